Background: an optimization exercise with open tools, aiming at small area, a short achievable clock period and few clock cycles per item. Do not read the settings as production practice. Function was checked by simulation only, so behaviour that the tests miss may differ from the original. Runs are listed by start time; runs that overlapped did not see each other's results, and the first one shown may already differ from the original design. The series may have gaps, and a smaller design here may also do less where the tests do not look. Power figures rest on the tool's default switching activity, not on a simulated workload.

<file path="design/flow/design.v">
`timescale 1ns / 1ps
(* dont_touch="true" *)
module CRC32_D32#(
    parameter               HW      =   10,
                            HIGH    =   0
    )(
    input                   clk,
    input                   rst_n,
    input       [63:0]      calc_data_i,
    input                   calc_en_i,
    output      [HW-1:0]    crc32_o,
    output  reg             crc32_valid_o
    );
    wire    [31:0]  new_crc;
    reg     [31:0]  crc32;
    assign new_crc = nextCRC32_D32(calc_data_i[31:0],32'h8ec7_95ad);
    always@(posedge clk or negedge rst_n)begin
        if(!rst_n)begin
            crc32           <=    32'h0;
        end
        else if(calc_en_i) begin
            crc32           <=    new_crc;
        end
    end
    assign  crc32_o     =   (HIGH == 1)?crc32[31:32-HW]:crc32[HW-1:0]; 
    always@(posedge clk or negedge rst_n)begin
        if(!rst_n)begin
            crc32_valid_o   <=    1'h0;
        end
        else begin
            crc32_valid_o   <=    calc_en_i;
        end
    end
  function [31:0] nextCRC32_D32;
    input [31:0] Data;
    input [31:0] crc;
    reg [31:0] d;
    reg [31:0] c;
    reg [31:0] newcrc;
  begin
    d = Data;
    c = crc;
    newcrc[0] = d[31] ^ d[30] ^ d[29] ^ d[28] ^ d[26] ^ d[25] ^ d[24] ^ d[16] ^ d[12] ^ d[10] ^ d[9] ^ d[6] ^ d[0] ^ c[0] ^ c[6] ^ c[9] ^ c[10] ^ c[12] ^ c[16] ^ c[24] ^ c[25] ^ c[26] ^ c[28] ^ c[29] ^ c[30] ^ c[31];
    newcrc[1] = d[28] ^ d[27] ^ d[24] ^ d[17] ^ d[16] ^ d[13] ^ d[12] ^ d[11] ^ d[9] ^ d[7] ^ d[6] ^ d[1] ^ d[0] ^ c[0] ^ c[1] ^ c[6] ^ c[7] ^ c[9] ^ c[11] ^ c[12] ^ c[13] ^ c[16] ^ c[17] ^ c[24] ^ c[27] ^ c[28];
    newcrc[2] = d[31] ^ d[30] ^ d[26] ^ d[24] ^ d[18] ^ d[17] ^ d[16] ^ d[14] ^ d[13] ^ d[9] ^ d[8] ^ d[7] ^ d[6] ^ d[2] ^ d[1] ^ d[0] ^ c[0] ^ c[1] ^ c[2] ^ c[6] ^ c[7] ^ c[8] ^ c[9] ^ c[13] ^ c[14] ^ c[16] ^ c[17] ^ c[18] ^ c[24] ^ c[26] ^ c[30] ^ c[31];
    newcrc[3] = d[31] ^ d[27] ^ d[25] ^ d[19] ^ d[18] ^ d[17] ^ d[15] ^ d[14] ^ d[10] ^ d[9] ^ d[8] ^ d[7] ^ d[3] ^ d[2] ^ d[1] ^ c[1] ^ c[2] ^ c[3] ^ c[7] ^ c[8] ^ c[9] ^ c[10] ^ c[14] ^ c[15] ^ c[17] ^ c[18] ^ c[19] ^ c[25] ^ c[27] ^ c[31];
    newcrc[4] = d[31] ^ d[30] ^ d[29] ^ d[25] ^ d[24] ^ d[20] ^ d[19] ^ d[18] ^ d[15] ^ d[12] ^ d[11] ^ d[8] ^ d[6] ^ d[4] ^ d[3] ^ d[2] ^ d[0] ^ c[0] ^ c[2] ^ c[3] ^ c[4] ^ c[6] ^ c[8] ^ c[11] ^ c[12] ^ c[15] ^ c[18] ^ c[19] ^ c[20] ^ c[24] ^ c[25] ^ c[29] ^ c[30] ^ c[31];
    newcrc[5] = d[29] ^ d[28] ^ d[24] ^ d[21] ^ d[20] ^ d[19] ^ d[13] ^ d[10] ^ d[7] ^ d[6] ^ d[5] ^ d[4] ^ d[3] ^ d[1] ^ d[0] ^ c[0] ^ c[1] ^ c[3] ^ c[4] ^ c[5] ^ c[6] ^ c[7] ^ c[10] ^ c[13] ^ c[19] ^ c[20] ^ c[21] ^ c[24] ^ c[28] ^ c[29];
    newcrc[6] = d[30] ^ d[29] ^ d[25] ^ d[22] ^ d[21] ^ d[20] ^ d[14] ^ d[11] ^ d[8] ^ d[7] ^ d[6] ^ d[5] ^ d[4] ^ d[2] ^ d[1] ^ c[1] ^ c[2] ^ c[4] ^ c[5] ^ c[6] ^ c[7] ^ c[8] ^ c[11] ^ c[14] ^ c[20] ^ c[21] ^ c[22] ^ c[25] ^ c[29] ^ c[30];
    newcrc[7] = d[29] ^ d[28] ^ d[25] ^ d[24] ^ d[23] ^ d[22] ^ d[21] ^ d[16] ^ d[15] ^ d[10] ^ d[8] ^ d[7] ^ d[5] ^ d[3] ^ d[2] ^ d[0] ^ c[0] ^ c[2] ^ c[3] ^ c[5] ^ c[7] ^ c[8] ^ c[10] ^ c[15] ^ c[16] ^ c[21] ^ c[22] ^ c[23] ^ c[24] ^ c[25] ^ c[28] ^ c[29];
    newcrc[8] = d[31] ^ d[28] ^ d[23] ^ d[22] ^ d[17] ^ d[12] ^ d[11] ^ d[10] ^ d[8] ^ d[4] ^ d[3] ^ d[1] ^ d[0] ^ c[0] ^ c[1] ^ c[3] ^ c[4] ^ c[8] ^ c[10] ^ c[11] ^ c[12] ^ c[17] ^ c[22] ^ c[23] ^ c[28] ^ c[31];
    newcrc[9] = d[29] ^ d[24] ^ d[23] ^ d[18] ^ d[13] ^ d[12] ^ d[11] ^ d[9] ^ d[5] ^ d[4] ^ d[2] ^ d[1] ^ c[1] ^ c[2] ^ c[4] ^ c[5] ^ c[9] ^ c[11] ^ c[12] ^ c[13] ^ c[18] ^ c[23] ^ c[24] ^ c[29];
    newcrc[10] = d[31] ^ d[29] ^ d[28] ^ d[26] ^ d[19] ^ d[16] ^ d[14] ^ d[13] ^ d[9] ^ d[5] ^ d[3] ^ d[2] ^ d[0] ^ c[0] ^ c[2] ^ c[3] ^ c[5] ^ c[9] ^ c[13] ^ c[14] ^ c[16] ^ c[19] ^ c[26] ^ c[28] ^ c[29] ^ c[31];
    newcrc[11] = d[31] ^ d[28] ^ d[27] ^ d[26] ^ d[25] ^ d[24] ^ d[20] ^ d[17] ^ d[16] ^ d[15] ^ d[14] ^ d[12] ^ d[9] ^ d[4] ^ d[3] ^ d[1] ^ d[0] ^ c[0] ^ c[1] ^ c[3] ^ c[4] ^ c[9] ^ c[12] ^ c[14] ^ c[15] ^ c[16] ^ c[17] ^ c[20] ^ c[24] ^ c[25] ^ c[26] ^ c[27] ^ c[28] ^ c[31];
    newcrc[12] = d[31] ^ d[30] ^ d[27] ^ d[24] ^ d[21] ^ d[18] ^ d[17] ^ d[15] ^ d[13] ^ d[12] ^ d[9] ^ d[6] ^ d[5] ^ d[4] ^ d[2] ^ d[1] ^ d[0] ^ c[0] ^ c[1] ^ c[2] ^ c[4] ^ c[5] ^ c[6] ^ c[9] ^ c[12] ^ c[13] ^ c[15] ^ c[17] ^ c[18] ^ c[21] ^ c[24] ^ c[27] ^ c[30] ^ c[31];
    newcrc[13] = d[31] ^ d[28] ^ d[25] ^ d[22] ^ d[19] ^ d[18] ^ d[16] ^ d[14] ^ d[13] ^ d[10] ^ d[7] ^ d[6] ^ d[5] ^ d[3] ^ d[2] ^ d[1] ^ c[1] ^ c[2] ^ c[3] ^ c[5] ^ c[6] ^ c[7] ^ c[10] ^ c[13] ^ c[14] ^ c[16] ^ c[18] ^ c[19] ^ c[22] ^ c[25] ^ c[28] ^ c[31];
    newcrc[14] = d[29] ^ d[26] ^ d[23] ^ d[20] ^ d[19] ^ d[17] ^ d[15] ^ d[14] ^ d[11] ^ d[8] ^ d[7] ^ d[6] ^ d[4] ^ d[3] ^ d[2] ^ c[2] ^ c[3] ^ c[4] ^ c[6] ^ c[7] ^ c[8] ^ c[11] ^ c[14] ^ c[15] ^ c[17] ^ c[19] ^ c[20] ^ c[23] ^ c[26] ^ c[29];
    newcrc[15] = d[30] ^ d[27] ^ d[24] ^ d[21] ^ d[20] ^ d[18] ^ d[16] ^ d[15] ^ d[12] ^ d[9] ^ d[8] ^ d[7] ^ d[5] ^ d[4] ^ d[3] ^ c[3] ^ c[4] ^ c[5] ^ c[7] ^ c[8] ^ c[9] ^ c[12] ^ c[15] ^ c[16] ^ c[18] ^ c[20] ^ c[21] ^ c[24] ^ c[27] ^ c[30];
    newcrc[16] = d[30] ^ d[29] ^ d[26] ^ d[24] ^ d[22] ^ d[21] ^ d[19] ^ d[17] ^ d[13] ^ d[12] ^ d[8] ^ d[5] ^ d[4] ^ d[0] ^ c[0] ^ c[4] ^ c[5] ^ c[8] ^ c[12] ^ c[13] ^ c[17] ^ c[19] ^ c[21] ^ c[22] ^ c[24] ^ c[26] ^ c[29] ^ c[30];
    newcrc[17] = d[31] ^ d[30] ^ d[27] ^ d[25] ^ d[23] ^ d[22] ^ d[20] ^ d[18] ^ d[14] ^ d[13] ^ d[9] ^ d[6] ^ d[5] ^ d[1] ^ c[1] ^ c[5] ^ c[6] ^ c[9] ^ c[13] ^ c[14] ^ c[18] ^ c[20] ^ c[22] ^ c[23] ^ c[25] ^ c[27] ^ c[30] ^ c[31];
    newcrc[18] = d[31] ^ d[28] ^ d[26] ^ d[24] ^ d[23] ^ d[21] ^ d[19] ^ d[15] ^ d[14] ^ d[10] ^ d[7] ^ d[6] ^ d[2] ^ c[2] ^ c[6] ^ c[7] ^ c[10] ^ c[14] ^ c[15] ^ c[19] ^ c[21] ^ c[23] ^ c[24] ^ c[26] ^ c[28] ^ c[31];
    newcrc[19] = d[29] ^ d[27] ^ d[25] ^ d[24] ^ d[22] ^ d[20] ^ d[16] ^ d[15] ^ d[11] ^ d[8] ^ d[7] ^ d[3] ^ c[3] ^ c[7] ^ c[8] ^ c[11] ^ c[15] ^ c[16] ^ c[20] ^ c[22] ^ c[24] ^ c[25] ^ c[27] ^ c[29];
    newcrc[20] = d[30] ^ d[28] ^ d[26] ^ d[25] ^ d[23] ^ d[21] ^ d[17] ^ d[16] ^ d[12] ^ d[9] ^ d[8] ^ d[4] ^ c[4] ^ c[8] ^ c[9] ^ c[12] ^ c[16] ^ c[17] ^ c[21] ^ c[23] ^ c[25] ^ c[26] ^ c[28] ^ c[30];
    newcrc[21] = d[31] ^ d[29] ^ d[27] ^ d[26] ^ d[24] ^ d[22] ^ d[18] ^ d[17] ^ d[13] ^ d[10] ^ d[9] ^ d[5] ^ c[5] ^ c[9] ^ c[10] ^ c[13] ^ c[17] ^ c[18] ^ c[22] ^ c[24] ^ c[26] ^ c[27] ^ c[29] ^ c[31];
    newcrc[22] = d[31] ^ d[29] ^ d[27] ^ d[26] ^ d[24] ^ d[23] ^ d[19] ^ d[18] ^ d[16] ^ d[14] ^ d[12] ^ d[11] ^ d[9] ^ d[0] ^ c[0] ^ c[9] ^ c[11] ^ c[12] ^ c[14] ^ c[16] ^ c[18] ^ c[19] ^ c[23] ^ c[24] ^ c[26] ^ c[27] ^ c[29] ^ c[31];
    newcrc[23] = d[31] ^ d[29] ^ d[27] ^ d[26] ^ d[20] ^ d[19] ^ d[17] ^ d[16] ^ d[15] ^ d[13] ^ d[9] ^ d[6] ^ d[1] ^ d[0] ^ c[0] ^ c[1] ^ c[6] ^ c[9] ^ c[13] ^ c[15] ^ c[16] ^ c[17] ^ c[19] ^ c[20] ^ c[26] ^ c[27] ^ c[29] ^ c[31];
    newcrc[24] = d[30] ^ d[28] ^ d[27] ^ d[21] ^ d[20] ^ d[18] ^ d[17] ^ d[16] ^ d[14] ^ d[10] ^ d[7] ^ d[2] ^ d[1] ^ c[1] ^ c[2] ^ c[7] ^ c[10] ^ c[14] ^ c[16] ^ c[17] ^ c[18] ^ c[20] ^ c[21] ^ c[27] ^ c[28] ^ c[30];
    newcrc[25] = d[31] ^ d[29] ^ d[28] ^ d[22] ^ d[21] ^ d[19] ^ d[18] ^ d[17] ^ d[15] ^ d[11] ^ d[8] ^ d[3] ^ d[2] ^ c[2] ^ c[3] ^ c[8] ^ c[11] ^ c[15] ^ c[17] ^ c[18] ^ c[19] ^ c[21] ^ c[22] ^ c[28] ^ c[29] ^ c[31];
    newcrc[26] = d[31] ^ d[28] ^ d[26] ^ d[25] ^ d[24] ^ d[23] ^ d[22] ^ d[20] ^ d[19] ^ d[18] ^ d[10] ^ d[6] ^ d[4] ^ d[3] ^ d[0] ^ c[0] ^ c[3] ^ c[4] ^ c[6] ^ c[10] ^ c[18] ^ c[19] ^ c[20] ^ c[22] ^ c[23] ^ c[24] ^ c[25] ^ c[26] ^ c[28] ^ c[31];
    newcrc[27] = d[29] ^ d[27] ^ d[26] ^ d[25] ^ d[24] ^ d[23] ^ d[21] ^ d[20] ^ d[19] ^ d[11] ^ d[7] ^ d[5] ^ d[4] ^ d[1] ^ c[1] ^ c[4] ^ c[5] ^ c[7] ^ c[11] ^ c[19] ^ c[20] ^ c[21] ^ c[23] ^ c[24] ^ c[25] ^ c[26] ^ c[27] ^ c[29];
    newcrc[28] = d[30] ^ d[28] ^ d[27] ^ d[26] ^ d[25] ^ d[24] ^ d[22] ^ d[21] ^ d[20] ^ d[12] ^ d[8] ^ d[6] ^ d[5] ^ d[2] ^ c[2] ^ c[5] ^ c[6] ^ c[8] ^ c[12] ^ c[20] ^ c[21] ^ c[22] ^ c[24] ^ c[25] ^ c[26] ^ c[27] ^ c[28] ^ c[30];
    newcrc[29] = d[31] ^ d[29] ^ d[28] ^ d[27] ^ d[26] ^ d[25] ^ d[23] ^ d[22] ^ d[21] ^ d[13] ^ d[9] ^ d[7] ^ d[6] ^ d[3] ^ c[3] ^ c[6] ^ c[7] ^ c[9] ^ c[13] ^ c[21] ^ c[22] ^ c[23] ^ c[25] ^ c[26] ^ c[27] ^ c[28] ^ c[29] ^ c[31];
    newcrc[30] = d[30] ^ d[29] ^ d[28] ^ d[27] ^ d[26] ^ d[24] ^ d[23] ^ d[22] ^ d[14] ^ d[10] ^ d[8] ^ d[7] ^ d[4] ^ c[4] ^ c[7] ^ c[8] ^ c[10] ^ c[14] ^ c[22] ^ c[23] ^ c[24] ^ c[26] ^ c[27] ^ c[28] ^ c[29] ^ c[30];
    newcrc[31] = d[31] ^ d[30] ^ d[29] ^ d[28] ^ d[27] ^ d[25] ^ d[24] ^ d[23] ^ d[15] ^ d[11] ^ d[9] ^ d[8] ^ d[5] ^ c[5] ^ c[8] ^ c[9] ^ c[11] ^ c[15] ^ c[23] ^ c[24] ^ c[25] ^ c[27] ^ c[28] ^ c[29] ^ c[30] ^ c[31];
    nextCRC32_D32 = newcrc;
  end
  endfunction
endmodule
`timescale 1ns / 1ps
module dual_port_ram #(
    parameter               DPW     =   10,
                            DW      =   64
    )(
    input                   rst_n,
    input                   clka,
    input                   wea,
    input       [DPW-1:0]   addra,
    input       [DW-1:0]    dina,
    output  reg [DW-1:0]    douta,
    input                   clkb,
    input                   web,
    input       [DPW-1:0]   addrb,
    input       [DW-1:0]    dinb,
    output  reg [DW-1:0]    doutb
    );
    wire    [DW*(2**DPW)-1:0]   ram_flat;
    genvar g;
    generate
        for (g=0; g<2**DPW; g=g+1) begin : g_word
            reg     [DW-1:0]    word;
            always @ (posedge clka or negedge rst_n) begin
                if (!rst_n)
                    word    <=  {DW{1'b0}};
                else if (web && (addrb == g))
                    word    <=  dinb;
                else if (wea && (addra == g))
                    word    <=  dina;
            end
            assign  ram_flat[g*DW +: DW]    =   word;
        end
    endgenerate
    always @ (posedge clka or negedge rst_n) begin
        if (!rst_n) begin
            douta   <=  {DW{1'b0}};
            doutb   <=  {DW{1'b0}};
        end
        else begin
            douta   <=  ram_flat[addra*DW +: DW];
            doutb   <=  ram_flat[addrb*DW +: DW];
        end
    end
endmodule
`timescale 1ns / 1ps
(* dont_touch="true" *)
module distri_sketch_ram_top_2RAM#(
	parameter               DW  =   64,      
									HW  =   10       
	)(
	input                   clk,
	input                   rst,
	input                   rama_wea_i,
	input   [HW-1:0]        rama_addra_i,
	input   [DW-1:0] 		 	rama_dina_i,
	output  [DW-1:0] 		 	rama_douta_o,
	input                   rama_web_i,
	input   [HW-1:0]        rama_addrb_i,
	input   [DW-1:0] 		 	rama_dinb_i,
	output  [DW-1:0] 		 	rama_doutb_o,
	input                   ramb_wea_i,
	input   [HW-1:0]        ramb_addra_i,
	input   [DW-1:0] 		 	ramb_dina_i,
	output  [DW-1:0] 		 	ramb_douta_o,
	input                   ramb_web_i,
	input   [HW-1:0]        ramb_addrb_i,
	input   [DW-1:0] 		 	ramb_dinb_i,
	output  [DW-1:0] 		 	ramb_doutb_o
	);
	dual_port_ram #(
		 .DPW        (HW),
		 .DW         (DW)
	) U0_dual_port_ram(
		 .rst_n      (rst),
		 .clka       (clk),
		 .wea        (rama_wea_i),
		 .addra      (rama_addra_i),
		 .dina       (rama_dina_i),
		 .douta      (rama_douta_o),
		 .clkb       (clk),
		 .web        (rama_web_i),
		 .addrb      (rama_addrb_i),
		 .dinb       (rama_dinb_i),
		 .doutb      (rama_doutb_o)
	);
	dual_port_ram #(
		 .DPW        (HW),
		 .DW         (DW)
	) U1_dual_port_ram(
		 .rst_n      (rst),
		 .clka       (clk),
		 .wea        (ramb_wea_i),
		 .addra      (ramb_addra_i),
		 .dina       (ramb_dina_i),
		 .douta      (ramb_douta_o),
		 .clkb       (clk),
		 .web        (ramb_web_i),
		 .addrb      (ramb_addrb_i),
		 .dinb       (ramb_dinb_i),
		 .doutb      (ramb_doutb_o)
	);
endmodule
module distri_sketch_ram_top_4RAM#(
	parameter               DW  =   32,      
									HW  =   10       
	)(
	input                   clk,
	input                   rst,
	input                   rama_wea_i,
	input   [HW-1:0]        rama_addra_i,
	input   [DW-1:0] 		 	rama_dina_i,
	output  [DW-1:0] 		 	rama_douta_o,
	input                   rama_web_i,
	input   [HW-1:0]        rama_addrb_i,
	input   [DW-1:0] 		 	rama_dinb_i,
	output  [DW-1:0] 		 	rama_doutb_o,
	input                   ramb_wea_i,
	input   [HW-1:0]        ramb_addra_i,
	input   [DW-1:0] 		 	ramb_dina_i,
	output  [DW-1:0] 		 	ramb_douta_o,
	input                   ramb_web_i,
	input   [HW-1:0]        ramb_addrb_i,
	input   [DW-1:0] 		 	ramb_dinb_i,
	output  [DW-1:0] 		 	ramb_doutb_o,
	input                   ramc_wea_i,
	input   [HW-1:0]        ramc_addra_i,
	input   [DW-1:0] 		 	ramc_dina_i,
	output  [DW-1:0] 		 	ramc_douta_o,
	input                   ramc_web_i,
	input   [HW-1:0]        ramc_addrb_i,
	input   [DW-1:0] 		 	ramc_dinb_i,
	output  [DW-1:0] 		 	ramc_doutb_o,
	input                   ramd_wea_i,
	input   [HW-1:0]        ramd_addra_i,
	input   [DW-1:0] 		 	ramd_dina_i,
	output  [DW-1:0] 		 	ramd_douta_o,
	input                   ramd_web_i,
	input   [HW-1:0]        ramd_addrb_i,
	input   [DW-1:0] 		 	ramd_dinb_i,
	output  [DW-1:0] 		 	ramd_doutb_o
	);
	dual_port_ram #(
		 .DPW        (HW),
		 .DW         (DW)
	) U0_dual_port_ram(
		 .rst_n      (rst),
		 .clka       (clk),
		 .wea        (rama_wea_i),
		 .addra      (rama_addra_i),
		 .dina       (rama_dina_i),
		 .douta      (rama_douta_o),
		 .clkb       (clk),
		 .web        (rama_web_i),
		 .addrb      (rama_addrb_i),
		 .dinb       (rama_dinb_i),
		 .doutb      (rama_doutb_o)
	);
	dual_port_ram #(
		 .DPW        (HW),
		 .DW         (DW)
	) U1_dual_port_ram(
		 .rst_n      (rst),
		 .clka       (clk),
		 .wea        (ramb_wea_i),
		 .addra      (ramb_addra_i),
		 .dina       (ramb_dina_i),
		 .douta      (ramb_douta_o),
		 .clkb       (clk),
		 .web        (ramb_web_i),
		 .addrb      (ramb_addrb_i),
		 .dinb       (ramb_dinb_i),
		 .doutb      (ramb_doutb_o)
	);
	dual_port_ram #(
		 .DPW        (HW),
		 .DW         (DW)
	) U2_dual_port_ram(
		 .rst_n      (rst),
		 .clka       (clk),
		 .wea        (ramc_wea_i),
		 .addra      (ramc_addra_i),
		 .dina       (ramc_dina_i),
		 .douta      (ramc_douta_o),
		 .clkb       (clk),
		 .web        (ramc_web_i),
		 .addrb      (ramc_addrb_i),
		 .dinb       (ramc_dinb_i),
		 .doutb      (ramc_doutb_o)
	);
	dual_port_ram #(
		 .DPW        (HW),
		 .DW         (DW)
	) U3_dual_port_ram(
		 .rst_n      (rst),
		 .clka       (clk),
		 .wea        (ramd_wea_i),
		 .addra      (ramd_addra_i),
		 .dina       (ramd_dina_i),
		 .douta      (ramd_douta_o),
		 .clkb       (clk),
		 .web        (ramd_web_i),
		 .addrb      (ramd_addrb_i),
		 .dinb       (ramd_dinb_i),
		 .doutb      (ramd_doutb_o)
	);
endmodule
`timescale 1ns / 1ps
module log2fun#(
    parameter   DW  =   64       
    )(
	input wire [DW-1:0] in,
	output wire [DW-1:0] out
	);
wire	[DW-1:0]	in_m1	=	in - 1'b1;
reg		[DW-1:0]	nbits;
integer k;
always @ (*) begin
	nbits = {DW{1'b0}};
	for (k=0; k<DW; k=k+1)
		if (in_m1[k]) nbits = k+1;
end
assign out = (in == {DW{1'b0}}) ? {DW{1'b0}} : nbits;
endmodule
`timescale 1ns / 1ps
module stage1_hash #(
    parameter               	HW  =   10,      
										DW  =   64       
    )(
	 input							clk,
	 input 							rst,
    input                   	insert_i,
    input   [DW-1:0]        	insert_data_i,
	 input	[DW-1:0]				freq_threshold,	 
    output                  	insert_end_o,
    output                  	insert_pass_o,		 
    input                   	search_a_i,
    input   [DW-1:0]        	search_a_data_i,
	 output  [DW-1:0]          search_a_freq,
    output                  	search_a_end_o,
    output                  	rama_wea_o,
    output  [HW-1:0]        	rama_addra_o,
    output  [DW-1:0] 			rama_dina_o,
    input   [DW-1:0] 			rama_douta_i,
    output                  	rama_web_o,
    output  [HW-1:0]        	rama_addrb_o,
    output  [DW-1:0] 			rama_dinb_o,
    input   [DW-1:0] 			rama_doutb_i,
    output                  	ramb_wea_o,
    output  [HW-1:0]        	ramb_addra_o,
    output  [DW-1:0] 			ramb_dina_o,
    input   [DW-1:0] 			ramb_douta_i,
    output                  	ramb_web_o,
    output  [HW-1:0]        	ramb_addrb_o,
    output  [DW-1:0] 			ramb_dinb_o,
    input   [DW-1:0] 			ramb_doutb_i
    );
    reg								insert_r;
    reg								insert_rr;
    reg								search_a_r;
    reg								search_a_rr;
    wire								hash_a_valid;
    wire    [DW-1:0]				hash_a_data;
    reg     [DW-1:0]				hash_a_data_r;
    reg     [DW-1:0]				hash_a_data_rr;
    wire								hasha_a_result_valid;
    wire    [HW-1:0]				hasha_a_result;
    reg     [HW-1:0]				hasha_a_result_r;
    wire								hashb_a_result_valid;
    wire    [HW-1:0]				hashb_a_result;
    reg     [HW-1:0]				hashb_a_result_r;
    wire    [HW-1:0]				rama_rd_addra;
    wire    [HW-1:0]				ramb_rd_addra;
	 wire		[DW-1:0]				rama_counter_a;
	 wire		[DW-1:0]				ramb_counter_a;
	 wire		[DW-1:0]				counter_min;
	 wire								iscounterplus;
    wire                    	rama_wr;
    wire    [HW-1:0]        	rama_wr_addr;
    wire    [DW-1:0] 			rama_wr_data_insert;
    wire    [DW-1:0] 			rama_wr_data;
    wire                    	ramb_wr;
    wire    [HW-1:0]        	ramb_wr_addr;
    wire    [DW-1:0] 			ramb_wr_data_insert;
    wire    [DW-1:0] 			ramb_wr_data;
    reg                     	insert_end;
    reg                     	insert_pass;
    always @(posedge clk or negedge rst) begin
        if (!rst) begin
            insert_r        <=  1'b0;
            insert_rr       <=  1'b0;
            search_a_r      <=  1'b0;
            search_a_rr     <=  1'b0;
        end
        else begin
            insert_r        <=  insert_i;
            insert_rr       <=  insert_r;
            search_a_r      <=  search_a_i;
            search_a_rr     <=  search_a_r;
        end
    end
    assign  hash_a_valid    =   insert_i | search_a_i;							 
    assign  hash_a_data     =   insert_i?insert_data_i:							 
                                search_a_i?search_a_data_i:{DW{1'h0}};	
    always @(posedge clk or negedge rst) begin										 
        if (!rst) begin
            hash_a_data_r   <=  {DW{1'b0}};
            hash_a_data_rr  <=  {DW{1'b0}};
        end
        else begin
            hash_a_data_r   <=  hash_a_data;
            hash_a_data_rr  <=  hash_a_data_r;
        end
    end
    CRC32_D32 #(																				 
        .HW                 (HW),
        .HIGH               (0)
    ) U0_CRC32_D32(
        .clk                (clk),
        .rst_n              (rst),
        .calc_data_i        (hash_a_data),
        .calc_en_i          (hash_a_valid),
        .crc32_o            (hasha_a_result),
        .crc32_valid_o      (hasha_a_result_valid)
    );
    CRC32_D32 #(																				 
        .HW                 (HW),
        .HIGH               (1)
    ) U1_CRC32_D32(
        .clk                (clk),
        .rst_n              (rst),
        .calc_data_i        (hash_a_data),
        .calc_en_i          (hash_a_valid),
        .crc32_o            (hashb_a_result),
        .crc32_valid_o      (hashb_a_result_valid)
    );
    always @ (posedge clk or negedge rst) begin										 
        if (!rst) begin
            hasha_a_result_r    <=  {HW{1'b0}};
            hashb_a_result_r    <=  {HW{1'b0}};
        end
        else begin
            hasha_a_result_r    <=  hasha_a_result;
            hashb_a_result_r    <=  hashb_a_result;
        end
    end
	 assign  rama_rd_addra       		=   	hasha_a_result;
    assign  ramb_rd_addra      		=   	hashb_a_result;
	 assign  rama_counter_a				=		rama_douta_i[DW-1:0];
	 assign  ramb_counter_a				=  	ramb_douta_i[DW-1:0];
	 assign  counter_min					=		rama_counter_a < ramb_counter_a?rama_counter_a:ramb_counter_a;		 
	 assign  iscounterplus				=		counter_min < freq_threshold?1:0;
	 assign  rama_wr						=	   insert_rr;
    assign  rama_wr_addr				=  	hasha_a_result_r;
    assign  ramb_wr         			=  	insert_rr;
    assign  ramb_wr_addr    			=   	hashb_a_result_r;
	 assign	rama_wr_data_insert  	=  	iscounterplus?rama_counter_a+1:rama_counter_a;							 
	 assign	ramb_wr_data_insert  	=  	iscounterplus?ramb_counter_a+1:ramb_counter_a;
	 assign  rama_wr_data    			=   	rama_wr_data_insert;
    assign  ramb_wr_data    			=   	ramb_wr_data_insert;
    always @(posedge clk or negedge rst) begin
        if (!rst) begin
            insert_end          <=  1'b0;
            insert_pass         <=  1'b0;
        end
        else begin
            insert_end          <=  insert_rr;
            insert_pass         <=  ~iscounterplus;
        end
    end
    assign  insert_end_o			=   insert_end;
    assign  insert_pass_o			=   insert_pass;
	 assign  search_a_freq			=   counter_min;
    assign  search_a_end_o			=   search_a_rr;
    assign  rama_wea_o				=   1'b0;
    assign  rama_addra_o			=   rama_rd_addra;
    assign  rama_dina_o				=   {DW{1'b0}};
    assign  rama_web_o          	=   rama_wr;
    assign  rama_addrb_o       	=   rama_wr?rama_wr_addr:{HW{1'b0}};
    assign  rama_dinb_o        	=   rama_wr?rama_wr_data:{DW{1'b0}};
    assign  ramb_wea_o          	=   1'b0;
    assign  ramb_addra_o        	=   ramb_rd_addra;
    assign  ramb_dina_o         	=   {DW{1'b0}};
    assign  ramb_web_o          	=   ramb_wr;
    assign  ramb_addrb_o        	=   ramb_wr?ramb_wr_addr:{HW{1'b0}};
    assign  ramb_dinb_o         	=   ramb_wr?ramb_wr_data:{DW{1'b0}};
endmodule
`timescale 1ns / 1ps
module stage2_hash #(
    parameter               	HW  =   10,      
										DW  =   64       
    )(
	 input							clk,
	 input 							rst,
    input                   	insert_i,
    input   [DW-1:0]        	insert_data_i,
	 input	[DW-1:0]				insert_latency,	 
    output                  	insert_end_o,
    input                   	search_a_i,
    input   [DW-1:0]        	search_a_data_i,
	 output  [DW-1:0]          search_a_freq,
	 output  [DW-1:0]          search_a_latency,
    output                  	search_a_end_o,
    output                  	rama_wea_o,
    output  [HW-1:0]        	rama_addra_o,
    output  [DW-1:0] 			rama_dina_o,
    input   [DW-1:0] 			rama_douta_i,
    output                  	rama_web_o,
    output  [HW-1:0]        	rama_addrb_o,
    output  [DW-1:0] 			rama_dinb_o,
    input   [DW-1:0] 			rama_doutb_i,
    output                  	ramb_wea_o,
    output  [HW-1:0]        	ramb_addra_o,
    output  [DW-1:0] 			ramb_dina_o,
    input   [DW-1:0] 			ramb_douta_i,
    output                  	ramb_web_o,
    output  [HW-1:0]        	ramb_addrb_o,
    output  [DW-1:0] 			ramb_dinb_o,
    input   [DW-1:0] 			ramb_doutb_i,
    output                  	ramc_wea_o,
    output  [HW-1:0]        	ramc_addra_o,
    output  [DW-1:0] 			ramc_dina_o,
    input   [DW-1:0] 			ramc_douta_i,
    output                  	ramc_web_o,
    output  [HW-1:0]        	ramc_addrb_o,
    output  [DW-1:0] 			ramc_dinb_o,
    input   [DW-1:0] 			ramc_doutb_i,
    output                  	ramd_wea_o,
    output  [HW-1:0]        	ramd_addra_o,
    output  [DW-1:0] 			ramd_dina_o,
    input   [DW-1:0] 			ramd_douta_i,
    output                  	ramd_web_o,
    output  [HW-1:0]        	ramd_addrb_o,
    output  [DW-1:0] 			ramd_dinb_o,
    input   [DW-1:0] 			ramd_doutb_i
    );
    reg								insert_r;
    reg								insert_rr;
    reg								search_a_r;
    reg								search_a_rr;
	 reg		[DW-1:0]				insert_latency_r;
	 reg		[DW-1:0]				insert_latency_rr;
    wire								hash_a_valid;
    wire    [DW-1:0]				hash_a_data;
    reg     [DW-1:0]				hash_a_data_r;
    reg     [DW-1:0]				hash_a_data_rr;
    wire								hasha_a_result_valid;
    wire    [HW-1:0]				hasha_a_result;
    reg     [HW-1:0]				hasha_a_result_r;
    wire								hashb_a_result_valid;
    wire    [HW-1:0]				hashb_a_result;
    reg     [HW-1:0]				hashb_a_result_r;
    wire    [HW-1:0]				rama_rd_addra;
    wire    [HW-1:0]				ramb_rd_addra;
	 wire    [HW-1:0]				ramc_rd_addra;
    wire    [HW-1:0]				ramd_rd_addra;
	 wire		[DW-1:0]				rama_counter_a;
	 wire		[DW-1:0]				ramb_counter_a;
	 wire		[DW-1:0]				ramc_latency_a;
	 wire		[DW-1:0]				ramd_latency_a;
	 wire		[DW-1:0]				counter_min;
	 wire		[DW-1:0]				latency_min;
    wire                    	rama_wr;
    wire    [HW-1:0]        	rama_wr_addr;
    wire    [DW-1:0] 			rama_wr_data_insert;
    wire    [DW-1:0] 			rama_wr_data;
    wire                    	ramb_wr;
    wire    [HW-1:0]        	ramb_wr_addr;
    wire    [DW-1:0] 			ramb_wr_data_insert;
    wire    [DW-1:0] 			ramb_wr_data;
	 wire                    	ramc_wr;
    wire    [HW-1:0]        	ramc_wr_addr;
    wire    [DW-1:0] 			ramc_wr_data_insert;
    wire    [DW-1:0] 			ramc_wr_data;
	 wire                    	ramd_wr;
    wire    [HW-1:0]        	ramd_wr_addr;
    wire    [DW-1:0] 			ramd_wr_data_insert;
    wire    [DW-1:0] 			ramd_wr_data;
    reg                     	insert_end;
    always @(posedge clk or negedge rst) begin
        if (!rst) begin
            insert_r        <=  1'b0;
            insert_rr       <=  1'b0;
            search_a_r      <=  1'b0;
            search_a_rr     <=  1'b0;
				insert_latency_r<=  {DW{1'b0}};
				insert_latency_rr<= {DW{1'b0}};
        end
        else begin
            insert_r        <=  insert_i;
            insert_rr       <=  insert_r;
            search_a_r      <=  search_a_i;
            search_a_rr     <=  search_a_r;
				insert_latency_r<=  insert_latency;
				insert_latency_rr<= insert_latency_r;
        end
    end
    assign  hash_a_valid    =   insert_i | search_a_i;							 
    assign  hash_a_data     =   insert_i?insert_data_i:							 
                                search_a_i?search_a_data_i:{DW{1'h0}};	
    always @(posedge clk or negedge rst) begin										 
        if (!rst) begin
            hash_a_data_r   <=  {DW{1'b0}};
            hash_a_data_rr  <=  {DW{1'b0}};
        end
        else begin
            hash_a_data_r   <=  hash_a_data;
            hash_a_data_rr  <=  hash_a_data_r;
        end
    end
    CRC32_D32 #(																				 
        .HW                 (HW),
        .HIGH               (0)
    ) U0_CRC32_D32(
        .clk                (clk),
        .rst_n              (rst),
        .calc_data_i        (hash_a_data),
        .calc_en_i          (hash_a_valid),
        .crc32_o            (hasha_a_result),
        .crc32_valid_o      (hasha_a_result_valid)
    );
    CRC32_D32 #(																				 
        .HW                 (HW),
        .HIGH               (1)
    ) U1_CRC32_D32(
        .clk                (clk),
        .rst_n              (rst),
        .calc_data_i        (hash_a_data),
        .calc_en_i          (hash_a_valid),
        .crc32_o            (hashb_a_result),
        .crc32_valid_o      (hashb_a_result_valid)
    );
    always @ (posedge clk or negedge rst) begin										 
        if (!rst) begin
            hasha_a_result_r    <=  {HW{1'b0}};
            hashb_a_result_r    <=  {HW{1'b0}};
        end
        else begin
            hasha_a_result_r    <=  hasha_a_result;
            hashb_a_result_r    <=  hashb_a_result;
        end
    end
	 assign  rama_rd_addra       		=   	hasha_a_result;
	 assign  ramc_rd_addra       		=   	hasha_a_result;
    assign  ramb_rd_addra      		=   	hashb_a_result;
	 assign  ramd_rd_addra      		=   	hashb_a_result;
	 assign  rama_counter_a				=		rama_douta_i[DW-1:0];
	 assign  ramb_counter_a				=  	ramb_douta_i[DW-1:0];
	 assign  ramc_latency_a				=		ramc_douta_i[DW-1:0];
	 assign  ramd_latency_a				=  	ramd_douta_i[DW-1:0];
	 assign  counter_min					=		rama_counter_a < ramb_counter_a?rama_counter_a:ramb_counter_a;		 
	 assign  latency_min					=		ramc_latency_a < ramd_latency_a?ramc_latency_a:ramd_latency_a;		 
	 assign  rama_wr						=	   insert_rr;
    assign  rama_wr_addr				=  	hasha_a_result_r;
	 assign  ramc_wr						=	   insert_rr;
    assign  ramc_wr_addr				=  	hasha_a_result_r;
    assign  ramb_wr         			=  	insert_rr;
    assign  ramb_wr_addr    			=   	hashb_a_result_r;
	 assign  ramd_wr         			=  	insert_rr;
    assign  ramd_wr_addr    			=   	hashb_a_result_r;
	 assign	rama_wr_data_insert  	=  	rama_counter_a+1;							 
	 assign	ramb_wr_data_insert  	=  	ramb_counter_a+1;
	 assign	ramc_wr_data_insert  	=  	ramc_latency_a > insert_latency_rr?ramc_latency_a:insert_latency_rr;							 
	 assign	ramd_wr_data_insert  	=  	ramd_latency_a > insert_latency_rr?ramd_latency_a:insert_latency_rr;	
	 assign  rama_wr_data    			=   	rama_wr_data_insert;
    assign  ramb_wr_data    			=   	ramb_wr_data_insert;
	 assign  ramc_wr_data    			=   	ramc_wr_data_insert;
    assign  ramd_wr_data    			=   	ramd_wr_data_insert;
    always @(posedge clk or negedge rst) begin
        if (!rst) begin
            insert_end          <=  1'b0;
        end
        else begin
            insert_end          <=  insert_rr;
        end
    end
    assign  insert_end_o			=   insert_end;
	 assign  search_a_freq			=   counter_min;
	 assign  search_a_latency		=   latency_min;
    assign  search_a_end_o			=   search_a_rr;
    assign  rama_wea_o				=   1'b0;
    assign  rama_addra_o			=   rama_rd_addra;
    assign  rama_dina_o				=   {DW{1'b0}};
    assign  rama_web_o          	=   rama_wr;
    assign  rama_addrb_o       	=   rama_wr?rama_wr_addr:{HW{1'b0}};
    assign  rama_dinb_o        	=   rama_wr?rama_wr_data:{DW{1'b0}};
    assign  ramb_wea_o          	=   1'b0;
    assign  ramb_addra_o        	=   ramb_rd_addra;
    assign  ramb_dina_o         	=   {DW{1'b0}};
    assign  ramb_web_o          	=   ramb_wr;
    assign  ramb_addrb_o        	=   ramb_wr?ramb_wr_addr:{HW{1'b0}};
    assign  ramb_dinb_o         	=   ramb_wr?ramb_wr_data:{DW{1'b0}};
    assign  ramc_wea_o				=   1'b0;
    assign  ramc_addra_o			=   ramc_rd_addra;
    assign  ramc_dina_o				=   {DW{1'b0}};
    assign  ramc_web_o          	=   ramc_wr;
    assign  ramc_addrb_o       	=   ramc_wr?ramc_wr_addr:{HW{1'b0}};
    assign  ramc_dinb_o        	=   ramc_wr?ramc_wr_data:{DW{1'b0}};
    assign  ramd_wea_o          	=   1'b0;
    assign  ramd_addra_o        	=   ramd_rd_addra;
    assign  ramd_dina_o         	=   {DW{1'b0}};
    assign  ramd_web_o          	=   ramd_wr;
    assign  ramd_addrb_o        	=   ramd_wr?ramd_wr_addr:{HW{1'b0}};
    assign  ramd_dinb_o         	=   ramd_wr?ramd_wr_data:{DW{1'b0}};
endmodule
`timescale 1ns / 1ps
module stage3_hash #(
    parameter               	HW  =   10,      
										DW  =   64       
    )(
	 input							clk,
	 input 							rst,
    input                   	insert_i,
    input   [DW-1:0]        	insert_data_i,
	 input	[DW-1:0]				insert_latency_i,	
    output                  	insert_end_o,
    input                   	search_a_i,
    input   [DW-1:0]        	search_a_data_i,
	 input   [DW-1:0]        	search_a_latency_i,
	 output  [DW-1:0]          search_a_freq_o,
    output                  	search_a_end_o,
    output                  	rama_wea_o,
    output  [HW-1:0]        	rama_addra_o,
    output  [DW-1:0] 			rama_dina_o,
    input   [DW-1:0] 			rama_douta_i,
    output                  	rama_web_o,
    output  [HW-1:0]        	rama_addrb_o,
    output  [DW-1:0] 			rama_dinb_o,
    input   [DW-1:0] 			rama_doutb_i,
    output                  	ramb_wea_o,
    output  [HW-1:0]        	ramb_addra_o,
    output  [DW-1:0] 			ramb_dina_o,
    input   [DW-1:0] 			ramb_douta_i,
    output                  	ramb_web_o,
    output  [HW-1:0]        	ramb_addrb_o,
    output  [DW-1:0] 			ramb_dinb_o,
    input   [DW-1:0] 			ramb_doutb_i
    );
    reg								insert_r;
    reg								insert_rr;
    reg								search_a_r;
    reg								search_a_rr;
    wire								hash_a_valid;
	 wire    [DW-1:0]				hash_a_data_temp;
    wire    [DW-1:0]				hash_a_data;
    reg     [DW-1:0]				hash_a_data_r;
    reg     [DW-1:0]				hash_a_data_rr;
    wire								hasha_a_result_valid;
    wire    [HW-1:0]				hasha_a_result;
    reg     [HW-1:0]				hasha_a_result_r;
    wire								hashb_a_result_valid;
    wire    [HW-1:0]				hashb_a_result;
    reg     [HW-1:0]				hashb_a_result_r;
    wire    [HW-1:0]				rama_rd_addra;
    wire    [HW-1:0]				ramb_rd_addra;
	 wire		[DW-1:0]				rama_counter_a;
	 wire		[DW-1:0]				ramb_counter_a;
	 wire		[DW-1:0]				counter_min;
    wire                    	rama_wr;
    wire    [HW-1:0]        	rama_wr_addr;
    wire    [DW-1:0] 			rama_wr_data_insert;
    wire    [DW-1:0] 			rama_wr_data;
    wire                    	ramb_wr;
    wire    [HW-1:0]        	ramb_wr_addr;
    wire    [DW-1:0] 			ramb_wr_data_insert;
    wire    [DW-1:0] 			ramb_wr_data;
    reg                     	insert_end;
    always @(posedge clk or negedge rst) begin
        if (!rst) begin
            insert_r        <=  1'b0;
            insert_rr       <=  1'b0;
            search_a_r      <=  1'b0;
            search_a_rr     <=  1'b0;
        end
        else begin
            insert_r        <=  insert_i;
            insert_rr       <=  insert_r;
            search_a_r      <=  search_a_i;
            search_a_rr     <=  search_a_r;
        end
    end
    assign  hash_a_valid    =   insert_i | search_a_i;							 
	 assign	hash_a_data_temp=   insert_i?{insert_data_i[DW/2-1:0],
											insert_latency_i[DW/2-1:0]}:
											search_a_i?{search_a_data_i[DW/2-1:0],
											search_a_latency_i[DW/2-1:0]}:{DW{1'b0}};					 
    assign  hash_a_data     =   hash_a_valid?hash_a_data_temp:{DW{1'h0}};	
    always @(posedge clk or negedge rst) begin										 
        if (!rst) begin
            hash_a_data_r   <=  {DW{1'b0}};
            hash_a_data_rr  <=  {DW{1'b0}};
        end
        else begin
            hash_a_data_r   <=  hash_a_data;
            hash_a_data_rr  <=  hash_a_data_r;
        end
    end
    CRC32_D32 #(																				 
        .HW                 (HW),
        .HIGH               (0)
    ) U0_CRC32_D32(
        .clk                (clk),
        .rst_n              (rst),
        .calc_data_i        (hash_a_data),
        .calc_en_i          (hash_a_valid),
        .crc32_o            (hasha_a_result),
        .crc32_valid_o      (hasha_a_result_valid)
    );
    CRC32_D32 #(																				 
        .HW                 (HW),
        .HIGH               (1)
    ) U1_CRC32_D32(
        .clk                (clk),
        .rst_n              (rst),
        .calc_data_i        (hash_a_data),
        .calc_en_i          (hash_a_valid),
        .crc32_o            (hashb_a_result),
        .crc32_valid_o      (hashb_a_result_valid)
    );
    always @ (posedge clk or negedge rst) begin										 
        if (!rst) begin
            hasha_a_result_r    <=  {HW{1'b0}};
            hashb_a_result_r    <=  {HW{1'b0}};
        end
        else begin
            hasha_a_result_r    <=  hasha_a_result;
            hashb_a_result_r    <=  hashb_a_result;
        end
    end
	 assign  rama_rd_addra       		=   	hasha_a_result;
    assign  ramb_rd_addra      		=   	hashb_a_result;
	 assign  rama_counter_a				=		rama_douta_i[DW-1:0];
	 assign  ramb_counter_a				=  	ramb_douta_i[DW-1:0];
	 assign  counter_min					=		rama_counter_a < ramb_counter_a?rama_counter_a:ramb_counter_a;		 
	 assign  rama_wr						=	   insert_rr;
    assign  rama_wr_addr				=  	hasha_a_result_r;
    assign  ramb_wr         			=  	insert_rr;
    assign  ramb_wr_addr    			=   	hashb_a_result_r;
	 assign	rama_wr_data_insert  	=  	rama_counter_a+1;							 
	 assign	ramb_wr_data_insert  	=  	ramb_counter_a+1;
	 assign  rama_wr_data    			=   	rama_wr_data_insert;
    assign  ramb_wr_data    			=   	ramb_wr_data_insert;
    always @(posedge clk or negedge rst) begin
        if (!rst) begin
            insert_end          <=  1'b0;
        end
        else begin
            insert_end          <=  insert_rr;
        end
    end
    assign  insert_end_o			=   insert_end;
	 assign  search_a_freq_o		=   counter_min;
    assign  search_a_end_o			=   search_a_rr;
    assign  rama_wea_o				=   1'b0;
    assign  rama_addra_o			=   rama_rd_addra;
    assign  rama_dina_o				=   {DW{1'b0}};
    assign  rama_web_o          	=   rama_wr;
    assign  rama_addrb_o       	=   rama_wr?rama_wr_addr:{HW{1'b0}};
    assign  rama_dinb_o        	=   rama_wr?rama_wr_data:{DW{1'b0}};
    assign  ramb_wea_o          	=   1'b0;
    assign  ramb_addra_o        	=   ramb_rd_addra;
    assign  ramb_dina_o         	=   {DW{1'b0}};
    assign  ramb_web_o          	=   ramb_wr;
    assign  ramb_addrb_o        	=   ramb_wr?ramb_wr_addr:{HW{1'b0}};
    assign  ramb_dinb_o         	=   ramb_wr?ramb_wr_data:{DW{1'b0}};
endmodule
`timescale 1ns / 1ps
module stage4_hash #(
    parameter               	HW  =   10,      
										DW  =   64       
    )(
	 input							clk,
	 input 							rst,
    input                   	insert_i,
    input   [DW-1:0]        	insert_data_i,
	 input	[DW-1:0]				insert_latency_i,	
    output                  	insert_end_o,
    input                   	search_a_i,
    input   [DW-1:0]        	search_a_data_i,
	 input   [DW-1:0]        	search_a_latency_i,
	 output  			         search_a_freq_o,
    output                  	search_a_end_o,
    output                  	rama_wea_o,
    output  [HW-1:0]        	rama_addra_o,
    output  			 			rama_dina_o,
    input   						rama_douta_i,
    output                  	rama_web_o,
    output  [HW-1:0]        	rama_addrb_o,
    output  						rama_dinb_o,
    input   			 			rama_doutb_i,
    output                  	ramb_wea_o,
    output  [HW-1:0]        	ramb_addra_o,
    output  			 			ramb_dina_o,
    input   			 			ramb_douta_i,
    output                  	ramb_web_o,
    output  [HW-1:0]        	ramb_addrb_o,
    output  			 			ramb_dinb_o,
    input   			 			ramb_doutb_i
    );
    reg								insert_r;
    reg								insert_rr;
    reg								search_a_r;
    reg								search_a_rr;
    wire								hash_a_valid;
	 wire    [DW-1:0]				hash_a_data_temp;
    wire    [DW-1:0]				hash_a_data;
    reg     [DW-1:0]				hash_a_data_r;
    reg     [DW-1:0]				hash_a_data_rr;
    wire								hasha_a_result_valid;
    wire    [HW-1:0]				hasha_a_result;
    reg     [HW-1:0]				hasha_a_result_r;
    wire								hashb_a_result_valid;
    wire    [HW-1:0]				hashb_a_result;
    reg     [HW-1:0]				hashb_a_result_r;
    wire    [HW-1:0]				rama_rd_addra;
    wire    [HW-1:0]				ramb_rd_addra;
	 wire								rama_counter_a;
	 wire								ramb_counter_a;
	 wire								counter_min;
    wire                    	rama_wr;
    wire    [HW-1:0]        	rama_wr_addr;
    wire    			 			rama_wr_data_insert;
    wire    			 			rama_wr_data;
    wire                    	ramb_wr;
    wire    [HW-1:0]        	ramb_wr_addr;
    wire    			 			ramb_wr_data_insert;
    wire    			 			ramb_wr_data;
    reg                     	insert_end;
    always @(posedge clk or negedge rst) begin
        if (!rst) begin
            insert_r        <=  1'b0;
            insert_rr       <=  1'b0;
            search_a_r      <=  1'b0;
            search_a_rr     <=  1'b0;
        end
        else begin
            insert_r        <=  insert_i;
            insert_rr       <=  insert_r;
            search_a_r      <=  search_a_i;
            search_a_rr     <=  search_a_r;
        end
    end
    assign  hash_a_valid    =   insert_i | search_a_i;							 
	 assign	hash_a_data_temp=   insert_i?{insert_data_i[DW/2-1:0],
											insert_latency_i[DW/2-1:0]}:
											search_a_i?{search_a_data_i[DW/2-1:0],
											search_a_latency_i[DW/2-1:0]}:{DW{1'b0}};					 
    assign  hash_a_data     =   hash_a_valid?hash_a_data_temp:{DW{1'h0}};	
    always @(posedge clk or negedge rst) begin										 
        if (!rst) begin
            hash_a_data_r   <=  {DW{1'b0}};
            hash_a_data_rr  <=  {DW{1'b0}};
        end
        else begin
            hash_a_data_r   <=  hash_a_data;
            hash_a_data_rr  <=  hash_a_data_r;
        end
    end
    CRC32_D32 #(																				 
        .HW                 (HW),
        .HIGH               (0)
    ) U0_CRC32_D32(
        .clk                (clk),
        .rst_n              (rst),
        .calc_data_i        (hash_a_data),
        .calc_en_i          (hash_a_valid),
        .crc32_o            (hasha_a_result),
        .crc32_valid_o      (hasha_a_result_valid)
    );
    CRC32_D32 #(																				 
        .HW                 (HW),
        .HIGH               (1)
    ) U1_CRC32_D32(
        .clk                (clk),
        .rst_n              (rst),
        .calc_data_i        (hash_a_data),
        .calc_en_i          (hash_a_valid),
        .crc32_o            (hashb_a_result),
        .crc32_valid_o      (hashb_a_result_valid)
    );
    always @ (posedge clk or negedge rst) begin										 
        if (!rst) begin
            hasha_a_result_r    <=  {HW{1'b0}};
            hashb_a_result_r    <=  {HW{1'b0}};
        end
        else begin
            hasha_a_result_r    <=  hasha_a_result;
            hashb_a_result_r    <=  hashb_a_result;
        end
    end
	 assign  rama_rd_addra       		=   	hasha_a_result;
    assign  ramb_rd_addra      		=   	hashb_a_result;
	 assign  rama_counter_a				=		rama_douta_i;
	 assign  ramb_counter_a				=  	ramb_douta_i;
	 assign  counter_min					=		rama_counter_a & ramb_counter_a;		 
	 assign  rama_wr						=	   insert_rr;
    assign  rama_wr_addr				=  	hasha_a_result_r;
    assign  ramb_wr         			=  	insert_rr;
    assign  ramb_wr_addr    			=   	hashb_a_result_r;
	 assign	rama_wr_data_insert  	=  	1;												 
	 assign	ramb_wr_data_insert  	=  	1;
	 assign  rama_wr_data    			=   	rama_wr_data_insert;
    assign  ramb_wr_data    			=   	ramb_wr_data_insert;
    always @(posedge clk or negedge rst) begin
        if (!rst) begin
            insert_end          <=  1'b0;
        end
        else begin
            insert_end          <=  insert_rr;
        end
    end
    assign  insert_end_o			=   insert_end;
	 assign  search_a_freq_o		=   counter_min;
    assign  search_a_end_o			=   search_a_rr;
    assign  rama_wea_o				=   1'b0;
    assign  rama_addra_o			=   rama_rd_addra;
    assign  rama_dina_o				=   {DW{1'b0}};
    assign  rama_web_o          	=   rama_wr;
    assign  rama_addrb_o       	=   rama_wr?rama_wr_addr:{HW{1'b0}};
    assign  rama_dinb_o        	=   rama_wr?rama_wr_data:{DW{1'b0}};
    assign  ramb_wea_o          	=   1'b0;
    assign  ramb_addra_o        	=   ramb_rd_addra;
    assign  ramb_dina_o         	=   {DW{1'b0}};
    assign  ramb_web_o          	=   ramb_wr;
    assign  ramb_addrb_o        	=   ramb_wr?ramb_wr_addr:{HW{1'b0}};
    assign  ramb_dinb_o         	=   ramb_wr?ramb_wr_data:{DW{1'b0}};
endmodule
`timescale 1ns / 1ps
module insert_control#(
    parameter               	HW  =   10,      
										DW  =   64       
    )(
	input clk,
	input rst,
	input 							insert_control_en_i,
	input 	[DW-1:0]				insert_id_i,
	input 	[DW-1:0]				insert_latency_i,
	input 	[DW-1:0]				insert_freq_th_i,
	output	reg					whole_insert_end,
	output 	[DW-1:0]				insert_id_i_o,
	output 	[DW-1:0]				insert_latency_o,
	output 	[DW-1:0]				insert_freq_th_o,
	input								stage1_insert_end,
	input								stage1_insert_pass,
	input								stage2_insert_end,
	input								stage3_insert_end,
	input								stage4_insert_end,
	output	reg					stage1_insert,
	output	reg					stage2_insert,
	output	reg					stage3_insert,
	output	reg					stage4_insert
	);
	parameter	IDLE 		= 	3'b000;
	parameter	STAGE1 	= 	3'b001;
	parameter	STAGE2 	= 	3'b010;
	parameter	STAGE3 	= 	3'b011;
	parameter	STAGE4 	= 	3'b100;
	reg[2:0]	current_state;
	always @ (posedge clk or negedge rst) begin
		if(!rst) begin
			current_state		<=	IDLE;
			stage1_insert		<=	1'b0;
			stage2_insert		<=	1'b0;
			stage3_insert		<=	1'b0;
			stage4_insert		<=	1'b0;
			whole_insert_end	<=	1'b0;
		end
		else begin
			stage1_insert		<=	1'b0;
			stage2_insert		<=	1'b0;
			stage3_insert		<=	1'b0;
			stage4_insert		<=	1'b0;
			whole_insert_end	<=	1'b0;
			case(current_state)
				IDLE: begin
					if(insert_control_en_i) begin
						stage1_insert		<=	1'b1;
						current_state		<=	STAGE1;
					end
				end
				STAGE1: begin
					if(stage1_insert_end) begin
						if(stage1_insert_pass) begin
							stage2_insert		<=	1'b1;
							current_state		<=	STAGE2;
						end
						else begin
							whole_insert_end	<=	1'b1;
							current_state		<=	IDLE;
						end
					end
				end
				STAGE2: begin
					if(stage2_insert_end) begin
						stage3_insert		<=	1'b1;
						current_state		<=	STAGE3;
					end
				end
				STAGE3: begin
					if(stage3_insert_end) begin
						stage4_insert		<=	1'b1;
						current_state		<=	STAGE4;
					end
				end
				STAGE4: begin
					if(stage4_insert_end) begin
						whole_insert_end	<=	1'b1;
						current_state		<=	IDLE;
					end
				end
				default: current_state	<=	IDLE;
			endcase
		end
	end
	assign 		insert_id_i_o  =  insert_id_i;
	assign		insert_freq_th_o  =  insert_freq_th_i;
	log2fun #(
		.DW(DW)
	) U_log2fun(
		.in(insert_latency_i),
		.out(insert_latency_o)
	);
endmodule
`timescale 1ns / 1ps
module search_control#(
    parameter               	HW  =   10,      
										DW  =   64       
    )(
	input clk,
	input rst,
	input 							search_control_en_i,
	input 	[DW-1:0]				search_id_i,
	input 	[DW-1:0]				search_quantile_i,
	output	reg	[DW-1:0]		w_latency_out,
	output	reg					whole_search_end,
	output	[DW-1:0]				search_id_o,
	output	[DW-1:0]				search_lantency_o,
	input		[DW-1:0]				stage2_freq_out,
	input		[DW-1:0]				stage2_latency_out,
	input		[DW-1:0]				stage3_freq_out,
	input								stage4_freq_out,
	input								stage2_search_end,
	input								stage3_search_end,
	input								stage4_search_end,
	output	reg				stage2_search,
	output	reg				stage3_search,
	output	reg				stage4_search
	);
	parameter	IDLE 		= 	3'b000;
	parameter	STAGE2 	= 	3'b001;
	parameter	STAGE4 	= 	3'b010;
	parameter	TMINUS1 	= 	3'b011;
	parameter	STAGE3 	= 	3'b100;
	parameter	COMPARE 	= 	3'b101;
	reg		[DW-1:0]				stage2_latency;
	reg		[DW-1:0]				m;
	reg		[DW-1:0]				number_counter;
	reg[2:0]	current_state;
	always @ (posedge clk or negedge rst) begin
		if(!rst) begin
			current_state		<=	IDLE;
			stage2_search		<=	1'b0;
			stage3_search		<=	1'b0;
			stage4_search		<=	1'b0;
			whole_search_end	<=	1'b0;
			w_latency_out		<=	{DW{1'b0}};
			stage2_latency		<=	{DW{1'b0}};
			m					<=	{DW{1'b0}};
			number_counter		<=	{DW{1'b0}};
		end
		else begin
			stage2_search		<=	1'b0;
			stage3_search		<=	1'b0;
			stage4_search		<=	1'b0;
			whole_search_end	<=	1'b0;
			case(current_state)
				IDLE: begin
					if(search_control_en_i) begin
						stage2_search		<=	1'b1;
						current_state		<=	STAGE2;
					end
				end
				STAGE2: begin
					if(stage2_search_end) begin
						stage2_latency		<=	stage2_latency_out;
						number_counter		<=	{DW{1'b0}};
						m					<=	(((64'd65536-search_quantile_i)*stage2_freq_out)>>16);
						stage4_search		<=	1'b1;
						current_state		<=	STAGE4;
					end
				end
				STAGE4: begin
					if(stage4_search_end) begin
						if(stage4_freq_out) begin
							stage3_search		<=	1'b1;
							current_state		<=	STAGE3;
						end
						else
							current_state		<=	TMINUS1;
					end
				end
				STAGE3: begin
					if(stage3_search_end) begin
						number_counter		<=	number_counter+stage3_freq_out;
						current_state		<=	COMPARE;
					end
				end
				COMPARE: begin
					if(m>number_counter)
						current_state		<=	TMINUS1;
					else begin
						w_latency_out		<=	({{(DW-1){1'b0}},1'b1}  <<  stage2_latency);
						whole_search_end	<=	1'b1;
						current_state		<=	IDLE;
					end
				end
				TMINUS1: begin
					if(stage2_latency == {DW{1'b0}}) begin
						w_latency_out		<=	{{(DW-1){1'b0}},1'b1};
						whole_search_end	<=	1'b1;
						current_state		<=	IDLE;
					end
					else begin
						stage2_latency		<=	stage2_latency-1'b1;
						stage4_search		<=	1'b1;
						current_state		<=	STAGE4;
					end
				end
				default: current_state	<=	IDLE;
			endcase
		end
	end
	assign search_id_o  =  search_id_i;
	assign search_lantency_o  =  stage2_latency;
endmodule
`timescale 1ns / 1ps
module distri_sketch_top#(
    parameter              	HW  =   5,     		 
										DW  =   16      		 
    )(
	input                		clk,
	input								rst,
	input                		insert_i,				 
	input   		[DW-1:0]    	insert_id_i,			 
	input   		[DW-1:0]    	insert_latency_i,		 
	input   		[DW-1:0]    	insert_freq_th_i,		 
	output                  	insert_end_o,			 
	input                		search_i,				 
	input   		[DW-1:0]    	search_id_i,			 
	input   		[DW-1:0]    	search_quantile_i,	 
	output		[DW-1:0]   	 	search_latency_o,		 
	output                  	search_end_o			 
);
    wire                   	rama_wea_s1;
    wire    	[HW-1:0]       rama_addra_s1;
    wire    	[DW-1:0] 		rama_dina_s1;
    wire    	[DW-1:0] 		rama_douta_s1;
    wire                    	rama_web_s1;
    wire    	[HW-1:0]       rama_addrb_s1;
    wire    	[DW-1:0] 		rama_dinb_s1;
    wire    	[DW-1:0] 		rama_doutb_s1;
    wire                    	ramb_wea_s1;
    wire    	[HW-1:0]       ramb_addra_s1;
    wire    	[DW-1:0] 		ramb_dina_s1;
    wire    	[DW-1:0] 		ramb_douta_s1;
    wire                    	ramb_web_s1;
    wire    	[HW-1:0]       ramb_addrb_s1;
    wire    	[DW-1:0] 		ramb_dinb_s1;
    wire    	[DW-1:0] 		ramb_doutb_s1;
    wire                   	rama_wea_s2;
    wire    	[HW-1:0]       rama_addra_s2;
    wire    	[DW-1:0] 		rama_dina_s2;
    wire    	[DW-1:0] 		rama_douta_s2;
    wire                    	rama_web_s2;
    wire    	[HW-1:0]       rama_addrb_s2;
    wire    	[DW-1:0] 		rama_dinb_s2;
    wire    	[DW-1:0] 		rama_doutb_s2;
    wire                    	ramb_wea_s2;
    wire    	[HW-1:0]       ramb_addra_s2;
    wire    	[DW-1:0] 		ramb_dina_s2;
    wire    	[DW-1:0] 		ramb_douta_s2;
    wire                    	ramb_web_s2;
    wire    	[HW-1:0]       ramb_addrb_s2;
    wire    	[DW-1:0] 		ramb_dinb_s2;
    wire    	[DW-1:0] 		ramb_doutb_s2;
    wire                  		ramc_wea_s2;
    wire  		[HW-1:0]       ramc_addra_s2;
    wire  		[DW-1:0] 		ramc_dina_s2;
    wire   		[DW-1:0] 		ramc_douta_s2;
    wire                  		ramc_web_s2;
    wire  		[HW-1:0]       ramc_addrb_s2;
    wire  		[DW-1:0] 		ramc_dinb_s2;
    wire   		[DW-1:0] 		ramc_doutb_s2;
    wire                  		ramd_wea_s2;
    wire  		[HW-1:0]       ramd_addra_s2;
    wire  		[DW-1:0] 		ramd_dina_s2;
    wire   		[DW-1:0] 		ramd_douta_s2;
    wire                  		ramd_web_s2;
    wire  		[HW-1:0]       ramd_addrb_s2;
    wire  		[DW-1:0] 		ramd_dinb_s2;
    wire   		[DW-1:0] 		ramd_doutb_s2;
    wire                   	rama_wea_s3;
    wire    	[HW-1:0]       rama_addra_s3;
    wire    	[DW-1:0] 		rama_dina_s3;
    wire    	[DW-1:0] 		rama_douta_s3;
    wire                    	rama_web_s3;
    wire    	[HW-1:0]       rama_addrb_s3;
    wire    	[DW-1:0] 		rama_dinb_s3;
    wire    	[DW-1:0] 		rama_doutb_s3;
    wire                    	ramb_wea_s3;
    wire    	[HW-1:0]       ramb_addra_s3;
    wire    	[DW-1:0] 		ramb_dina_s3;
    wire    	[DW-1:0] 		ramb_douta_s3;
    wire                    	ramb_web_s3;
    wire    	[HW-1:0]       ramb_addrb_s3;
    wire    	[DW-1:0] 		ramb_dinb_s3;
    wire    	[DW-1:0] 		ramb_doutb_s3;
    wire                   	rama_wea_s4;
    wire    	[HW-1:0]       rama_addra_s4;
    wire    	        		rama_dina_s4;
    wire    	        		rama_douta_s4;
    wire                    	rama_web_s4;
    wire    	[HW-1:0]       rama_addrb_s4;
    wire    	        		rama_dinb_s4;
    wire    	        		rama_doutb_s4;
    wire                    	ramb_wea_s4;
    wire    	[HW-1:0]       ramb_addra_s4;
    wire    	        		ramb_dina_s4;
    wire    	        		ramb_douta_s4;
    wire                    	ramb_web_s4;
    wire    	[HW-1:0]       ramb_addrb_s4;
    wire    	        		ramb_dinb_s4;
    wire    	        		ramb_doutb_s4;
	 wire			[DW-1:0]			search_id;
	 wire			[DW-1:0]			search_latency;
	 wire			[DW-1:0]			stage2_freq_out;
	 wire			[DW-1:0]			stage2_latency_out;
	 wire			[DW-1:0]			stage3_freq_out;
	 wire			[DW-1:0]			stage4_freq_out;
	 wire								stage2_search_end;
	 wire								stage3_search_end;
	 wire								stage4_search_end;
	 wire								stage2_search;				 
	 wire								stage3_search;
	 wire								stage4_search;
	 wire			[DW-1:0]			insert_id;
	 wire			[DW-1:0]			insert_latency;
	 wire			[DW-1:0]			insert_freq_th;
	 wire								stage1_insert_end;
	 wire								stage1_insert_pass;
	 wire								stage2_insert_end;
	 wire								stage3_insert_end;
	 wire								stage4_insert_end;
	 wire								stage1_insert;				 
	 wire								stage2_insert;
	 wire								stage3_insert;
	 wire								stage4_insert;
	 insert_control#(
			.HW                 (HW),   
			.DW                 (DW)
    ) U_insert_control(
	.clk(clk),
	.rst(rst),
	.insert_control_en_i(insert_i),
	.insert_id_i(insert_id_i),
	.insert_latency_i(insert_latency_i),
	.insert_freq_th_i(insert_freq_th_i),
	.whole_insert_end(insert_end_o),
	.insert_id_i_o(insert_id),
	.insert_latency_o(insert_latency),
	.insert_freq_th_o(insert_freq_th),
	.stage1_insert_end(stage1_insert_end),
	.stage1_insert_pass(stage1_insert_pass),
	.stage2_insert_end(stage2_insert_end),
	.stage3_insert_end(stage3_insert_end),
	.stage4_insert_end(stage4_insert_end),
	.stage1_insert(stage1_insert),
	.stage2_insert(stage2_insert),
	.stage3_insert(stage3_insert),
	.stage4_insert(stage4_insert)
	 );
	 search_control#(
			.HW                 (HW),   
			.DW                 (DW)
    ) U_search_control(
	.clk(clk),
	.rst(rst),
	.search_control_en_i(search_i),
	.search_id_i(search_id_i),
	.search_quantile_i(search_quantile_i),
	.w_latency_out(search_latency_o),
	.whole_search_end(search_end_o),
	.search_id_o(search_id),
	.search_lantency_o(search_latency),
	.stage2_freq_out(stage2_freq_out),
	.stage2_latency_out(stage2_latency_out),
	.stage3_freq_out(stage3_freq_out),
	.stage4_freq_out(stage4_freq_out),
	.stage2_search_end(stage2_search_end),
	.stage3_search_end(stage3_search_end),
	.stage4_search_end(stage4_search_end),
	.stage2_search(stage2_search),
	.stage3_search(stage3_search),
	.stage4_search(stage4_search)
	 );
	 stage1_hash #(
			.HW                 (HW),   
			.DW                 (DW)
    ) U_stage1_hash(
			.clk(clk),
			.rst(rst),
			.insert_i(stage1_insert),
			.insert_data_i(insert_id),
			.freq_threshold(insert_freq_th),	 
			.insert_end_o(stage1_insert_end),
			.insert_pass_o(stage1_insert_pass),
			.search_a_i(),
			.search_a_data_i(),
			.search_a_freq(),
			.search_a_end_o(),
			.rama_wea_o(rama_wea_s1),
			.rama_addra_o(rama_addra_s1),
			.rama_dina_o(rama_dina_s1),
			.rama_douta_i(rama_douta_s1),
			.rama_web_o(rama_web_s1),
			.rama_addrb_o(rama_addrb_s1),
			.rama_dinb_o(rama_dinb_s1),
			.rama_doutb_i(rama_doutb_s1),
			.ramb_wea_o(ramb_wea_s1),
			.ramb_addra_o(ramb_addra_s1),
			.ramb_dina_o(ramb_dina_s1),
			.ramb_douta_i(ramb_douta_s1),
			.ramb_web_o(ramb_web_s1),
			.ramb_addrb_o(ramb_addrb_s1),
			.ramb_dinb_o(ramb_dinb_s1),
			.ramb_doutb_i(ramb_doutb_s1)
    );
	 stage2_hash #(
			.HW                 (HW),   
			.DW                 (DW)
    ) U_stage2_hash(
			.clk(clk),
			.rst(rst),
			.insert_i(stage2_insert),
			.insert_data_i(insert_id),
			.insert_latency(insert_latency),	 
			.insert_end_o(stage2_insert_end),
			.search_a_i(stage2_search),
			.search_a_data_i(search_id),
			.search_a_freq(stage2_freq_out),
			.search_a_latency(stage2_latency_out),
			.search_a_end_o(stage2_search_end),
			.rama_wea_o(rama_wea_s2),
			.rama_addra_o(rama_addra_s2),
			.rama_dina_o(rama_dina_s2),
			.rama_douta_i(rama_douta_s2),
			.rama_web_o(rama_web_s2),
			.rama_addrb_o(rama_addrb_s2),
			.rama_dinb_o(rama_dinb_s2),
			.rama_doutb_i(rama_doutb_s2),
			.ramb_wea_o(ramb_wea_s2),
			.ramb_addra_o(ramb_addra_s2),
			.ramb_dina_o(ramb_dina_s2),
			.ramb_douta_i(ramb_douta_s2),
			.ramb_web_o(ramb_web_s2),
			.ramb_addrb_o(ramb_addrb_s2),
			.ramb_dinb_o(ramb_dinb_s2),
			.ramb_doutb_i(ramb_doutb_s2),
			.ramc_wea_o(ramc_wea_s2),
			.ramc_addra_o(ramc_addra_s2),
			.ramc_dina_o(ramc_dina_s2),
			.ramc_douta_i(ramc_douta_s2),
			.ramc_web_o(ramc_web_s2),
			.ramc_addrb_o(ramc_addrb_s2),
			.ramc_dinb_o(ramc_dinb_s2),
			.ramc_doutb_i(ramc_doutb_s2),
			.ramd_wea_o(ramd_wea_s2),
			.ramd_addra_o(ramd_addra_s2),
			.ramd_dina_o(ramd_dina_s2),
			.ramd_douta_i(ramd_douta_s2),
			.ramd_web_o(ramd_web_s2),
			.ramd_addrb_o(ramd_addrb_s2),
			.ramd_dinb_o(ramd_dinb_s2),
			.ramd_doutb_i(ramd_doutb_s2)
    );
	 stage3_hash #(
			.HW                 (HW),   
			.DW                 (DW)
    ) U_stage3_hash(
			.clk(clk),
			.rst(rst),
			.insert_i(stage3_insert),
			.insert_data_i(insert_id),
			.insert_latency_i(insert_latency),	
			.insert_end_o(stage3_insert_end),
			.search_a_i(stage3_search),
			.search_a_data_i(search_id),
			.search_a_latency_i(search_latency),
			.search_a_freq_o(stage3_freq_out),
			.search_a_end_o(stage3_search_end),
			.rama_wea_o(rama_wea_s3),
			.rama_addra_o(rama_addra_s3),
			.rama_dina_o(rama_dina_s3),
			.rama_douta_i(rama_douta_s3),
			.rama_web_o(rama_web_s3),
			.rama_addrb_o(rama_addrb_s3),
			.rama_dinb_o(rama_dinb_s3),
			.rama_doutb_i(rama_doutb_s3),
			.ramb_wea_o(ramb_wea_s3),
			.ramb_addra_o(ramb_addra_s3),
			.ramb_dina_o(ramb_dina_s3),
			.ramb_douta_i(ramb_douta_s3),
			.ramb_web_o(ramb_web_s3),
			.ramb_addrb_o(ramb_addrb_s3),
			.ramb_dinb_o(ramb_dinb_s3),
			.ramb_doutb_i(ramb_doutb_s3)
    );
	 stage4_hash #(
			.HW                 (HW),   
			.DW                 (DW)
    ) U_stage4_hash(
			.clk(clk),
			.rst(rst),
			.insert_i(stage4_insert),
			.insert_data_i(insert_id),
			.insert_latency_i(insert_latency),	
			.insert_end_o(stage4_insert_end),
			.search_a_i(stage4_search),
			.search_a_data_i(search_id),
			.search_a_latency_i(search_latency),
			.search_a_freq_o(stage4_freq_out),
			.search_a_end_o(stage4_search_end),
			.rama_wea_o(rama_wea_s4),
			.rama_addra_o(rama_addra_s4),
			.rama_dina_o(rama_dina_s4),
			.rama_douta_i(rama_douta_s4),
			.rama_web_o(rama_web_s4),
			.rama_addrb_o(rama_addrb_s4),
			.rama_dinb_o(rama_dinb_s4),
			.rama_doutb_i(rama_doutb_s4),
			.ramb_wea_o(ramb_wea_s4),
			.ramb_addra_o(ramb_addra_s4),
			.ramb_dina_o(ramb_dina_s4),
			.ramb_douta_i(ramb_douta_s4),
			.ramb_web_o(ramb_web_s4),
			.ramb_addrb_o(ramb_addrb_s4),
			.ramb_dinb_o(ramb_dinb_s4),
			.ramb_doutb_i(ramb_doutb_s4)
    );
	 distri_sketch_ram_top_2RAM #(
        .DW                 (DW),    
        .HW                 (HW)     
    ) U1_distri_sketch_ram_top_2RAM(
        .clk                (clk),
        .rst                (rst),
        .rama_wea_i         (rama_wea_s1),
        .rama_addra_i       (rama_addra_s1),
        .rama_dina_i        (rama_dina_s1),
        .rama_douta_o       (rama_douta_s1),
        .rama_web_i         (rama_web_s1),
        .rama_addrb_i       (rama_addrb_s1),
        .rama_dinb_i        (rama_dinb_s1),
        .rama_doutb_o       (rama_doutb_s1),
        .ramb_wea_i         (ramb_wea_s1),
        .ramb_addra_i       (ramb_addra_s1),
        .ramb_dina_i        (ramb_dina_s1),
        .ramb_douta_o       (ramb_douta_s1),
        .ramb_web_i         (ramb_web_s1),
        .ramb_addrb_i       (ramb_addrb_s1),
        .ramb_dinb_i        (ramb_dinb_s1),
        .ramb_doutb_o       (ramb_doutb_s1)
    );
	 distri_sketch_ram_top_4RAM #(
        .DW                 (DW),    
        .HW                 (HW)     
    ) U_distri_sketch_ram_top_4RAM(
        .clk                (clk),
        .rst                (rst),
        .rama_wea_i         (rama_wea_s2),
        .rama_addra_i       (rama_addra_s2),
        .rama_dina_i        (rama_dina_s2),
        .rama_douta_o       (rama_douta_s2),
        .rama_web_i         (rama_web_s2),
        .rama_addrb_i       (rama_addrb_s2),
        .rama_dinb_i        (rama_dinb_s2),
        .rama_doutb_o       (rama_doutb_s2),
        .ramb_wea_i         (ramb_wea_s2),
        .ramb_addra_i       (ramb_addra_s2),
        .ramb_dina_i        (ramb_dina_s2),
        .ramb_douta_o       (ramb_douta_s2),
        .ramb_web_i         (ramb_web_s2),
        .ramb_addrb_i       (ramb_addrb_s2),
        .ramb_dinb_i        (ramb_dinb_s2),
        .ramb_doutb_o       (ramb_doutb_s2),
        .ramc_wea_i         (ramc_wea_s2),
        .ramc_addra_i       (ramc_addra_s2),
        .ramc_dina_i        (ramc_dina_s2),
        .ramc_douta_o       (ramc_douta_s2),
        .ramc_web_i         (ramc_web_s2),
        .ramc_addrb_i       (ramc_addrb_s2),
        .ramc_dinb_i        (ramc_dinb_s2),
        .ramc_doutb_o       (ramc_doutb_s2),
        .ramd_wea_i         (ramd_wea_s2),
        .ramd_addra_i       (ramd_addra_s2),
        .ramd_dina_i        (ramd_dina_s2),
        .ramd_douta_o       (ramd_douta_s2),
        .ramd_web_i         (ramd_web_s2),
        .ramd_addrb_i       (ramd_addrb_s2),
        .ramd_dinb_i        (ramd_dinb_s2),
        .ramd_doutb_o       (ramd_doutb_s2)
    );
	 distri_sketch_ram_top_2RAM #(
        .DW                 (DW),    
        .HW                 (HW)     
    ) U2_distri_sketch_ram_top_2RAM(
        .clk                (clk),
        .rst                (rst),
        .rama_wea_i         (rama_wea_s3),
        .rama_addra_i       (rama_addra_s3),
        .rama_dina_i        (rama_dina_s3),
        .rama_douta_o       (rama_douta_s3),
        .rama_web_i         (rama_web_s3),
        .rama_addrb_i       (rama_addrb_s3),
        .rama_dinb_i        (rama_dinb_s3),
        .rama_doutb_o       (rama_doutb_s3),
        .ramb_wea_i         (ramb_wea_s3),
        .ramb_addra_i       (ramb_addra_s3),
        .ramb_dina_i        (ramb_dina_s3),
        .ramb_douta_o       (ramb_douta_s3),
        .ramb_web_i         (ramb_web_s3),
        .ramb_addrb_i       (ramb_addrb_s3),
        .ramb_dinb_i        (ramb_dinb_s3),
        .ramb_doutb_o       (ramb_doutb_s3)
    );
	 distri_sketch_ram_top_2RAM #(
        .DW                 (1),     
        .HW                 (HW)     
    ) U3_distri_sketch_ram_top_2RAM(
        .clk                (clk),
        .rst              	 (rst),
        .rama_wea_i         (rama_wea_s4),
        .rama_addra_i       (rama_addra_s4),
        .rama_dina_i        (rama_dina_s4),
        .rama_douta_o       (rama_douta_s4),
        .rama_web_i         (rama_web_s4),
        .rama_addrb_i       (rama_addrb_s4),
        .rama_dinb_i        (rama_dinb_s4),
        .rama_doutb_o       (rama_doutb_s4),
        .ramb_wea_i         (ramb_wea_s4),
        .ramb_addra_i       (ramb_addra_s4),
        .ramb_dina_i        (ramb_dina_s4),
        .ramb_douta_o       (ramb_douta_s4),
        .ramb_web_i         (ramb_web_s4),
        .ramb_addrb_i       (ramb_addrb_s4),
        .ramb_dinb_i        (ramb_dinb_s4),
        .ramb_doutb_o       (ramb_doutb_s4)
    );
endmodule	
</file>
<file path="design/flow/run.sh">
#!/bin/bash
# synth_recipe.tcl (not shown) runs the flow's synth.tcl, then flattens the netlist and writes it again
# the make line also repeats each setting of config.mk as NAME=value (left out here)
make -C /OpenROAD-flow-scripts/flow DESIGN_CONFIG=/design/flow/config.mk WORK_HOME=/design/flow/orfs CLKGATE_MAP_FILE= SYNTH_SCRIPT=/design/flow/synth_recipe.tcl finish
</file>
<file path="design/flow/config.mk">
export PLATFORM = sky130hd
export DESIGN_NAME = distri_sketch_top
export DESIGN_NICKNAME = distri_sketch_top
export VERILOG_FILES = /design/flow/design.v
export SDC_FILE = /design/flow/constraint.sdc
export NUM_CORES = 4
export LEC_CHECK = 0
export CAP_MARGIN = 20
export CORE_MARGIN = 2
export CORE_UTILIZATION = 45
export PLACE_DENSITY = 0.6
export SLEW_MARGIN = 20
</file>
<file path="design/flow/constraint.sdc">
create_clock -name core_clock -period 9.5 [get_ports {clk}]
set_input_delay 1.9000 -clock core_clock [delete_from_list [all_inputs] [get_ports {clk}]]
set_output_delay 1.9000 -clock core_clock [all_outputs]
set_load 0.01 [all_outputs]
</file>
==> summary.txt, run 1 <==
Critical path
  – Critical R2R Capture: U_search_control.m[12]
  – CP endpoint kind: register
  – Type of origin of the critical path: register
  – Critical path's most frequent cell: fa_1
  – R2R setup slack: ~0.47 ns
  – Worst path max stage delay: slightly below 0.8 ns
  – CP Max Fanout: 9
  – Crit Path Category: reg2reg
  – Worst R2R Path Depth: 29
  – Crit path DAT: 9.91 ns
  – CP Data Required Time: slightly above 10 ns
  – Slowest CP cell: mux2i_2

CTS
  – Clock latency at the later pin of the worst-skew pair: 1.06 ns
  – Clock-pin slew on the worst setup and hold paths: around 0.060 ns
  – Root Buffer: clkbuf_16
  – CTS max path bufs: 4
  – Postcts setup bufs: 0
  – Post-CTS Hold Fix Bufs: 0
  – Post-CTS sizing: 0
  – Clk sinks: 4478
  – CTS tree: yes
  – CTS Buf Count: roughly 470
  – H-tree lvl count: 5

Routing
  – Routed Antenna Nets: 0
  – Total wire length: around 600000 um
  – Vias: approximately 140k
  – DR iter-0 viols: approximately 12000
  – Via density: 5.640
  – DRC Markers: 0
  – Pre-antenna DRT Iters: 6
  – Routed length per instance: about 24 um

Timing
  – Setup-failing EPs final: 0
  – Final WS setup: around 0.47 ns
  – RSZ-0062 raised after global routing: false
  – Max-slew violations: 0
  – Final Hold Fails: 0
  – Achievable Freq: about 0.11 GHz
  – Relative slew margins: 0.2057
  – Post-route minimum period: 9.029 ns
  – Skew final: roughly 0.083 ns
  – Crit share post-route: 0.9504
  – Pin slew with the least headroom to its limit: between 1 and 1.5 ns

Floorplan
  – Ports: around 100
  – Die width: slightly below 700 um
  – Die footprint: about 470000 um2
  – Initial core utilization: 0.4521
  – Die Ht: 683.7 um
  – Core Box Area: ~460000 um2
  – FP Rows: 249

GRT
  – First-pass GRT wire length: 905800 um
  – GRT Resource Usage Total: 0.2518
  – Gr ovfl total: 0
  – Vias in the first global route: approximately 140k
  – Pin count of the biggest net entering global routing: 183
  – Initial antenna violation count: 36

Synthesis
  – Mapped Avg Cell Area: 11.11 um2
  – Post-Synthesis Cells: approximately 19000
  – Synth Cell Area: approximately 210000 um2
  – Seq/Total Area, Yosys: 0.5390
  – Yosys Warn Count: 38
  – Post-Syn Nets: slightly below 20000
  – Number of library cell types mapped by synthesis: 91
  – EDFF count, synth: 0
  – Asr flop ratio synth: 1.000
  – Synthesis-stage register bit count: between 4000 and 5000
  – Top FF cell, synth: dfrtp_1

Cells and area
  – Final instance area: 230800 um2
  – Area Growth Syn to Fin: 11.01%
  – Layout cells sized above 1: 0.1629
  – Final #Nets: around 19000

Power and ir drop
  – Final Power: between 50000 and 60000 uW
  – Static Leakage: approximately 0.10 uW
  – Max rail drop VDD: 0.4247 mV
  – Pwr per Cell Area: between 200 and 250 nW/um2

Hold path
  – Hold depth: 0
  – Min-delay src: U_stage2_hash.insert_latency_r[1]
  – Hold Crit Class: reg2reg
  – Min-Delay Endpoint: U_stage2_hash.insert_latency_rr[1]

Place
  – HPWL after DPL: approximately 340000 um
  – Post-DP Area: approximately 210000 um2
  – Number of port buffers: about 100
  – Place WS: -0.4714 ns
  – Routability Congestion: ~0.83

Run status
  – Status: finished clean

Job
  – Maxcap violations: 0
-- layer usage --
layer  routed length, um  share of wire  GRT usage  up-vias
met2              276700           0.47     0.4080     3452
met3               29760          0.051    0.03231      919
met1              257900           0.44     0.3571    70860
met4               21250          0.036    0.07654        0
met5                   0              0          0        -
li1                    -              -          -    63580
-- critical path: cells and delay by family (launching register included) --
| kind | cells | cell delay [ns] |
|---|---|---|
| mux | 1 | 0.77 |
| buf+inv | 5 | 0.30 |
| simple gates | 3 | 0.71 |
| flops | 1 | 0.46 |
| fa+ha+maj | 8 | 3.80 |
| compound gates | 11 | 2.56 |
| xor+xnor | 1 | 0.23 |
-- how the worst max path moves through the flow --
stage / from / end / slack (ns) / depth (start not counted)
2_1_floorplan: search_quantile_i[0] / U_search_control.m[12] / 0.02 / 31
3_3_place_gp: search_quantile_i[1] / U_search_control.m[12] / -0.42 / 29
3_5_place_dp: search_quantile_i[1] / U_search_control.m[12] / -0.47 / 29
4_1_cts: register / U_search_control.m[12] / 0.56 / 29
5_1_grt: register / U_search_control.m[12] / 0.07 / 29
6_report: register / U_search_control.m[12] / 0.47 / 29
-- final cells by class --
type                       instances  area, um2
tap                             6149       7694
timing repair buffer             504       4544
clock buffer                     678      13670
antenna                           29      72.57
sequential                      4478     112100
inverter                         385       1446
multi-input combinational      12220      88910
fill                           40980     229100
clock inverter                   170       2307
-- synth_stat cells (all sizes together) (13+ instances only) --
library cell	number	area [um2]
nand2	4501	16890
a21oi	99	499.2
nand3	139	695.7
inv	383	1438
ha	225	2815
a211oi	16	125.1
nand2b	44	275.3
dfrtp	4478	112100
nor3	62	325.3
clkbuf	1485	5585
nor3b	92	690.7
and2	28	175.2
and3	30	187.7
nor2	278	1044
mux4	1300	29280
mux2i	34	340.3
fa	207	4144
or3b	13	113.9
o21a	14	105.1
xnor2	207	1832
o21ai	3973	20020
o31ai	17	132.6
mux2	326	3671
a21o	72	540.5
o21bai	40	300.3
a22oi	35	267.8
or3	48	305.3
a31oi	19	148.9
nand3b	14	105.1
nor4	30	251.5
nor2b	32	200.2
nand4	62	387.9
a211o	50	437.9
xor2	94	823.3
buf	154	673.2
-- where the power goes --
part / switching [uW] / internal (uW)
clock: 7940 / 11200
sequential: 1400 / 20400
combinational: 8670 / 4850
total: 18000 / 36400
-- metrics by stage --
step                      setup TNS, ns  instances    util  hold WS [ns]
after global placement           -3.267      23730  0.4665        0.3314
after detailed placement         -3.847      23730  0.4666        0.3347
after floorplan                       0      18720       -        0.3312
after CTS                             0      24580  0.5014        0.3479
after global routing                  0      24600  0.5018        0.3515
final                                 0      24610  0.5019        0.3456
-- layout by cell type (no fill, tap or decap), types with 50 or more instances in the layout --
cell and count:
clkdlybuf4s50_1 100, nand4_1 62, nand2_4 56, clkbuf_16 470, a21oi_1 97, clkinv_2 81, fa_1 207, a21o_1 72
o21ai_1 114, ha_1 223, buf_4 363, a211o_1 50, mux2_2 326, o21ai_0 3820, clkbuf_1 95, mux4_2 1300
nand2_1 4436, xor2_1 89, nand3_1 131, nor2_1 277, nor3b_1 92, nor3_1 55, inv_1 382, xnor2_1 197
clkbuf_8 113, dfrtp_1 4449
-- logic make-up (layout without fill, tap and decap cells) --
group,Yosys count,count (layout),share of synthesized area
and+or+nand+nor,5410,5410,0.1056
DFF,4478,4478,0.5390
AOI/OAI and AO/OA,4415,4415,0.1120
adders and majority gates,432,432,0.03347
muxes,1660,1660,0.1601
xor gates and xnor gates,301,301,0.01277
other,0,29,0
buffers and inverters,2024,1737,0.03705
-- registers in the layout, summed over array words and instances (netlist names), 32 cells and up --
signal                                                      flops
U1_distri_sketch_ram_top_2RAM.U0_dual_port_ram.g_word.word    512
U1_distri_sketch_ram_top_2RAM.U1_dual_port_ram.g_word.word    512
U2_distri_sketch_ram_top_2RAM.U0_dual_port_ram.g_word.word    512
U2_distri_sketch_ram_top_2RAM.U1_dual_port_ram.g_word.word    512
U_distri_sketch_ram_top_4RAM.U0_dual_port_ram.g_word.word     512
U_distri_sketch_ram_top_4RAM.U1_dual_port_ram.g_word.word     512
U_distri_sketch_ram_top_4RAM.U2_dual_port_ram.g_word.word     512
U_distri_sketch_ram_top_4RAM.U3_dual_port_ram.g_word.word     512
U3_distri_sketch_ram_top_2RAM.U0_dual_port_ram.g_word.word     32
U3_distri_sketch_ram_top_2RAM.U1_dual_port_ram.g_word.word     32
Testbench counts, summed over its fixed seeds: cycles 57,363, items 3,840.
==> run 2, diff against run 1 <==
==> design/flow/design.v (replaced) <==
`timescale 1ns / 1ps
`timescale 1ns / 1ps
`timescale 1ns / 1ps
`timescale 1ns / 1ps
`timescale 1ns / 1ps
`timescale 1ns / 1ps
`timescale 1ns / 1ps
`timescale 1ns / 1ps
`timescale 1ns / 1ps
`timescale 1ns / 1ps
`timescale 1ns / 1ps
module distri_sketch_top#(
    parameter               HW  =   5,
                            DW  =   16
    )(
    input                   clk,
    input                   rst,
    input                   insert_i,
    input   [DW-1:0]        insert_id_i,
    input   [DW-1:0]        insert_latency_i,
    input   [DW-1:0]        insert_freq_th_i,
    output                  insert_end_o,
    input                   search_i,
    input   [DW-1:0]        search_id_i,
    input   [DW-1:0]        search_quantile_i,
    output  [DW-1:0]        search_latency_o,
    output                  search_end_o
);
  function [31:0] nextCRC32_D32;
    input [31:0] Data;
    input [31:0] crc;
    reg [31:0] d;
    reg [31:0] c;
    reg [31:0] newcrc;
  begin
    d = Data;
    c = crc;
    newcrc[0] = d[31] ^ d[30] ^ d[29] ^ d[28] ^ d[26] ^ d[25] ^ d[24] ^ d[16] ^ d[12] ^ d[10] ^ d[9] ^ d[6] ^ d[0] ^ c[0] ^ c[6] ^ c[9] ^ c[10] ^ c[12] ^ c[16] ^ c[24] ^ c[25] ^ c[26] ^ c[28] ^ c[29] ^ c[30] ^ c[31];
    newcrc[1] = d[28] ^ d[27] ^ d[24] ^ d[17] ^ d[16] ^ d[13] ^ d[12] ^ d[11] ^ d[9] ^ d[7] ^ d[6] ^ d[1] ^ d[0] ^ c[0] ^ c[1] ^ c[6] ^ c[7] ^ c[9] ^ c[11] ^ c[12] ^ c[13] ^ c[16] ^ c[17] ^ c[24] ^ c[27] ^ c[28];
    newcrc[2] = d[31] ^ d[30] ^ d[26] ^ d[24] ^ d[18] ^ d[17] ^ d[16] ^ d[14] ^ d[13] ^ d[9] ^ d[8] ^ d[7] ^ d[6] ^ d[2] ^ d[1] ^ d[0] ^ c[0] ^ c[1] ^ c[2] ^ c[6] ^ c[7] ^ c[8] ^ c[9] ^ c[13] ^ c[14] ^ c[16] ^ c[17] ^ c[18] ^ c[24] ^ c[26] ^ c[30] ^ c[31];
    newcrc[3] = d[31] ^ d[27] ^ d[25] ^ d[19] ^ d[18] ^ d[17] ^ d[15] ^ d[14] ^ d[10] ^ d[9] ^ d[8] ^ d[7] ^ d[3] ^ d[2] ^ d[1] ^ c[1] ^ c[2] ^ c[3] ^ c[7] ^ c[8] ^ c[9] ^ c[10] ^ c[14] ^ c[15] ^ c[17] ^ c[18] ^ c[19] ^ c[25] ^ c[27] ^ c[31];
    newcrc[4] = d[31] ^ d[30] ^ d[29] ^ d[25] ^ d[24] ^ d[20] ^ d[19] ^ d[18] ^ d[15] ^ d[12] ^ d[11] ^ d[8] ^ d[6] ^ d[4] ^ d[3] ^ d[2] ^ d[0] ^ c[0] ^ c[2] ^ c[3] ^ c[4] ^ c[6] ^ c[8] ^ c[11] ^ c[12] ^ c[15] ^ c[18] ^ c[19] ^ c[20] ^ c[24] ^ c[25] ^ c[29] ^ c[30] ^ c[31];
    newcrc[5] = d[29] ^ d[28] ^ d[24] ^ d[21] ^ d[20] ^ d[19] ^ d[13] ^ d[10] ^ d[7] ^ d[6] ^ d[5] ^ d[4] ^ d[3] ^ d[1] ^ d[0] ^ c[0] ^ c[1] ^ c[3] ^ c[4] ^ c[5] ^ c[6] ^ c[7] ^ c[10] ^ c[13] ^ c[19] ^ c[20] ^ c[21] ^ c[24] ^ c[28] ^ c[29];
    newcrc[6] = d[30] ^ d[29] ^ d[25] ^ d[22] ^ d[21] ^ d[20] ^ d[14] ^ d[11] ^ d[8] ^ d[7] ^ d[6] ^ d[5] ^ d[4] ^ d[2] ^ d[1] ^ c[1] ^ c[2] ^ c[4] ^ c[5] ^ c[6] ^ c[7] ^ c[8] ^ c[11] ^ c[14] ^ c[20] ^ c[21] ^ c[22] ^ c[25] ^ c[29] ^ c[30];
    newcrc[7] = d[29] ^ d[28] ^ d[25] ^ d[24] ^ d[23] ^ d[22] ^ d[21] ^ d[16] ^ d[15] ^ d[10] ^ d[8] ^ d[7] ^ d[5] ^ d[3] ^ d[2] ^ d[0] ^ c[0] ^ c[2] ^ c[3] ^ c[5] ^ c[7] ^ c[8] ^ c[10] ^ c[15] ^ c[16] ^ c[21] ^ c[22] ^ c[23] ^ c[24] ^ c[25] ^ c[28] ^ c[29];
    newcrc[8] = d[31] ^ d[28] ^ d[23] ^ d[22] ^ d[17] ^ d[12] ^ d[11] ^ d[10] ^ d[8] ^ d[4] ^ d[3] ^ d[1] ^ d[0] ^ c[0] ^ c[1] ^ c[3] ^ c[4] ^ c[8] ^ c[10] ^ c[11] ^ c[12] ^ c[17] ^ c[22] ^ c[23] ^ c[28] ^ c[31];
    newcrc[9] = d[29] ^ d[24] ^ d[23] ^ d[18] ^ d[13] ^ d[12] ^ d[11] ^ d[9] ^ d[5] ^ d[4] ^ d[2] ^ d[1] ^ c[1] ^ c[2] ^ c[4] ^ c[5] ^ c[9] ^ c[11] ^ c[12] ^ c[13] ^ c[18] ^ c[23] ^ c[24] ^ c[29];
    newcrc[10] = d[31] ^ d[29] ^ d[28] ^ d[26] ^ d[19] ^ d[16] ^ d[14] ^ d[13] ^ d[9] ^ d[5] ^ d[3] ^ d[2] ^ d[0] ^ c[0] ^ c[2] ^ c[3] ^ c[5] ^ c[9] ^ c[13] ^ c[14] ^ c[16] ^ c[19] ^ c[26] ^ c[28] ^ c[29] ^ c[31];
    newcrc[11] = d[31] ^ d[28] ^ d[27] ^ d[26] ^ d[25] ^ d[24] ^ d[20] ^ d[17] ^ d[16] ^ d[15] ^ d[14] ^ d[12] ^ d[9] ^ d[4] ^ d[3] ^ d[1] ^ d[0] ^ c[0] ^ c[1] ^ c[3] ^ c[4] ^ c[9] ^ c[12] ^ c[14] ^ c[15] ^ c[16] ^ c[17] ^ c[20] ^ c[24] ^ c[25] ^ c[26] ^ c[27] ^ c[28] ^ c[31];
    newcrc[12] = d[31] ^ d[30] ^ d[27] ^ d[24] ^ d[21] ^ d[18] ^ d[17] ^ d[15] ^ d[13] ^ d[12] ^ d[9] ^ d[6] ^ d[5] ^ d[4] ^ d[2] ^ d[1] ^ d[0] ^ c[0] ^ c[1] ^ c[2] ^ c[4] ^ c[5] ^ c[6] ^ c[9] ^ c[12] ^ c[13] ^ c[15] ^ c[17] ^ c[18] ^ c[21] ^ c[24] ^ c[27] ^ c[30] ^ c[31];
    newcrc[13] = d[31] ^ d[28] ^ d[25] ^ d[22] ^ d[19] ^ d[18] ^ d[16] ^ d[14] ^ d[13] ^ d[10] ^ d[7] ^ d[6] ^ d[5] ^ d[3] ^ d[2] ^ d[1] ^ c[1] ^ c[2] ^ c[3] ^ c[5] ^ c[6] ^ c[7] ^ c[10] ^ c[13] ^ c[14] ^ c[16] ^ c[18] ^ c[19] ^ c[22] ^ c[25] ^ c[28] ^ c[31];
    newcrc[14] = d[29] ^ d[26] ^ d[23] ^ d[20] ^ d[19] ^ d[17] ^ d[15] ^ d[14] ^ d[11] ^ d[8] ^ d[7] ^ d[6] ^ d[4] ^ d[3] ^ d[2] ^ c[2] ^ c[3] ^ c[4] ^ c[6] ^ c[7] ^ c[8] ^ c[11] ^ c[14] ^ c[15] ^ c[17] ^ c[19] ^ c[20] ^ c[23] ^ c[26] ^ c[29];
    newcrc[15] = d[30] ^ d[27] ^ d[24] ^ d[21] ^ d[20] ^ d[18] ^ d[16] ^ d[15] ^ d[12] ^ d[9] ^ d[8] ^ d[7] ^ d[5] ^ d[4] ^ d[3] ^ c[3] ^ c[4] ^ c[5] ^ c[7] ^ c[8] ^ c[9] ^ c[12] ^ c[15] ^ c[16] ^ c[18] ^ c[20] ^ c[21] ^ c[24] ^ c[27] ^ c[30];
    newcrc[16] = d[30] ^ d[29] ^ d[26] ^ d[24] ^ d[22] ^ d[21] ^ d[19] ^ d[17] ^ d[13] ^ d[12] ^ d[8] ^ d[5] ^ d[4] ^ d[0] ^ c[0] ^ c[4] ^ c[5] ^ c[8] ^ c[12] ^ c[13] ^ c[17] ^ c[19] ^ c[21] ^ c[22] ^ c[24] ^ c[26] ^ c[29] ^ c[30];
    newcrc[17] = d[31] ^ d[30] ^ d[27] ^ d[25] ^ d[23] ^ d[22] ^ d[20] ^ d[18] ^ d[14] ^ d[13] ^ d[9] ^ d[6] ^ d[5] ^ d[1] ^ c[1] ^ c[5] ^ c[6] ^ c[9] ^ c[13] ^ c[14] ^ c[18] ^ c[20] ^ c[22] ^ c[23] ^ c[25] ^ c[27] ^ c[30] ^ c[31];
    newcrc[18] = d[31] ^ d[28] ^ d[26] ^ d[24] ^ d[23] ^ d[21] ^ d[19] ^ d[15] ^ d[14] ^ d[10] ^ d[7] ^ d[6] ^ d[2] ^ c[2] ^ c[6] ^ c[7] ^ c[10] ^ c[14] ^ c[15] ^ c[19] ^ c[21] ^ c[23] ^ c[24] ^ c[26] ^ c[28] ^ c[31];
    newcrc[19] = d[29] ^ d[27] ^ d[25] ^ d[24] ^ d[22] ^ d[20] ^ d[16] ^ d[15] ^ d[11] ^ d[8] ^ d[7] ^ d[3] ^ c[3] ^ c[7] ^ c[8] ^ c[11] ^ c[15] ^ c[16] ^ c[20] ^ c[22] ^ c[24] ^ c[25] ^ c[27] ^ c[29];
    newcrc[20] = d[30] ^ d[28] ^ d[26] ^ d[25] ^ d[23] ^ d[21] ^ d[17] ^ d[16] ^ d[12] ^ d[9] ^ d[8] ^ d[4] ^ c[4] ^ c[8] ^ c[9] ^ c[12] ^ c[16] ^ c[17] ^ c[21] ^ c[23] ^ c[25] ^ c[26] ^ c[28] ^ c[30];
    newcrc[21] = d[31] ^ d[29] ^ d[27] ^ d[26] ^ d[24] ^ d[22] ^ d[18] ^ d[17] ^ d[13] ^ d[10] ^ d[9] ^ d[5] ^ c[5] ^ c[9] ^ c[10] ^ c[13] ^ c[17] ^ c[18] ^ c[22] ^ c[24] ^ c[26] ^ c[27] ^ c[29] ^ c[31];
    newcrc[22] = d[31] ^ d[29] ^ d[27] ^ d[26] ^ d[24] ^ d[23] ^ d[19] ^ d[18] ^ d[16] ^ d[14] ^ d[12] ^ d[11] ^ d[9] ^ d[0] ^ c[0] ^ c[9] ^ c[11] ^ c[12] ^ c[14] ^ c[16] ^ c[18] ^ c[19] ^ c[23] ^ c[24] ^ c[26] ^ c[27] ^ c[29] ^ c[31];
    newcrc[23] = d[31] ^ d[29] ^ d[27] ^ d[26] ^ d[20] ^ d[19] ^ d[17] ^ d[16] ^ d[15] ^ d[13] ^ d[9] ^ d[6] ^ d[1] ^ d[0] ^ c[0] ^ c[1] ^ c[6] ^ c[9] ^ c[13] ^ c[15] ^ c[16] ^ c[17] ^ c[19] ^ c[20] ^ c[26] ^ c[27] ^ c[29] ^ c[31];
    newcrc[24] = d[30] ^ d[28] ^ d[27] ^ d[21] ^ d[20] ^ d[18] ^ d[17] ^ d[16] ^ d[14] ^ d[10] ^ d[7] ^ d[2] ^ d[1] ^ c[1] ^ c[2] ^ c[7] ^ c[10] ^ c[14] ^ c[16] ^ c[17] ^ c[18] ^ c[20] ^ c[21] ^ c[27] ^ c[28] ^ c[30];
    newcrc[25] = d[31] ^ d[29] ^ d[28] ^ d[22] ^ d[21] ^ d[19] ^ d[18] ^ d[17] ^ d[15] ^ d[11] ^ d[8] ^ d[3] ^ d[2] ^ c[2] ^ c[3] ^ c[8] ^ c[11] ^ c[15] ^ c[17] ^ c[18] ^ c[19] ^ c[21] ^ c[22] ^ c[28] ^ c[29] ^ c[31];
    newcrc[26] = d[31] ^ d[28] ^ d[26] ^ d[25] ^ d[24] ^ d[23] ^ d[22] ^ d[20] ^ d[19] ^ d[18] ^ d[10] ^ d[6] ^ d[4] ^ d[3] ^ d[0] ^ c[0] ^ c[3] ^ c[4] ^ c[6] ^ c[10] ^ c[18] ^ c[19] ^ c[20] ^ c[22] ^ c[23] ^ c[24] ^ c[25] ^ c[26] ^ c[28] ^ c[31];
    newcrc[27] = d[29] ^ d[27] ^ d[26] ^ d[25] ^ d[24] ^ d[23] ^ d[21] ^ d[20] ^ d[19] ^ d[11] ^ d[7] ^ d[5] ^ d[4] ^ d[1] ^ c[1] ^ c[4] ^ c[5] ^ c[7] ^ c[11] ^ c[19] ^ c[20] ^ c[21] ^ c[23] ^ c[24] ^ c[25] ^ c[26] ^ c[27] ^ c[29];
    newcrc[28] = d[30] ^ d[28] ^ d[27] ^ d[26] ^ d[25] ^ d[24] ^ d[22] ^ d[21] ^ d[20] ^ d[12] ^ d[8] ^ d[6] ^ d[5] ^ d[2] ^ c[2] ^ c[5] ^ c[6] ^ c[8] ^ c[12] ^ c[20] ^ c[21] ^ c[22] ^ c[24] ^ c[25] ^ c[26] ^ c[27] ^ c[28] ^ c[30];
    newcrc[29] = d[31] ^ d[29] ^ d[28] ^ d[27] ^ d[26] ^ d[25] ^ d[23] ^ d[22] ^ d[21] ^ d[13] ^ d[9] ^ d[7] ^ d[6] ^ d[3] ^ c[3] ^ c[6] ^ c[7] ^ c[9] ^ c[13] ^ c[21] ^ c[22] ^ c[23] ^ c[25] ^ c[26] ^ c[27] ^ c[28] ^ c[29] ^ c[31];
    newcrc[30] = d[30] ^ d[29] ^ d[28] ^ d[27] ^ d[26] ^ d[24] ^ d[23] ^ d[22] ^ d[14] ^ d[10] ^ d[8] ^ d[7] ^ d[4] ^ c[4] ^ c[7] ^ c[8] ^ c[10] ^ c[14] ^ c[22] ^ c[23] ^ c[24] ^ c[26] ^ c[27] ^ c[28] ^ c[29] ^ c[30];
    newcrc[31] = d[31] ^ d[30] ^ d[29] ^ d[28] ^ d[27] ^ d[25] ^ d[24] ^ d[23] ^ d[15] ^ d[11] ^ d[9] ^ d[8] ^ d[5] ^ c[5] ^ c[8] ^ c[9] ^ c[11] ^ c[15] ^ c[23] ^ c[24] ^ c[25] ^ c[27] ^ c[28] ^ c[29] ^ c[30] ^ c[31];
    nextCRC32_D32 = newcrc;
  end
  endfunction
    function [4:0] lg;
        input [15:0] v;
        reg   [15:0] vm1;
        integer k;
    begin
        vm1 = v - 16'd1;
        lg = 5'd0;
        for (k = 0; k < 16; k = k + 1)
            if (vm1[k]) lg = k + 1;
        if (v == 16'd0) lg = 5'd0;
    end
    endfunction
    localparam [31:0] INIT = 32'h8ec7_95ad;
    wire [15:0] id_a  = insert_i ? insert_id_i : search_id_i;
    wire [31:0] crc_id = nextCRC32_D32({16'h0, id_a}, INIT);
    wire [31:0] crc_kp = nextCRC32_D32({16'h0, id_a[7:0], 8'h0}, INIT);
    reg         insB, srB;
    reg  [4:0]  r1B, r2B, kp1B, kp2B;
    reg  [15:0] latB, opB;
    reg         ins_done, srch_done;
    reg  [15:0] res;
    always @(posedge clk or negedge rst) begin
        if (!rst) begin
            insB     <= 1'b0;
            srB      <= 1'b0;
            ins_done <= 1'b0;
        end else begin
            insB     <= insert_i;
            srB      <= search_i;
            ins_done <= insert_i;
        end
    end
    always @(posedge clk) begin
        r1B  <= crc_id[4:0];
        r2B  <= crc_id[31:27];
        kp1B <= crc_kp[4:0];
        kp2B <= crc_kp[31:27];
        latB <= insert_latency_i;
        opB  <= insert_i ? insert_freq_th_i : search_quantile_i;
    end
    reg         insC, srC, passC;
    reg  [4:0]  r1C, r2C, hk1C, hk2C, lC;
    reg  [15:0] naC, nbC;
    wire [15:0] s2a_new, s2b_new, s3a_new, s3b_new;
    wire [4:0]  s2c_new, s2d_new;
    wire [4:0]  a3a, a3b;
    wire [32*16-1:0] f_s1a, f_s1b, f_s2a, f_s2b, f_s3a, f_s3b;
    wire [32*5-1:0]  f_s2c, f_s2d;
    wire [31:0]      f_v1a, f_v1b, f_v2a, f_v2b, f_s4a, f_s4b, f_nzc, f_nzd;
    wire w1 = insC & ~passC;
    wire w2 = insC &  passC;
    genvar g;
    generate
        for (g = 0; g < 32; g = g + 1) begin : row
            reg [15:0] s1a, s1b, s2a, s2b, s3a, s3b;
            reg [4:0]  s2c, s2d;
            reg        v1a, v1b, v2a, v2b, s4a, s4b;
            wire we1a = w1 & (r1C  == g);
            wire we1b = w1 & (r2C  == g);
            wire we2a = w2 & (r1C  == g);
            wire we2b = w2 & (r2C  == g);
            wire we3a = w2 & (hk1C == g);
            wire we3b = w2 & (hk2C == g);
            always @(posedge clk) begin
                if (we1a) s1a <= naC;
                if (we1b) s1b <= nbC;
                if (we2a) begin s2a <= s2a_new; s2c <= s2c_new; end
                if (we2b) begin s2b <= s2b_new; s2d <= s2d_new; end
                if (we3a) s3a <= s3a_new;
                if (we3b) s3b <= s3b_new;
            end
            always @(posedge clk or negedge rst) begin
                if (!rst) begin
                    v1a <= 1'b0; v1b <= 1'b0; v2a <= 1'b0; v2b <= 1'b0;
                    s4a <= 1'b0; s4b <= 1'b0;
                end else begin
                    if (we1a) v1a <= 1'b1;
                    if (we1b) v1b <= 1'b1;
                    if (we2a) v2a <= 1'b1;
                    if (we2b) v2b <= 1'b1;
                    if (we3a) s4a <= 1'b1;
                    if (we3b) s4b <= 1'b1;
                end
            end
            assign f_s1a[g*16 +: 16] = s1a;
            assign f_s1b[g*16 +: 16] = s1b;
            assign f_s2a[g*16 +: 16] = s2a;
            assign f_s2b[g*16 +: 16] = s2b;
            assign f_s3a[g*16 +: 16] = s3a;
            assign f_s3b[g*16 +: 16] = s3b;
            assign f_s2c[g*5 +: 5]   = s2c;
            assign f_s2d[g*5 +: 5]   = s2d;
            assign f_v1a[g] = v1a;
            assign f_v1b[g] = v1b;
            assign f_v2a[g] = v2a;
            assign f_v2b[g] = v2b;
            assign f_s4a[g] = s4a;
            assign f_s4b[g] = s4b;
            assign f_nzc[g] = v2a & (|s2c);
            assign f_nzd[g] = v2b & (|s2d);
        end
    endgenerate
    wire [15:0] a_raw = f_s1a[r1B*16 +: 16] & {16{f_v1a[r1B]}};
    wire [15:0] b_raw = f_s1b[r2B*16 +: 16] & {16{f_v1b[r2B]}};
    wire        m1 = (r1C == r1B);
    wire        m2 = (r2C == r2B);
    wire [15:0] a_B = (w1 & m1) ? naC : a_raw;
    wire [15:0] b_B = (w1 & m2) ? nbC : b_raw;
    wire        pass_B = (a_B >= opB) & (b_B >= opB);
    wire [4:0]  l_B = lg(latB);
    wire [31:0] crc_l = nextCRC32_D32({27'h0, l_B}, 32'h0);
    wire        lnz = |lC;
    wire        nz1 = f_nzc[r1B] | (w2 & m1 & lnz);
    wire        nz2 = f_nzd[r2B] | (w2 & m2 & lnz);
    wire        t0zero = ~(nz1 & nz2);
    always @(posedge clk or negedge rst) begin
        if (!rst) begin
            insC <= 1'b0;
            srC  <= 1'b0;
        end else begin
            insC <= insB;
            srC  <= srB & ~t0zero;
        end
    end
    always @(posedge clk) begin
        passC <= pass_B;
        naC   <= srB ? opB : a_B + 16'd1;
        nbC   <= b_B + 16'd1;
        r1C   <= r1B;
        r2C   <= r2B;
        hk1C  <= srB ? kp1B : (kp1B ^ crc_l[4:0]);
        hk2C  <= srB ? kp2B : (kp2B ^ crc_l[31:27]);
        lC    <= l_B;
    end
    wire [15:0] s2a_rd = f_s2a[r1C*16 +: 16] & {16{f_v2a[r1C]}};
    wire [15:0] s2b_rd = f_s2b[r2C*16 +: 16] & {16{f_v2b[r2C]}};
    wire [4:0]  s2c_rd = f_s2c[r1C*5 +: 5]   & {5{f_v2a[r1C]}};
    wire [4:0]  s2d_rd = f_s2d[r2C*5 +: 5]   & {5{f_v2b[r2C]}};
    assign s2a_new = s2a_rd + 16'd1;
    assign s2b_new = s2b_rd + 16'd1;
    assign s2c_new = (s2c_rd > lC) ? s2c_rd : lC;
    assign s2d_new = (s2d_rd > lC) ? s2d_rd : lC;
    wire [15:0] f_C  = (s2a_rd < s2b_rd) ? s2a_rd : s2b_rd;
    wire [4:0]  t0_C = (s2c_rd < s2d_rd) ? s2c_rd : s2d_rd;
    reg         srD, vE, vF, hitE, hitF;
    reg  [4:0]  tD, tE, tF, kp1D, kp2D;
    reg  [15:0] fD, vAE, vBE, cnt, m;
    reg  [16:0] qD;
    reg  [23:0] plo;
    reg  [24:0] phi;
    wire [31:0] crc_t = nextCRC32_D32({27'h0, tD}, 32'h0);
    assign a3a = insC ? hk1C : (kp1D ^ crc_t[4:0]);
    assign a3b = insC ? hk2C : (kp2D ^ crc_t[31:27]);
    wire        s4a_rd = f_s4a[a3a];
    wire        s4b_rd = f_s4b[a3b];
    wire [15:0] s3a_rd = f_s3a[a3a*16 +: 16] & {16{s4a_rd}};
    wire [15:0] s3b_rd = f_s3b[a3b*16 +: 16] & {16{s4b_rd}};
    assign s3a_new = s3a_rd + 16'd1;
    assign s3b_new = s3b_rd + 16'd1;
    wire        stop = vF & ((hitF & (m <= cnt)) | (tF == 5'd0));
    wire [15:0] vmin = (vAE < vBE) ? vAE : vBE;
    wire [32:0] prod = {9'h0, plo} + {phi, 8'h0};
    always @(posedge clk or negedge rst) begin
        if (!rst) begin
            srD       <= 1'b0;
            vE        <= 1'b0;
            vF        <= 1'b0;
            srch_done <= 1'b0;
        end else begin
            if (srC)
                srD <= 1'b1;
            else if (stop | (tD == 5'd0))
                srD <= 1'b0;
            vE        <= srD & ~stop;
            vF        <= vE & ~stop;
            srch_done <= (srB & t0zero) | stop;
        end
    end
    always @(posedge clk) begin
        if (srC) begin
            fD   <= f_C;
            tD   <= t0_C;
            kp1D <= hk1C;
            kp2D <= hk2C;
            qD   <= 17'h10000 - {1'b0, naC};
        end else
            tD   <= tD - 5'd1;
        vAE  <= s3a_rd;
        vBE  <= s3b_rd;
        hitE <= s4a_rd & s4b_rd;
        tE   <= tD;
        plo  <= fD * qD[7:0];
        phi  <= fD * qD[16:8];
        if (srC)
            cnt <= 16'd0;
        else if (vE)
            cnt <= cnt + (hitE ? vmin : 16'd0);
        m    <= prod[31:16];
        tF   <= tE;
        hitF <= hitE;
        if (srB & t0zero)
            res <= 16'd1;
        else if (stop)
            res <= 16'd1 << tF;
    end
    assign insert_end_o     = ins_done;
    assign search_end_o     = srch_done;
    assign search_latency_o = res;
endmodule
==> run 2 against run 1 <==
Total power is 4.3% lower. Via count fell by 37%. Combinational power up 3%. Still clean on timing, DRC and antenna. Final area decreased by 20%. Area after synthesis shrank 21%. Highest routed layer unchanged.
==> summary.txt, run 2 <==
Run status
  – Status: finished clean

GRT
  – Pin count of the biggest net entering global routing: 119 (-35%)
  – Vias in the first global route: 88690 (-37%)
  – Initial antenna violation count: 10 (-72%)
  – GRT met1 Usage: 0.3188 (-0.03831)
  – GR Util met3: 0.03501 (+0.002701)
  – GRT Resource Usage Total: 0.2257 (-0.02613)
  – Busiest layer in global routing: met2
  – Met2 Usage GRT: 0.3653 (-0.04265)
  – First-pass GRT wire length: 612300 um (-32%)
  – Gr ovfl total: 0 (unchanged)

Synthesis
  – Synthesis-stage register bit count: 3882 (-13%)
  – Asr flop ratio synth: 0.05152 (-0.9485)
  – Synth Cell Area: 163800 um2 (-21%)
  – Mapped Avg Cell Area: 17.83 um2 (+61%)
  – Post-Synthesis Cells: 9187 (-51%)
  – Top FF cell, synth: edfxtp_1
  – Synth cell count leaders: 3435 x edfxtp_1, 925 x mux4_2, 520 x nand2_1
  – Yosys Warn Count: 1 (-97%)
  – EDFF count, synth: 3435 (+3435)
  – Seq/Total Area, Yosys: 0.6906 (+0.1516)
  – Top-count cell post-synth: edfxtp_1
  – Number of library cell types mapped by synthesis: 88 (-3.3%)
  – Top-area cell type share of the netlist area: 0.6298 (+0.09084)
  – Cell taking the most area after synthesis: edfxtp_1
  – Area contributors post-synth: edfxtp_1 63%, mux4_2 13%, dfrtp_1 3.1%
  – Post-Syn Nets: 9674 (-50%)

Timing
  – Crit share post-route: 0.7810 (-0.1694)
  – Achievable Freq: 0.1348 GHz (+22%)
  – Relative slew margins: 0.2020 (-0.003691)
  – Setup-failing EPs final: 0 (unchanged)
  – Pin slew with the least headroom to its limit: 1.194 ns (+0.002702 ns)
  – Max-slew violations: 0 (unchanged)
  – RSZ-0062 raised after global routing: false
  – Setup TNS: 0 ns (unchanged)
  – Final Hold Fails: 0 (unchanged)
  – Skew final: 0.06174 ns (-0.02105 ns)
  – Post-route minimum period: 7.420 ns (-1.609 ns)

CTS
  – CTS tree: yes
  – Clk sinks: 3882 (-13%)
  – Post-CTS Hold Fix Bufs: 0 (unchanged)
  – CTS Buf Count: 397 (-15%)
  – Clock latency at the later pin of the worst-skew pair: 0.97 ns (-0.09 ns)
  – Post-CTS sizing: 0 (unchanged)
  – Postcts setup bufs: 0 (unchanged)
  – H-tree lvl count: 5 (unchanged)
  – CTS max path bufs: 4 (unchanged)
  – Root Buffer: clkbuf_16
  – Clock-pin slew on the worst setup and hold paths: 0.06 ns (about the same)

Cells and area
  – Utilization after layout: 0.5126 (+0.01072)
  – Layout cells sized above 1: 0.2404 (+0.07744)
  – Multi-input logic area: 48920 um2 (-45%)
  – Reg area: 113200 um2 (+0.93%)
  – Commonest cells after routing, fill and taps aside: 3435 x edfxtp_1, 925 x mux4_2, 520 x nand2_1, 399 x clkbuf_16, 348 x inv_1
  – Final #Nets: 10020 (-46%)
  – Fin cells: 14670 (-40%)
  – Area Growth Syn to Fin: 13.37%
  – Fillers: 28890 (-30%)
  – Commonest non-fill, non-tap cell in the layout: edfxtp_1

Critical path
  – CP endpoint kind: register
  – CP Max Fanout: 75 (+66)
  – Crit path DAT: 8.07 ns (-1.84 ns)
  – CP Data Required Time: 10.15 ns (-0.23 ns)
  – Type of origin of the critical path: register
  – Crit Path Category: reg2reg

Routing
  – DR iter-0 viols: 9535 (-19%)
  – Via density: 5.926 (+5.1%)
  – Pre-antenna DRT Iters: 6 (unchanged)
  – Vias: 86960 (-37%)
  – DRC Markers: 0 (unchanged)
  – Routed length per instance: 28.67 um (+20%)
  – Routed Antenna Nets: 0 (unchanged)
  – Total wire length: 420700 um (-28%)

Floorplan
  – Die width: 607.3 um (-11%)
  – Initial core utilization: 0.4521 (about the same)
  – Core Box Area: 362200 um2 (-21%)
  – FP Rows: 221 (-11%)
  – Die Ht: 607.3 um (-11%)
  – Die footprint: 368800 um2 (-21%)
  – Ports: 102 (unchanged)

Power and ir drop
  – Max rail drop VDD: 0.2392 mV (-44%)
  – Final Power: 52060 uW (-4.3%)
  – Pwr per Cell Area: 280.4 nW/um2 (+19%)
  – Static Leakage: 0.06134 uW (-39%)

Place
  – Routability Congestion: 0.8580 (+2.8%)
  – HPWL after DPL: 248400 um (-27%)
  – Number of port buffers: 101 (unchanged)
  – Inst Count DP: 13930 (-41%)

Job
  – Maxcap violations: 0 (unchanged)

Hold path
  – Hold Crit Class: reg2reg
==> run 2: per-stage QoR <==
stage / hold WS, ns / setup slack, ns / cell area, um2
2_1_floorplan: 0.3096 / 3.037 / 163800
3_3_place_gp: 0.3155 / 2.399 / 172200
3_5_place_dp: 0.3132 / 2.077 / 172400
4_1_cts: 0.3272 / 2.038 / 185400
5_1_grt: 0.3286 / 1.628 / 185700
6_report: 0.3325 / 2.080 / 185700
==> run 2: final cells by class <==
cell class / instances / share of cell area
inverters: 349 / 0.007055
repair buffers: 374 / 0.01739
multi-input cells: 4529 / 0.2635
clock buffers: 524 / 0.05738
well taps: 4794 / 0.03231
diodes: 7 / 0.00009434
flip-flops and latches: 3882 / 0.6096
clock inverters: 215 / 0.01273
==> run 2: cell families (layout without fill, tap and decap cells) <==
| kind of cell | count (synthesis) | in the layout | synth area share |
|---|---|---|---|
| xor gates and xnor gates | 248 | 248 | 0.01360 |
| DFF | 3882 | 3882 | 0.6906 |
| AOI/OAI and AO/OA | 672 | 672 | 0.02688 |
| and+or+nand+nor | 1891 | 1891 | 0.05742 |
| muxes | 1315 | 1315 | 0.1517 |
| buffers and inverters | 776 | 1462 | 0.02070 |
| adders and majority gates | 403 | 403 | 0.03913 |
| other | 0 | 7 | 0 |
==> run 2: worst max-delay path, cell delays in order, from the launching register on <==
cell and delay (ns):
dfxtp_1 0.52, xor2_1 0.18, o21ai_4 0.67, buf_4 0.83
mux2i_1 0.17, mux2_2 0.30, o211a_1 0.21, a311o_1 0.45
nand2_1 0.33, nand2_1 0.64, inv_1 0.27, ha_1 0.22
nor4bb_1 0.47, nand3_1 0.36, nor4_1 0.78, xor2_4 0.64
==> run 2: layer usage <==
layer  part of all wire  up-vias  wire, um
met5                  0        -         0
met4              0.030        0     12690
met3              0.074      647     31320
met2               0.48     3349    201500
met1               0.42    46340    175100
li1                   -    36620         -
==> run 2: final timing paths <==
path	slack (ns)	from	to	cells after the start
setup / recovery	2.08	tD[0]	row[2].s3a[14]	15
hold / removal	0.33	tE[3]	tF[3]	0
setup reg to reg	2.08	tD[0]	row[2].s3a[14]	15
hold reg to reg	0.33	tE[3]	tF[3]	0
max in group asynchronous	7.06	rst	srB	2
min in group asynchronous	0.97	rst	row[10].v1a	1
==> run 2: power breakdown <==
part | leakage (uW) | internal (uW) | total, uW | switching [uW]
registers | 0.0342 | 21500 | 22700 | 1160
logic | 0.0208 | 5250 | 13900 | 8600
clock network | 0.00632 | 8950 | 15500 | 6600
total | 0.0613 | 35700 | 52100 | 16400
Testbench counts for the RTL of run 2, summed over its fixed seeds: cycles 6,216, items 3,840.
==> run 3, diff against run 2 <==
--- a/design/flow/config.mk
+++ b/design/flow/config.mk
@@ -5,8 +5,10 @@
 export SDC_FILE = /design/flow/constraint.sdc
 export NUM_CORES = 4
 export LEC_CHECK = 0
+export ABC_CLOCK_PERIOD_IN_PS = 3000
 export CAP_MARGIN = 20
 export CORE_MARGIN = 2
 export CORE_UTILIZATION = 45
 export PLACE_DENSITY = 0.6
+export SETUP_SLACK_MARGIN = 5
 export SLEW_MARGIN = 20
==> run 3 against run 2 <==
Worst hold slack improved by 0.0056 ns. Clock power about the same. Critical path depth is 5 higher. Utilization is 2.4 points higher. Critical endpoint is now phi[23]. Largest power group unchanged. Highest routed layer is now met5.
==> summary.txt, run 3 <==
Run status
  – Status: finished clean

Floorplan
  – Die footprint: 368800 um2 (unchanged)
  – Die width: 607.3 um (unchanged)
  – FP Rows: 221 (unchanged)
  – Initial core utilization: 0.4521 (unchanged)
  – Core Box Area: 362200 um2 (unchanged)
  – Ports: 102 (unchanged)
  – Die Ht: 607.3 um (unchanged)

Job
  – Maxcap violations: 0 (unchanged)

CTS
  – Clock latency at the later pin of the worst-skew pair: 1.02 ns (+0.05 ns)
  – Clock-pin slew on the worst setup and hold paths: 0.06 ns (about the same)
  – Post-CTS Hold Fix Bufs: 0 (unchanged)
  – Root Buffer: clkbuf_16
  – H-tree lvl count: 5 (unchanged)
  – Clk sinks: 3882 (unchanged)
  – CTS max path bufs: 4 (unchanged)
  – CTS Buf Count: 400 (+0.76%)
  – CTS tree: yes

Routing
  – Routed Antenna Nets: 0 (unchanged)
  – DR iter-0 viols: 10500 (+10%)
  – Total wire length: 459400 um (+9.2%)
  – DRC Markers: 0 (unchanged)
  – Vias: 91330 (+5.0%)
  – Pre-antenna DRT Iters: 5 (-1)
  – Routed length per instance: 30.36 um (+5.9%)
  – Via density: 6.035 (+1.8%)

Synthesis
  – Top-area cell type share of the netlist area: 0.6298 (unchanged)
  – Synth Cell Area: 163800 um2 (unchanged)
  – Yosys Warn Count: 1 (unchanged)
  – EDFF count, synth: 3435 (unchanged)
  – Top-count cell post-synth: edfxtp_1
  – Top FF cell, synth: edfxtp_1
  – Seq/Total Area, Yosys: 0.6906 (unchanged)
  – Post-Syn Nets: 9674 (unchanged)
  – Number of library cell types mapped by synthesis: 88 (unchanged)
  – Asr flop ratio synth: 0.05152 (unchanged)
  – Mapped Avg Cell Area: 17.83 um2 (unchanged)
  – Synth cell count leaders: 3435 x edfxtp_1, 925 x mux4_2, 520 x nand2_1
  – Area contributors post-synth: edfxtp_1 63%, mux4_2 13%, dfrtp_1 3.1%
  – Synthesis-stage register bit count: 3882 (unchanged)
  – Cell taking the most area after synthesis: edfxtp_1
  – Post-Synthesis Cells: 9187 (unchanged)

Timing
  – Achievable Freq: 0.2065 GHz (+53%)
  – Crit share post-route: 0.5098 (-0.2712)
  – Max-slew violations: 0 (unchanged)
  – Skew final: 0.09934 ns (+0.03760 ns)
  – Setup TNS: 0 ns (unchanged)
  – Post-route minimum period: 4.843 ns (-2.577 ns)
  – Pin slew with the least headroom to its limit: 1.233 ns (+0.03857 ns)
  – Setup-failing EPs final: 0 (unchanged)
  – Final Hold Fails: 0 (unchanged)
  – Final WS setup: 4.657 ns (+2.577 ns)
  – Relative slew margins: 0.1763 (-0.02577)
  – RSZ-0062 raised after global routing: true

Hold path
  – Hold depth: 0 (unchanged)
  – Min-Delay Endpoint: tF[4]
  – Min-delay src: tE[4]
  – Hold Crit Class: reg2reg

Critical path
  – Type of origin of the critical path: register
  – Crit Path Category: reg2reg
  – CP endpoint kind: register
  – CP Data Required Time: 10.36 ns (+0.21 ns)
  – Crit path DAT: 5.70 ns (-2.37 ns)
  – R2R setup slack: 4.66 ns (+2.58 ns)
  – Critical R2R Capture: phi[23]
  – CP Max Fanout: 7 (-91%)
  – Worst R2R Path Depth: 20 (+5)
  – Reg-to-reg startpoint: fD[5]

GRT
  – Pin count of the biggest net entering global routing: 80 (-33%)
  – Initial antenna violation count: 9 (-1)
  – Gr ovfl total: 0 (unchanged)
  – GRT Resource Usage Total: 0.2436 (+0.01788)
  – First-pass GRT wire length: 654200 um (+6.8%)
  – Vias in the first global route: 91580 (+3.3%)

Cells and area
  – Commonest non-fill, non-tap cell in the layout: edfxtp_1
  – Multi-input logic area: 51840 um2 (+6.0%)
  – Commonest cells after routing, fill and taps aside: 3435 x edfxtp_1, 925 x mux4_2, 495 x nand2_1, 478 x buf_4, 418 x clkbuf_16
  – Layout cells sized above 1: 0.3031 (+0.06272)
  – Area Growth Syn to Fin: 18.59%
  – Fin cells: 15130 (+3.1%)
  – Fillers: 28080 (-2.8%)
  – Reg area: 113200 um2 (about the same)
  – Final #Nets: 10480 (+4.6%)
  – Utilization after layout: 0.5362 (+0.02358)

Place
  – Place WS: 3.055 ns (+0.9780 ns)
  – HPWL after DPL: 251000 um (+1.0%)
  – Number of port buffers: 101 (unchanged)
  – Routability Congestion: 0.8721 (+1.6%)
  – Inst Count DP: 13930 (+0.0072%)

Power and ir drop
  – Pwr per Cell Area: 286.8 nW/um2 (+2.3%)
  – Static Leakage: 0.06505 uW (+6.0%)
  – Max rail drop VDD: 0.2726 mV (+14%)
[run 3: changes by cell type in the layout (fill, tap and decap cells not counted), moves of 25 or more]
cell     previous run  this run
nand2_1           520       495
buf_6               3        35
ha_4                0        26
nor2_2            103       134
a21oi_1           124        93
buf_16              3        36
buf_4             260       478
ha_1              220       190
buf_12              7        94
inv_1             348       321
[run 3: worst max-delay path by stage]
stage	from	endpoint	slack (ns)	depth (start not counted)
after floorplan	insC	row[0].s3b[6]	4.88	14
after global placement	insC	row[10].s3a[12]	3.17	16
after detailed placement	insC	row[9].s3a[12]	3.06	16
after CTS	fD[4]	phi[23]	4.64	18
after global routing	fD[4]	phi[23]	4.46	20
final	fD[5]	phi[23]	4.66	20
[run 3: area by class of cell]
type	count	area share
flip-flops and latches	3882	0.5829
diodes	6	0.00007731
repair buffers	792	0.04659
clock buffers	547	0.05604
inverters	349	0.006797
clock inverters	196	0.009760
multi-input cells	4568	0.2669
well taps	4794	0.03088
[run 3: cell families after synthesis]
logic type,synth area share
AO/OA/AOI/OAI,0.02688
XOR/XNOR,0.01360
flip-flops,0.6906
buffers and inverters,0.02070
adder cells (fa/ha/maj),0.03913
AND/OR/NAND/NOR,0.05742
multiplexers,0.1517
[run 3: critical path: stages, from the launching register on]
cell and delay [ns]:
edfxtp_1 0.40, buf_12 0.17, nand2_4 0.06, fa_1 0.54
inv_1 0.05, fa_1 0.43, ha_1 0.31, inv_2 0.05
fa_1 0.53, inv_1 0.05, ha_1 0.26, a21o_1 0.18
a21oi_4 0.17, o21ai_2 0.11, a2111oi_4 0.38, nor3_4 0.07
nor3b_2 0.23, o31ai_2 0.11, a221o_1 0.37, a21oi_2 0.14
xnor2_1 0.12
[run 3: routing by layer]
layer | up-vias | share of wire | global-route usage
met4 | 4 | 0.036 | 0.07696
li1 | 37630 | - | -
met2 | 4315 | 0.47 | 0.3903
met1 | 48480 | 0.40 | 0.3406
met5 | - | 0.000054 | 0
met3 | 892 | 0.090 | 0.04307
[run 3: repair_timing]
action	CTS	global route
pin swaps	103	122
setup buffers	258	114
gates cloned	63	22
hold endpoints to repair	0	0
setup endpoints to repair	2304	1343
gates resized for setup	443	247
[run 3: report_power, final]
group	leakage (uW)	switching [uW]	total (uW)	internal, uW
Combinational	0.0246	10400	18000	7510
Sequential	0.0342	916	22400	21500
Clock	0.00619	6660	15300	8690
Total	0.0650	18000	55700	37700
[run 3: per-stage QoR]
step	hold slack [ns]	power, uW	area [um2]
after floorplan	0.3096	32160	164700
after global placement	0.3262	36350	172500
after detailed placement	0.3303	36700	172500
after CTS	0.3430	54490	191600
after global routing	0.3520	57700	194200
final	0.3381	55710	194200
==> run 4, diff against run 3 <==
--- a/design/flow/design.v
+++ b/design/flow/design.v
@@ -82,15 +82,47 @@
         if (v == 16'd0) lg = 5'd0;
     end
     endfunction
+    function [15:0] rd16;
+        input [32*16-1:0] t;
+        input [31:0]      sel;
+        integer k;
+    begin
+        rd16 = 16'h0;
+        for (k = 0; k < 32; k = k + 1)
+            rd16 = rd16 | (t[k*16 +: 16] & {16{sel[k]}});
+    end
+    endfunction
+    function [4:0] rd5;
+        input [32*5-1:0] t;
+        input [31:0]     sel;
+        integer k;
+    begin
+        rd5 = 5'h0;
+        for (k = 0; k < 32; k = k + 1)
+            rd5 = rd5 | (t[k*5 +: 5] & {5{sel[k]}});
+    end
+    endfunction
+    function [31:0] dec;
+        input [4:0] a;
+    begin
+        dec = 32'h1 << a;
+    end
+    endfunction
+    function [9:0] qt;
+        input [4:0] t;
+        reg  [31:0] c;
+    begin
+        c  = nextCRC32_D32({27'h0, t}, 32'h0);
+        qt = {c[31:27], c[4:0]};
+    end
+    endfunction
     localparam [31:0] INIT = 32'h8ec7_95ad;
-    wire [15:0] id_a  = insert_i ? insert_id_i : search_id_i;
+    wire [15:0] id_a   = insert_i ? insert_id_i : search_id_i;
     wire [31:0] crc_id = nextCRC32_D32({16'h0, id_a}, INIT);
     wire [31:0] crc_kp = nextCRC32_D32({16'h0, id_a[7:0], 8'h0}, INIT);
-    reg         insB, srB;
+    reg         insB, srB, ins_done;
     reg  [4:0]  r1B, r2B, kp1B, kp2B;
     reg  [15:0] latB, opB;
-    reg         ins_done, srch_done;
-    reg  [15:0] res;
     always @(posedge clk or negedge rst) begin
         if (!rst) begin
             insB     <= 1'b0;
@@ -111,47 +143,60 @@
         opB  <= insert_i ? insert_freq_th_i : search_quantile_i;
     end
     reg         insC, srC, passC;
-    reg  [4:0]  r1C, r2C, hk1C, hk2C, lC;
+    reg  [4:0]  r1C, r2C, kp1C, kp2C, lC, a3a, a3b;
     reg  [15:0] naC, nbC;
-    wire [15:0] s2a_new, s2b_new, s3a_new, s3b_new;
-    wire [4:0]  s2c_new, s2d_new;
-    wire [4:0]  a3a, a3b;
+    reg         insD, passD;
+    reg  [4:0]  r1D, r2D, a3aD, a3bD, lD;
+    reg  [15:0] s2aD, s2bD, s3aD, s3bD;
+    reg  [4:0]  s2cD, s2dD;
+    reg         srD, vE, vF, hitE, hitF, srch_done;
+    reg  [4:0]  tD, tE, tF, kp1D, kp2D;
+    reg  [15:0] fD, vAE, vBE, cnt, m, res;
+    reg  [16:0] qD;
+    reg  [19:0] pp0, pp1, pp2, pp3;
+    wire w1C = insC & ~passC;
+    wire w2C = insC &  passC;
+    wire w2D = insD &  passD;
+    wire [15:0] s2a_new = s2aD + 16'd1;
+    wire [15:0] s2b_new = s2bD + 16'd1;
+    wire [4:0]  s2c_new = (s2cD > lD) ? s2cD : lD;
+    wire [4:0]  s2d_new = (s2dD > lD) ? s2dD : lD;
+    wire [15:0] s3a_new = s3aD + 16'd1;
+    wire [15:0] s3b_new = s3bD + 16'd1;
     wire [32*16-1:0] f_s1a, f_s1b, f_s2a, f_s2b, f_s3a, f_s3b;
     wire [32*5-1:0]  f_s2c, f_s2d;
     wire [31:0]      f_v1a, f_v1b, f_v2a, f_v2b, f_s4a, f_s4b, f_nzc, f_nzd;
-    wire w1 = insC & ~passC;
-    wire w2 = insC &  passC;
+    wire [31:0] e1a = {32{w1C}} & dec(r1C);
+    wire [31:0] e1b = {32{w1C}} & dec(r2C);
+    wire [31:0] e2a = {32{w2D}} & dec(r1D);
+    wire [31:0] e2b = {32{w2D}} & dec(r2D);
+    wire [31:0] e3a = {32{w2D}} & dec(a3aD);
+    wire [31:0] e3b = {32{w2D}} & dec(a3bD);
     genvar g;
     generate
         for (g = 0; g < 32; g = g + 1) begin : row
             reg [15:0] s1a, s1b, s2a, s2b, s3a, s3b;
             reg [4:0]  s2c, s2d;
             reg        v1a, v1b, v2a, v2b, s4a, s4b;
-            wire we1a = w1 & (r1C  == g);
-            wire we1b = w1 & (r2C  == g);
-            wire we2a = w2 & (r1C  == g);
-            wire we2b = w2 & (r2C  == g);
-            wire we3a = w2 & (hk1C == g);
-            wire we3b = w2 & (hk2C == g);
             always @(posedge clk) begin
-                if (we1a) s1a <= naC;
-                if (we1b) s1b <= nbC;
-                if (we2a) begin s2a <= s2a_new; s2c <= s2c_new; end
-                if (we2b) begin s2b <= s2b_new; s2d <= s2d_new; end
-                if (we3a) s3a <= s3a_new;
-                if (we3b) s3b <= s3b_new;
+                if (e1a[g]) s1a <= naC;
+                if (e1b[g]) s1b <= nbC;
+                if (e2a[g]) begin s2a <= s2a_new; s2c <= s2c_new; end
+                if (e2b[g]) begin s2b <= s2b_new; s2d <= s2d_new; end
+                if (e3a[g]) s3a <= s3a_new;
+                if (e3b[g]) s3b <= s3b_new;
             end
             always @(posedge clk or negedge rst) begin
                 if (!rst) begin
                     v1a <= 1'b0; v1b <= 1'b0; v2a <= 1'b0; v2b <= 1'b0;
                     s4a <= 1'b0; s4b <= 1'b0;
                 end else begin
-                    if (we1a) v1a <= 1'b1;
-                    if (we1b) v1b <= 1'b1;
-                    if (we2a) v2a <= 1'b1;
-                    if (we2b) v2b <= 1'b1;
-                    if (we3a) s4a <= 1'b1;
-                    if (we3b) s4b <= 1'b1;
+                    if (e1a[g]) v1a <= 1'b1;
+                    if (e1b[g]) v1b <= 1'b1;
+                    if (e2a[g]) v2a <= 1'b1;
+                    if (e2b[g]) v2b <= 1'b1;
+                    if (e3a[g]) s4a <= 1'b1;
+                    if (e3b[g]) s4b <= 1'b1;
                 end
             end
             assign f_s1a[g*16 +: 16] = s1a;
@@ -172,73 +217,59 @@
             assign f_nzd[g] = v2b & (|s2d);
         end
     endgenerate
-    wire [15:0] a_raw = f_s1a[r1B*16 +: 16] & {16{f_v1a[r1B]}};
-    wire [15:0] b_raw = f_s1b[r2B*16 +: 16] & {16{f_v1b[r2B]}};
-    wire        m1 = (r1C == r1B);
-    wire        m2 = (r2C == r2B);
-    wire [15:0] a_B = (w1 & m1) ? naC : a_raw;
-    wire [15:0] b_B = (w1 & m2) ? nbC : b_raw;
+    wire [31:0] d1B = dec(r1B);
+    wire [31:0] d2B = dec(r2B);
+    wire [15:0] a_raw = rd16(f_s1a, d1B & f_v1a);
+    wire [15:0] b_raw = rd16(f_s1b, d2B & f_v1b);
+    wire        m1C = (r1C == r1B);
+    wire        m2C = (r2C == r2B);
+    wire [15:0] a_B = (w1C & m1C) ? naC : a_raw;
+    wire [15:0] b_B = (w1C & m2C) ? nbC : b_raw;
     wire        pass_B = (a_B >= opB) & (b_B >= opB);
     wire [4:0]  l_B = lg(latB);
-    wire [31:0] crc_l = nextCRC32_D32({27'h0, l_B}, 32'h0);
-    wire        lnz = |lC;
-    wire        nz1 = f_nzc[r1B] | (w2 & m1 & lnz);
-    wire        nz2 = f_nzd[r2B] | (w2 & m2 & lnz);
+    wire [9:0]  ql_B = qt(l_B);
+    wire        nz1 = (|(f_nzc & d1B)) | (w2C & m1C & (|lC)) | (w2D & (r1D == r1B) & (|lD));
+    wire        nz2 = (|(f_nzd & d2B)) | (w2C & m2C & (|lC)) | (w2D & (r2D == r2B) & (|lD));
     wire        t0zero = ~(nz1 & nz2);
-    always @(posedge clk or negedge rst) begin
-        if (!rst) begin
-            insC <= 1'b0;
-            srC  <= 1'b0;
-        end else begin
-            insC <= insB;
-            srC  <= srB & ~t0zero;
-        end
-    end
-    always @(posedge clk) begin
-        passC <= pass_B;
-        naC   <= srB ? opB : a_B + 16'd1;
-        nbC   <= b_B + 16'd1;
-        r1C   <= r1B;
-        r2C   <= r2B;
-        hk1C  <= srB ? kp1B : (kp1B ^ crc_l[4:0]);
-        hk2C  <= srB ? kp2B : (kp2B ^ crc_l[31:27]);
-        lC    <= l_B;
-    end
-    wire [15:0] s2a_rd = f_s2a[r1C*16 +: 16] & {16{f_v2a[r1C]}};
-    wire [15:0] s2b_rd = f_s2b[r2C*16 +: 16] & {16{f_v2b[r2C]}};
-    wire [4:0]  s2c_rd = f_s2c[r1C*5 +: 5]   & {5{f_v2a[r1C]}};
-    wire [4:0]  s2d_rd = f_s2d[r2C*5 +: 5]   & {5{f_v2b[r2C]}};
-    assign s2a_new = s2a_rd + 16'd1;
-    assign s2b_new = s2b_rd + 16'd1;
-    assign s2c_new = (s2c_rd > lC) ? s2c_rd : lC;
-    assign s2d_new = (s2d_rd > lC) ? s2d_rd : lC;
-    wire [15:0] f_C  = (s2a_rd < s2b_rd) ? s2a_rd : s2b_rd;
-    wire [4:0]  t0_C = (s2c_rd < s2d_rd) ? s2c_rd : s2d_rd;
-    reg         srD, vE, vF, hitE, hitF;
-    reg  [4:0]  tD, tE, tF, kp1D, kp2D;
-    reg  [15:0] fD, vAE, vBE, cnt, m;
-    reg  [16:0] qD;
-    reg  [23:0] plo;
-    reg  [24:0] phi;
-    wire [31:0] crc_t = nextCRC32_D32({27'h0, tD}, 32'h0);
-    assign a3a = insC ? hk1C : (kp1D ^ crc_t[4:0]);
-    assign a3b = insC ? hk2C : (kp2D ^ crc_t[31:27]);
-    wire        s4a_rd = f_s4a[a3a];
-    wire        s4b_rd = f_s4b[a3b];
-    wire [15:0] s3a_rd = f_s3a[a3a*16 +: 16] & {16{s4a_rd}};
-    wire [15:0] s3b_rd = f_s3b[a3b*16 +: 16] & {16{s4b_rd}};
-    assign s3a_new = s3a_rd + 16'd1;
-    assign s3b_new = s3b_rd + 16'd1;
+    wire [31:0] d1C = dec(r1C) & f_v2a;
+    wire [31:0] d2C = dec(r2C) & f_v2b;
+    wire        f1 = w2D & (r1D == r1C);
+    wire        f2 = w2D & (r2D == r2C);
+    wire [15:0] s2a_c = f1 ? s2a_new : rd16(f_s2a, d1C);
+    wire [15:0] s2b_c = f2 ? s2b_new : rd16(f_s2b, d2C);
+    wire [4:0]  s2c_c = f1 ? s2c_new : rd5(f_s2c, d1C);
+    wire [4:0]  s2d_c = f2 ? s2d_new : rd5(f_s2d, d2C);
+    wire [31:0] d3a = dec(a3a) & f_s4a;
+    wire [31:0] d3b = dec(a3b) & f_s4b;
+    wire        f3a = w2D & (a3aD == a3a);
+    wire        f3b = w2D & (a3bD == a3b);
+    wire [15:0] s3a_c = f3a ? s3a_new : rd16(f_s3a, d3a);
+    wire [15:0] s3b_c = f3b ? s3b_new : rd16(f_s3b, d3b);
+    wire        hit_D = (|d3a) & (|d3b);
+    wire [15:0] f_C  = (s2a_c < s2b_c) ? s2a_c : s2b_c;
+    wire        c_lt = (s2c_c < s2d_c);
+    wire [4:0]  t0_C = c_lt ? s2c_c : s2d_c;
+    wire [9:0]  qc   = qt(s2c_c);
+    wire [9:0]  qd   = qt(s2d_c);
+    wire [9:0]  q0   = c_lt ? qc : qd;
+    wire [4:0]  tn   = tD - 5'd1;
+    wire [9:0]  qn   = qt(tn);
     wire        stop = vF & ((hitF & (m <= cnt)) | (tF == 5'd0));
     wire [15:0] vmin = (vAE < vBE) ? vAE : vBE;
-    wire [32:0] prod = {9'h0, plo} + {phi, 8'h0};
+    wire [31:0] psum = {12'h0, pp0} + {8'h0, pp1, 4'h0} + {4'h0, pp2, 8'h0} + {pp3, 12'h0};
     always @(posedge clk or negedge rst) begin
         if (!rst) begin
+            insC      <= 1'b0;
+            srC       <= 1'b0;
+            insD      <= 1'b0;
             srD       <= 1'b0;
             vE        <= 1'b0;
             vF        <= 1'b0;
             srch_done <= 1'b0;
         end else begin
+            insC      <= insB;
+            srC       <= srB & ~t0zero;
+            insD      <= insC;
             if (srC)
                 srD <= 1'b1;
             else if (stop | (tD == 5'd0))
@@ -249,25 +280,57 @@
         end
     end
     always @(posedge clk) begin
+        passC <= pass_B;
+        naC   <= srB ? opB : a_B + 16'd1;
+        nbC   <= b_B + 16'd1;
+        r1C   <= r1B;
+        r2C   <= r2B;
+        kp1C  <= kp1B;
+        kp2C  <= kp2B;
+        lC    <= l_B;
+        if (insB) begin
+            a3a <= kp1B ^ ql_B[4:0];
+            a3b <= kp2B ^ ql_B[9:5];
+        end else if (srC) begin
+            a3a <= kp1C ^ q0[4:0];
+            a3b <= kp2C ^ q0[9:5];
+        end else begin
+            a3a <= kp1D ^ qn[4:0];
+            a3b <= kp2D ^ qn[9:5];
+        end
+        passD <= passC;
+        r1D   <= r1C;
+        r2D   <= r2C;
+        a3aD  <= a3a;
+        a3bD  <= a3b;
+        lD    <= lC;
+        s2aD  <= s2a_c;
+        s2bD  <= s2b_c;
+        s2cD  <= s2c_c;
+        s2dD  <= s2d_c;
+        s3aD  <= s3a_c;
+        s3bD  <= s3b_c;
         if (srC) begin
             fD   <= f_C;
             tD   <= t0_C;
-            kp1D <= hk1C;
-            kp2D <= hk2C;
+            kp1D <= kp1C;
+            kp2D <= kp2C;
             qD   <= 17'h10000 - {1'b0, naC};
         end else
-            tD   <= tD - 5'd1;
-        vAE  <= s3a_rd;
-        vBE  <= s3b_rd;
-        hitE <= s4a_rd & s4b_rd;
+            tD   <= tn;
+        vAE  <= s3a_c;
+        vBE  <= s3b_c;
+        hitE <= hit_D;
         tE   <= tD;
-        plo  <= fD * qD[7:0];
-        phi  <= fD * qD[16:8];
+        pp0  <= fD * qD[3:0];
+        pp1  <= fD * qD[7:4];
+        pp2  <= fD * qD[11:8];
+        pp3  <= fD * qD[15:12];
         if (srC)
             cnt <= 16'd0;
         else if (vE)
             cnt <= cnt + (hitE ? vmin : 16'd0);
-        m    <= prod[31:16];
+        m    <= qD[16] ? fD : psum[31:16];
         tF   <= tE;
         hitF <= hitE;
         if (srB & t0zero)
==> run 4 against run 3 <==
Still clean on timing, DRC and antenna. Clock power is 5% higher. Total power is 22% lower. Count of clock-buffer cells in the layout is 19 lower. Combinational power is 65% lower. Non-clock buffer count is 11 lower. Fmax is 2.3% higher. Sequential cell count is 115 higher. Register-to-register slack better by 0.11 ns. Utilization is 0.37 points lower. Synthesized cell count is 14% higher. Critical path type unchanged. Largest cell class unchanged. Largest power group unchanged.
==> summary.txt, run 4 <==
Synthesis
  – Top FF cell, synth: edfxtp_1
  – Cell taking the most area after synthesis: edfxtp_1
  – Top-count cell post-synth: edfxtp_1
  – Post-Syn Nets: 10960 (+13%)
  – Area contributors post-synth: edfxtp_1 65%, dfxtp_1 4.5%, a22oi_1 4.0%
  – Synthesis-stage register bit count: 3997 (+3.0%)
  – Mapped Avg Cell Area: 15.25 um2 (-14%)
  – Yosys Warn Count: 1 (unchanged)
  – Asr flop ratio synth: 0.05029 (-0.001232)
  – Seq/Total Area, Yosys: 0.7222 (+0.03156)
  – Synth Cell Area: 159800 um2 (-2.4%)
  – Top-area cell type share of the netlist area: 0.6455 (+0.01562)
  – Number of library cell types mapped by synthesis: 94 (+6.8%)
  – EDFF count, synth: 3435 (unchanged)
  – Post-Synthesis Cells: 10480 (+14%)
  – Synth cell count leaders: 3435 x edfxtp_1, 859 x a22oi_1, 485 x clkbuf_1

CTS
  – CTS Buf Count: 404 (+1.0%)
  – Clk sinks: 3997 (+3.0%)
  – CTS max path bufs: 4 (unchanged)
  – Clock latency at the later pin of the worst-skew pair: 0.98 ns (-0.04 ns)
  – H-tree lvl count: 5 (unchanged)
  – Root Buffer: clkbuf_16
  – CTS tree: yes
  – Clock-pin slew on the worst setup and hold paths: 0.06 ns (about the same)
  – Post-CTS Hold Fix Bufs: 0 (unchanged)

Routing
  – DR iter-0 viols: 16490 (+57%)
  – Routed Antenna Nets: 0 (unchanged)
  – DRC Markers: 0 (unchanged)
  – Vias: 104800 (+15%)
  – Pre-antenna DRT Iters: 8 (+3)
  – Routed wl met2: 259500 um (+19%)
  – Met1 Wirelength: 220000 um (+20%)
  – Routed length per instance: 35.39 um (+17%)
  – Total wire length: 572900 um (+25%)
  – DR WL met3: 65960 um (+60%)
  – Top Metal Used: met5
  – Via density: 6.473 (+7.3%)

Critical path
  – Crit path DAT: 5.40 ns (-0.30 ns)
  – CP endpoint kind: register
  – Critical path's most frequent cell: buf_12
  – Type of origin of the critical path: register
  – Crit Path Category: reg2reg
  – CP Data Required Time: 10.17 ns (-0.19 ns)
  – Slowest CP cell: nor4_1
  – Buffers & Inverters on Critical Path: 4 (unchanged)
  – CP Cell Sequence: buf_12 > nor2b_1 > buf_6 > and3_4 > buf_12 > a22o_1 > a221oi_1 > nand3_1 > nor4_1 > a21oi_1 > inv_1 > ha_1 > o21ai_1 > nand2b_1 > a221o_2 > mux2_4
  – Worst path max stage delay: 0.70 ns (+0.16 ns)
  – CP top delay family: compound AO/OA/AOI/OAI gates
  – R2R setup slack: 4.77 ns (+0.11 ns)
  – CP Max Fanout: 18 (+11)

Power and ir drop
  – Pwr per Cell Area: 232.5 nW/um2 (-19%)
  – Static Leakage: 0.06178 uW (-5.0%)
  – Max rail drop VDD: 0.2334 mV (-14%)

Floorplan
  – Core Box Area: 353000 um2 (-2.6%)
  – Die Ht: 599.9 um (-1.2%)
  – Die width: 599.9 um (-1.2%)
  – Initial core utilization: 0.4528 (+0.0006620)
  – Ports: 102 (unchanged)
  – FP Rows: 218 (-1.4%)
  – Die footprint: 359900 um2 (-2.4%)

GRT
  – Pin count of the biggest net entering global routing: 58 (-28%)
  – First-pass GRT wire length: 787700 um (+20%)
  – Initial antenna violation count: 27 (+18)
  – Vias in the first global route: 101300 (+11%)
  – GRT Resource Usage Total: 0.3111 (+0.06749)
  – Gr ovfl total: 0 (unchanged)

Timing
  – Final WS setup: 4.767 ns (+0.1102 ns)
  – Post-route minimum period: 4.733 ns (-0.1102 ns)
  – Skew final: 0.07040 ns (-0.02894 ns)
  – Pin slew with the least headroom to its limit: 1.210 ns (-0.02239 ns)
  – Final Hold Fails: 0 (unchanged)
  – Achievable Freq: 0.2113 GHz (+2.3%)
  – RSZ-0062 raised after global routing: true
  – Setup-failing EPs final: 0 (unchanged)
  – Setup TNS: 0 ns (unchanged)
  – Crit share post-route: 0.4982 (-0.01160)
  – Relative slew margins: 0.1912 (+0.01496)
  – Max-slew violations: 0 (unchanged)

Job
  – Maxcap violations: 0 (unchanged)

Place
  – HPWL after DPL: 338000 um (+35%)
  – Place WS: 3.294 ns (+0.2390 ns)
  – Number of port buffers: 101 (unchanged)
  – Routability Congestion: 1.010 (+16%)
  – Inst Count DP: 15170 (+8.9%)

Cells and area
  – Commonest non-fill, non-tap cell in the layout: edfxtp_1
  – Commonest cells after routing, fill and taps aside: 3435 x edfxtp_1, 851 x a22oi_1, 564 x buf_4, 446 x nand2_1, 413 x clkbuf_16
  – Layout cells sized above 1: 0.1884 (-0.1147)
  – Final #Nets: 11580 (+10%)
  – Area Growth Syn to Fin: 17.60%
  – Fin cells: 16190 (+7.0%)
  – Utilization after layout: 0.5325 (-0.003682)

Hold path
  – Hold Crit Class: reg2reg

Run status
  – Status: finished clean
-- run 4: changes by cell type in the layout (fill, tap and decap cells not counted), sizes merged, moves of 203 or more --
cell / previous run / this run
a221oi: 6 / 321
a22o: 20 / 315
a22oi: 14 / 859
and3: 28 / 231
mux2i: 318 / 69
mux4: 925 / 0
nand4: 33 / 300
-- run 4: logic make-up (layout without fill, tap and decap cells) --
logic type / Yosys count / after routing / synth area share
buf+inv: 833 / 1796 / 0.02061
fa+ha+maj: 394 / 394 / 0.03724
xor+xnor: 328 / 333 / 0.01815
mux: 111 / 112 / 0.007595
flops: 3997 / 3997 / 0.7222
other cells: 0 / 7 / 0
compound gates: 2147 / 2148 / 0.1035
simple gates: 2671 / 2672 / 0.09070
-- run 4: final cells by class --
| class | count | area [um2] |
|---|---|---|
| fill | 28490 | 165000 |
| sequential | 3997 | 115500 |
| multi-input combinational | 5659 | 44860 |
| clock buffer | 528 | 11030 |
| timing repair buffer | 781 | 7266 |
| tap | 4730 | 5918 |
| clock inverter | 231 | 2367 |
| inverter | 256 | 964.7 |
| antenna | 7 | 17.52 |
-- run 4: timing repair --
item                                   in CTS  in global routing
setup endpoints to repair                  84                 56
pin swaps                                 100                 92
resized for setup                         423                193
gates cloned                               12                  5
setup buffers                             156                 73
endpoints found under the hold margin       0                  0
-- run 4: final timing paths --
| check | depth (start not counted) | from | to |
|---|---|---|---|
| setup / recovery | 16 | r2C[2] | fD[1] |
| hold / removal | 0 | tE[0] | tF[0] |
| setup reg to reg | 16 | r2C[2] | fD[1] |
| hold reg to reg | 0 | tE[0] | tF[0] |
| max in group asynchronous | 3 | rst | vE |
| min in group asynchronous | 1 | rst | row[4].v2b |
-- run 4: stage by stage --
step / total power (uW) / hold slack (ns) / area, um2
after floorplan: 24520 / 0.3096 / 159800
after global placement: 26860 / 0.3165 / 169200
after detailed placement: 27010 / 0.3143 / 169500
after CTS: 43410 / 0.3247 / 186000
after global routing: 44850 / 0.3324 / 187900
final: 43690 / 0.3240 / 187900
-- run 4: per-layer routing --
| layer | vias to the layer above | GRT usage |
|---|---|---|
| met3 | 1363 | 0.06826 |
| li1 | 42720 | - |
| met2 | 7110 | 0.4847 |
| met4 | 16 | 0.1237 |
| met1 | 53580 | 0.4258 |
| met5 | - | 0 |
-- run 4: power by group --
| group | internal [uW] | switching (uW) | leakage, uW |
|---|---|---|---|
| logic | 2170 | 4150 | 0.0223 |
| registers | 20400 | 864 | 0.0330 |
| clock network | 9140 | 6940 | 0.00652 |
| total | 31700 | 12000 | 0.0618 |
Testbench counts for the RTL of run 4, summed over its fixed seeds: cycles 6,216, items 3,840.
==> run 5, diff against run 4 <==
--- a/design/flow/design.v
+++ b/design/flow/design.v
@@ -142,36 +142,58 @@
         latB <= insert_latency_i;
         opB  <= insert_i ? insert_freq_th_i : search_quantile_i;
     end
-    reg         insC, srC, passC;
-    reg  [4:0]  r1C, r2C, kp1C, kp2C, lC, a3a, a3b;
-    reg  [15:0] naC, nbC;
-    reg         insD, passD;
-    reg  [4:0]  r1D, r2D, a3aD, a3bD, lD;
-    reg  [15:0] s2aD, s2bD, s3aD, s3bD;
-    reg  [4:0]  s2cD, s2dD;
-    reg         srD, vE, vF, hitE, hitF, srch_done;
-    reg  [4:0]  tD, tE, tF, kp1D, kp2D;
-    reg  [15:0] fD, vAE, vBE, cnt, m, res;
-    reg  [16:0] qD;
+    reg         insC, srC, vD, hitD, srch_done;
+    reg  [4:0]  a3a, a3b, tC, tD, kp1C, kp2C;
+    reg  [15:0] fC, vminD, cnt, res;
+    reg  [16:0] qC;
     reg  [19:0] pp0, pp1, pp2, pp3;
-    wire w1C = insC & ~passC;
-    wire w2C = insC &  passC;
-    wire w2D = insD &  passD;
-    wire [15:0] s2a_new = s2aD + 16'd1;
-    wire [15:0] s2b_new = s2bD + 16'd1;
-    wire [4:0]  s2c_new = (s2cD > lD) ? s2cD : lD;
-    wire [4:0]  s2d_new = (s2dD > lD) ? s2dD : lD;
-    wire [15:0] s3a_new = s3aD + 16'd1;
-    wire [15:0] s3b_new = s3bD + 16'd1;
+    wire [31:0] d1B = dec(r1B);
+    wire [31:0] d2B = dec(r2B);
+    wire [15:0] a_B = rd16(f_s1a, d1B & f_v1a);
+    wire [15:0] b_B = rd16(f_s1b, d2B & f_v1b);
+    wire [31:0] d1S = d1B & f_v2a;
+    wire [31:0] d2S = d2B & f_v2b;
+    wire [15:0] s2a_rd = rd16(f_s2a, d1S);
+    wire [15:0] s2b_rd = rd16(f_s2b, d2S);
+    wire [4:0]  s2c_rd = rd5(f_s2c, d1S);
+    wire [4:0]  s2d_rd = rd5(f_s2d, d2S);
+    wire        pass_B = (a_B >= opB) & (b_B >= opB);
+    wire [4:0]  l_B    = lg(latB);
+    wire [9:0]  ql_B   = qt(l_B);
+    wire        w1 = insB & ~pass_B;
+    wire        w2 = insB &  pass_B;
+    wire [15:0] s1a_new = a_B + 16'd1;
+    wire [15:0] s1b_new = b_B + 16'd1;
+    wire [15:0] s2a_new = s2a_rd + 16'd1;
+    wire [15:0] s2b_new = s2b_rd + 16'd1;
+    wire [4:0]  s2c_new = (s2c_rd > l_B) ? s2c_rd : l_B;
+    wire [4:0]  s2d_new = (s2d_rd > l_B) ? s2d_rd : l_B;
+    wire [15:0] f_B    = (s2a_rd < s2b_rd) ? s2a_rd : s2b_rd;
+    wire        c_lt   = (s2c_rd < s2d_rd);
+    wire [4:0]  t0_B   = c_lt ? s2c_rd : s2d_rd;
+    wire        t0zero = (t0_B == 5'd0);
+    wire [9:0]  qc     = qt(s2c_rd);
+    wire [9:0]  qd     = qt(s2d_rd);
+    wire [9:0]  q0     = c_lt ? qc : qd;
+    wire [31:0] d3a = dec(a3a) & f_s4a;
+    wire [31:0] d3b = dec(a3b) & f_s4b;
+    wire [15:0] s3a_rd = rd16(f_s3a, d3a);
+    wire [15:0] s3b_rd = rd16(f_s3b, d3b);
+    wire        hit_C  = (|d3a) & (|d3b);
+    wire [15:0] s3a_new = s3a_rd + 16'd1;
+    wire [15:0] s3b_new = s3b_rd + 16'd1;
+    wire [15:0] vmin_C  = (s3a_rd < s3b_rd) ? s3a_rd : s3b_rd;
+    wire [4:0]  tn      = tC - 5'd1;
+    wire [9:0]  qn      = qt(tn);
     wire [32*16-1:0] f_s1a, f_s1b, f_s2a, f_s2b, f_s3a, f_s3b;
     wire [32*5-1:0]  f_s2c, f_s2d;
-    wire [31:0]      f_v1a, f_v1b, f_v2a, f_v2b, f_s4a, f_s4b, f_nzc, f_nzd;
-    wire [31:0] e1a = {32{w1C}} & dec(r1C);
-    wire [31:0] e1b = {32{w1C}} & dec(r2C);
-    wire [31:0] e2a = {32{w2D}} & dec(r1D);
-    wire [31:0] e2b = {32{w2D}} & dec(r2D);
-    wire [31:0] e3a = {32{w2D}} & dec(a3aD);
-    wire [31:0] e3b = {32{w2D}} & dec(a3bD);
+    wire [31:0]      f_v1a, f_v1b, f_v2a, f_v2b, f_s4a, f_s4b;
+    wire [31:0] e1a = {32{w1}} & d1B;
+    wire [31:0] e1b = {32{w1}} & d2B;
+    wire [31:0] e2a = {32{w2}} & d1B;
+    wire [31:0] e2b = {32{w2}} & d2B;
+    wire [31:0] e3a = {32{insC}} & dec(a3a);
+    wire [31:0] e3b = {32{insC}} & dec(a3b);
     genvar g;
     generate
         for (g = 0; g < 32; g = g + 1) begin : row
@@ -179,8 +201,8 @@
             reg [4:0]  s2c, s2d;
             reg        v1a, v1b, v2a, v2b, s4a, s4b;
             always @(posedge clk) begin
-                if (e1a[g]) s1a <= naC;
-                if (e1b[g]) s1b <= nbC;
+                if (e1a[g]) s1a <= s1a_new;
+                if (e1b[g]) s1b <= s1b_new;
                 if (e2a[g]) begin s2a <= s2a_new; s2c <= s2c_new; end
                 if (e2b[g]) begin s2b <= s2b_new; s2d <= s2d_new; end
                 if (e3a[g]) s3a <= s3a_new;
@@ -213,130 +235,62 @@
             assign f_v2b[g] = v2b;
             assign f_s4a[g] = s4a;
             assign f_s4b[g] = s4b;
-            assign f_nzc[g] = v2a & (|s2c);
-            assign f_nzd[g] = v2b & (|s2d);
         end
     endgenerate
-    wire [31:0] d1B = dec(r1B);
-    wire [31:0] d2B = dec(r2B);
-    wire [15:0] a_raw = rd16(f_s1a, d1B & f_v1a);
-    wire [15:0] b_raw = rd16(f_s1b, d2B & f_v1b);
-    wire        m1C = (r1C == r1B);
-    wire        m2C = (r2C == r2B);
-    wire [15:0] a_B = (w1C & m1C) ? naC : a_raw;
-    wire [15:0] b_B = (w1C & m2C) ? nbC : b_raw;
-    wire        pass_B = (a_B >= opB) & (b_B >= opB);
-    wire [4:0]  l_B = lg(latB);
-    wire [9:0]  ql_B = qt(l_B);
-    wire        nz1 = (|(f_nzc & d1B)) | (w2C & m1C & (|lC)) | (w2D & (r1D == r1B) & (|lD));
-    wire        nz2 = (|(f_nzd & d2B)) | (w2C & m2C & (|lC)) | (w2D & (r2D == r2B) & (|lD));
-    wire        t0zero = ~(nz1 & nz2);
-    wire [31:0] d1C = dec(r1C) & f_v2a;
-    wire [31:0] d2C = dec(r2C) & f_v2b;
-    wire        f1 = w2D & (r1D == r1C);
-    wire        f2 = w2D & (r2D == r2C);
-    wire [15:0] s2a_c = f1 ? s2a_new : rd16(f_s2a, d1C);
-    wire [15:0] s2b_c = f2 ? s2b_new : rd16(f_s2b, d2C);
-    wire [4:0]  s2c_c = f1 ? s2c_new : rd5(f_s2c, d1C);
-    wire [4:0]  s2d_c = f2 ? s2d_new : rd5(f_s2d, d2C);
-    wire [31:0] d3a = dec(a3a) & f_s4a;
-    wire [31:0] d3b = dec(a3b) & f_s4b;
-    wire        f3a = w2D & (a3aD == a3a);
-    wire        f3b = w2D & (a3bD == a3b);
-    wire [15:0] s3a_c = f3a ? s3a_new : rd16(f_s3a, d3a);
-    wire [15:0] s3b_c = f3b ? s3b_new : rd16(f_s3b, d3b);
-    wire        hit_D = (|d3a) & (|d3b);
-    wire [15:0] f_C  = (s2a_c < s2b_c) ? s2a_c : s2b_c;
-    wire        c_lt = (s2c_c < s2d_c);
-    wire [4:0]  t0_C = c_lt ? s2c_c : s2d_c;
-    wire [9:0]  qc   = qt(s2c_c);
-    wire [9:0]  qd   = qt(s2d_c);
-    wire [9:0]  q0   = c_lt ? qc : qd;
-    wire [4:0]  tn   = tD - 5'd1;
-    wire [9:0]  qn   = qt(tn);
-    wire        stop = vF & ((hitF & (m <= cnt)) | (tF == 5'd0));
-    wire [15:0] vmin = (vAE < vBE) ? vAE : vBE;
-    wire [31:0] psum = {12'h0, pp0} + {8'h0, pp1, 4'h0} + {4'h0, pp2, 8'h0} + {pp3, 12'h0};
+    wire [31:0] psum    = {12'h0, pp0} + {8'h0, pp1, 4'h0} + {4'h0, pp2, 8'h0} + {pp3, 12'h0};
+    wire [15:0] m_D     = qC[16] ? fC : psum[31:16];
+    wire [15:0] cnt_new = cnt + vminD;
+    wire        stop    = vD & ((hitD & (m_D <= cnt_new)) | (tD == 5'd0));
     always @(posedge clk or negedge rst) begin
         if (!rst) begin
             insC      <= 1'b0;
             srC       <= 1'b0;
-            insD      <= 1'b0;
-            srD       <= 1'b0;
-            vE        <= 1'b0;
-            vF        <= 1'b0;
+            vD        <= 1'b0;
             srch_done <= 1'b0;
         end else begin
-            insC      <= insB;
-            srC       <= srB & ~t0zero;
-            insD      <= insC;
-            if (srC)
-                srD <= 1'b1;
-            else if (stop | (tD == 5'd0))
-                srD <= 1'b0;
-            vE        <= srD & ~stop;
-            vF        <= vE & ~stop;
+            insC      <= w2;
+            if (srB & ~t0zero)
+                srC <= 1'b1;
+            else if (stop | (tC == 5'd0))
+                srC <= 1'b0;
+            vD        <= srC & ~stop;
             srch_done <= (srB & t0zero) | stop;
         end
     end
     always @(posedge clk) begin
-        passC <= pass_B;
-        naC   <= srB ? opB : a_B + 16'd1;
-        nbC   <= b_B + 16'd1;
-        r1C   <= r1B;
-        r2C   <= r2B;
-        kp1C  <= kp1B;
-        kp2C  <= kp2B;
-        lC    <= l_B;
         if (insB) begin
             a3a <= kp1B ^ ql_B[4:0];
             a3b <= kp2B ^ ql_B[9:5];
-        end else if (srC) begin
-            a3a <= kp1C ^ q0[4:0];
-            a3b <= kp2C ^ q0[9:5];
+        end else if (srB) begin
+            a3a <= kp1B ^ q0[4:0];
+            a3b <= kp2B ^ q0[9:5];
         end else begin
-            a3a <= kp1D ^ qn[4:0];
-            a3b <= kp2D ^ qn[9:5];
+            a3a <= kp1C ^ qn[4:0];
+            a3b <= kp2C ^ qn[9:5];
         end
-        passD <= passC;
-        r1D   <= r1C;
-        r2D   <= r2C;
-        a3aD  <= a3a;
-        a3bD  <= a3b;
-        lD    <= lC;
-        s2aD  <= s2a_c;
-        s2bD  <= s2b_c;
-        s2cD  <= s2c_c;
-        s2dD  <= s2d_c;
-        s3aD  <= s3a_c;
-        s3bD  <= s3b_c;
-        if (srC) begin
-            fD   <= f_C;
-            tD   <= t0_C;
-            kp1D <= kp1C;
-            kp2D <= kp2C;
-            qD   <= 17'h10000 - {1'b0, naC};
+        if (srB) begin
+            fC   <= f_B;
+            tC   <= t0_B;
+            kp1C <= kp1B;
+            kp2C <= kp2B;
+            qC   <= 17'h10000 - {1'b0, opB};
         end else
-            tD   <= tn;
-        vAE  <= s3a_c;
-        vBE  <= s3b_c;
-        hitE <= hit_D;
-        tE   <= tD;
-        pp0  <= fD * qD[3:0];
-        pp1  <= fD * qD[7:4];
-        pp2  <= fD * qD[11:8];
-        pp3  <= fD * qD[15:12];
-        if (srC)
+            tC   <= tn;
+        vminD <= hit_C ? vmin_C : 16'd0;
+        hitD  <= hit_C;
+        tD    <= tC;
+        pp0   <= fC * qC[3:0];
+        pp1   <= fC * qC[7:4];
+        pp2   <= fC * qC[11:8];
+        pp3   <= fC * qC[15:12];
+        if (srB)
             cnt <= 16'd0;
-        else if (vE)
-            cnt <= cnt + (hitE ? vmin : 16'd0);
-        m    <= qD[16] ? fD : psum[31:16];
-        tF   <= tE;
-        hitF <= hitE;
+        else if (vD)
+            cnt <= cnt_new;
         if (srB & t0zero)
             res <= 16'd1;
         else if (stop)
-            res <= 16'd1 << tF;
+            res <= 16'd1 << tD;
     end
     assign insert_end_o     = ins_done;
     assign search_end_o     = srch_done;
==> run 5 against run 4 <==
Clock skew fell by 0.0083 ns. Total power rose by 19%. Final cell count fell by 1.7%.
==> summary.txt, run 5 <==
Synthesis
  – Seq/Total Area, Yosys: 0.7286 (+0.006483)
  – Post-Synthesis Cells: 9793 (-6.6%)
  – Cell taking the most area after synthesis: edfxtp_1
  – Top FF cell, synth: edfxtp_1
  – Synth Cell Area: 153800 um2 (-3.8%)
  – Synthesis-stage register bit count: 3830 (-4.2%)
  – Yosys Warn Count: 1 (unchanged)
  – Mapped Avg Cell Area: 15.70 um2 (+3.0%)
  – Asr flop ratio synth: 0.05170 (+0.001409)
  – Synth cell count leaders: 3435 x edfxtp_1, 1239 x a22oi_1, 535 x clkbuf_1
  – EDFF count, synth: 3435 (unchanged)
  – Area contributors post-synth: edfxtp_1 67%, a22oi_1 6.0%, dfrtp_1 3.2%
  – Top-area cell type share of the netlist area: 0.6708 (+0.02531)
  – Number of library cell types mapped by synthesis: 88 (-6.4%)
  – Post-Syn Nets: 10270 (-6.3%)
  – Top-count cell post-synth: edfxtp_1

CTS
  – Clock latency at the later pin of the worst-skew pair: 1.02 ns (+0.04 ns)
  – Root Buffer: clkbuf_16
  – CTS tree: yes
  – Clk sinks: 3830 (-4.2%)
  – H-tree lvl count: 5 (unchanged)
  – CTS max path bufs: 4 (unchanged)
  – Clock-pin slew on the worst setup and hold paths: 0.06 ns (about the same)
  – CTS Buf Count: 389 (-3.7%)

Routing
  – Routed length per instance: 40.03 um (+13%)
  – Total wire length: 637200 um (+11%)
  – Via density: 6.774 (+4.6%)
  – Pre-antenna DRT Iters: 10 (+2)
  – DRC Markers: 0 (unchanged)
  – Vias: 107800 (+2.9%)
  – Routed Antenna Nets: 0 (unchanged)
  – DR iter-0 viols: 18420 (+12%)

Cells and area
  – Commonest non-fill, non-tap cell in the layout: edfxtp_1
  – Area Growth Syn to Fin: 28.62%
  – Final #Nets: 11490 (-0.76%)
  – Layout cells sized above 1: 0.2607 (+0.07234)
  – Fillers: 25010 (-12%)
  – Commonest cells after routing, fill and taps aside: 3435 x edfxtp_1, 1195 x a22oi_1, 450 x clkbuf_16, 445 x buf_4, 400 x nand4_1
  – Fin cells: 15920 (-1.7%)

Place
  – Place WS: 2.389 ns (-0.9055 ns)
  – Inst Count DP: 14180 (-6.6%)
  – Routability Congestion: 0.9806 (-2.9%)
  – HPWL after DPL: 363300 um (+7.5%)
  – Number of port buffers: 101 (unchanged)

Floorplan
  – Die Ht: 588.6 um (-1.9%)
  – FP Rows: 214 (-1.8%)
  – Core Box Area: 340100 um2 (-3.7%)
  – Die footprint: 346400 um2 (-3.7%)
  – Ports: 102 (unchanged)
  – Die width: 588.6 um (-1.9%)
  – Initial core utilization: 0.4522 (-0.0005557)

Critical path
  – R2R setup slack: 3.62 ns (-1.15 ns)
  – Crit Path Category: reg2reg
  – Worst R2R Path Depth: 24 (+8)
  – CP Max Fanout: 10 (-8)
  – Critical R2R Capture: row[25].s2a[12]
  – Reg-to-reg startpoint: r1B[4]
  – CP Data Required Time: 10.17 ns (about the same)
  – Type of origin of the critical path: register
  – CP endpoint kind: register
  – Crit path DAT: 6.56 ns (+1.16 ns)

Timing
  – Crit share post-route: 0.6193 (+0.1211)
  – Achievable Freq: 0.1700 GHz (-20%)
  – Final Hold Fails: 0 (unchanged)
  – Relative slew margins: 0.08232 (-0.1089)
  – Pin slew with the least headroom to its limit: 1.377 ns (+0.1662 ns)
  – Max-slew violations: 0 (unchanged)
  – Setup TNS: 0 ns (unchanged)
  – Setup-failing EPs final: 0 (unchanged)
  – Skew final: 0.06211 ns (-0.008291 ns)
  – RSZ-0062 raised after global routing: true
  – Final WS setup: 3.616 ns (-1.151 ns)
  – Post-route minimum period: 5.884 ns (+1.151 ns)

Power and ir drop
  – Max rail drop VDD: 0.3747 mV (+61%)
  – Static Leakage: 0.06644 uW (+7.5%)
  – Pwr per Cell Area: 262.6 nW/um2 (+13%)

GRT
  – First-pass GRT wire length: 838100 um (+6.4%)
  – Initial antenna violation count: 28 (+3.7%)
  – Pin count of the biggest net entering global routing: 65 (+12%)
  – Gr ovfl total: 0 (unchanged)
  – Vias in the first global route: 101500 (+0.14%)
  – GRT Resource Usage Total: 0.3488 (+0.03775)

Job
  – Maxcap violations: 0 (unchanged)

Hold path
  – Hold Crit Class: reg2reg
  – Hold depth: 1 (+1)
  – Min-Delay Endpoint: row[17].s4b
  – Min-delay src: row[17].s4b

Run status
  – Status: finished clean
==> run 5: cell count changes after synthesis, sizes merged, moves of 58 or more <==
cell    delta
a22oi    +380
nor2     -205
a22o     -162
nand4    +101
and4      +62
a31o      +76
nor3      -75
nand2    -176
a221oi   -173
or2      -130
dfxtp    -164
inv       -58
==> run 5: through the flow <==
stage                     cell area, um2  hold slack, ns    util  total power (uW)
after floorplan                   155700          0.3290       -             27520
after global placement            163900          0.4424  0.4821             32530
after detailed placement          164200          0.4433  0.4830             32690
after CTS                         192100          0.4580  0.5650             50410
after global routing              197700          0.4667  0.5815             53090
final                             197800          0.4557  0.5817             51940
==> run 5: kinds of logic (layout without fill, tap and decap cells) <==
family / count (synthesis) / count (layout) / synth area share
compound gates: 2102 / 2106 / 0.1039
xor+xnor: 304 / 323 / 0.01731
fa+ha+maj: 394 / 394 / 0.03870
buf+inv: 859 / 2359 / 0.02235
flops: 3830 / 3830 / 0.7286
mux: 86 / 86 / 0.005899
other cells: 0 / 40 / 0
simple gates: 2218 / 2245 / 0.08316
==> run 5: report_power, final <==
group          internal [uW]  switching (uW)
Clock                   8890            6800
Sequential             20900             725
Combinational           5090            9490
Total                  34900           17000
==> run 5: how the worst max path moves through the flow <==
stage	from	to	slack, ns	depth (start not counted)
after floorplan	r1B[2]	row[15].s2a[0]	4.46	24
after global placement	r1B[0]	row[13].s2b[4]	2.41	19
after detailed placement	r1B[0]	row[19].s2a[10]	2.39	19
after CTS	pp0[14]	res[5]	3.74	25
after global routing	pp0[14]	res[0]	3.47	25
final	r1B[4]	row[25].s2a[12]	3.62	24
==> run 5: routing by layer <==
metal | wire [um] | GRT usage | up-vias | share of wire
li1 | - | - | 41870 | -
met5 | 423 | 0.0001368 | - | 0.00066
met1 | 218500 | 0.4457 | 54210 | 0.34
met4 | 55310 | 0.2248 | 30 | 0.087
met3 | 82290 | 0.08220 | 2593 | 0.13
met2 | 280700 | 0.5363 | 9136 | 0.44
==> run 5: area by class of cell <==
cell class / count / area, um2 / area share
flip-flops and latches: 3830 / 112100 / 0.5668
multi-input cells: 5154 / 46010 / 0.2326
repair buffers: 1437 / 20240 / 0.1023
clock buffers: 501 / 10520 / 0.05316
well taps: 4536 / 5675 / 0.02869
clock inverters: 222 / 2365 / 0.01196
inverters: 198 / 760.7 / 0.003846
diodes: 40 / 100.1 / 0.0005061
repair inverters: 1 / 5.005 / 0.00002530
==> run 5: timing repair <==
item / CTS / global route
hold buffers: 0 / 0
endpoints found under the setup margin: 5296 / 3925
resized for setup: 1189 / 479
cloned: 164 / 73
pin swaps: 284 / 263
buffers inserted: 597 / 144
==> run 5: critical path: stages (launching register included) <==
cell,delay [ns]
dfxtp_4,0.37
buf_6,0.10
and3b_2,0.21
buf_6,0.11
buf_6,0.11
and3_4,0.17
buf_12,0.12
buf_4,0.19
buf_4,0.18
a22oi_1,0.49
nand4_1,0.21
or4_4,0.62
ha_1,0.33
a21oi_1,0.06
o21ai_0,0.30
a21oi_4,0.08
or4_4,0.58
buf_12,0.17
buf_12,0.14
buf_8,0.13
buf_12,0.14
nor3_4,0.24
buf_6,0.16
buf_12,0.13
buf_12,0.14
Testbench counts for the RTL of run 5, summed over its fixed seeds: cycles 5,554, items 3,840.
==> run 6, diff against run 5 <==
--- a/design/flow/design.v
+++ b/design/flow/design.v
@@ -102,6 +102,15 @@
             rd5 = rd5 | (t[k*5 +: 5] & {5{sel[k]}});
     end
     endfunction
+    function [4:0] nbits;
+        input [16:0] v;
+        integer k;
+    begin
+        nbits = 5'd0;
+        for (k = 0; k < 17; k = k + 1)
+            if (v[k]) nbits = k + 1;
+    end
+    endfunction
     function [31:0] dec;
         input [4:0] a;
     begin
@@ -120,6 +129,10 @@
     wire [15:0] id_a   = insert_i ? insert_id_i : search_id_i;
     wire [31:0] crc_id = nextCRC32_D32({16'h0, id_a}, INIT);
     wire [31:0] crc_kp = nextCRC32_D32({16'h0, id_a[7:0], 8'h0}, INIT);
+    wire [31:0] crc_s  = nextCRC32_D32({16'h0, search_id_i}, INIT);
+    wire [4:0]  r1A    = crc_s[4:0];
+    wire [4:0]  r2A    = crc_s[31:27];
+    wire        zA;                      
     reg         insB, srB, ins_done;
     reg  [4:0]  r1B, r2B, kp1B, kp2B;
     reg  [15:0] latB, opB;
@@ -130,7 +143,7 @@
             ins_done <= 1'b0;
         end else begin
             insB     <= insert_i;
-            srB      <= search_i;
+            srB      <= search_i & ~zA;
             ins_done <= insert_i;
         end
     end
@@ -142,58 +155,35 @@
         latB <= insert_latency_i;
         opB  <= insert_i ? insert_freq_th_i : search_quantile_i;
     end
-    reg         insC, srC, vD, hitD, srch_done;
-    reg  [4:0]  a3a, a3b, tC, tD, kp1C, kp2C;
-    reg  [15:0] fC, vminD, cnt, res;
+    reg         insC, passC, srC, vD, hitD, vE, hitE, srch_done;
+    reg         firstC;
+    reg  [5:0]  saC, sbC;
+    reg  [4:0]  r1C, r2C, lC, a3a, a3b, tC, tD, tE, kp1C, kp2C;
+    reg  [15:0] naC, nbC, s2aC, s2bC, fC, vAD, vBD, cnt, m, res;
+    reg  [4:0]  s2cC, s2dC;
     reg  [16:0] qC;
     reg  [19:0] pp0, pp1, pp2, pp3;
-    wire [31:0] d1B = dec(r1B);
-    wire [31:0] d2B = dec(r2B);
-    wire [15:0] a_B = rd16(f_s1a, d1B & f_v1a);
-    wire [15:0] b_B = rd16(f_s1b, d2B & f_v1b);
-    wire [31:0] d1S = d1B & f_v2a;
-    wire [31:0] d2S = d2B & f_v2b;
-    wire [15:0] s2a_rd = rd16(f_s2a, d1S);
-    wire [15:0] s2b_rd = rd16(f_s2b, d2S);
-    wire [4:0]  s2c_rd = rd5(f_s2c, d1S);
-    wire [4:0]  s2d_rd = rd5(f_s2d, d2S);
-    wire        pass_B = (a_B >= opB) & (b_B >= opB);
-    wire [4:0]  l_B    = lg(latB);
-    wire [9:0]  ql_B   = qt(l_B);
-    wire        w1 = insB & ~pass_B;
-    wire        w2 = insB &  pass_B;
-    wire [15:0] s1a_new = a_B + 16'd1;
-    wire [15:0] s1b_new = b_B + 16'd1;
-    wire [15:0] s2a_new = s2a_rd + 16'd1;
-    wire [15:0] s2b_new = s2b_rd + 16'd1;
-    wire [4:0]  s2c_new = (s2c_rd > l_B) ? s2c_rd : l_B;
-    wire [4:0]  s2d_new = (s2d_rd > l_B) ? s2d_rd : l_B;
-    wire [15:0] f_B    = (s2a_rd < s2b_rd) ? s2a_rd : s2b_rd;
-    wire        c_lt   = (s2c_rd < s2d_rd);
-    wire [4:0]  t0_B   = c_lt ? s2c_rd : s2d_rd;
-    wire        t0zero = (t0_B == 5'd0);
-    wire [9:0]  qc     = qt(s2c_rd);
-    wire [9:0]  qd     = qt(s2d_rd);
-    wire [9:0]  q0     = c_lt ? qc : qd;
+    wire w1C = insC & ~passC;
+    wire w2C = insC &  passC;
+    wire [15:0] s2a_new = s2aC + 16'd1;
+    wire [15:0] s2b_new = s2bC + 16'd1;
+    wire [4:0]  s2c_new = (s2cC > lC) ? s2cC : lC;
+    wire [4:0]  s2d_new = (s2dC > lC) ? s2dC : lC;
+    wire [32*16-1:0] f_s1a, f_s1b, f_s2a, f_s2b, f_s3a, f_s3b;
+    wire [32*5-1:0]  f_s2c, f_s2d;
+    wire [31:0]      f_v1a, f_v1b, f_v2a, f_v2b, f_s4a, f_s4b, f_nzc, f_nzd;
     wire [31:0] d3a = dec(a3a) & f_s4a;
     wire [31:0] d3b = dec(a3b) & f_s4b;
     wire [15:0] s3a_rd = rd16(f_s3a, d3a);
     wire [15:0] s3b_rd = rd16(f_s3b, d3b);
-    wire        hit_C  = (|d3a) & (|d3b);
     wire [15:0] s3a_new = s3a_rd + 16'd1;
     wire [15:0] s3b_new = s3b_rd + 16'd1;
-    wire [15:0] vmin_C  = (s3a_rd < s3b_rd) ? s3a_rd : s3b_rd;
-    wire [4:0]  tn      = tC - 5'd1;
-    wire [9:0]  qn      = qt(tn);
-    wire [32*16-1:0] f_s1a, f_s1b, f_s2a, f_s2b, f_s3a, f_s3b;
-    wire [32*5-1:0]  f_s2c, f_s2d;
-    wire [31:0]      f_v1a, f_v1b, f_v2a, f_v2b, f_s4a, f_s4b;
-    wire [31:0] e1a = {32{w1}} & d1B;
-    wire [31:0] e1b = {32{w1}} & d2B;
-    wire [31:0] e2a = {32{w2}} & d1B;
-    wire [31:0] e2b = {32{w2}} & d2B;
-    wire [31:0] e3a = {32{insC}} & dec(a3a);
-    wire [31:0] e3b = {32{insC}} & dec(a3b);
+    wire [31:0] e1a = {32{w1C}} & dec(r1C);
+    wire [31:0] e1b = {32{w1C}} & dec(r2C);
+    wire [31:0] e2a = {32{w2C}} & dec(r1C);
+    wire [31:0] e2b = {32{w2C}} & dec(r2C);
+    wire [31:0] e3a = {32{w2C}} & dec(a3a);
+    wire [31:0] e3b = {32{w2C}} & dec(a3b);
     genvar g;
     generate
         for (g = 0; g < 32; g = g + 1) begin : row
@@ -201,8 +191,8 @@
             reg [4:0]  s2c, s2d;
             reg        v1a, v1b, v2a, v2b, s4a, s4b;
             always @(posedge clk) begin
-                if (e1a[g]) s1a <= s1a_new;
-                if (e1b[g]) s1b <= s1b_new;
+                if (e1a[g]) s1a <= naC;
+                if (e1b[g]) s1b <= nbC;
                 if (e2a[g]) begin s2a <= s2a_new; s2c <= s2c_new; end
                 if (e2b[g]) begin s2b <= s2b_new; s2d <= s2d_new; end
                 if (e3a[g]) s3a <= s3a_new;
@@ -235,29 +225,85 @@
             assign f_v2b[g] = v2b;
             assign f_s4a[g] = s4a;
             assign f_s4b[g] = s4b;
+            assign f_nzc[g] = v2a & (|s2c);
+            assign f_nzd[g] = v2b & (|s2d);
         end
     endgenerate
-    wire [31:0] psum    = {12'h0, pp0} + {8'h0, pp1, 4'h0} + {4'h0, pp2, 8'h0} + {pp3, 12'h0};
-    wire [15:0] m_D     = qC[16] ? fC : psum[31:16];
-    wire [15:0] cnt_new = cnt + vminD;
-    wire        stop    = vD & ((hitD & (m_D <= cnt_new)) | (tD == 5'd0));
+    wire        nzA1 = |(f_nzc & dec(r1A));
+    wire        nzA2 = |(f_nzd & dec(r2A));
+    wire        pendA = (insB & ((r1B == r1A) | (r2B == r2A))) |
+                        (w2C  & ((r1C == r1A) | (r2C == r2A)));
+    assign      zA = search_i & ~pendA & ~(nzA1 & nzA2);
+    wire [31:0] d1B = dec(r1B);
+    wire [31:0] d2B = dec(r2B);
+    wire        m1 = (r1C == r1B);
+    wire        m2 = (r2C == r2B);
+    wire [15:0] a_B = (w1C & m1) ? naC : rd16(f_s1a, d1B & f_v1a);
+    wire [15:0] b_B = (w1C & m2) ? nbC : rd16(f_s1b, d2B & f_v1b);
+    wire [31:0] d1S = d1B & f_v2a;
+    wire [31:0] d2S = d2B & f_v2b;
+    wire        f1 = w2C & m1;
+    wire        f2 = w2C & m2;
+    wire [15:0] s2a_B = f1 ? s2a_new : rd16(f_s2a, d1S);
+    wire [15:0] s2b_B = f2 ? s2b_new : rd16(f_s2b, d2S);
+    wire [4:0]  s2c_B = f1 ? s2c_new : rd5(f_s2c, d1S);
+    wire [4:0]  s2d_B = f2 ? s2d_new : rd5(f_s2d, d2S);
+    wire        pass_B = (a_B >= opB) & (b_B >= opB);
+    wire [4:0]  l_B    = lg(latB);
+    wire [9:0]  ql_B   = qt(l_B);
+    wire [15:0] f_B    = (s2a_B < s2b_B) ? s2a_B : s2b_B;
+    wire        c_lt   = (s2c_B < s2d_B);
+    wire [4:0]  t0_B   = c_lt ? s2c_B : s2d_B;
+    wire        zB     = srB & (t0_B == 5'd0);
+    wire [16:0] q2_B   = 17'h10000 - {1'b0, opB};
+    wire [9:0]  qc     = qt(s2c_B);
+    wire [9:0]  qd     = qt(s2d_B);
+    wire [9:0]  q0     = c_lt ? qc : qd;
+    wire        hit_C = (|d3a) & (|d3b);
+    wire        m0    = (saC <= 6'd16) | (sbC <= 6'd16);
+    wire [15:0] mga   = (saC > 6'd31) ? 16'h0 : ~((16'h1 << (saC - 6'd16)) - 16'd1);
+    wire [15:0] mgb   = (sbC > 6'd31) ? 16'h0 : ~((16'h1 << (sbC - 6'd16)) - 16'd1);
+    wire [15:0] mge   = mga | mgb;
+    wire        geA   = |(s3a_rd & mge);
+    wire        geB   = |(s3b_rd & mge);
+    wire        fast  = srC & hit_C & (m0 | (firstC & geA & geB));
+    wire [4:0]  tn    = tC - 5'd1;
+    wire [9:0]  qn    = qt(tn);
+    wire [15:0] vmin  = (vAD < vBD) ? vAD : vBD;
+    wire [31:0] psum  = {12'h0, pp0} + {8'h0, pp1, 4'h0} + {4'h0, pp2, 8'h0} + {pp3, 12'h0};
+    wire        stopE = vE & ((hitE & (m <= cnt)) | (tE == 5'd0));
+    wire        stop  = stopE | fast;
     always @(posedge clk or negedge rst) begin
         if (!rst) begin
             insC      <= 1'b0;
             srC       <= 1'b0;
+            firstC    <= 1'b0;
             vD        <= 1'b0;
+            vE        <= 1'b0;
             srch_done <= 1'b0;
         end else begin
-            insC      <= w2;
-            if (srB & ~t0zero)
+            insC      <= insB;
+            firstC    <= srB & ~zB;
+            if (srB & ~zB)
                 srC <= 1'b1;
             else if (stop | (tC == 5'd0))
                 srC <= 1'b0;
             vD        <= srC & ~stop;
-            srch_done <= (srB & t0zero) | stop;
+            vE        <= vD & ~stop;
+            srch_done <= zA | zB | stop;
         end
     end
     always @(posedge clk) begin
+        passC <= pass_B;
+        naC   <= a_B + 16'd1;
+        nbC   <= b_B + 16'd1;
+        r1C   <= r1B;
+        r2C   <= r2B;
+        lC    <= l_B;
+        s2aC  <= s2a_B;
+        s2bC  <= s2b_B;
+        s2cC  <= s2c_B;
+        s2dC  <= s2d_B;
         if (insB) begin
             a3a <= kp1B ^ ql_B[4:0];
             a3b <= kp2B ^ ql_B[9:5];
@@ -273,24 +319,32 @@
             tC   <= t0_B;
             kp1C <= kp1B;
             kp2C <= kp2B;
-            qC   <= 17'h10000 - {1'b0, opB};
+            qC   <= q2_B;
+            saC  <= {1'b0, nbits({1'b0, s2a_B})} + {1'b0, nbits(q2_B)};
+            sbC  <= {1'b0, nbits({1'b0, s2b_B})} + {1'b0, nbits(q2_B)};
         end else
             tC   <= tn;
-        vminD <= hit_C ? vmin_C : 16'd0;
-        hitD  <= hit_C;
-        tD    <= tC;
-        pp0   <= fC * qC[3:0];
-        pp1   <= fC * qC[7:4];
-        pp2   <= fC * qC[11:8];
-        pp3   <= fC * qC[15:12];
+        vAD  <= s3a_rd;
+        vBD  <= s3b_rd;
+        hitD <= hit_C;
+        tD   <= tC;
+        pp0  <= fC * qC[3:0];
+        pp1  <= fC * qC[7:4];
+        pp2  <= fC * qC[11:8];
+        pp3  <= fC * qC[15:12];
         if (srB)
             cnt <= 16'd0;
-        else if (vD)
-            cnt <= cnt_new;
-        if (srB & t0zero)
+        else if (vD & hitD)
+            cnt <= cnt + vmin;
+        m    <= qC[16] ? fC : psum[31:16];
+        hitE <= hitD;
+        tE   <= tD;
+        if (zA | zB)
             res <= 16'd1;
-        else if (stop)
-            res <= 16'd1 << tD;
+        else if (stopE)
+            res <= 16'd1 << tE;
+        else if (fast)
+            res <= 16'd1 << tC;
     end
     assign insert_end_o     = ins_done;
     assign search_end_o     = srch_done;
--- a/design/flow/config.mk
+++ b/design/flow/config.mk
@@ -8,7 +8,9 @@
 export ABC_CLOCK_PERIOD_IN_PS = 3000
 export CAP_MARGIN = 20
 export CORE_MARGIN = 2
-export CORE_UTILIZATION = 45
-export PLACE_DENSITY = 0.6
+export CORE_UTILIZATION = 55
+export CTS_CLUSTER_DIAMETER = 100
+export CTS_CLUSTER_SIZE = 30
+export PLACE_DENSITY = 0.7
 export SETUP_SLACK_MARGIN = 5
 export SLEW_MARGIN = 20
==> run 6 against run 5 <==
Sequential power is essentially flat. Register-to-register slack improved by 1.1 ns. Count of clock-buffer cells in the layout is 246 lower. Fmax rose by 23%. Critical path type unchanged. Via count up 6.5%. Synthesized cell count is 17% higher. Final cell count increased by 0.81%. Worst hold slack worse by 0.12 ns. Critical endpoint is now res[1]. Die area is 12% lower. Clock power is 42% lower. Utilization up 4.4 points. Non-clock buffer count decreased by 493. Largest power group unchanged.
==> summary.txt, run 6 <==
Timing
  – Worst hold slack: 0.3347 ns (-0.1210 ns)
  – Final Hold Fails: 0 (unchanged)
  – Setup TNS: 0 ns (unchanged)
  – Achievable Freq: 0.2095 GHz (+23%)
  – Max-slew violations: 0 (unchanged)
  – Final WS setup: 4.728 ns (+1.112 ns)
  – Relative slew margins: 0.1815 (+0.09916)
  – Setup-failing EPs final: 0 (unchanged)
  – Crit share post-route: 0.5023 (-0.1170)
  – Post-route minimum period: 4.772 ns (-1.112 ns)
  – Pin slew with the least headroom to its limit: 1.222 ns (-0.1544 ns)
  – RSZ-0062 raised after global routing: true
  – Skew final: 0.1101 ns (+0.04803 ns)

CTS
  – CTS max path bufs: 4 (unchanged)
  – H-tree lvl count: 4 (-1)
  – CTS Buf Count: 165 (-58%)
  – Root Buffer: clkbuf_16
  – CTS tree: yes
  – Clk sinks: 3972 (+3.7%)
  – Clock latency at the later pin of the worst-skew pair: 0.98 ns (-0.04 ns)
  – Clock-pin slew on the worst setup and hold paths: 0.11 ns (+0.05 ns)
  – Post-CTS Hold Fix Bufs: 0 (unchanged)

Synthesis
  – Cell taking the most area after synthesis: edfxtp_1
  – Synth cell count leaders: 3447 x edfxtp_1, 1009 x a22oi_1, 529 x nand3_1
  – Post-Synthesis Cells: 11500 (+17%)
  – Seq/Total Area, Yosys: 0.6944 (-0.03420)
  – EDFF count, synth: 3447 (+0.35%)
  – Synth Area in Adders: 0.03730 (-0.001395)
  – Complex-gate fraction of the synthesized area: 0.08962 (-0.01433)
  – Main combinational cell family by area after synthesis: simple AND/OR/NAND/NOR gates
  – Top FF cell, synth: edfxtp_1
  – Top-area cell type share of the netlist area: 0.6249 (-0.04583)
  – Fraction of the mapped netlist area in simple logic gates: 0.1292 (+0.04606)
  – Top-count cell post-synth: edfxtp_1
  – Mapped Avg Cell Area: 14.40 um2 (-8.3%)
  – Post-synthesis mux area share: 0.005243 (-0.0006564)
  – Area contributors post-synth: edfxtp_1 62%, a22oi_1 4.6%, dfxtp_1 3.9%
  – Synthesis-stage register bit count: 3972 (+3.7%)
  – Number of library cell types mapped by synthesis: 121 (+38%)
  – Asr flop ratio synth: 0.05035 (-0.001345)
  – Yosys Warn Count: 1 (unchanged)
  – Synth Area in XOR/XNOR: 0.01989 (+0.002576)
  – Synth Cell Area: 165600 um2 (+7.7%)
  – Post-Syn Nets: 12000 (+17%)

Critical path
  – Critical R2R Capture: res[1]
  – R2R setup slack: 4.73 ns (+1.11 ns)
  – Type of origin of the critical path: register
  – CP Data Required Time: 10.34 ns (+0.17 ns)
  – Crit Path Category: reg2reg
  – CP endpoint kind: register
  – Crit path DAT: 5.61 ns (-0.95 ns)
  – CP Max Fanout: 8 (-2)
  – Reg-to-reg startpoint: r2B[3]
  – Worst R2R Path Depth: 21 (-13%)

Cells and area
  – Utilization after layout: 0.6258 (+0.04418)
  – Commonest cells after routing, fill and taps aside: 3447 x edfxtp_1, 992 x a22oi_1, 633 x buf_4, 519 x nand3_1, 512 x nand4_1
  – Layout cells sized above 1: 0.1819 (-0.07874)
  – Commonest non-fill, non-tap cell in the layout: edfxtp_1
  – Fillers: 21810 (-13%)
  – Final #Nets: 12430 (+8.2%)
  – Area Growth Syn to Fin: 13.27%

Floorplan
  – FP Rows: 201 (-6.1%)
  – Core Box Area: 299800 um2 (-12%)
  – Die footprint: 305500 um2 (-12%)
  – Initial core utilization: 0.5525 (+0.1003)
  – Die Ht: 552.8 um (-6.1%)
  – Ports: 102 (unchanged)
  – Die width: 552.8 um (-6.1%)

Place
  – Number of port buffers: 101 (unchanged)
  – Place WS: 2.815 ns (+0.4261 ns)
  – Routability Congestion: 0.9935 (+1.3%)
  – HPWL after DPL: 377500 um (+3.9%)

Hold path
  – Hold depth: 0 (-1)
  – Min-delay src: tD[2]
  – Min-Delay Endpoint: tE[2]
  – Hold Crit Class: reg2reg

Power and ir drop
  – Pwr per Cell Area: 227.3 nW/um2 (-13%)
  – Clock network power share: 0.215 (-0.087)
  – P_sw: 14230 uW (-16%)
  – Pint: 28410 uW (-19%)
  – Max rail drop VDD: 0.2449 mV (-35%)
  – Sequential power share: 0.508 (+0.091)
  – Static Leakage: 0.06236 uW (-6.1%)
  – Final Power: 42640 uW (-18%)
  – Net Sw Frac: 0.3338 (+0.006260)
  – Gate power share: 0.277 (-0.004)

GRT
  – Gr ovfl total: 0 (unchanged)
  – GRT Resource Usage Total: 0.3899 (+0.04106)
  – Initial antenna violation count: 43 (+54%)
  – Vias in the first global route: 108900 (+7.3%)
  – First-pass GRT wire length: 839200 um (+0.13%)
  – Pin count of the biggest net entering global routing: 99 (+52%)

Routing
  – Pre-antenna DRT Iters: 8 (-2)
  – DR iter-0 viols: 19210 (+4.3%)
  – Routed length per instance: 38.33 um (-4.2%)
  – Total wire length: 615100 um (-3.5%)
  – Vias: 114900 (+6.5%)
  – Routed Antenna Nets: 0 (unchanged)
  – DRC Markers: 0 (unchanged)
  – Via density: 7.157 (+5.7%)

Job
  – Maxcap violations: 0 (unchanged)

Run status
  – Status: finished clean
run 6: cell count changes after synthesis, moves of 128 or more:
cell / delta
nand3_1: +347
a22oi_1: -230
and3_1: +209
nand2_1: +188
nor2_1: +172
or2_2: +131
dfxtp_1: +128
run 6: cell type report:
class | instances | area (um2) | area share
sequential | 3972 | 115100 | 0.6135
antenna | 26 | 65.06 | 0.0003468
timing repair buffer | 944 | 9483 | 0.05055
clock buffer | 255 | 4614 | 0.02460
clock inverter | 40 | 623.1 | 0.003321
inverter | 261 | 991.0 | 0.005282
tap | 3958 | 4952 | 0.02640
multi-input combinational | 6592 | 51770 | 0.2760
run 6: what timing repair did:
action                                  CTS  global route
buffers inserted                        157           162
cloned                                   33            19
pin swaps                                89           108
endpoints found under the setup margin  969           810
gates resized for setup                 572           440
run 6: power groups by stage:
stage | clock network [uW] | logic (uW) | registers (uW)
after floorplan | 0 | 6070 | 21400
after global placement | 0 | 9480 | 21900
after detailed placement | 0 | 9680 | 22000
after CTS | 9150 | 10800 | 21600
after global routing | 9710 | 12400 | 21700
final | 9170 | 11800 | 21600
run 6: cell families after synthesis:
logic type / count (synthesis)
XOR/XNOR: 356
adder cells (fa/ha/maj): 411
AO/OA/AOI/OAI: 2008
flip-flops: 3972
multiplexers: 79
AND/OR/NAND/NOR: 3719
buffers and inverters: 957
run 6: layer usage:
metal / track usage / wire length, um
met1: 0.5128 / 211900
met5: 0 / 213
met3: 0.1053 / 87570
met2: 0.5835 / 269800
met4: 0.2312 / 45620
run 6: worst max-delay path by stage:
stage / startpoint / end / depth (start not counted)
2_1_floorplan: search_id_i[7] / res[10] / 12
3_3_place_gp: r2B[3] / fC[0] / 21
3_5_place_dp: r2B[3] / res[0] / 18
4_1_cts: r2B[1] / res[1] / 20
5_1_grt: r2B[2] / res[3] / 20
6_report: r2B[3] / res[1] / 21
run 6: critical path: stages (launching register included):
cell	delay [ns]
dfxtp_4	0.47
buf_12	0.15
and3b_4	0.25
buf_12	0.15
and2_4	0.14
buf_12	0.14
buf_6	0.12
a2111oi_4	0.35
nand4_1	0.29
or3_4	0.42
o21a_4	0.16
inv_4	0.07
ha_4	0.20
nand4_1	0.17
nor2_2	0.07
a22o_1	0.28
nor3_4	0.30
mux2i_4	0.34
a31oi_4	0.13
buf_12	0.21
buf_12	0.15
o21a_1	0.11
run 6: through the flow:
stage                     cell area (um2)  cells
after floorplan                    165800  11500
after global placement             173800  15350
after detailed placement           174000  15350
after CTS                          183700  15840
after global routing               187600  16040
final                              187600  16050
Testbench counts for the RTL of run 6, summed over its fixed seeds: cycles 5,058, items 3,840.
==> run 7, diff against run 6 <==
--- a/design/flow/config.mk
+++ b/design/flow/config.mk
@@ -6,11 +6,11 @@
 export NUM_CORES = 4
 export LEC_CHECK = 0
 export ABC_CLOCK_PERIOD_IN_PS = 3000
-export CAP_MARGIN = 20
+export CAP_MARGIN = 0
 export CORE_MARGIN = 2
 export CORE_UTILIZATION = 55
-export CTS_CLUSTER_DIAMETER = 100
-export CTS_CLUSTER_SIZE = 30
+export CTS_CLUSTER_DIAMETER = 80
+export CTS_CLUSTER_SIZE = 24
 export PLACE_DENSITY = 0.7
 export SETUP_SLACK_MARGIN = 5
-export SLEW_MARGIN = 20
+export SLEW_MARGIN = 0
==> run 7 against run 6 <==
Still clean on timing, DRC and antenna. Fmax shrank 1.6%. Worst setup slack worse by 0.080 ns. Sequential power barely moved. First-iteration DRC count is 3.6% higher. Utilization increased by 0.27 points. Critical path type unchanged.
==> summary.txt, run 7 <==
Synthesis
  – Seq/Total Area, Yosys: 0.6944 (unchanged)
  – Asr flop ratio synth: 0.05035 (unchanged)
  – Top FF cell, synth: edfxtp_1
  – Area contributors post-synth: edfxtp_1 62%, a22oi_1 4.6%, dfxtp_1 3.9%
  – Number of library cell types mapped by synthesis: 121 (unchanged)
  – Mapped Avg Cell Area: 14.40 um2 (unchanged)
  – Synthesis-stage register bit count: 3972 (unchanged)
  – Synth Cell Area: 165600 um2 (unchanged)
  – Top-count cell post-synth: edfxtp_1
  – Synth cell count leaders: 3447 x edfxtp_1, 1009 x a22oi_1, 529 x nand3_1
  – Cell taking the most area after synthesis: edfxtp_1
  – Post-Syn Nets: 12000 (unchanged)
  – Yosys Warn Count: 1 (unchanged)
  – Top-area cell type share of the netlist area: 0.6249 (unchanged)
  – Post-Synthesis Cells: 11500 (unchanged)
  – EDFF count, synth: 3447 (unchanged)

Timing
  – RSZ-0062 raised after global routing: true
  – Achievable Freq: 0.2061 GHz (-1.6%)
  – Crit share post-route: 0.5107 (+0.008404)
  – Final Hold Fails: 0 (unchanged)
  – Setup TNS: 0 ns (unchanged)
  – Max-slew violations: 0 (unchanged)
  – Post-route minimum period: 4.852 ns (+0.07984 ns)
  – Skew final: 0.07377 ns (-0.03637 ns)
  – Relative slew margins: 0.08437 (-0.09711)
  – Pin slew with the least headroom to its limit: 1.366 ns (+0.1439 ns)
  – Setup-failing EPs final: 0 (unchanged)

Floorplan
  – Core Box Area: 299800 um2 (unchanged)
  – Ports: 102 (unchanged)
  – Die width: 552.8 um (unchanged)
  – FP Rows: 201 (unchanged)
  – Die footprint: 305500 um2 (unchanged)
  – Die Ht: 552.8 um (unchanged)
  – Initial core utilization: 0.5525 (unchanged)

Routing
  – Via density: 7.129 (-0.39%)
  – Vias: 114800 (-0.083%)
  – Total wire length: 615500 um (about the same)
  – DR iter-0 viols: 19900 (+3.6%)
  – Pre-antenna DRT Iters: 6 (-2)
  – Routed length per instance: 38.23 um (-0.24%)
  – DRC Markers: 0 (unchanged)
  – Routed Antenna Nets: 0 (unchanged)

CTS
  – CTS Buf Count: 203 (+23%)
  – Root Buffer: clkbuf_16
  – Clk sinks: 3972 (unchanged)
  – CTS tree: yes
  – Post-CTS Hold Fix Bufs: 0 (unchanged)
  – CTS max path bufs: 4 (unchanged)
  – Clock-pin slew on the worst setup and hold paths: 0.10 ns (about the same)
  – H-tree lvl count: 4 (unchanged)
  – Clock latency at the later pin of the worst-skew pair: 0.99 ns (about the same)

Cells and area
  – Layout cells sized above 1: 0.1829 (+0.0009222)
  – Fillers: 21740 (-0.30%)
  – Commonest non-fill, non-tap cell in the layout: edfxtp_1
  – Commonest cells after routing, fill and taps aside: 3447 x edfxtp_1, 992 x a22oi_1, 631 x buf_4, 520 x nand3_1, 512 x nand4_1
  – Fin cells: 16100 (+0.31%)
  – Final #Nets: 12450 (+0.16%)
  – Area Growth Syn to Fin: 13.76%
  – Utilization after layout: 0.6286 (+0.002729)

Power and ir drop
  – Max rail drop VDD: 0.3343 mV (+37%)
  – Pwr per Cell Area: 230.9 nW/um2 (+1.6%)
  – Static Leakage: 0.06273 uW (+0.59%)

Job
  – Maxcap violations: 0 (unchanged)

Critical path
  – CP endpoint kind: register
  – CP Max Fanout: 9 (+1)
  – Crit path DAT: 5.72 ns (+0.11 ns)
  – Type of origin of the critical path: register
  – Crit Path Category: reg2reg
  – CP Data Required Time: 10.36 ns (+0.02 ns)

Run status
  – Status: finished clean

Place
  – Inst Count DP: 15350 (-0.033%)
  – Number of port buffers: 101 (unchanged)
  – HPWL after DPL: 376700 um (-0.19%)
  – Routability Congestion: 0.9935 (unchanged)

GRT
  – Gr ovfl total: 0 (unchanged)
  – Vias in the first global route: 109200 (+0.34%)
  – First-pass GRT wire length: 841500 um (+0.27%)
  – Initial antenna violation count: 36 (-16%)
  – GRT Resource Usage Total: 0.3907 (+0.0008233)
  – Pin count of the biggest net entering global routing: 99 (unchanged)

Hold path
  – Hold Crit Class: reg2reg
-- run 7: cell counts after synthesis --
No cell type changed its count.
-- run 7: kinds of logic after synthesis --
group | after synthesis | synth area share
flops | 3972 | 0.6944
simple gates | 3719 | 0.1292
compound gates | 2008 | 0.08962
buf+inv | 957 | 0.02429
fa+ha+maj | 411 | 0.03730
xor+xnor | 356 | 0.01989
mux | 79 | 0.005243
-- run 7: metrics by stage --
stage,instance area (um2),total power [uW],hold WS (ns),worst slack [ns]
global placement,173800,31430,0.3132,2.660
CTS,185500,42510,0.3350,4.814
finish,188400,43510,0.3340,4.648
detailed placement,173800,31700,0.3121,2.592
global route,188400,44780,0.3378,4.703
floorplan,165800,27510,0.3096,4.789
-- run 7: worst paths after layout --
check,slack (ns),from,endpoint,depth (start not counted)
min reg2reg,0.33,tD[2],tE[2],0
max,4.65,r2B[2],res[8],20
max reg2reg,4.65,r2B[2],res[8],20
max in group asynchronous,7.04,rst,row[6].s4b,2
min in group asynchronous,0.95,rst,row[15].v1b,1
min,0.33,tD[2],tE[2],0
-- run 7: layer usage --
metal / routed length, um / track usage / part of all wire / vias up
met3: 84820 / 0.1071 / 0.14 / 2052
met1: 214400 / 0.5126 / 0.35 / 57370
met2: 270400 / 0.5867 / 0.44 / 9326
met4: 45720 / 0.2278 / 0.074 / 28
li1: - / - / - / 45980
met5: 181 / 0 / 0.00029 / -
-- run 7: worst max-delay path, cell delays in order, from the launching register on --
cell and delay, ns:
dfxtp_4 0.54, buf_8 0.20, clkbuf_16 0.16, nor2_1 0.07
buf_4 0.20, and4_4 0.20, a2111oi_4 0.30, nand4_1 0.32
or3_4 0.46, and2_4 0.18, inv_2 0.09, ha_4 0.21
nand4_1 0.18, nor2_1 0.10, a22o_4 0.26, nor3_4 0.29
mux2i_4 0.35, a31oi_4 0.14, buf_12 0.22, buf_16 0.15
o21a_1 0.10
-- run 7: where the power goes --
part / leakage [uW] / internal [uW] / total [uW] / switching, uW
clock: 0.00300 / 4250 / 10000 / 5760
sequential: 0.0328 / 20500 / 21700 / 1150
combinational: 0.0269 / 4330 / 11800 / 7510
-- run 7: cell type report --
class / instances / area [um2] / area share
Timing Repair Buffer: 927 / 9250 / 0.04909
Inverter: 261 / 988.4 / 0.005246
Clock buffer: 318 / 5625 / 0.02985
Clock inverter: 49 / 625.6 / 0.003320
Multi-Input combinational cell: 6591 / 51840 / 0.2751
Tap cell: 3958 / 4952 / 0.02628
Antenna cell: 22 / 55.05 / 0.0002922
Sequential cell: 3972 / 115100 / 0.6108
-- run 7: timing repair --
action | 4_1_cts | 5_1_grt
pin swaps | 107 | 101
endpoints found under the hold margin | 0 | 0
setup endpoints to repair | 1031 | 753
gates cloned | 36 | 15
setup buffers | 192 | 118
resized for setup | 686 | 363
==> run 8, diff against run 7 <==
--- a/design/flow/config.mk
+++ b/design/flow/config.mk
@@ -5,6 +5,7 @@
 export SDC_FILE = /design/flow/constraint.sdc
 export NUM_CORES = 4
 export LEC_CHECK = 0
+export ABC_AREA = 1
 export ABC_CLOCK_PERIOD_IN_PS = 3000
 export CAP_MARGIN = 0
 export CORE_MARGIN = 2
==> run 8 against run 7 <==
Still clean on timing, DRC and antenna. Sequential share of layout area increased by 0.90 points. Routed wire length decreased by 12%. Worst setup slack improved by 0.33 ns. Highest routed layer unchanged.
==> summary.txt, run 8 <==
Place
  – Place WS: 3.505 ns (+0.9136 ns)
  – Number of port buffers: 101 (unchanged)
  – Routability Congestion: 1.025 (+3.1%)
  – HPWL after DPL: 343200 um (-8.9%)

Critical path
  – CP Cell Sequence: inv_2 > nand3_2 > nor2_2 > nand3_2 > clkinv_2 > a211oi_1 > nand2_1 > nor2_1 > nand2_1 > ha_1
  – Worst R2R Path Depth: 10 (-50%)
  – CP Data Required Time: 10.06 ns (-0.30 ns)
  – Worst path max stage delay: 1.18 ns (+0.64 ns)
  – CP Depth: 10 (-50%)
  – Crit Path Category: reg2reg
  – CP top delay family: adder cells
  – CP endpoint kind: register
  – CP Max Fanout: 32 (+23)
  – Slowest CP cell: ha_1
  – R2R setup slack: 4.98 ns (+0.33 ns)
  – Crit path DAT: 5.08 ns (-0.64 ns)
  – Type of origin of the critical path: register
  – Buffers & Inverters on Critical Path: 2 (-4)

GRT
  – Vias in the first global route: 105500 (-3.4%)
  – Pin count of the biggest net entering global routing: 74 (-25%)
  – Initial antenna violation count: 25 (-31%)
  – GRT Resource Usage Total: 0.3429 (-0.04777)
  – First-pass GRT wire length: 756200 um (-10%)
  – Gr ovfl total: 0 (unchanged)

Timing
  – Max-slew violations: 0 (unchanged)
  – Final Hold Fails: 0 (unchanged)
  – Setup TNS: 0 ns (unchanged)
  – Final WS setup: 4.976 ns (+0.3280 ns)
  – Setup-failing EPs final: 0 (unchanged)
  – Post-route minimum period: 4.524 ns (-0.3280 ns)
  – RSZ-0062 raised after global routing: true
  – Skew final: 0.06103 ns (-0.01274 ns)
  – Achievable Freq: 0.2210 GHz (+7.3%)
  – Pin slew with the least headroom to its limit: 1.369 ns (+0.003134 ns)
  – Crit share post-route: 0.4762 (-0.03453)
  – Relative slew margins: 0.07944 (-0.004930)

Routing
  – DR iter-0 viols: 19030 (-4.4%)
  – Routed Antenna Nets: 0 (unchanged)
  – Via density: 6.148 (-14%)
  – Routed length per instance: 29.05 um (-24%)
  – Vias: 114300 (-0.38%)
  – Pre-antenna DRT Iters: 7 (+1)
  – DRC Markers: 0 (unchanged)
  – Total wire length: 540200 um (-12%)

Floorplan
  – Die footprint: 307100 um2 (+0.51%)
  – Ports: 102 (unchanged)
  – Initial core utilization: 0.5512 (-0.001286)
  – Core Box Area: 302000 um2 (+0.75%)
  – Die Ht: 554.2 um (+0.26%)
  – FP Rows: 202 (+0.50%)
  – Die width: 554.2 um (+0.26%)

Cells and area
  – Commonest non-fill, non-tap cell in the layout: nand2_1
  – Reg area: 115100 um2 (about the same)
  – Fillers: 23080 (+6.1%)
  – Multi-input logic area: 47370 um2 (-8.6%)
  – Layout cells sized above 1: 0.1334 (-0.04945)
  – Final #Nets: 14930 (+20%)
  – Commonest cells after routing, fill and taps aside: 3583 x nand2_1, 3447 x edfxtp_1, 1073 x inv_1, 748 x nor2_1, 606 x buf_4
  – Area Growth Syn to Fin: 11.53%

CTS
  – Clk sinks: 3972 (unchanged)
  – H-tree lvl count: 4 (unchanged)
  – Clock-pin slew on the worst setup and hold paths: 0.10 ns (about the same)
  – CTS tree: yes
  – Post-CTS Hold Fix Bufs: 0 (unchanged)
  – CTS max path bufs: 4 (unchanged)
  – Clock latency at the later pin of the worst-skew pair: 0.97 ns (-0.02 ns)
  – CTS Buf Count: 198 (-2.5%)
  – Root Buffer: clkbuf_16

Synthesis
  – Post-Synthesis Cells: 13830 (+20%)
  – Seq/Total Area, Yosys: 0.6909 (-0.003565)
  – EDFF count, synth: 3447 (unchanged)
  – Mapped Avg Cell Area: 12.04 um2 (-16%)
  – Top-area cell type share of the netlist area: 0.6217 (-0.003208)
  – Asr flop ratio synth: 0.05035 (unchanged)
  – Post-Syn Nets: 14320 (+19%)
  – Area contributors post-synth: edfxtp_1 62%, nand2_1 8.1%, dfxtp_1 3.9%
  – Yosys Warn Count: 1 (unchanged)
  – Top-count cell post-synth: nand2_1
  – Top FF cell, synth: edfxtp_1
  – Synthesis-stage register bit count: 3972 (unchanged)
  – Number of library cell types mapped by synthesis: 78 (-36%)
  – Synth Cell Area: 166500 um2 (+0.52%)
  – Cell taking the most area after synthesis: edfxtp_1
  – Synth cell count leaders: 3610 x nand2_1, 3447 x edfxtp_1, 1132 x inv_1

Hold path
  – Hold Crit Class: reg2reg
  – Hold depth: 0 (unchanged)

Job
  – Maxcap violations: 0 (unchanged)

Run status
  – Status: finished clean

Power and ir drop
  – Max rail drop VDD: 0.3281 mV (-1.8%)
  – Pwr per Cell Area: 241.5 nW/um2 (+4.6%)
  – Static Leakage: 0.06849 uW (+9.2%)
## run 8: logic make-up (layout without fill, tap and decap cells)
group                    after synthesis  after routing  share of synthesized area
flip-flops                          3972           3972                     0.6909
AND/OR/NAND/NOR                     6105           6113                     0.1588
other                                  0             16                          0
XOR/XNOR                             324            325                    0.01723
AO/OA/AOI/OAI                       1352           1352                    0.05468
buffers and inverters               1636           2402                    0.03955
multiplexers                          26             26                   0.001714
adder cells (fa/ha/maj)              411            411                    0.03711
## run 8: worst reg2reg max path, stage by stage (launching register included)
cell and delay (ns):
dfxtp_1 0.62, inv_2 0.17, nand3_2 0.14, nor2_2 0.07, nand3_2 0.09, clkinv_2 0.46
a211oi_1 0.61, nand2_1 0.11, nor2_1 0.39, nand2_1 0.27, ha_1 1.18
## run 8: where the power goes
part | total, uW | leakage [uW] | switching, uW | internal, uW
Clock | 9860 | 0.00291 | 5650 | 4210
Combinational | 12900 | 0.0321 | 8910 | 3980
Sequential | 22100 | 0.0335 | 1030 | 21100
Total | 44800 | 0.0685 | 15600 | 29300
## run 8: area by class of cell
type	instances	area share
timing repair buffer	781	0.03677
timing repair inverter	6	0.0001887
inverter	1245	0.02833
clock buffer	328	0.02994
sequential	3972	0.6198
multi-input combinational	8227	0.2551
tap	3978	0.02680
clock inverter	42	0.002837
antenna	16	0.0002156
## run 8: final timing paths
| check | endpoint | startpoint |
|---|---|---|
| setup / recovery | row[31].s3b[1] | a3b[2] |
| hold / removal | tE[2] | tD[2] |
| setup reg to reg | row[31].s3b[1] | a3b[2] |
| hold reg to reg | tE[2] | tD[2] |
| max in group asynchronous | row[22].v1b | rst |
| min in group asynchronous | ins_done | rst |
## run 8: routing by layer
layer,GRT usage,wire length (um),vias up
met4,0.1182,22980,20
met2,0.5137,236200,7972
met5,0.002813,233,-
met1,0.4835,202700,55760
li1,-,-,49360
met3,0.09530,78110,1214
## run 8: repair_timing
action / in CTS / in global routing
endpoints found under the setup margin: 277 / 413
pin swaps: 25 / 66
gates cloned: 9 / 10
gates resized for setup: 304 / 365
buffers inserted: 144 / 154
## run 8: stage by stage
stage	utilization	hold slack, ns	power, uW	instances	area, um2
after floorplan	-	0.3096	29280	13830	166500
after global placement	0.5768	0.3108	33580	17890	174200
after detailed placement	0.5768	0.3121	33770	17890	174200
after CTS	0.6054	0.3178	43840	18420	182800
after global routing	0.6147	0.3245	46570	18580	185700
final	0.6148	0.3179	44840	18600	185700
==> run 9, diff against run 8 <==
--- a/design/flow/config.mk
+++ b/design/flow/config.mk
@@ -10,8 +10,8 @@
 export CAP_MARGIN = 0
 export CORE_MARGIN = 2
 export CORE_UTILIZATION = 55
-export CTS_CLUSTER_DIAMETER = 80
-export CTS_CLUSTER_SIZE = 24
+export CTS_CLUSTER_DIAMETER = 90
+export CTS_CLUSTER_SIZE = 28
 export PLACE_DENSITY = 0.7
 export SETUP_SLACK_MARGIN = 5
 export SLEW_MARGIN = 0
==> run 9 against run 8 <==
Utilization down 0.30 points. Worst hold slack worse by 0.0040 ns. Non-clock buffer count down 2. Final cell count down 0.32%. Die area unchanged. Area after synthesis unchanged. Critical path depth up 3. Largest power group unchanged. Sequential cell count unchanged. Still clean on timing, DRC and antenna. Fmax down 1.4%. Largest cell class unchanged. Critical path type unchanged.
==> summary.txt, run 9 <==
Cells and area
  – Layout cells sized above 1: 0.1308 (-0.002613)
  – Area Growth Syn to Fin: 10.98%
  – Commonest cells after routing, fill and taps aside: 3583 x nand2_1, 3447 x edfxtp_1, 1075 x inv_1, 756 x nor2_1, 601 x buf_4
  – Fin cells: 18540 (-0.32%)
  – Commonest non-fill, non-tap cell in the layout: nand2_1
  – Final #Nets: 14900 (-0.18%)

CTS
  – CTS tree: yes
  – Clk sinks: 3972 (unchanged)
  – H-tree lvl count: 4 (unchanged)
  – Root Buffer: clkbuf_16
  – CTS Buf Count: 174 (-12%)
  – Post-CTS Hold Fix Bufs: 0 (unchanged)
  – CTS max path bufs: 4 (unchanged)
  – Clock-pin slew on the worst setup and hold paths: 0.11 ns (about the same)
  – Clock latency at the later pin of the worst-skew pair: 0.94 ns (-0.03 ns)

Timing
  – Setup TNS: 0 ns (unchanged)
  – Pin slew with the least headroom to its limit: 1.376 ns (+0.006635 ns)
  – Skew final: 0.06139 ns (+0.0003537 ns)
  – RSZ-0062 raised after global routing: true
  – Post-route minimum period: 4.588 ns (+0.06414 ns)
  – Relative slew margins: 0.07312 (-0.006313)
  – Crit share post-route: 0.4830 (+0.006752)
  – Setup-failing EPs final: 0 (unchanged)
  – Final Hold Fails: 0 (unchanged)
  – Max-slew violations: 0 (unchanged)
  – Achievable Freq: 0.2180 GHz (-1.4%)

Routing
  – Routed Antenna Nets: 0 (unchanged)
  – Pre-antenna DRT Iters: 7 (unchanged)
  – DRC Markers: 0 (unchanged)
  – Vias: 114000 (-0.28%)
  – Total wire length: 539300 um (-0.18%)
  – Via density: 6.151 (about the same)
  – Routed length per instance: 29.09 um (+0.14%)
  – DR iter-0 viols: 18440 (-3.1%)

Critical path
  – Buffers & Inverters on Critical Path: 2 (unchanged)
  – Worst path max stage delay: 1.01 ns (-0.17 ns)
  – Crit path DAT: 5.11 ns (+0.03 ns)
  – CP top delay family: simple AND/OR/NAND/NOR gates
  – CP endpoint kind: register
  – CP Cell Sequence: inv_2 > nand3_2 > nor2_2 > nand3_2 > inv_2 > a211oi_1 > nand2_1 > nor2_1 > nand2_1 > ha_1 > nand2_1 > nor3_2 > nor2_2
  – CP Data Required Time: 10.02 ns (-0.04 ns)
  – Slowest CP cell: nor2_2
  – CP Max Fanout: 32 (unchanged)
  – Critical path's most frequent cell: nand2_1
  – CP Depth: 13 (+3)
  – Type of origin of the critical path: register
  – Crit Path Category: reg2reg
  – Worst R2R Path Depth: 13 (+3)
  – R2R setup slack: 4.91 ns (-0.06 ns)

Synthesis
  – Top-area cell type share of the netlist area: 0.6217 (unchanged)
  – Number of library cell types mapped by synthesis: 78 (unchanged)
  – Mapped Avg Cell Area: 12.04 um2 (unchanged)
  – Synth cell count leaders: 3610 x nand2_1, 3447 x edfxtp_1, 1132 x inv_1
  – Top FF cell, synth: edfxtp_1
  – Asr flop ratio synth: 0.05035 (unchanged)
  – Yosys Warn Count: 1 (unchanged)
  – Post-Syn Nets: 14320 (unchanged)
  – Post-Synthesis Cells: 13830 (unchanged)
  – EDFF count, synth: 3447 (unchanged)
  – Seq/Total Area, Yosys: 0.6909 (unchanged)
  – Top-count cell post-synth: nand2_1
  – Area contributors post-synth: edfxtp_1 62%, nand2_1 8.1%, dfxtp_1 3.9%
  – Synth Cell Area: 166500 um2 (unchanged)
  – Cell taking the most area after synthesis: edfxtp_1
  – Synthesis-stage register bit count: 3972 (unchanged)

GRT
  – Busiest layer in global routing: met2
  – Gr ovfl total: 0 (unchanged)
  – GR Util met3: 0.09498 (-0.0003125)
  – Pin count of the biggest net entering global routing: 74 (unchanged)
  – Met2 Usage GRT: 0.5144 (+0.0006979)
  – First-pass GRT wire length: 753400 um (-0.37%)
  – Vias in the first global route: 105000 (-0.50%)
  – GRT Resource Usage Total: 0.3418 (-0.001173)
  – Initial antenna violation count: 28 (+12%)
  – GRT met1 Usage: 0.4833 (about the same)

Run status
  – Status: finished clean

Place
  – HPWL after DPL: 343200 um (unchanged)
  – Number of port buffers: 101 (unchanged)
  – Inst Count DP: 17890 (unchanged)
  – Routability Congestion: 1.025 (unchanged)

Power and ir drop
  – Max rail drop VDD: 0.3106 mV (-5.3%)
  – Pwr per Cell Area: 239.8 nW/um2 (-0.69%)
  – Static Leakage: 0.06807 uW (-0.61%)

Floorplan
  – Die Ht: 554.2 um (unchanged)
  – Die footprint: 307100 um2 (unchanged)
  – Die width: 554.2 um (unchanged)
  – Core Box Area: 302000 um2 (unchanged)
  – Ports: 102 (unchanged)
  – FP Rows: 202 (unchanged)
  – Initial core utilization: 0.5512 (unchanged)

Hold path
  – Hold Crit Class: reg2reg
  – Hold depth: 0 (unchanged)

Job
  – Maxcap violations: 0 (unchanged)
-- run 9: cell count changes in the layout (fill, tap and decap cells not counted), sizes merged --
cell,delta
clkbuf,-46
nand2,-1
inv,+2
clkinvlp,+4
diode,+1
clkinv,-10
buf,-5
bufinv,-4
-- run 9: metal layers --
| metal | vias up | part of all wire |
|---|---|---|
| met3 | 1188 | 0.15 |
| met4 | 24 | 0.040 |
| li1 | 49290 | - |
| met5 | - | 0.00057 |
| met1 | 55630 | 0.37 |
| met2 | 7878 | 0.44 |
-- run 9: worst paths after layout --
check	to	startpoint
min in group asynchronous	ins_done	rst
worst min register to register	tE[2]	tD[2]
worst max-delay path	row[24].s3b[6]	a3b[2]
worst min-delay path	tE[2]	tD[2]
max in group asynchronous	insC	rst
worst max register to register	row[24].s3b[6]	a3b[2]
-- run 9: through the flow --
stage                       util  power [uW]  setup WS (ns)  hold WS (ns)  cell area [um2]
after CTS                 0.6023       43130          4.969        0.3223           181900
final                     0.6118       44310          4.912        0.3139           184800
after detailed placement  0.5768       33770          3.505        0.3121           174200
after global routing      0.6117       46010          4.822        0.3244           184700
after global placement    0.5768       33580          3.449        0.3108           174200
after floorplan                -       29280          5.089        0.3096           166500
-- run 9: area by class of cell --
cell class | count | area [um2]
fillers | 23220 | 117300
flip-flops and latches | 3972 | 115100
multi-input cells | 8226 | 47310
repair buffers | 779 | 6797
inverters | 1245 | 5189
well taps | 3978 | 4977
clock buffers | 279 | 4907
clock inverters | 34 | 420.4
diodes | 17 | 42.54
repair inverters | 6 | 35.03
-- run 9: cells by family after synthesis --
family,Yosys count,synth area share
xor gates and xnor gates,324,0.01723
DFF,3972,0.6909
adders and majority gates,411,0.03711
AOI/OAI and AO/OA,1352,0.05468
muxes,26,0.001714
buffers and inverters,1636,0.03955
and+or+nand+nor,6105,0.1588
-- run 9: where the power goes --
group	leakage (uW)	internal [uW]	total [uW]	switching, uW
combinational	0.0320	4070	13000	8930
clock	0.00254	3720	9210	5490
sequential	0.0335	21100	22100	1030
total	0.0681	28900	44300	15500
-- run 9: timing repair --
| action | CTS | global route |
|---|---|---|
| resized for setup | 297 | 329 |
| setup endpoints to repair | 266 | 397 |
| buffers inserted | 133 | 161 |
| gates cloned | 8 | 12 |
| pin swaps | 22 | 72 |
-- run 9: worst reg2reg max path, cell delays in order (launching register included) --
cell      delay [ns]
dfxtp_1         0.60
inv_2           0.17
nand3_2         0.14
nor2_2          0.07
nand3_2         0.09
inv_2           0.29
a211oi_1        0.57
nand2_1         0.12
nor2_1          0.36
nand2_1         0.26
ha_1            0.32
nand2_1         0.12
nor3_2          0.08
nor2_2          1.01
==> run 10, diff against run 9 <==
--- a/design/flow/config.mk
+++ b/design/flow/config.mk
@@ -6,12 +6,11 @@
 export NUM_CORES = 4
 export LEC_CHECK = 0
 export ABC_AREA = 1
-export ABC_CLOCK_PERIOD_IN_PS = 3000
 export CAP_MARGIN = 0
 export CORE_MARGIN = 2
 export CORE_UTILIZATION = 55
-export CTS_CLUSTER_DIAMETER = 90
-export CTS_CLUSTER_SIZE = 28
+export CTS_CLUSTER_DIAMETER = 80
+export CTS_CLUSTER_SIZE = 24
 export PLACE_DENSITY = 0.7
 export SETUP_SLACK_MARGIN = 5
 export SLEW_MARGIN = 0
==> run 10 against run 9 <==
Still clean. Sequential cell count unchanged. Worst setup slack improved by 0.064 ns. Count of clock-buffer cells in the layout increased by 49. Sequential power about the same. Combinational power about the same. Global-route usage increased by 0.12 points. Final area increased by 0.50%. Register-to-register slack improved by 0.06 ns. Clock skew about the same. Clock power increased by 7.1%. Final cell count increased by 0.32%. Fmax increased by 1.4%. Critical endpoint is now row[31].s3b[1]. Largest cell class unchanged. Highest routed layer unchanged.
==> summary.txt, run 10 <==
Run status
  – Status: finished clean

Hold path
  – Hold depth: 0 (unchanged)
  – Min-Delay Endpoint: tE[2]
  – Min-delay src: tD[2]
  – Hold Crit Class: reg2reg

Power and ir drop
  – Pint: 29250 uW (+1.4%)
  – Net Sw Frac: 0.3477 (-0.001182)
  – Clock network power share: 0.220 (+0.012)
  – Final Power: 44840 uW (+1.2%)
  – Sequential power share: 0.493 (-0.006)
  – Max rail drop VDD: 0.3281 mV (+5.6%)
  – P_sw: 15590 uW (+0.85%)
  – Pwr per Cell Area: 241.5 nW/um2 (+0.69%)
  – Static Leakage: 0.06849 uW (+0.61%)
  – Gate power share: 0.287 (-0.007)

Critical path
  – Buffers & Inverters on Critical Path: 2 (unchanged)
  – Worst path max stage delay: 1.18 ns (+0.17 ns)
  – Reg-to-reg startpoint: a3b[2]
  – Crit Path Category: reg2reg
  – Crit path DAT: 5.08 ns (-0.03 ns)
  – Worst R2R Path Depth: 10 (-3)
  – CP endpoint kind: register
  – Type of origin of the critical path: register
  – CP Max Fanout: 32 (unchanged)
  – Critical R2R Capture: row[31].s3b[1]
  – CP Data Required Time: 10.06 ns (+0.04 ns)
  – Slowest CP cell: ha_1
  – CP Depth: 10 (-3)
  – CP Cell Sequence: inv_2 > nand3_2 > nor2_2 > nand3_2 > clkinv_2 > a211oi_1 > nand2_1 > nor2_1 > nand2_1 > ha_1
  – CP top delay family: adder cells
  – R2R setup slack: 4.98 ns (+0.06 ns)

Synthesis
  – Area contributors post-synth: edfxtp_1 62%, nand2_1 8.1%, dfxtp_1 3.9%
  – Yosys Warn Count: 1 (unchanged)
  – Top-area cell type share of the netlist area: 0.6217 (unchanged)
  – Synth Cell Area: 166500 um2 (unchanged)
  – Top FF cell, synth: edfxtp_1
  – Post-Syn Nets: 14320 (unchanged)
  – Cell taking the most area after synthesis: edfxtp_1
  – Mapped Avg Cell Area: 12.04 um2 (unchanged)
  – Synth cell count leaders: 3610 x nand2_1, 3447 x edfxtp_1, 1132 x inv_1
  – Seq/Total Area, Yosys: 0.6909 (unchanged)
  – EDFF count, synth: 3447 (unchanged)
  – Asr flop ratio synth: 0.05035 (unchanged)
  – Post-Synthesis Cells: 13830 (unchanged)
  – Top-count cell post-synth: nand2_1
  – Number of library cell types mapped by synthesis: 78 (unchanged)
  – Synthesis-stage register bit count: 3972 (unchanged)

Timing
  – Crit share post-route: 0.4762 (-0.006752)
  – Final Hold Fails: 0 (unchanged)
  – Setup TNS: 0 ns (unchanged)
  – Worst hold slack: 0.3179 ns (+0.004025 ns)
  – Pin slew with the least headroom to its limit: 1.369 ns (-0.006635 ns)
  – Relative slew margins: 0.07944 (+0.006313)
  – Post-route minimum period: 4.524 ns (-0.06414 ns)
  – Setup-failing EPs final: 0 (unchanged)
  – RSZ-0062 raised after global routing: true
  – Max-slew violations: 0 (unchanged)
  – Skew final: 0.06103 ns (-0.0003537 ns)
  – Achievable Freq: 0.2210 GHz (+1.4%)

CTS
  – CTS Buf Count: 198 (+14%)
  – Clock-pin slew on the worst setup and hold paths: 0.10 ns (about the same)
  – H-tree lvl count: 4 (unchanged)
  – Clk sinks: 3972 (unchanged)
  – CTS tree: yes
  – Clock latency at the later pin of the worst-skew pair: 0.97 ns (+0.03 ns)
  – Root Buffer: clkbuf_16
  – CTS max path bufs: 4 (unchanged)
  – Post-CTS Hold Fix Bufs: 0 (unchanged)

Cells and area
  – Fin cells: 18600 (+0.32%)
  – Layout cells sized above 1: 0.1334 (+0.002613)
  – Commonest non-fill, non-tap cell in the layout: nand2_1
  – Area Growth Syn to Fin: 11.53%
  – Commonest cells after routing, fill and taps aside: 3583 x nand2_1, 3447 x edfxtp_1, 1073 x inv_1, 748 x nor2_1, 606 x buf_4
  – Final instance area: 185700 um2 (+0.50%)
  – Fillers: 23080 (-0.61%)
  – Final #Nets: 14930 (+0.18%)

Floorplan
  – Die footprint: 307100 um2 (unchanged)
  – Core Box Area: 302000 um2 (unchanged)
  – Die width: 554.2 um (unchanged)
  – FP Rows: 202 (unchanged)
  – Die Ht: 554.2 um (unchanged)
  – Ports: 102 (unchanged)
  – Initial core utilization: 0.5512 (unchanged)

GRT
  – GR Util met3: 0.09530 (+0.0003125)
  – Pin count of the biggest net entering global routing: 74 (unchanged)
  – Vias in the first global route: 105500 (+0.50%)
  – First-pass GRT wire length: 756200 um (+0.37%)
  – Initial antenna violation count: 25 (-11%)
  – Met2 Usage GRT: 0.5137 (-0.0006979)
  – GRT Resource Usage Total: 0.3429 (+0.001173)
  – GRT met1 Usage: 0.4835 (about the same)
  – Busiest layer in global routing: met2
  – Gr ovfl total: 0 (unchanged)

Routing
  – Vias: 114300 (+0.28%)
  – DRC Markers: 0 (unchanged)
  – Pre-antenna DRT Iters: 7 (unchanged)
  – Routed length per instance: 29.05 um (-0.14%)
  – Routed Antenna Nets: 0 (unchanged)
  – Total wire length: 540200 um (+0.18%)
  – Via density: 6.148 (about the same)
  – DR iter-0 viols: 19030 (+3.2%)

Place
  – Number of port buffers: 101 (unchanged)
  – Inst Count DP: 17890 (unchanged)
  – Post-DP Area: 174200 um2 (unchanged)
  – Routability Congestion: 1.025 (unchanged)
  – HPWL after DPL: 343200 um (unchanged)

Job
  – Maxcap violations: 0 (unchanged)
## run 10: repair_timing
action / in CTS / in global routing
pin swaps: 25 / 66
setup endpoints to repair: 277 / 413
resized for setup: 304 / 365
gates cloned: 9 / 10
buffers inserted: 144 / 154
## run 10: worst max path at each step
| stage | startpoint | end | slack [ns] |
|---|---|---|---|
| floorplan | lC[4] | res[10] | 5.09 |
| global placement | insC | fC[0] | 3.45 |
| detailed placement | insC | fC[8] | 3.51 |
| CTS | r1B[2] | saC[5] | 4.99 |
| global route | fC[4] | pp1[18] | 4.69 |
| finish | a3b[2] | row[31].s3b[1] | 4.98 |
## run 10: power groups by stage
stage	sequential (uW)	combinational (uW)	clock, uW
final	22100	12900	9860
after global routing	22200	14000	10400
after CTS	22100	11900	9850
after detailed placement	22400	11400	0
after global placement	22400	11200	0
after floorplan	22000	7250	0
## run 10: cell families after synthesis
| logic type | synth area share |
|---|---|
| simple gates | 0.1588 |
| flops | 0.6909 |
| buf+inv | 0.03955 |
| compound gates | 0.05468 |
| fa+ha+maj | 0.03711 |
| xor+xnor | 0.01723 |
| mux | 0.001714 |
## run 10: cell type report
type	instances	area, um2	area share
sequential	3972	115100	0.6198
multi-input combinational	8227	47370	0.2551
timing repair buffer	781	6828	0.03677
clock buffer	328	5559	0.02994
inverter	1245	5261	0.02833
tap	3978	4977	0.02680
clock inverter	42	526.8	0.002837
antenna	16	40.04	0.0002156
timing repair inverter	6	35.03	0.0001887
## run 10: metrics by stage
stage,worst slack [ns],utilization
floorplan,5.089,-
global placement,3.449,0.5768
detailed placement,3.505,0.5768
CTS,4.986,0.6054
global route,4.687,0.6147
finish,4.976,0.6148
## run 10: per-layer routing
metal | part of all wire | up-vias
met3 | 0.14 | 1214
met5 | 0.00043 | -
met2 | 0.44 | 7972
met1 | 0.38 | 55760
met4 | 0.043 | 20
li1 | - | 49360
==> run 11, diff against run 10 <==
--- a/design/flow/config.mk
+++ b/design/flow/config.mk
@@ -6,11 +6,12 @@
 export NUM_CORES = 4
 export LEC_CHECK = 0
 export ABC_AREA = 1
+export ABC_CLOCK_PERIOD_IN_PS = 3000
 export CAP_MARGIN = 0
 export CORE_MARGIN = 2
-export CORE_UTILIZATION = 55
+export CORE_UTILIZATION = 65
 export CTS_CLUSTER_DIAMETER = 80
 export CTS_CLUSTER_SIZE = 24
-export PLACE_DENSITY = 0.7
+export PLACE_DENSITY = 0.78
 export SETUP_SLACK_MARGIN = 5
 export SLEW_MARGIN = 0
==> run 11 against run 10 <==
Utilization rose by 11 points. Fmax increased by 1.4%. Sequential power about the same. Sequential cell count stayed put. Critical path depth increased by 10. Via count is 2.1% higher. Worst hold slack improved by 0.015 ns.
==> summary.txt, run 11 <==
Critical path
  – Critical R2R Capture: srC
  – Buffers & Inverters on Critical Path: 3 (+1)
  – Crit Path Category: reg2reg
  – CP top delay family: simple AND/OR/NAND/NOR gates
  – CP Capture Point: srC
  – CP Data Required Time: 10.35 ns (+0.29 ns)
  – CP Cell Sequence: buf_6 > inv_8 > nand3_1 > clkinv_2 > a22o_1 > nor2_1 > nand2_1 > nor2_1 > nand2_2 > nand2_1 > nand2_1 > nor2_1 > nand4_1 > nand3_1 > nand2_2 > nand2_8 > nand2_4 > nor2_2 > nand2_1 > nand2_1
  – Reg-to-reg startpoint: a3a[4]
  – CP endpoint kind: register
  – Critical path's most frequent cell: nand2_1
  – Slowest CP cell: clkinv_2
  – CP startpoint: a3a[4]
  – Type of origin of the critical path: register
  – CP Max Fanout: 26 (-19%)
  – R2R setup slack: 5.04 ns (+0.06 ns)
  – Worst R2R Path Depth: 20 (+10)
  – Crit path DAT: 5.31 ns (+0.23 ns)
  – CP Depth: 20 (+10)
  – Worst path max stage delay: 0.40 ns (-0.78 ns)

Synthesis
  – Synth cell count leaders: 3610 x nand2_1, 3447 x edfxtp_1, 1132 x inv_1
  – Post-synthesis mux area share: 0.001714 (unchanged)
  – Post-Synthesis Cells: 13830 (unchanged)
  – Synthesis-stage register bit count: 3972 (unchanged)
  – Yosys Warn Count: 1 (unchanged)
  – Top-area cell type share of the netlist area: 0.6217 (unchanged)
  – Seq/Total Area, Yosys: 0.6909 (unchanged)
  – Top-count cell post-synth: nand2_1
  – Fraction of the mapped netlist area in simple logic gates: 0.1588 (unchanged)
  – Cell taking the most area after synthesis: edfxtp_1
  – EDFF count, synth: 3447 (unchanged)
  – Area contributors post-synth: edfxtp_1 62%, nand2_1 8.1%, dfxtp_1 3.9%
  – Main combinational cell family by area after synthesis: simple AND/OR/NAND/NOR gates
  – Asr flop ratio synth: 0.05035 (unchanged)
  – Post-Syn Nets: 14320 (unchanged)
  – Synth Area in Adders: 0.03711 (unchanged)
  – Complex-gate fraction of the synthesized area: 0.05468 (unchanged)
  – Synth Cell Area: 166500 um2 (unchanged)
  – Mapped Avg Cell Area: 12.04 um2 (unchanged)
  – Top FF cell, synth: edfxtp_1
  – Synth Area in XOR/XNOR: 0.01723 (unchanged)
  – Number of library cell types mapped by synthesis: 78 (unchanged)

Cells and area
  – Commonest cells after routing, fill and taps aside: 3572 x nand2_1, 3447 x edfxtp_1, 1087 x inv_1, 783 x nor2_1, 588 x buf_4
  – Final #Nets: 14920 (-0.047%)
  – Area Growth Syn to Fin: 11.27%
  – Fillers: 16390 (-29%)
  – Utilization after layout: 0.7282 (+0.1134)
  – Commonest non-fill, non-tap cell in the layout: nand2_1
  – Layout cells sized above 1: 0.1315 (-0.001961)

Floorplan
  – Ports: 102 (unchanged)
  – Core Box Area: 254400 um2 (-16%)
  – Die width: 510.1 um (-8.0%)
  – Die Ht: 510.1 um (-8.0%)
  – Die footprint: 260200 um2 (-15%)
  – FP Rows: 185 (-8.4%)
  – Initial core utilization: 0.6545 (+0.1032)

Timing
  – Relative slew margins: 0.08324 (+0.003806)
  – Setup-failing EPs final: 0 (unchanged)
  – RSZ-0062 raised after global routing: true
  – Pin slew with the least headroom to its limit: 1.374 ns (+0.004482 ns)
  – Max-slew violations: 0 (unchanged)
  – Final Hold Fails: 0 (unchanged)
  – Skew final: 0.07864 ns (+0.01761 ns)
  – Achievable Freq: 0.2242 GHz (+1.4%)
  – Setup TNS: 0 ns (unchanged)
  – Post-route minimum period: 4.460 ns (-0.06351 ns)
  – Crit share post-route: 0.4695 (-0.006685)

Routing
  – Routed Antenna Nets: 0 (unchanged)
  – DR iter-0 viols: 18850 (-0.97%)
  – Via density: 6.495 (+5.6%)
  – Total wire length: 562300 um (+4.1%)
  – DRC Markers: 0 (unchanged)
  – Routed length per instance: 31.30 um (+7.7%)
  – Pre-antenna DRT Iters: 9 (+2)
  – Vias: 116700 (+2.1%)

Run status
  – Status: finished clean

Hold path
  – Hold Crit Class: reg2reg

Place
  – Routability Congestion: 1.013 (-1.1%)
  – HPWL after DPL: 365400 um (+6.5%)
  – Number of port buffers: 101 (unchanged)

CTS
  – Clock latency at the later pin of the worst-skew pair: 0.95 ns (-0.02 ns)
  – Root Buffer: clkbuf_16
  – Post-CTS Hold Fix Bufs: 0 (unchanged)
  – Clock-pin slew on the worst setup and hold paths: 0.09 ns (about the same)
  – CTS Buf Count: 196 (-1.0%)
  – H-tree lvl count: 4 (unchanged)
  – Clk sinks: 3972 (unchanged)
  – CTS max path bufs: 3 (-1)
  – CTS tree: yes

GRT
  – Pin count of the biggest net entering global routing: 64 (-14%)
  – Initial antenna violation count: 32 (+28%)
  – GRT Resource Usage Total: 0.4275 (+0.08453)
  – First-pass GRT wire length: 785000 um (+3.8%)
  – Gr ovfl total: 0 (unchanged)
  – Vias in the first global route: 110900 (+5.1%)

Power and ir drop
  – Max rail drop VDD: 0.4558 mV (+39%)
  – Static Leakage: 0.06880 uW (+0.45%)
  – Pwr per Cell Area: 241.5 nW/um2 (about the same)

Job
  – Maxcap violations: 0 (unchanged)
run 11: changes by cell type in the layout (fill, tap and decap cells not counted), moves of 9 or more:
cell / previous run / this run
nor2_2: 181 / 151
clkinv_16: 1 / 11
nand3_4: 18 / 30
buf_4: 606 / 588
clkbuf_1: 124 / 109
nor2_1: 748 / 783
nand2_1: 3583 / 3572
a221oi_2: 14 / 5
nand3_2: 93 / 79
xnor2_1: 86 / 75
inv_1: 1073 / 1087
run 11: power breakdown:
part	switching [uW]	total [uW]	internal [uW]	leakage, uW
clock network	5690	9800	4110	0.00294
registers	1110	22200	21100	0.0335
logic	8780	12700	3970	0.0324
total	15600	44700	29100	0.0688
run 11: worst min path at each step:
stage                     slack (ns)     to  depth (start not counted)   from
final                           0.33  tE[2]                          0  tD[2]
after global placement          0.31  tE[1]                          0  tD[1]
after CTS                       0.33  tE[2]                          0  tD[2]
after floorplan                 0.31  tE[0]                          0  tD[0]
after detailed placement        0.31  tE[0]                          0  tD[0]
after global routing            0.35  tE[0]                          0  tD[0]
run 11: cells by family (layout without fill, tap and decap cells):
family	after synthesis	in the layout
AND/OR/NAND/NOR	6105	6108
flip-flops	3972	3972
buffers and inverters	1636	2389
AO/OA/AOI/OAI	1352	1352
adder cells (fa/ha/maj)	411	411
XOR/XNOR	324	325
multiplexers	26	26
other	0	18
run 11: per-layer routing:
| metal | vias up | share of wire | GRT usage |
|---|---|---|---|
| met5 | - | 0.00030 | 0 |
| met4 | 24 | 0.070 | 0.2345 |
| met3 | 1812 | 0.15 | 0.1160 |
| met2 | 9282 | 0.44 | 0.6468 |
| met1 | 56260 | 0.34 | 0.5675 |
| li1 | 49320 | - | - |
run 11: cell type report:
cell class,count,area [um2],share of cell area
inverters,1245,5199,0.02806
flip-flops and latches,3972,115100,0.6213
repair buffers,779,6950,0.03752
clock inverters,48,782.0,0.004221
repair inverters,8,56.30,0.0003039
well taps,3366,4212,0.02273
diodes,18,45.04,0.0002431
clock buffers,309,5403,0.02916
multi-input cells,8222,47500,0.2564
run 11: what timing repair did:
action | in CTS | in global routing
buffers inserted | 147 | 133
gates cloned | 8 | 9
resized for setup | 360 | 372
setup endpoints to repair | 744 | 384
pin swaps | 24 | 58
run 11: stage by stage:
stage | setup slack [ns] | total power [uW] | cell area [um2] | hold WS, ns | std cells
finish | 5.040 | 44740 | 185200 | 0.3334 | 17970
global route | 4.918 | 46300 | 185200 | 0.3457 | 17950
CTS | 4.956 | 43730 | 182400 | 0.3347 | 17810
detailed placement | 3.238 | 33870 | 173500 | 0.3132 | 17300
global placement | 3.328 | 33540 | 173500 | 0.3106 | 17290
floorplan | 5.089 | 29280 | 166500 | 0.3096 | 13830

static timing again, ports no longer ideal:
The results above use ideal ports. As a check the final layouts listed here were re-extracted and re-timed, cells and wires unchanged. Step 1: set_driving_cell puts a clkbuf_16 on clk and a buf_2 on each other input, an assumption about the parent block. Step 2 also shifts input and output timing later by t, the mid clock arrival at the registers, as if the neighbouring blocks saw the same clock. Slacks: no drivers / after step 1 / after step 2; pairs: no drivers / after step 1.
run	t (ns)	setup WS [ns]	worst setup path after step 2	latest minus earliest clock arrival (ns)	worst data-port slew with drivers (ns)
run 1	1.141	0.471 / 0.471 / -0.561	input to register	0.093 / 0.093	0.33
run 2	1.046	2.080 / 2.080 / 2.080	register to register	0.071 / 0.072	0.12
run 3	1.076	4.657 / 4.657 / 4.657	register to register	0.109 / 0.108	0.12
run 4	1.052	4.767 / 4.767 / 4.427	input to register	0.083 / 0.084	0.13
run 5	1.093	3.616 / 3.616 / 3.616	register to register	0.062 / 0.062	0.32
run 6	1.030	4.728 / 4.728 / 3.703	input to register	0.124 / 0.125	0.24
run 7	1.052	4.648 / 4.648 / 3.717	input to register	0.080 / 0.081	0.21
run 8	1.039	4.976 / 4.976 / 4.140	input to register	0.064 / 0.064	0.31
run 9	1.019	4.912 / 4.912 / 4.123	input to register	0.064 / 0.064	0.32
run 10	1.039	4.976 / 4.976 / 4.140	input to register	0.064 / 0.064	0.31
run 11	1.011	5.040 / 5.040 / 4.143	input to register	0.091 / 0.091	0.12
Met with ideal ports but missed after step 2: setup timing in run 1. For run 1, which loses most, drivers alone change the setup slack by 0.000 ns; drivers and shift together by -1.032 ns.
